What follows belongs to an exercise in optimizing a design on an open flow for small area and a short achievable clock period; a production flow would make more cautious choices. Where RTL was checked, it was by simulation tests only, not by an equivalence proof against the original. Runs are listed by start time; runs that overlapped did not see each other's results, and the first one shown may already differ from the original design. Some runs may be left out. An edit can pass the tests and still lose a function that they never use. Function not checked in runs 2 to 5, 10, 16, 17 and 19: the RTL went through the layout flow alone. Power is estimated from default activity; no workload was simulated.

$ cat run.sh
#!/bin/bash
# synth_recipe.tcl (not shown) runs the flow's synth.tcl, then flattens the netlist and writes it again
# the make line also repeats each setting of config.mk as NAME=value (left out here)
make -C /OpenROAD-flow-scripts/flow DESIGN_CONFIG=/design/flow/config.mk WORK_HOME=/design/flow/orfs CLKGATE_MAP_FILE= SYNTH_SCRIPT=/design/flow/synth_recipe.tcl finish
$ cat config.mk
export PLATFORM = sky130hd
export DESIGN_NAME = dualPortRAM
export DESIGN_NICKNAME = dualPortRAM
export VERILOG_FILES = /design/flow/design.v
export SDC_FILE = /design/flow/constraint.sdc
export NUM_CORES = 4
export LEC_CHECK = 0
export CAP_MARGIN = 20
export CORE_MARGIN = 2
export CORE_UTILIZATION = 40
export SLEW_MARGIN = 20
$ cat constraint.sdc
create_clock -name core_clock -period 3.6 [get_ports {clk}]
set_input_delay 0.7200 -clock core_clock [delete_from_list [all_inputs] [get_ports {clk}]]
set_output_delay 0.7200 -clock core_clock [all_outputs]
set_load 0.01 [all_outputs]
$ cat design.v
`timescale 1ns / 1ps
module dualPortRAM(clk,rst,wr_en,rd_en,din,wr_add,rd_add,dout);
	input clk,rst;
	input wr_en, rd_en;
	input [5:0] wr_add,rd_add;
	input [7:0] din;
	output reg [7:0] dout;
	reg [7:0] ram [63:0];
	integer i;
	always@(posedge clk or posedge rst)begin
		if(rst)begin
			for(i=0;i<64;i=i+1)begin
				ram[i] <= 8'd0;
			end
			dout <=8'd0;
		end
		else begin
			if(wr_en)begin
				ram[wr_add] <= din;
			end
			if(rd_en)begin
				dout <= ram[rd_add];
			end
		end
	end
endmodule
==> results of run 1 <==
[cells in the mapped netlist (23+ instances only)]
library cell / n
clkbuf_1: 107
a32oi_1: 78
mux2_2: 521
nand3_1: 143
buf_2: 30
a22oi_1: 28
a31oi_1: 31
dfrtp_1: 520
nand4_1: 57
nor2_1: 23
nand2_1: 55
and3_1: 39
[power by group through the flow]
stage	clock (mW)	combinational, mW	sequential (mW)
floorplan	0	1.07	7.00
global placement	0	1.56	7.19
detailed placement	0	1.61	7.21
CTS	6.09	1.61	7.11
global route	6.33	1.73	7.20
finish	6.05	1.62	7.15
[stage by stage]
step | instance area [µm²] | total power [mW] | util, %
2_1_floorplan | 23800 | 8.07 | -
3_3_place_gp | 26400 | 8.75 | 44.7
3_5_place_dp | 26400 | 8.81 | 44.7
4_1_cts | 28200 | 14.8 | 48.0
5_1_grt | 28200 | 15.3 | 48.0
6_report | 28200 | 14.8 | 48.0
[state kept, by name (all words and copies together), names as in the netlist]
signal	flops
ram	512
dout	8
[cells in the final DEF, fill, tap and decap left out, drive strengths merged, types with 12 or more instances in the layout]
cell type      netlist  final
mux2               521    521
dfrtp              520    520
buf                 57    221
nand3              144    144
a32oi               78     78
clkbuf             107     76
nand4               57     57
nand2               55     55
and3                39     39
a31oi               31     31
nor2                31     31
a22oi               28     28
and2                25     25
clkdlybuf4s50        0     23
a22o                18     18
nor4                15     15
clkinv               0     12
[cell families (layout without fill, tap and decap cells)]
| group | after synthesis | count (layout) | synth area share [%] |
|---|---|---|---|
| mux | 530 | 530 | 25.0 |
| flops | 520 | 520 | 54.7 |
| simple gates | 432 | 432 | 10.4 |
| compound gates | 204 | 204 | 6.78 |
| buf+inv | 165 | 347 | 3.06 |
[worst paths after layout]
check | startpoint | endpoint | slack, ns | cells after the start
worst max-delay path | rd_add[5] | dout[6] | 0.13 | 10
worst min-delay path | rst | ram[40][3] | 0.49 | 2
worst max register to register | ram[46][0] | dout[0] | 1.28 | 6
worst min register to register | ram[54][5] | ram[54][5] | 0.50 | 1
max in group asynchronous | rst | ram[22][3] | 2.09 | 3
min in group core_clock | ram[54][5] | ram[54][5] | 0.50 | 1
[layer usage]
metal	share of wire (%)	wire length, µm
met5	0.041	41
met4	6.7	6660
met3	11	10600
met2	43	42700
met1	40	39900
[worst max-delay path: stages]
cell	delay, ns
clkdlybuf4s50_1	0.44
buf_4	0.19
and2_2	0.32
buf_12	0.22
and2_1	0.18
buf_4	0.17
a22oi_1	0.40
nand4_1	0.38
nor4b_1	0.73
a21oi_1	0.16
[area by class of cell]
type	count	area share (%)
flip-flops and latches	520	46.1
repair buffers	244	7.81
well taps	773	3.42
multi-input cells	1166	36.0
inverters	1	0.0266
clock buffers	76	5.55
clock inverters	26	1.16
==> results.cfg, run 1 <==
[cts]
cts_buffer_depth = 3
post_cts_buffers = 0
cts_resized = 0
clock-sinks = 520
cts_root_buffer = clkbuf_16
hold_buffers = 0
clkLatencyLatePin_ns = 0.63
clk_pin_slew_ns = 0.06
h-tree-depth = 2
cts_tree = built
cts_buffers = 56

[place]
gp_congestion = 1.08
preCtsSetupSlack_ns = -0.338
io_buffers = 31
place_hpwl_mm = 70.5
dp.cells = 2704

[yosys]
synth_top_area_share_pct = 54.7
ys_types = 60
synthArstFlopShare_pct = 100
synthFlopType = dfrtp_1
synth_seq_cells = 520
synth.area.top_cells = dfrtp_1, mux2_2, nand3_1
postSynthNetCount = 1875
synth-edff-count = 0
syn-cell-area_um2 = 23800
syn_avg_cell_area_um2 = 12.8
synth_area_leader_cell = dfrtp_1
yosysSeqAreaShare_pct = 54.7
netlist_instances = 1851
ys_warn_count = 2

[sta]
fin_crit_sh_pct = 96.3
hold_slack_ns = 0.488
skew_ns = 0.0231
worst_slack_ns = 0.135
slew_headroom_pct = 29.4
finalHoldViolations = 0
setup-tns-final_ns = 0
timing_worst_slew_pin_value_ns = 1.06
report.final.setup_viol = 0
rsz0062_at_grt = false
min_period_ns = 3.47
fmax_ghz = 0.289
slew_viol_final = 0

[die]
dieArea_um2 = 61400
io_pins = 32
die_w_um = 248
initial_core_util_pct = 40.4
core_area_um2 = 58900
num_rows = 89
die_y_um = 248

[route]
routed_wl_mm = 99.9
first_pass_iters = 6
drc_errors = 0
postRouteAntennaNets = 0
vias = 18292
via_per_inst = 6.52
wl_per_cell_um = 35.6
initialDrtViolationCount = 2399

[layout]
instances_no_fill = 2806
antenna_cells = 0
multi_input_area_um2 = 10200
drive_gt1_share_pct = 42.5
area_growth_pct = 18.8
regArea_um2 = 13000
nets = 2013
fillers = 5205

[worst_hold_path]
min_path_type = input port to async pin

[critical_path]
required_ns = 4.09
critPathCaptureType = register
cp_max_fo = 14
path_class = input port to register
start_kind = input port
cp.arrival_ns = 3.95

[power_and_ir_drop]
power_density_nw_per_um2 = 524
intPower_mw = 11.0
seqPwrFrac_pct = 48.2
p_leak_nw = 13.1
netSwitchingPower_mw = 3.84
p_clk_share_pct = 40.8
comb_power_share_pct = 11.0
peakVddDrop_mv = 0.434
p_sw_share_pct = 25.9

[outcome]
status = no timing/DRC/antenna violations

[global_route]
antenna_found_initial = 3
grt_overflow_total = 0
grtUsageMet3_pct = 8.78
grt_max_degree = 103
grt_usage_pct = 32.9
grt_pass1_vias = 18073
met1_usage_pct = 44.2
top_usage_layer = met2
grt_util_met2_pct = 48.4
grt_pass1_wl_mm = 141

[flow_run]
maxCapViolations = 0
==> inputs of run 2 (changes only) <==
==> design.v (replaced) <==
`timescale 1ns / 1ps
module dualPortRAM(clk,rst,wr_en,rd_en,din,wr_add,rd_add,dout);
	input clk,rst;
	input wr_en, rd_en;
	input [5:0] wr_add,rd_add;
	input [7:0] din;
	output reg [7:0] dout;
	reg [7:0] ram [63:0];
	reg [63:0] valid;
	wire [7:0] whi_n, wlo_n;
	wire [63:0] we;
	wire [7:0] rhi, rlo;
	wire [63:0] rsel;
	wire rd_en_n;
	genvar g, b, t;
	generate
		for (g = 0; g < 8; g = g + 1) begin : pre
			dp_dec4n #(.K(g)) u_whi (.en(wr_en), .a(wr_add[5:3]), .y(whi_n[g]));
			dp_dec3n #(.K(g)) u_wlo (.a(wr_add[2:0]), .y(wlo_n[g]));
			dp_dec4 #(.K(g)) u_rhi (.en(rd_en), .a(rd_add[5:3]), .y(rhi[g]));
			dp_dec3 #(.K(g)) u_rlo (.a(rd_add[2:0]), .y(rlo[g]));
		end
		for (g = 0; g < 64; g = g + 1) begin : row
			dp_nor2 u_we (.a(whi_n[g/8]), .b(wlo_n[g%8]), .y(we[g]));
			dp_and3 u_rs (.a(rhi[g/8]), .b(rlo[g%8]), .c(valid[g]), .y(rsel[g]));
			always @(posedge clk)
				if (we[g]) ram[g] <= din;
			always @(posedge clk or posedge rst)
				if (rst) valid[g] <= 1'b0;
				else valid[g] <= valid[g] | we[g];
		end
	endgenerate
	dp_inv u_rdn (.a(rd_en), .y(rd_en_n));
	wire [7:0] rdata;
	generate
		for (b = 0; b < 8; b = b + 1) begin : col
			wire [65:0] s, d;
			wire [21:0] n;
			wire [5:0] o;
			wire [1:0] m;
			for (t = 0; t < 64; t = t + 1) begin : term
				assign s[t] = rsel[t];
				assign d[t] = ram[t][b];
			end
			assign s[64] = rd_en_n;
			assign d[64] = dout[b];
			assign s[65] = 1'b0;
			assign d[65] = 1'b0;
			for (t = 0; t < 21; t = t + 1) begin : ao
				dp_a222oi u (.a1(s[3*t]), .a2(d[3*t]), .b1(s[3*t+1]), .b2(d[3*t+1]),
				             .c1(s[3*t+2]), .c2(d[3*t+2]), .y(n[t]));
			end
			dp_a22oi u_last (.a1(s[63]), .a2(d[63]), .b1(s[64]), .b2(d[64]), .y(n[21]));
			dp_nand4 u_o0 (.a(n[0]),  .b(n[1]),  .c(n[2]),  .d(n[3]),  .y(o[0]));
			dp_nand4 u_o1 (.a(n[4]),  .b(n[5]),  .c(n[6]),  .d(n[7]),  .y(o[1]));
			dp_nand4 u_o2 (.a(n[8]),  .b(n[9]),  .c(n[10]), .d(n[11]), .y(o[2]));
			dp_nand4 u_o3 (.a(n[12]), .b(n[13]), .c(n[14]), .d(n[15]), .y(o[3]));
			dp_nand3 u_o4 (.a(n[16]), .b(n[17]), .c(n[18]), .y(o[4]));
			dp_nand3 u_o5 (.a(n[19]), .b(n[20]), .c(n[21]), .y(o[5]));
			dp_nor3 u_m0 (.a(o[0]), .b(o[1]), .c(o[2]), .y(m[0]));
			dp_nor3 u_m1 (.a(o[3]), .b(o[4]), .c(o[5]), .y(m[1]));
			dp_nand2 u_f (.a(m[0]), .b(m[1]), .y(rdata[b]));
		end
	endgenerate
	always @(posedge clk or posedge rst)
		if (rst) dout <= 8'd0;
		else dout <= rdata;
endmodule
module dp_dec4n #(parameter K = 0) (input en, input [2:0] a, output y);
	assign y = ~(en & (a == K));
endmodule
module dp_dec3n #(parameter K = 0) (input [2:0] a, output y);
	assign y = ~(a == K);
endmodule
module dp_dec4 #(parameter K = 0) (input en, input [2:0] a, output y);
	assign y = en & (a == K);
endmodule
module dp_dec3 #(parameter K = 0) (input [2:0] a, output y);
	assign y = (a == K);
endmodule
module dp_inv(input a, output y);
	assign y = ~a;
endmodule
module dp_nor2(input a, b, output y);
	assign y = ~(a | b);
endmodule
module dp_nand2(input a, b, output y);
	assign y = ~(a & b);
endmodule
module dp_nand3(input a, b, c, output y);
	assign y = ~(a & b & c);
endmodule
module dp_nand4(input a, b, c, d, output y);
	assign y = ~(a & b & c & d);
endmodule
module dp_nor3(input a, b, c, output y);
	assign y = ~(a | b | c);
endmodule
module dp_and3(input a, b, c, output y);
	assign y = a & b & c;
endmodule
module dp_a22oi(input a1, a2, b1, b2, output y);
	assign y = ~((a1 & a2) | (b1 & b2));
endmodule
module dp_a222oi(input a1, a2, b1, b2, c1, c2, output y);
	assign y = ~((a1 & a2) | (b1 & b2) | (c1 & c2));
endmodule
--- a/config.mk
+++ b/config.mk
@@ -11 +11,2 @@
 export SLEW_MARGIN = 20
+export SYNTH_HIERARCHICAL = 1
==> run 2 against run 1 <==
Against the previous run: via count is 36% lower; maximum frequency is 7.9% higher; critical path depth is 2 lower; sequential share of layout area is 24 points higher; routed wire length is 47% lower; count of clock-buffer cells in the layout stayed put; total power is 6.7% lower; register-to-register slack hardly changed; sequential power is 7.1% higher; first-iteration DRC count is 24% lower.
==> results.cfg, run 2 <==
[critical_path]
path_class = input port to register
cp-endpoint = dout[2]
reg2reg_from = valid[6]
cp_max_fo = 8
reg2reg_slack_ns = 1.28
critPathCaptureType = register
required_ns = 4.08
start_kind = input port
r2r_cells = 5
reg2reg_to = dout[2]
cp.arrival_ns = 3.69
cp-startpoint = rd_add[0]

[layout]
reg_top3 = ram: 512 flops, valid: 64 flops, dout: 8 flops
drive_gt1_share_pct = 17.6
final_cell_mix = edfxtp_1, a222oi_1, buf_4
largest_reg_flops = 512
nets = 1277
fillers = 4329
multi_input_area_um2 = 3600
regArea_um2 = 17200
final_common_cell = edfxtp_1
area_growth_pct = 17.6
instances_no_fill = 1981
antenna_cells = 0
largest-register = ram

[die]
die_w_um = 232
dieArea_um2 = 54000
num_rows = 83
core_area_um2 = 51400
die_y_um = 232
io_pins = 32
initial_core_util_pct = 40.6

[yosys]
synth_most_common_cell = edfxtp_1
synth.area.top_cells = edfxtp_1, dfrtp_1, a222oi_1
synth_area_leader_cell = edfxtp_1
ys_warn_count = 8
yosysSeqAreaShare_pct = 82.4
synth-edff-count = 512
synth_top_area_share_pct = 73.8
postSynthNetCount = 1090
synthArstFlopShare_pct = 12.3
syn_avg_cell_area_um2 = 19.6
synth_seq_cells = 584
synthFlopType = edfxtp_1
synth_commonest_cells = edfxtp_1, a222oi_1, dfrtp_1
syn-cell-area_um2 = 20800
netlist_instances = 1066
ys_types = 25

[cts]
cts_buffers = 57
clkLatencyLatePin_ns = 0.61
clk_pin_slew_ns = 0.06
cts_buffer_depth = 3
hold_buffers = 0
clock-sinks = 584
cts_root_buffer = clkbuf_16
h-tree-depth = 2
cts_tree = built
cts_resized = 0
post_cts_buffers = 0

[route]
routed_wl_mm = 53.3
initialDrtViolationCount = 1825
wl_per_cell_um = 26.9
drc_errors = 0
first_pass_iters = 8
postRouteAntennaNets = 0
via_per_inst = 5.96
vias = 11798

[place]
dp.cells = 1873
io_buffers = 31
gp_congestion = 0.868
place_hpwl_mm = 34.4

[power_and_ir_drop]
p_leak_nw = 8.48
power_density_nw_per_um2 = 564
fin_total_pwr_mw = 13.8
peakVddDrop_mv = 0.377

[sta]
min_period_ns = 3.21
rsz0062_at_grt = false
slew_headroom_pct = 48.5
report.final.setup_viol = 0
fin_crit_sh_pct = 89.2
skew_ns = 0.0185
fmax_ghz = 0.311
slew_viol_final = 0
finalHoldViolations = 0
timing_worst_slew_pin_value_ns = 0.770

[global_route]
grt_max_degree = 65
grt_usage_pct = 20.0
grt_overflow_total = 0
grt_pass1_wl_mm = 78.9
grt_pass1_vias = 11772
antenna_found_initial = 1

[worst_hold_path]
min_path_type = register to register

[outcome]
status = no timing/DRC/antenna violations

[flow_run]
maxCapViolations = 0
run 2: per-stage QoR:
| stage | util (%) | cell area (µm²) | hold slack, ns | worst slack (ns) | setup TNS (ns) |
|---|---|---|---|---|---|
| after global placement | 44.2 | 22700 | 0.438 | -0.183 | -0.637 |
| after CTS | 47.6 | 24500 | 0.456 | 0.436 | 0 |
| after global routing | 47.7 | 24500 | 0.461 | 0.351 | 0 |
| final | 47.7 | 24500 | 0.456 | 0.388 | 0 |
| after floorplan | - | 20800 | 0.424 | 1.06 | 0 |
| after detailed placement | 44.2 | 22700 | 0.440 | -0.211 | -0.841 |
run 2: layer usage:
metal  routed length (µm)  track usage [%]  vias to the layer above
met5                    0                0                        -
met2                24100             30.3                      543
met3                 4140             2.95                       84
met1                23500             29.4                     6119
met4                 1630             7.03                        0
li1                     -                -                     5052
run 2: worst min path at each step:
stage                         start         to  slack [ns]  cells after the start
after global routing      valid[51]  valid[51]        0.46                      1
after CTS                 valid[27]  valid[27]        0.46                      1
after detailed placement  valid[62]  valid[62]        0.44                      1
after global placement    valid[61]  valid[61]        0.44                      1
final                      valid[5]   valid[5]        0.46                      1
after floorplan            valid[0]   valid[0]        0.42                      1
run 2: power by group:
group / switching, mW / internal (mW)
sequential: 0.0996 / 7.56
combinational: 0.309 / 0.171
clock: 2.46 / 3.22
total: 2.87 / 10.9
run 2: Yosys stat by module, one instance, submodules excluded, a selection:
module	flops+latches	cell area (µm²)
dp_inv	0	3.75
dp_a222oi	0	10.0
dp_nor2	0	3.75
dp_nand3	0	5.00
dp_and3	0	6.26
dp_nand2	0	3.75
dp_nand4	0	6.26
dualPortRAM	584	17600
dp_nor3	0	10.0
dp_a22oi	0	12.5
run 2: kinds of logic (layout without fill, tap and decap cells):
group | after synthesis | after routing | synth area share [%]
flops | 584 | 584 | 82.4
simple gates | 296 | 296 | 8.73
compound gates | 176 | 176 | 8.55
buf+inv | 10 | 245 | 0.324
run 2: area by class of cell:
cell class	instances	area share, %
clock buffers	76	6.27
clock inverters	31	1.02
inverters	2	0.0357
multi-input cells	472	14.7
flip-flops and latches	584	70.1
well taps	680	3.47
repair buffers	136	4.44
run 2: critical path, stage by stage:
cell	delay, ns
clkdlybuf4s50_1	0.65
and3b_1	0.36
buf_4	0.22
and3_1	0.26
a222oi_1	0.58
nand4_1	0.33
nor3_2	0.47
nand2_1	0.09
==> inputs of run 3 (changes only) <==
--- a/config.mk
+++ b/config.mk
@@ -10,2 +10,3 @@
 export CORE_UTILIZATION = 40
+export SETUP_SLACK_MARGIN = 1.5
 export SLEW_MARGIN = 20
==> run 3 against run 2 <==
Against the previous run: still clean on timing, DRC and antenna; cell count increased by 1.3%; worst hold slack got worse by 0.12 ns; via count up 0.75%; sequential power about the same; count of clock-buffer cells in the layout increased by 4; synthesized area unchanged; worst setup slack improved by 0.86 ns; largest cell class unchanged.
==> results.cfg, run 3 <==
[global_route]
grt_usage_pct = 20.4
grt_overflow_total = 0
antenna_found_initial = 2
grt_pass1_vias = 11966
grt_max_degree = 65
grt_pass1_wl_mm = 80.2

[yosys]
synth_top_family_by_area = simple AND/OR/NAND/NOR gates
ys_types = 25
synth_seq_cells = 584
syn-cell-area_um2 = 20800
synthFlopType = edfxtp_1
postSynthNetCount = 1090
synth_area_leader_cell = edfxtp_1
synthArstFlopShare_pct = 12.3
synth_most_common_cell = edfxtp_1
synth_adder_area_share_pct = 0
netlist_instances = 1066
synth_commonest_cells = edfxtp_1, a222oi_1, dfrtp_1
synth_xor_area_share_pct = 0
ys_warn_count = 8
yosys.area_share.simple_pct = 8.73
synth_top_area_share_pct = 73.8
synth_mux_area_share_pct = 0
yosysSeqAreaShare_pct = 82.4
syn_avg_cell_area_um2 = 19.6
synth-edff-count = 512
synth.area.top_cells = edfxtp_1, dfrtp_1, a222oi_1
synth_compound_area_share_pct = 8.55

[sta]
setup-tns-final_ns = 0
timing_worst_slew_pin_value_ns = 0.988
min_period_ns = 2.35
report.final.setup_viol = 0
skew_ns = 0.0114
fin_crit_sh_pct = 65.4
worst_slack_ns = 1.25
rsz0062_at_grt = true
slew_viol_final = 0
fmax_ghz = 0.425
finalHoldViolations = 0
slew_headroom_pct = 34.2

[critical_path]
required_ns = 4.07
cp_max_fo = 5
reg2reg_from = valid[26]
path_class = input port to register
start_kind = input port
cp.arrival_ns = 2.82
cp-startpoint = rd_en
critPathCaptureType = register
reg2reg_slack_ns = 1.42

[route]
via_per_inst = 5.92
initialDrtViolationCount = 1821
vias = 11886
first_pass_iters = 7
wl_per_cell_um = 27.1
drc_errors = 0
routed_wl_mm = 54.4
postRouteAntennaNets = 0

[die]
initial_core_util_pct = 40.6
io_pins = 32
num_rows = 83
die_w_um = 232
core_area_um2 = 51400
dieArea_um2 = 54000
die_y_um = 232

[layout]
postLayoutCellArea_um2 = 25000
reg_top3 = ram: 512 flops, valid: 64 flops, dout: 8 flops
area_growth_pct = 19.9
drive_gt1_share_pct = 23.0
nets = 1305
largest-register = ram
final_cell_mix = edfxtp_1, a222oi_1, buf_4
final_common_cell = edfxtp_1
largest_reg_flops = 512

[cts]
clk_pin_slew_ns = 0.06
cts_buffer_depth = 3
cts_buffers = 56
cts_root_buffer = clkbuf_16
clock-sinks = 584
h-tree-depth = 2
clkLatencyLatePin_ns = 0.60
cts_tree = built
hold_buffers = 0

[place]
place_area_um2 = 22800
place_hpwl_mm = 35.0
io_buffers = 31
gp_congestion = 0.815
preCtsSetupSlack_ns = -0.170

[worst_hold_path]
worstHoldStart = din[5]
min_path_type = input port to register

[flow_run]
maxCapViolations = 0

[power_and_ir_drop]
fin_total_pwr_mw = 13.7
power_density_nw_per_um2 = 547
peakVddDrop_mv = 0.362
p_leak_nw = 8.70

[outcome]
status = no timing/DRC/antenna violations
## run 3: modules after synthesis, one instance, submodules excluded, excerpt
| module | flip-flops and latches | cells inside | times used | cell area [µm²] |
|---|---|---|---|---|
| dp_a222oi | 0 | 1 | 168 | 10.0 |
| dp_nand4 | 0 | 1 | 32 | 6.26 |
| dp_a22oi | 0 | 1 | 8 | 12.5 |
| dp_nor2 | 0 | 1 | 64 | 3.75 |
| dp_and3 | 0 | 1 | 64 | 6.26 |
| dp_nor3 | 0 | 1 | 16 | 10.0 |
## run 3: area by class of cell
type	instances	area (µm²)
diodes	1	2.50
clock buffers	80	1570
clock inverters	23	134
fillers	4266	26400
inverters	2	11.3
multi-input cells	472	3810
flip-flops and latches	584	17200
well taps	680	851
repair buffers	165	1440
## run 3: per-layer routing
metal / vias up / part of all wire [%] / GRT usage, %
met3: 100 / 6.8 / 3.29
li1: 5110 / - / -
met2: 496 / 49 / 33.3
met5: - / 0 / 0
met4: 0 / 3.2 / 7.75
met1: 6180 / 41 / 27.6
## run 3: path summary, 6_finish.rpt
path	cells past startpoint	endpoint
max reg2reg	6	dout[4]
min	1	ram[51][5]
max in group asynchronous	3	dout[6]
max	8	dout[4]
min in group asynchronous	2	valid[23]
min reg2reg	1	valid[47]
## run 3: logic make-up (layout without fill, tap and decap cells)
logic type / after synthesis / after routing
other cells: 0 / 1
simple gates: 296 / 296
buf+inv: 10 / 270
compound gates: 176 / 176
flops: 584 / 584
## run 3: where the power goes
| group | internal (mW) | switching [mW] | total [mW] | leakage, nW |
|---|---|---|---|---|
| logic | 0.196 | 0.323 | 0.518 | 2.36 |
| clock network | 3.09 | 2.41 | 5.50 | 0.837 |
| registers | 7.56 | 0.101 | 7.66 | 5.51 |
| total | 10.9 | 2.83 | 13.7 | 8.70 |
## run 3: timing repair
item | CTS | global route
gates resized for setup | 143 | 8
endpoints found under the setup margin | 187 | 217
pin swaps | 79 | 29
setup buffers | 24 | 1
gates cloned | 1 | 0
## run 3: per-stage QoR
stage          util [%]  hold slack, ns  std cells
3_5_place_dp       44.3           0.440       1877
6_report           48.6           0.339       2007
5_1_grt            48.6           0.337       2006
3_3_place_gp       44.3           0.438       1877
4_1_cts            48.5           0.313       2005
2_1_floorplan         -           0.424       1066
## run 3: critical path: stages
cell	delay, ns
buf_8	0.10
and4b_2	0.31
and3_4	0.20
buf_4	0.13
a222oi_1	0.54
nand4_1	0.33
nor3_4	0.36
nand2_1	0.11
==> inputs of run 4 (changes only) <==
--- a/config.mk
+++ b/config.mk
@@ -10,2 +10,3 @@
 export CORE_UTILIZATION = 40
+export CTS_BUF_LIST = sky130_fd_sc_hd__clkbuf_4 sky130_fd_sc_hd__clkbuf_8
 export SETUP_SLACK_MARGIN = 1.5
==> run 4 against run 3 <==
Against the previous run: worst setup slack improved by 0.078 ns; global-route usage increased by 0.28 points; via count increased by 2.1%; design area increased by 0.15%; largest power group unchanged; synthesized cell count unchanged; cell count increased by 3.2%; first-iteration DRC count increased by 1.4%; sequential share of layout area decreased by 0.10 points; combinational power decreased by 1%; largest cell class unchanged; clock power increased by 3%.
==> results.cfg, run 4 <==
[die]
io_pins = 32
die_y_um = 232
initial_core_util_pct = 40.6
num_rows = 83
dieArea_um2 = 54000
core_area_um2 = 51400
die_w_um = 232

[worst_hold_path]
min_path_type = input port to register

[cts]
cts_buffers = 92
cts_root_buffer = clkbuf_8
clkLatencyLatePin_ns = 0.70
clock-sinks = 584
clk_pin_slew_ns = 0.06
cts_tree = built
cts_buffer_depth = 3
h-tree-depth = 3

[place]
place_area_um2 = 22800
io_buffers = 31
preCtsSetupSlack_ns = -0.170
place_hpwl_mm = 35.0
gp_congestion = 0.815

[critical_path]
path_cells = buf_6 > and4b_2 > and3_4 > buf_4 > a222oi_1 > nand4_1 > nor3_4 > nand2_1
start_kind = input port
cp_slowest_cell = a222oi_1
crit_path_max_incr_delay_ns = 0.52
critPathCaptureType = register
required_ns = 4.16
cp.arrival_ns = 2.84
cp_max_fo = 9
path_class = input port to register

[route]
via_per_inst = 5.86
initialDrtViolationCount = 1846
drc_errors = 0
postRouteAntennaNets = 0
first_pass_iters = 9
wl_per_cell_um = 26.6
vias = 12141
routed_wl_mm = 55.1

[global_route]
grt_pass1_vias = 12287
grt_usage_pct = 20.7
antenna_found_initial = 2
grt_pass1_wl_mm = 80.8
grt_max_degree = 65
grt_overflow_total = 0

[sta]
slew_viol_final = 0
worst_slack_ns = 1.32
fmax_ghz = 0.439
rsz0062_at_grt = true
report.final.setup_viol = 0
setup-tns-final_ns = 0
finalHoldViolations = 0
hold_slack_ns = 0.266
skew_ns = 0.0418
timing_worst_slew_pin_value_ns = 0.948
slew_headroom_pct = 36.8
min_period_ns = 2.28
fin_crit_sh_pct = 63.2

[yosys]
syn-cell-area_um2 = 20800
syn_avg_cell_area_um2 = 19.6
synth-edff-count = 512
netlist_instances = 1066
ys_warn_count = 8
synth.area.top_cells = edfxtp_1, dfrtp_1, a222oi_1
synth_seq_cells = 584
synthFlopType = edfxtp_1
synth_most_common_cell = edfxtp_1
synth_top_area_share_pct = 73.8
postSynthNetCount = 1090
yosysSeqAreaShare_pct = 82.4
synthArstFlopShare_pct = 12.3
synth_area_leader_cell = edfxtp_1
ys_types = 25
synth_commonest_cells = edfxtp_1, a222oi_1, dfrtp_1

[power_and_ir_drop]
p_clk_share_pct = 40.8
intPower_mw = 10.8
p_sw_share_pct = 21.7
comb_power_share_pct = 3.7
peakVddDrop_mv = 0.240
seqPwrFrac_pct = 55.5
netSwitchingPower_mw = 2.99
power_density_nw_per_um2 = 552
p_leak_nw = 8.77
fin_total_pwr_mw = 13.8

[outcome]
status = no timing/DRC/antenna violations

[layout]
nets = 1336
largest-register = ram
antenna_cells = 0
reg_top3 = ram: 512 flops, valid: 64 flops, dout: 8 flops
postLayoutCellArea_um2 = 25000
final_cell_mix = edfxtp_1, a222oi_1, buf_4
drive_gt1_share_pct = 28.6
area_growth_pct = 20.1
final_common_cell = edfxtp_1
largest_reg_flops = 512

[flow_run]
maxCapViolations = 0
==> run 4: cell counts after synthesis <==
No cell type changed its count.
==> run 4: layout make-up <==
| cell class | count | area, µm² |
|---|---|---|
| tap | 680 | 851 |
| inverter | 2 | 11.3 |
| sequential | 584 | 17200 |
| fill | 4263 | 26400 |
| timing repair buffer | 160 | 1290 |
| clock buffer | 144 | 1730 |
| clock inverter | 29 | 166 |
| multi-input combinational | 472 | 3810 |
==> run 4: timing repair <==
action | in CTS | in global routing
gates cloned | 0 | 0
resized for setup | 124 | 35
pin swaps | 25 | 41
setup buffers | 13 | 8
setup endpoints to repair | 34 | 170
hold buffers | 0 | 0
==> run 4: power groups by stage <==
stage | Clock [mW] | Combinational (mW) | Sequential [mW]
after global routing | 6.03 | 0.555 | 7.68
after CTS | 5.74 | 0.500 | 7.66
after global placement | 0 | 0.470 | 7.79
after floorplan | 0 | 0.211 | 7.75
final | 5.64 | 0.512 | 7.67
after detailed placement | 0 | 0.485 | 7.80
==> run 4: worst max-delay path, delay by kind of cell <==
family / cells / cell delay, ns
AND/OR/NAND/NOR: 5 / 1.34
AO/OA/AOI/OAI: 1 / 0.52
buffers and inverters: 2 / 0.24
==> run 4: Yosys stat by module, one instance, submodules excluded, excerpt <==
module / times used / area (µm²)
dp_a22oi: 8 / 12.5
dualPortRAM: 1 / 17600
dp_and3: 64 / 6.26
dp_nor3: 16 / 10.0
dp_nand4: 32 / 6.26
dp_nor2: 64 / 3.75
dp_inv: 1 / 3.75
dp_nand2: 8 / 3.75
dp_a222oi: 168 / 10.0
dp_nand3: 16 / 5.00
==> run 4: worst paths after layout <==
path                       startpoint         end  slack (ns)  cells past startpoint
max                             rd_en     dout[4]        1.32                      8
min                            din[5]  ram[51][5]        0.27                      1
max reg2reg                 valid[26]     dout[4]        1.41                      6
min reg2reg                 valid[62]   valid[62]        0.45                      1
max in group asynchronous         rst     dout[6]        2.43                      3
min in group asynchronous         rst   valid[23]        0.44                      2
==> run 4: stage by stage <==
step	utilization, %	std cells
2_1_floorplan	-	1066
5_1_grt	48.7	2071
3_5_place_dp	44.3	1877
4_1_cts	48.3	2063
6_report	48.7	2071
3_3_place_gp	44.3	1877
==> run 4: kinds of logic (layout without fill, tap and decap cells) <==
family / Yosys count / in the layout / share of synthesized area, %
compound gates: 176 / 176 / 8.55
buf+inv: 10 / 335 / 0.324
flops: 584 / 584 / 82.4
simple gates: 296 / 296 / 8.73
==> run 4: layer usage <==
| layer | global-route usage [%] | up-vias | routed length (µm) |
|---|---|---|---|
| li1 | - | 5188 | - |
| met1 | 27.2 | 6317 | 22700 |
| met2 | 34.0 | 535 | 26900 |
| met3 | 4.33 | 99 | 3950 |
| met4 | 7.53 | 2 | 1460 |
| met5 | 0 | - | 11 |
==> inputs of run 5 (changes only) <==
==> design.v (replaced) <==
`timescale 1ns / 1ps
module dualPortRAM(clk,rst,wr_en,rd_en,din,wr_add,rd_add,dout);
	input clk,rst;
	input wr_en, rd_en;
	input [5:0] wr_add,rd_add;
	input [7:0] din;
	output reg [7:0] dout;
	reg [7:0] ram [63:0];
	reg [63:0] valid;
	wire [5:0] wa_n, ra_n;
	wire [11:0] wa = {wa_n, wr_add};
	wire [11:0] ra = {ra_n, rd_add};
	wire rd_en_n;
	wire [7:0] whi_n, wlo_n;
	wire [63:0] we;
	wire [7:0] rhi, rlo;
	wire [63:0] rsel;
	genvar g, b, t;
	generate
		for (g = 0; g < 6; g = g + 1) begin : inv
			dp_inv u_wa (.a(wr_add[g]), .y(wa_n[g]));
			dp_inv u_ra (.a(rd_add[g]), .y(ra_n[g]));
		end
		for (g = 0; g < 8; g = g + 1) begin : pre
			dp_nand4 u_whi (.a(wr_en), .b(wa[5 + 6*(1-g/4)]), .c(wa[4 + 6*(1-(g/2)%2)]),
			                .d(wa[3 + 6*(1-g%2)]), .y(whi_n[g]));
			dp_nand3 u_wlo (.a(wa[2 + 6*(1-g/4)]), .b(wa[1 + 6*(1-(g/2)%2)]),
			                .c(wa[0 + 6*(1-g%2)]), .y(wlo_n[g]));
			dp_and4 u_rhi (.a(rd_en), .b(ra[5 + 6*(1-g/4)]), .c(ra[4 + 6*(1-(g/2)%2)]),
			               .d(ra[3 + 6*(1-g%2)]), .y(rhi[g]));
			dp_and3 u_rlo (.a(ra[2 + 6*(1-g/4)]), .b(ra[1 + 6*(1-(g/2)%2)]),
			               .c(ra[0 + 6*(1-g%2)]), .y(rlo[g]));
		end
		for (g = 0; g < 64; g = g + 1) begin : row
			dp_nor2 u_we (.a(whi_n[g/8]), .b(wlo_n[g%8]), .y(we[g]));
			dp_and3 u_rs (.a(rhi[g/8]), .b(rlo[g%8]), .c(valid[g]), .y(rsel[g]));
			always @(posedge clk)
				if (we[g]) ram[g] <= din;
			always @(posedge clk or posedge rst)
				if (rst) valid[g] <= 1'b0;
				else valid[g] <= valid[g] | we[g];
		end
	endgenerate
	dp_inv u_rdn (.a(rd_en), .y(rd_en_n));
	wire [7:0] rdata;
	generate
		for (b = 0; b < 8; b = b + 1) begin : col
			wire [31:0] n;
			wire [8:0] o;
			wire [2:0] m;
			for (t = 0; t < 32; t = t + 1) begin : ao
				dp_a22oi u (.a1(rsel[2*t]), .a2(ram[2*t][b]), .b1(rsel[2*t+1]), .b2(ram[2*t+1][b]),
				             .y(n[t]));
			end
			for (t = 0; t < 8; t = t + 1) begin : o4
				dp_nand4 u (.a(n[4*t]), .b(n[4*t+1]), .c(n[4*t+2]), .d(n[4*t+3]), .y(o[t]));
			end
			dp_and2 u_hold (.a(rd_en_n), .b(dout[b]), .y(o[8]));
			for (t = 0; t < 3; t = t + 1) begin : m3
				dp_nor3 u (.a(o[3*t]), .b(o[3*t+1]), .c(o[3*t+2]), .y(m[t]));
			end
			dp_nand3 u_f (.a(m[0]), .b(m[1]), .c(m[2]), .y(rdata[b]));
		end
	endgenerate
	always @(posedge clk or posedge rst)
		if (rst) dout <= 8'd0;
		else dout <= rdata;
endmodule
module dp_inv(input a, output y);
	assign y = ~a;
endmodule
module dp_nor2(input a, b, output y);
	assign y = ~(a | b);
endmodule
module dp_and2(input a, b, output y);
	assign y = a & b;
endmodule
module dp_nand3(input a, b, c, output y);
	assign y = ~(a & b & c);
endmodule
module dp_nand4(input a, b, c, d, output y);
	assign y = ~(a & b & c & d);
endmodule
module dp_nor3(input a, b, c, output y);
	assign y = ~(a | b | c);
endmodule
module dp_and3(input a, b, c, output y);
	assign y = a & b & c;
endmodule
module dp_and4(input a, b, c, d, output y);
	assign y = a & b & c & d;
endmodule
module dp_a22oi(input a1, a2, b1, b2, output y);
	assign y = ~((a1 & a2) | (b1 & b2));
endmodule
--- a/config.mk
+++ b/config.mk
@@ -10,3 +10,2 @@
 export CORE_UTILIZATION = 40
-export CTS_BUF_LIST = sky130_fd_sc_hd__clkbuf_4 sky130_fd_sc_hd__clkbuf_8
 export SETUP_SLACK_MARGIN = 1.5
==> run 5 against run 4 <==
Against the previous run: still clean; clock skew decreased by 0.023 ns; combinational power is 3% lower; synthesized area increased by 7.5%; critical endpoint is now ram[28][5]; largest cell class unchanged; largest power group unchanged.
==> results.cfg, run 5 <==
[route]
via_per_inst = 5.60
drc_errors = 0
wl_per_cell_um = 26.2
postRouteAntennaNets = 0
routed_wl_mm = 57.4
first_pass_iters = 5
initialDrtViolationCount = 1170
vias = 12255

[global_route]
grt_max_degree = 65
grt_usage_pct = 20.0
grt_overflow_total = 0
grt_pass1_vias = 12257
antenna_found_initial = 1
grt_pass1_wl_mm = 83.7

[die]
initial_core_util_pct = 40.6
core_area_um2 = 55200
dieArea_um2 = 57900
num_rows = 86
die_w_um = 241
io_pins = 32
die_y_um = 241

[layout]
reg_top3 = ram: 512 flops, valid: 64 flops, dout: 8 flops
nets = 1415
antenna_cells = 0
final_common_cell = edfxtp_1
largest_reg_flops = 512
multi_input_area_um2 = 5600
fillers = 4550
final_cell_mix = edfxtp_1, a22oi_2, buf_4
regArea_um2 = 17200
area_growth_pct = 19.2
utilization_pct = 48.4
largest-register = ram
drive_gt1_share_pct = 41.2
instances_no_fill = 2188

[worst_hold_path]
min_path_type = input port to register

[yosys]
ys_types = 12
postSynthNetCount = 1206
synth.area.top_cells = edfxtp_1, a22oi_2, dfrtp_1
synthArstFlopShare_pct = 12.3
netlist_instances = 1182
syn-cell-area_um2 = 22400
synth_commonest_cells = edfxtp_1, a22oi_2, and3_1, dfrtp_1, nand4_1
synth_area_leader_cell = edfxtp_1
ys_warn_count = 9
yosysSeqAreaShare_pct = 76.6
synth_most_common_cell = edfxtp_1
synth_seq_cells = 584
synth_top_area_share_pct = 68.6
syn_avg_cell_area_um2 = 19.0
synth-edff-count = 512
synthFlopType = edfxtp_1

[power_and_ir_drop]
peakVddDrop_mv = 0.383
p_leak_nw = 8.65
power_density_nw_per_um2 = 520

[cts]
cts_buffers = 57
clk_pin_slew_ns = 0.06
h-tree-depth = 2
hold_buffers = 0
cts_tree = built
cts_root_buffer = clkbuf_16
clock-sinks = 584
cts_buffer_depth = 3
clkLatencyLatePin_ns = 0.62

[critical_path]
required_ns = 3.93
critPathCaptureType = register
reg2reg_slack_ns = 1.72
path_class = input port to register
start_kind = input port
cp-endpoint = ram[28][5]
cp.arrival_ns = 2.59
cp_max_fo = 7
cp-startpoint = wr_add[0]
reg2reg_to = dout[5]
reg2reg_from = valid[28]
r2r_cells = 5

[sta]
timing_worst_slew_pin_value_ns = 0.813
fmax_ghz = 0.442
setup-tns-final_ns = 0
fin_crit_sh_pct = 62.8
slew_viol_final = 0
rsz0062_at_grt = true
worst_slack_ns = 1.34
min_period_ns = 2.26
finalHoldViolations = 0
report.final.setup_viol = 0
slew_headroom_pct = 45.8
skew_ns = 0.0191

[place]
preCtsSetupSlack_ns = 0.0661
dp.cells = 2049
io_buffers = 31
place_hpwl_mm = 37.8
gp_congestion = 0.849

[flow_run]
maxCapViolations = 0

[outcome]
status = no timing/DRC/antenna violations
-- run 5: changes by cell type in the layout (fill, tap and decap cells not counted), sizes merged, moves of 7 or more --
cell / previous run / this run
a222oi: 168 / 0
a22oi: 8 / 256
and2: 0 / 8
and3: 65 / 72
and4: 1 / 8
buf: 151 / 130
clkbuf: 144 / 83
inv: 5 / 16
nand2: 8 / 0
nand4: 33 / 72
nor3: 17 / 24
-- run 5: Yosys stat by module, one instance, submodules excluded --
| module | cell area, µm² | cells inside | times used |
|---|---|---|---|
| dualPortRAM | 17600 | 649 | 1 |
| dp_a22oi | 12.5 | 1 | 256 |
| dp_nor3 | 10.0 | 1 | 24 |
| dp_and4 | 8.76 | 1 | 8 |
| dp_and2 | 6.26 | 1 | 8 |
| dp_and3 | 6.26 | 1 | 72 |
| dp_nand4 | 6.26 | 1 | 72 |
| dp_nand3 | 5.00 | 1 | 16 |
| dp_inv | 3.75 | 1 | 13 |
| dp_nor2 | 3.75 | 1 | 64 |
-- run 5: stage by stage --
step | instance area [µm²] | hold slack, ns | total power, mW
final | 26700 | 0.360 | 13.9
after global placement | 24300 | 0.438 | 8.26
after global routing | 26700 | 0.348 | 14.3
after detailed placement | 24300 | 0.440 | 8.28
after CTS | 26500 | 0.333 | 14.0
after floorplan | 22400 | 0.424 | 7.95
-- run 5: worst min-delay path by stage --
stage | end | slack [ns] | cells after the start | startpoint
after floorplan | valid[0] | 0.42 | 1 | valid[0]
after global placement | valid[14] | 0.44 | 1 | valid[14]
after detailed placement | valid[26] | 0.44 | 1 | valid[26]
after CTS | ram[17][1] | 0.33 | 1 | din[1]
after global routing | ram[17][1] | 0.35 | 1 | din[1]
final | ram[17][1] | 0.36 | 1 | din[1]
-- run 5: report_power, final --
group	switching [mW]	internal (mW)
registers	0.116	7.56
logic	0.330	0.167
clock network	2.50	3.22
-- run 5: repair_timing --
item,CTS,global route
gates resized for setup,178,32
pin swaps,21,14
endpoints found under the setup margin,200,371
cloned,0,0
setup buffers,4,27
-- run 5: worst max-delay path: stages --
cell and delay [ns]:
clkdlybuf4s50_1 0.57, inv_1 0.23, nand3_1 0.34, buf_4 0.30, nor2_1 0.19, buf_4 0.22
-- run 5: kinds of logic after synthesis --
logic type	synth area share [%]
buffers and inverters	0.234
AOI/OAI and AO/OA	14.3
and+or+nand+nor	8.84
DFF	76.6
-- run 5: area by class of cell --
type	count	area share (%)
multi-input cells	584	21.0
inverters	14	0.211
clock inverters	31	0.927
well taps	748	3.50
repair buffers	150	4.29
flip-flops and latches	584	64.3
clock buffers	77	5.77
-- run 5: metal layers --
layer / wire length [µm] / GRT usage [%]
met4: 1080 / 4.72
met1: 25400 / 28.7
met5: 0 / 0
met3: 3840 / 3.85
met2: 27100 / 31.8
==> inputs of run 6 (changes only) <==
--- a/design.v
+++ b/design.v
@@ -47,17 +47,11 @@
 		for (b = 0; b < 8; b = b + 1) begin : col
-			wire [31:0] n;
-			wire [8:0] o;
-			wire [2:0] m;
-			for (t = 0; t < 32; t = t + 1) begin : ao
-				dp_a22oi u (.a1(rsel[2*t]), .a2(ram[2*t][b]), .b1(rsel[2*t+1]), .b2(ram[2*t+1][b]),
-				             .y(n[t]));
+			wire [63:0] d;
+			wire [7:0] o;
+			for (t = 0; t < 64; t = t + 1) begin : dd
+				assign d[t] = ram[t][b];
 			end
-			for (t = 0; t < 8; t = t + 1) begin : o4
-				dp_nand4 u (.a(n[4*t]), .b(n[4*t+1]), .c(n[4*t+2]), .d(n[4*t+3]), .y(o[t]));
+			for (t = 0; t < 8; t = t + 1) begin : grp
+				dp_or8 u (.s(rsel[8*t+7:8*t]), .d(d[8*t+7:8*t]), .y(o[t]));
 			end
-			dp_and2 u_hold (.a(rd_en_n), .b(dout[b]), .y(o[8]));
-			for (t = 0; t < 3; t = t + 1) begin : m3
-				dp_nor3 u (.a(o[3*t]), .b(o[3*t+1]), .c(o[3*t+2]), .y(m[t]));
-			end
-			dp_nand3 u_f (.a(m[0]), .b(m[1]), .c(m[2]), .y(rdata[b]));
+			dp_fin u_f (.o(o), .h(rd_en_n), .e(dout[b]), .y(rdata[b]));
 		end
@@ -74,5 +68,2 @@
 endmodule
-module dp_and2(input a, b, output y);
-	assign y = a & b;
-endmodule
 module dp_nand3(input a, b, c, output y);
@@ -82,5 +73,2 @@
 	assign y = ~(a & b & c & d);
-endmodule
-module dp_nor3(input a, b, c, output y);
-	assign y = ~(a | b | c);
 endmodule
@@ -92,4 +80,7 @@
 endmodule
-module dp_a22oi(input a1, a2, b1, b2, output y);
-	assign y = ~((a1 & a2) | (b1 & b2));
+module dp_or8(input [7:0] s, input [7:0] d, output y);
+	assign y = |(s & d);
 endmodule
+module dp_fin(input [7:0] o, input h, input e, output y);
+	assign y = (|o) | (h & e);
+endmodule
==> run 6 against run 5 <==
Against the previous run: clock power up 4.9%; first-iteration DRC count up 0.85%; synthesized area down 6.4%; non-clock buffer count down 11; cell count down 4.1%; worst hold slack better by 0.10 ns; global-route usage up 0.42 points; critical path type unchanged.
==> results.cfg, run 6 <==
[yosys]
synth_top_area_share_pct = 73.3
synth-edff-count = 512
synthFlopType = edfxtp_1
ys_types = 12
postSynthNetCount = 1198
synth_most_common_cell = edfxtp_1
synth_adder_area_share_pct = 0
synth_xor_area_share_pct = 0
synth.area.top_cells = edfxtp_1, a22oi_1, dfrtp_1
yosysSeqAreaShare_pct = 81.9
ys_warn_count = 8
synth_top_family_by_area = compound AO/OA/AOI/OAI gates
syn_avg_cell_area_um2 = 17.9
synth_seq_cells = 584
synth_mux_area_share_pct = 0
syn-cell-area_um2 = 21000
synthArstFlopShare_pct = 12.3
synth_compound_area_share_pct = 9.16
synth_area_leader_cell = edfxtp_1
synth_commonest_cells = edfxtp_1, a22oi_1, and3_1, dfrtp_1, nand4_1
netlist_instances = 1174
yosys.area_share.simple_pct = 8.69

[route]
wl_met3_mm = 3.75
routed_wl_mm = 54.5
vias = 12167
first_pass_iters = 5
via_per_inst = 5.80
wl_per_cell_um = 26.0
m1WireLength_mm = 23.6
drc_errors = 0
dr_wl_met2_mm = 25.7
initialDrtViolationCount = 1180
highest_layer = met4
postRouteAntennaNets = 0

[global_route]
grt_max_degree = 49
antenna_found_initial = 0
grt_pass1_wl_mm = 81.1
grt_pass1_vias = 12151
grt_usage_pct = 20.5
grt_overflow_total = 0

[die]
dieArea_um2 = 54300
io_pins = 32
num_rows = 83
die_y_um = 233
core_area_um2 = 51600
die_w_um = 233
initial_core_util_pct = 40.6

[sta]
fin_crit_sh_pct = 60.4
fmax_ghz = 0.460
finalHoldViolations = 0
worst_slack_ns = 1.43
skew_ns = 0.0155
timing_worst_slew_pin_value_ns = 1.12
setup-tns-final_ns = 0
slew_viol_final = 0
min_period_ns = 2.17
rsz0062_at_grt = true
slew_headroom_pct = 25.7
report.final.setup_viol = 0

[layout]
instances_no_fill = 2098
final_common_cell = edfxtp_1
utilization_pct = 49.4
nets = 1396
fillers = 4230
final_cell_mix = edfxtp_1, a22oi_1, buf_4
antenna_cells = 0
largest-register = ram
drive_gt1_share_pct = 25.0
largest_reg_flops = 512
area_growth_pct = 21.5
reg_top3 = ram: 512 flops, valid: 64 flops, dout: 8 flops

[place]
io_buffers = 31
dp.cells = 1976
preCtsSetupSlack_ns = -0.218
place_hpwl_mm = 36.1
gp_congestion = 0.846

[power_and_ir_drop]
p_leak_nw = 8.52
peakVddDrop_mv = 0.433
power_density_nw_per_um2 = 555
fin_total_pwr_mw = 14.2

[critical_path]
cp_top_family = buffers and inverters
cp_slowest_cell = clkdlybuf4s50_1
cp.arrival_ns = 2.48
r2r_cells = 5
start_kind = input port
path_class = input port to register
critPathCaptureType = register
path_cells = clkdlybuf4s50_1 > inv_1 > nand3_1 > nor2_1 > buf_4
required_ns = 3.91
critPathBufInv = 3
cp_max_fo = 8
crit_path_max_incr_delay_ns = 0.55
path_depth = 5

[cts]
cts_root_buffer = clkbuf_16
clkLatencyLatePin_ns = 0.61
clk_pin_slew_ns = 0.06
cts_tree = built
cts_buffer_depth = 3
clock-sinks = 584
hold_buffers = 0
cts_buffers = 57
h-tree-depth = 2

[flow_run]
maxCapViolations = 0

[outcome]
status = no timing/DRC/antenna violations

[worst_hold_path]
min_path_type = register to register
hold_depth = 1
[run 6: changes by cell type in the layout (fill, tap and decap cells not counted), moves of 6 or more]
cell / change
buf_4: -7
nor4_4: +7
and2_1: -8
nor3_4: -7
nand2_1: +8
a22oi_1: +217
clkbuf_2: -6
a22oi_2: -217
nor3_2: -17
[run 6: path summary, 6_finish.rpt]
| path | start | end | slack [ns] |
|---|---|---|---|
| max in group asynchronous | rst | valid[37] | 2.25 |
| worst max register to register | valid[8] | dout[2] | 1.64 |
| min in group asynchronous | rst | valid[9] | 0.55 |
| worst max-delay path | wr_add[0] | ram[62][5] | 1.43 |
| worst min register to register | valid[45] | valid[45] | 0.46 |
| worst min-delay path | valid[45] | valid[45] | 0.46 |
[run 6: metal layers]
| metal | GRT usage, % | vias up |
|---|---|---|
| met4 | 6.49 | 0 |
| li1 | - | 5289 |
| met5 | 0 | - |
| met3 | 3.00 | 96 |
| met1 | 29.3 | 6316 |
| met2 | 32.3 | 466 |
[run 6: cell type report]
type / instances / area, µm² / share of cell area (%)
Clock buffer: 77 / 1560 / 6.13
Tap cell: 680 / 851 / 3.34
Inverter: 14 / 58.8 / 0.231
Timing Repair Buffer: 139 / 1080 / 4.26
Sequential cell: 584 / 17200 / 67.4
Multi-Input combinational cell: 576 / 4430 / 17.4
Clock inverter: 28 / 317 / 1.24
[run 6: cell families after synthesis]
logic type,Yosys count
buffers and inverters,14
flip-flops,584
AND/OR/NAND/NOR,320
AO/OA/AOI/OAI,256
[run 6: Yosys stat by module, one instance, submodules excluded, a selection]
module       cells inside  copies in the design  area [µm²]
dp_and4                 1                     8        8.76
dualPortRAM           649                     1       17600
dp_and3                 1                    72        6.26
dp_nand4                1                     8        6.26
dp_or8                  5                    64        36.3
dp_fin                  4                     8        21.3
dp_nand3                1                     8        5.00
[run 6: metrics by stage]
| stage | hold slack (ns) | cell area, µm² |
|---|---|---|
| 6_report | 0.462 | 25500 |
| 5_1_grt | 0.475 | 25500 |
| 4_1_cts | 0.461 | 25300 |
| 3_5_place_dp | 0.440 | 22800 |
| 3_3_place_gp | 0.438 | 22800 |
| 2_1_floorplan | 0.424 | 21000 |
[run 6: timing repair]
action	in CTS	in global routing
hold endpoints to repair	0	0
setup buffers	8	9
pin swaps	58	23
resized for setup	246	22
endpoints found under the setup margin	38	218
cloned	0	0
[run 6: power breakdown]
part,internal [mW],total [mW],switching (mW)
registers,7.56,7.68,0.111
clock network,3.53,6.00,2.47
logic,0.164,0.482,0.317
==> inputs of run 7 (changes only) <==
==> flow/run.sh (new file) <==
#!/bin/bash
# Standard ORFS layout (standard.sh), with these changes after synthesis:
#  - ports are buffered with buf_4 instead of the default delay-type buffer
#  - delay cells (clkdlybuf4s*, dlygate4sd*, dlymetal6s*) are not used
#  - repair_timing may change a cell's footprint
set -euo pipefail
PLATFORM_DONT_USE="sky130_fd_sc_hd__probe_p_8 sky130_fd_sc_hd__probec_p_8 sky130_fd_sc_hd__lpflow_bleeder_1 sky130_fd_sc_hd__lpflow_clkbufkapwr_1 sky130_fd_sc_hd__lpflow_clkbufkapwr_16 sky130_fd_sc_hd__lpflow_clkbufkapwr_2 sky130_fd_sc_hd__lpflow_clkbufkapwr_4 sky130_fd_sc_hd__lpflow_clkbufkapwr_8 sky130_fd_sc_hd__lpflow_clkinvkapwr_1 sky130_fd_sc_hd__lpflow_clkinvkapwr_16 sky130_fd_sc_hd__lpflow_clkinvkapwr_2 sky130_fd_sc_hd__lpflow_clkinvkapwr_4 sky130_fd_sc_hd__lpflow_clkinvkapwr_8 sky130_fd_sc_hd__lpflow_decapkapwr_12 sky130_fd_sc_hd__lpflow_decapkapwr_3 sky130_fd_sc_hd__lpflow_decapkapwr_4 sky130_fd_sc_hd__lpflow_decapkapwr_6 sky130_fd_sc_hd__lpflow_decapkapwr_8 sky130_fd_sc_hd__lpflow_inputiso0n_1 sky130_fd_sc_hd__lpflow_inputiso0p_1 sky130_fd_sc_hd__lpflow_inputiso1n_1 sky130_fd_sc_hd__lpflow_inputiso1p_1 sky130_fd_sc_hd__lpflow_inputisolatch_1 sky130_fd_sc_hd__lpflow_isobufsrc_1 sky130_fd_sc_hd__lpflow_isobufsrc_16 sky130_fd_sc_hd__lpflow_isobufsrc_2 sky130_fd_sc_hd__lpflow_isobufsrc_4 sky130_fd_sc_hd__lpflow_isobufsrc_8 sky130_fd_sc_hd__lpflow_isobufsrckapwr_16 sky130_fd_sc_hd__lpflow_lsbuf_lh_hl_isowell_tap_1 sky130_fd_sc_hd__lpflow_lsbuf_lh_hl_isowell_tap_2 sky130_fd_sc_hd__lpflow_lsbuf_lh_hl_isowell_tap_4 sky130_fd_sc_hd__lpflow_lsbuf_lh_isowell_4 sky130_fd_sc_hd__lpflow_lsbuf_lh_isowell_tap_1 sky130_fd_sc_hd__lpflow_lsbuf_lh_isowell_tap_2 sky130_fd_sc_hd__lpflow_lsbuf_lh_isowell_tap_4 "
EXTRA_DONT_USE="sky130_fd_sc_hd__clkdlybuf4s15_1 sky130_fd_sc_hd__clkdlybuf4s15_2 sky130_fd_sc_hd__clkdlybuf4s18_1 sky130_fd_sc_hd__clkdlybuf4s18_2 sky130_fd_sc_hd__clkdlybuf4s25_1 sky130_fd_sc_hd__clkdlybuf4s25_2 sky130_fd_sc_hd__clkdlybuf4s50_1 sky130_fd_sc_hd__clkdlybuf4s50_2 sky130_fd_sc_hd__dlygate4sd1_1 sky130_fd_sc_hd__dlygate4sd2_1 sky130_fd_sc_hd__dlygate4sd3_1 sky130_fd_sc_hd__dlymetal6s2s_1 sky130_fd_sc_hd__dlymetal6s4s_1 sky130_fd_sc_hd__dlymetal6s6s_1"
bash standard.sh synth > synth.log 2>&1
bash standard.sh DONT_USE_CELLS="$PLATFORM_DONT_USE $EXTRA_DONT_USE" \
  BUFFER_PORTS_ARGS="-buffer_cell sky130_fd_sc_hd__buf_4" \
  MATCH_CELL_FOOTPRINT=0 finish > layout.log 2>&1
==> standard.sh (new file) <==
#!/bin/bash
# synth_recipe.tcl (not shown) runs the flow's synth.tcl, then flattens the netlist and writes it again
# the make line also repeats each setting of config.mk as NAME=value (left out here)
make -C /OpenROAD-flow-scripts/flow DESIGN_CONFIG=/design/flow/config.mk WORK_HOME=/design/flow/orfs CLKGATE_MAP_FILE= SYNTH_SCRIPT=/design/flow/synth_recipe.tcl "${@:-finish}"
--- a/config.mk
+++ b/config.mk
@@ -10,2 +10,5 @@
 export CORE_UTILIZATION = 40
+export CTS_CLUSTER_DIAMETER = 100
+export CTS_CLUSTER_SIZE = 30
+export GPL_TIMING_DRIVEN = 0
 export SETUP_SLACK_MARGIN = 1.5
removed: run.sh
==> run 7 against run 6 <==
Against the previous run: flip-flop and latch count unchanged; clock skew up 0.0065 ns; synthesized cell count unchanged; register-to-register slack better by 0.03 ns; worst setup slack worse by 0.19 ns; routed wire length down 1.5%; largest power group unchanged; global-route usage down 0.52 points; first-iteration DRC count up 18%; still clean on timing, DRC and antenna; sequential power about the same; sequential share of layout area up 4.8 points; count of clock-buffer cells in the layout down 38.
==> results.cfg, run 7 <==
[yosys]
ys_types = 12
synthArstFlopShare_pct = 12.3
synth-edff-count = 512
postSynthNetCount = 1198
synth_area_leader_cell = edfxtp_1
synth_seq_cells = 584
yosysSeqAreaShare_pct = 81.9
netlist_instances = 1174
syn-cell-area_um2 = 21000
ys_warn_count = 8
synth_commonest_cells = edfxtp_1, a22oi_1, and3_1, dfrtp_1, nand4_1
syn_avg_cell_area_um2 = 17.9
synth_most_common_cell = edfxtp_1
synthFlopType = edfxtp_1
synth_top_area_share_pct = 73.3
synth.area.top_cells = edfxtp_1, a22oi_1, dfrtp_1

[cts]
clk_pin_slew_ns = 0.11
hold_buffers = 0
cts_buffers = 23
h-tree-depth = 1
cts_root_buffer = clkbuf_16
cts_buffer_depth = 3
clkLatencyLatePin_ns = 0.59
clock-sinks = 584
cts_tree = built

[route]
highest_layer = met4
wl_per_cell_um = 27.6
initialDrtViolationCount = 1397
routed_wl_mm = 53.7
drc_errors = 0
wl_met3_mm = 3.63
first_pass_iters = 5
m1WireLength_mm = 23.8
vias = 11656
via_per_inst = 6.00
dr_wl_met2_mm = 25.1
postRouteAntennaNets = 0

[power_and_ir_drop]
power_density_nw_per_um2 = 475
fin_total_pwr_mw = 11.3
p_leak_nw = 7.41
peakVddDrop_mv = 0.310

[place]
place_hpwl_mm = 32.4
preCtsSetupSlack_ns = 0.156
io_buffers = 31
gp_congestion = 0.853

[layout]
largest-register = ram
nets = 1272
antenna_cells = 0
final_common_cell = edfxtp_1
final_cell_mix = edfxtp_1, a22oi_1, nand4_1, dfrtp_1, and3_4
largest_reg_flops = 512
drive_gt1_share_pct = 21.3
area_growth_pct = 13.4
reg_top3 = ram: 512 flops, valid: 64 flops, dout: 8 flops

[global_route]
grt_pass1_vias = 11393
grt_pass1_wl_mm = 78.2
antenna_found_initial = 0
grt_overflow_total = 0
grt_usage_pct = 19.9
grt_max_degree = 65

[sta]
fin_crit_sh_pct = 65.7
timing_worst_slew_pin_value_ns = 1.12
rsz0062_at_grt = true
fmax_ghz = 0.423
finalHoldViolations = 0
hold_slack_ns = 0.236
min_period_ns = 2.36
slew_headroom_pct = 25.2
slew_viol_final = 0
worst_slack_ns = 1.24
skew_ns = 0.0220
setup-tns-final_ns = 0
report.final.setup_viol = 0

[critical_path]
crit_path_max_incr_delay_ns = 0.81
reg2reg_slack_ns = 1.67
start_kind = input port
cp_slowest_cell = nand3_1
cp_max_fo = 9
critPathCaptureType = register
path_class = input port to register
r2r_cells = 5
reg2reg_from = valid[29]
required_ns = 3.83
path_cells = buf_4 > inv_1 > nand3_1 > nor2_2
reg2reg_to = dout[1]
cp.arrival_ns = 2.59

[flow_run]
maxCapViolations = 0

[die]
initial_core_util_pct = 40.6
io_pins = 32
die_w_um = 233
num_rows = 83
core_area_um2 = 51600
die_y_um = 233
dieArea_um2 = 54300

[outcome]
status = no timing/DRC/antenna violations

[worst_hold_path]
min_path_type = input port to async pin
## run 7: cell count changes in the layout (fill, tap and decap cells not counted), sizes merged
cell / delta
bufinv: -7
clkinvlp: -2
clkdlybuf4s15: -3
clkdlybuf4s50: -8
dlygate4sd2: -4
buf: -75
clkbuf: -38
clkinv: -18
## run 7: what timing repair did
action,4_1_cts,5_1_grt
cloned,0,0
setup buffers,0,16
pin swaps,23,46
gates resized for setup,181,115
endpoints found under the setup margin,496,520
## run 7: layer usage
layer / up-vias / GRT usage, %
met2: 451 / 31.1
met1: 6119 / 30.3
met3: 65 / 2.32
li1: 5021 / -
met5: - / 0
met4: 0 / 4.08
## run 7: cell type report
| type | count | area (µm²) |
|---|---|---|
| clock buffers | 39 | 636 |
| well taps | 680 | 851 |
| flip-flops and latches | 584 | 17200 |
| inverters | 14 | 56.3 |
| clock inverters | 1 | 16.3 |
| repair buffers | 49 | 365 |
| multi-input cells | 576 | 4690 |
| fillers | 4365 | 27800 |
## run 7: cell families (layout without fill, tap and decap cells)
kind of cell / Yosys count / after routing / synth area share, %
DFF: 584 / 584 / 81.9
buffers and inverters: 14 / 103 / 0.251
AOI/OAI and AO/OA: 256 / 256 / 9.16
and+or+nand+nor: 320 / 320 / 8.69
## run 7: worst max-delay path: cells and delay by family
kind / cells / cell delay (ns)
and+or+nand+nor: 2 / 1.59
buffers and inverters: 2 / 0.27
## run 7: worst max path at each step
stage          cells after the start  slack (ns)         end       from
4_1_cts                            4        1.30  ram[46][7]  wr_add[0]
3_5_place_dp                       8        0.16     dout[7]  rd_add[0]
5_1_grt                            4        1.29  ram[45][5]  wr_add[1]
2_1_floorplan                      7        1.60     dout[0]  rd_add[4]
6_report                           4        1.24  ram[29][5]  wr_add[1]
3_3_place_gp                       8        0.20     dout[7]  rd_add[0]
## run 7: Yosys stat by module (local to each module, per instance), a selection
module       copies in the design  cell area [µm²]  cells inside
dp_nand3                        8             5.00             1
dp_or8                         64             36.3             5
dp_fin                          8             21.3             4
dp_inv                         13             3.75             1
dualPortRAM                     1            17600           649
dp_and4                         8             8.76             1
dp_nor2                        64             3.75             1
dp_and3                        72             6.26             1
## run 7: per-stage QoR
step	util (%)	cell area (µm²)	instances
2_1_floorplan	-	21000	1174
4_1_cts	45.2	23300	1927
3_3_place_gp	42.7	22100	1885
6_report	46.1	23800	1943
3_5_place_dp	42.8	22100	1887
5_1_grt	46.1	23800	1943
## run 7: report_power, final
| part | switching (mW) | total (mW) | internal, mW | leakage [nW] |
|---|---|---|---|---|
| Clock | 1.94 | 3.18 | 1.24 | 0.310 |
| Sequential | 0.104 | 7.66 | 7.55 | 5.52 |
| Combinational | 0.330 | 0.474 | 0.144 | 1.59 |
| Total | 2.38 | 11.3 | 8.93 | 7.41 |
==> inputs of run 8 (changes only) <==
--- a/config.mk
+++ b/config.mk
@@ -10,5 +10,2 @@
 export CORE_UTILIZATION = 40
-export CTS_CLUSTER_DIAMETER = 100
-export CTS_CLUSTER_SIZE = 30
-export GPL_TIMING_DRIVEN = 0
 export SETUP_SLACK_MARGIN = 1.5
==> run 8 against run 7 <==
Against the previous run: critical path depth did not move; largest power group unchanged; combinational power fell by 5.7%; still clean; sequential power barely moved; clock power rose by 84%.
==> results.cfg, run 8 <==
[yosys]
synth_seq_cells = 584
synth_top_area_share_pct = 73.3
syn-cell-area_um2 = 21000
synth.area.top_cells = edfxtp_1, a22oi_1, dfrtp_1
netlist_instances = 1174
ys_warn_count = 8
synth_area_leader_cell = edfxtp_1
synth_most_common_cell = edfxtp_1
syn_avg_cell_area_um2 = 17.9
synth_commonest_cells = edfxtp_1, a22oi_1, and3_1, dfrtp_1, nand4_1
ys_types = 12
yosysSeqAreaShare_pct = 81.9
synthArstFlopShare_pct = 12.3
synthFlopType = edfxtp_1
synth-edff-count = 512
postSynthNetCount = 1198

[global_route]
grt_pass1_wl_mm = 79.7
grt_usage_pct = 20.2
grt_max_degree = 65
grt_overflow_total = 0
antenna_found_initial = 1
grt_pass1_vias = 11796

[layout]
final_cell_mix = edfxtp_1, a22oi_1, nand4_1, dfrtp_1, or2_1
regArea_um2 = 17200
multi_input_area_um2 = 4400
drive_gt1_share_pct = 17.9
fillers = 4266
area_growth_pct = 18.2
antenna_cells = 0
postLayoutCellArea_um2 = 24800
final_common_cell = edfxtp_1
largest-register = ram
largest_reg_flops = 512
nets = 1348
reg_top3 = ram: 512 flops, valid: 64 flops, dout: 8 flops

[critical_path]
r2r_cells = 5
required_ns = 3.83
cp_max_fo = 9
reg2reg_from = valid[16]
start_kind = input port
cp-startpoint = wr_add[2]
reg2reg_to = dout[6]
cp.arrival_ns = 2.38
path_class = input port to register
critPathCaptureType = register
reg2reg_slack_ns = 1.66

[cts]
clock-sinks = 584
hold_buffers = 0
cts_buffers = 57
clk_pin_slew_ns = 0.06
cts_root_buffer = clkbuf_16
clkLatencyLatePin_ns = 0.61
cts_buffer_depth = 3
h-tree-depth = 2
cts_tree = built

[place]
place_hpwl_mm = 34.1
place_area_um2 = 22300
io_buffers = 31
preCtsSetupSlack_ns = 0.204
gp_congestion = 0.861

[power_and_ir_drop]
p_leak_nw = 8.03
seqPwrFrac_pct = 54.9
netSwitchingPower_mw = 2.85
power_density_nw_per_um2 = 564
p_clk_share_pct = 41.9
peakVddDrop_mv = 0.410
p_sw_share_pct = 20.4
intPower_mw = 11.1
comb_power_share_pct = 3.2

[sta]
worst_slack_ns = 1.44
skew_ns = 0.0200
fin_crit_sh_pct = 59.9
slew_headroom_pct = 41.1
slew_viol_final = 0
min_period_ns = 2.16
setup-tns-final_ns = 0
finalHoldViolations = 0
fmax_ghz = 0.464
rsz0062_at_grt = true
timing_worst_slew_pin_value_ns = 0.884
report.final.setup_viol = 0

[route]
drc_errors = 0
via_per_inst = 5.88
initialDrtViolationCount = 1409
postRouteAntennaNets = 0
wl_per_cell_um = 26.4
vias = 12068
first_pass_iters = 6
routed_wl_mm = 54.2

[worst_hold_path]
min_path_type = input port to async pin

[die]
die_w_um = 233
core_area_um2 = 51600
num_rows = 83
dieArea_um2 = 54300
io_pins = 32
die_y_um = 233
initial_core_util_pct = 40.6

[flow_run]
maxCapViolations = 0

[outcome]
status = no timing/DRC/antenna violations
-- run 8: timing repair --
| item | 4_1_cts | 5_1_grt |
|---|---|---|
| setup endpoints to repair | 19 | 76 |
| gates resized for setup | 101 | 103 |
| pin swaps | 17 | 43 |
| cloned | 0 | 0 |
| endpoints found under the hold margin | 0 | 0 |
| setup buffers | 0 | 7 |
-- run 8: power by group through the flow --
stage / Clock [mW] / Combinational (mW) / Sequential (mW)
after floorplan: 0 / 0.161 / 7.76
after global placement: 0 / 0.408 / 7.79
after detailed placement: 0 / 0.427 / 7.78
after CTS: 5.94 / 0.442 / 7.65
after global routing: 6.22 / 0.488 / 7.68
final: 5.86 / 0.447 / 7.67
-- run 8: per-module statistics from Yosys (local to each module, per instance), excerpt --
| module | area [µm²] | times used | flip-flops and latches | cells inside |
|---|---|---|---|---|
| dp_inv | 3.75 | 13 | 0 | 1 |
| dp_nor2 | 3.75 | 64 | 0 | 1 |
| dp_fin | 21.3 | 8 | 0 | 4 |
| dualPortRAM | 17600 | 1 | 584 | 649 |
| dp_nand4 | 6.26 | 8 | 0 | 1 |
| dp_or8 | 36.3 | 64 | 0 | 5 |
| dp_nand3 | 5.00 | 8 | 0 | 1 |
| dp_and4 | 8.76 | 8 | 0 | 1 |
-- run 8: worst max-delay path by stage --
stage / endpoint / slack, ns / depth (start not counted)
2_1_floorplan: dout[0] / 1.60 / 7
3_3_place_gp: dout[1] / 0.27 / 8
3_5_place_dp: dout[5] / 0.20 / 8
4_1_cts: dout[5] / 1.45 / 8
5_1_grt: dout[7] / 1.42 / 8
6_report: ram[42][4] / 1.44 / 4
-- run 8: metrics by stage --
step | hold slack [ns] | instances | total power [mW] | util (%)
floorplan | 0.424 | 1174 | 7.92 | -
detailed placement | 0.441 | 1938 | 8.21 | 43.1
global placement | 0.438 | 1938 | 8.19 | 43.1
CTS | 0.282 | 2045 | 14.0 | 47.4
global route | 0.330 | 2052 | 14.4 | 48.0
finish | 0.273 | 2052 | 14.0 | 48.0
-- run 8: worst max-delay path: stages --
cell and delay [ns]:
buf_4 0.14, inv_1 0.12, nand3_1 0.56, nor2_1 0.84
-- run 8: cell type report --
| class | count | area share (%) |
|---|---|---|
| clock buffer | 78 | 6.36 |
| clock inverter | 29 | 1.08 |
| inverter | 14 | 0.227 |
| multi-input combinational | 576 | 17.7 |
| sequential | 584 | 69.3 |
| tap | 680 | 3.43 |
| timing repair buffer | 91 | 1.89 |
-- run 8: per-layer routing --
layer  GRT usage [%]  share of wire [%]  vias to the layer above
met3            3.76                7.2                       99
met1            29.0                 43                     6252
li1                -                  -                     5206
met2            31.3                 46                      511
met4            6.37                3.2                        0
met5               0                  0                        -
-- run 8: kinds of logic (layout without fill, tap and decap cells) --
| logic type | Yosys count | count (layout) | synth area share, % |
|---|---|---|---|
| AO/OA/AOI/OAI | 256 | 256 | 9.16 |
| buffers and inverters | 14 | 212 | 0.251 |
| flip-flops | 584 | 584 | 81.9 |
| AND/OR/NAND/NOR | 320 | 320 | 8.69 |
==> inputs of run 9 (changes only) <==
--- a/design.v
+++ b/design.v
@@ -12,3 +12,3 @@
 	wire [11:0] ra = {ra_n, rd_add};
-	wire rd_en_n;
+	reg [7:0] dout_n;
 	wire [7:0] whi_n, wlo_n;
@@ -43,4 +43,3 @@
 	endgenerate
-	dp_inv u_rdn (.a(rd_en), .y(rd_en_n));
-	wire [7:0] rdata;
+	wire [7:0] rdata, rdata_n;
 	generate
@@ -55,3 +54,3 @@
 			end
-			dp_fin u_f (.o(o), .h(rd_en_n), .e(dout[b]), .y(rdata[b]));
+			dp_fin u_f (.o(o), .rd_en(rd_en), .qn(dout_n[b]), .y(rdata[b]), .yn(rdata_n[b]));
 		end
@@ -59,4 +58,10 @@
 	always @(posedge clk or posedge rst)
-		if (rst) dout <= 8'd0;
-		else dout <= rdata;
+		if (rst) begin
+			dout <= 8'd0;
+			dout_n <= 8'hff;
+		end
+		else begin
+			dout <= rdata;
+			dout_n <= rdata_n;
+		end
 endmodule
@@ -83,4 +88,14 @@
 endmodule
-module dp_fin(input [7:0] o, input h, input e, output y);
-	assign y = (|o) | (h & e);
+module dp_fin(input [7:0] o, input rd_en, input qn, output y, output yn);
+	wire oh;
+	wire [2:0] m;
+	dp_nor2 u_h (.a(rd_en), .b(qn), .y(oh));
+	dp_nor3 u_m0 (.a(o[0]), .b(o[1]), .c(o[2]), .y(m[0]));
+	dp_nor3 u_m1 (.a(o[3]), .b(o[4]), .c(o[5]), .y(m[1]));
+	dp_nor3 u_m2 (.a(o[6]), .b(o[7]), .c(oh), .y(m[2]));
+	dp_nand3 u_y (.a(m[0]), .b(m[1]), .c(m[2]), .y(y));
+	dp_and3 u_yn (.a(m[0]), .b(m[1]), .c(m[2]), .y(yn));
 endmodule
+module dp_nor3(input a, b, c, output y);
+	assign y = ~(a | b | c);
+endmodule
--- a/flow/run.sh
+++ b/flow/run.sh
@@ -5,2 +5,3 @@
 #  - repair_timing may change a cell's footprint
+#  - after floorplan, flow/size.tcl sets the drive strength of the decoder gates
 set -euo pipefail
@@ -11,2 +12,2 @@
   BUFFER_PORTS_ARGS="-buffer_cell sky130_fd_sc_hd__buf_4" \
-  MATCH_CELL_FOOTPRINT=0 finish > layout.log 2>&1
+  MATCH_CELL_FOOTPRINT=0 POST_FLOORPLAN_TCL="$PWD/flow/size.tcl" finish > layout.log 2>&1
==> flow/size.tcl (new file) <==
# Size the decoder and select drivers by the nets they drive. The names come
# from the hierarchy of rtl/dualPortRAM.v (instance.port of each gate module).
proc my_size_drivers {pattern drive} {
  set block [ord::get_db_block]
  set db [ord::get_db]
  set n 0
  foreach net [$block getNets] {
    set nm [string map {"\\" ""} [$net getName]]
    if {![string match $pattern $nm]} { continue }
    foreach it [$net getITerms] {
      if {![$it isOutputSignal]} { continue }
      set inst [$it getInst]
      set master [[$inst getMaster] getName]
      if {![regsub {_[0-9]+$} $master "_$drive" new]} { continue }
      if {$new eq $master} { continue }
      set m [$db findMaster $new]
      if {$m eq "NULL" || $m eq ""} { puts "size: no $new"; continue }
      $inst swapMaster $m
      incr n
    }
  }
  puts "size: $pattern -> _$drive: $n cells"
}
my_size_drivers {inv\[*\].u_wa.y} 4
my_size_drivers {inv\[*\].u_ra.y} 2
my_size_drivers {pre\[*\].u_whi.y} 4
my_size_drivers {pre\[*\].u_wlo.y} 4
my_size_drivers {pre\[*\].u_rhi.y} 4
my_size_drivers {pre\[*\].u_rlo.y} 4
my_size_drivers {row\[*\].u_we.y} 2
my_size_drivers {row\[*\].u_rs.y} 4
--- a/config.mk
+++ b/config.mk
@@ -9,4 +9,6 @@
 export CORE_MARGIN = 2
-export CORE_UTILIZATION = 40
-export SETUP_SLACK_MARGIN = 1.5
+export CORE_UTILIZATION = 70
+export CTS_CLUSTER_DIAMETER = 80
+export CTS_CLUSTER_SIZE = 24
+export SETUP_SLACK_MARGIN = 1.8
 export SLEW_MARGIN = 20
==> run 9 against run 8 <==
Against the previous run: register-to-register slack improved by 0.20 ns; critical path depth decreased by 3; via count rose by 0.70%; critical endpoint is now dout[6]; die area down 41%; sequential share of layout area up 2.8 points; combinational power grew 17%; largest power group unchanged; synthesized cell count increased by 2.0%; critical path type is now register to primary output.
==> results.cfg, run 9 <==
[critical_path]
cp_slowest_cell = dfrtp_1
critPathBufInv = 1
path_cells = buf_6
path_class = register to primary output
required_ns = 2.88
reg2reg_slack_ns = 1.86
reg2reg_from = valid[35]
start_kind = register
cp.arrival_ns = 1.17
cp_max_fo = 1
crit_path_max_incr_delay_ns = 0.44
critPathCaptureType = primary output
cp-startpoint = dout[6]
cp_top_family = flip-flops

[sta]
setup-tns-final_ns = 0
fin_crit_sh_pct = 52.6
report.final.setup_viol = 0
slew_headroom_pct = 46.4
finalHoldViolations = 0
rsz0062_at_grt = true
slew_viol_final = 0
fmax_ghz = 0.528
skew_ns = 0.0164
min_period_ns = 1.89
hold_slack_ns = 0.253
timing_worst_slew_pin_value_ns = 0.804

[layout]
postLayoutCellArea_um2 = 24100
nets = 1291
largest_reg_flops = 512
antenna_cells = 0
final_cell_mix = edfxtp_1, a22oi_1, and3_4, dfrtp_1
fillers = 1482
final_common_cell = edfxtp_1
largest-register = ram
reg_top3 = ram: 512 flops, valid: 64 flops
drive_gt1_share_pct = 24.7
utilization_pct = 80.7
area_growth_pct = 12.8

[place]
place_hpwl_mm = 32.7
place_area_um2 = 22900
io_buffers = 31
gp_congestion = 0.948

[global_route]
grt_pass1_wl_mm = 76.6
grtUsageMet3_pct = 5.39
grt_usage_pct = 34.0
met1_usage_pct = 49.3
top_usage_layer = met2
grt_overflow_total = 0
grt_pass1_vias = 11711
grt_util_met2_pct = 54.3
antenna_found_initial = 0
grt_max_degree = 65

[cts]
cts_root_buffer = clkbuf_16
clock-sinks = 592
hold_buffers = 0
clkLatencyLatePin_ns = 0.60
clk_pin_slew_ns = 0.10
cts_buffers = 28
cts_tree = built
cts_buffer_depth = 3
h-tree-depth = 1

[die]
die_y_um = 179
num_rows = 63
core_area_um2 = 29900
die_w_um = 179
io_pins = 32
dieArea_um2 = 31900
initial_core_util_pct = 71.5

[flow_run]
maxCapViolations = 0

[route]
via_per_inst = 7.24
initialDrtViolationCount = 1720
drc_errors = 0
routed_wl_mm = 52.8
vias = 12152
postRouteAntennaNets = 0
wl_per_cell_um = 31.4
first_pass_iters = 7

[power_and_ir_drop]
peakVddDrop_mv = 0.561
power_density_nw_per_um2 = 490
p_leak_nw = 7.60

[yosys]
synth.area.top_cells = edfxtp_1, a22oi_1, dfrtp_1
ys_warn_count = 8
synth-edff-count = 512
synth_top_area_share_pct = 71.9
synth_area_leader_cell = edfxtp_1
ys_types = 12
syn-cell-area_um2 = 21400
synth_commonest_cells = edfxtp_1, a22oi_1, and3_1
postSynthNetCount = 1221
netlist_instances = 1197
synthFlopType = edfxtp_1
syn_avg_cell_area_um2 = 17.9
synthArstFlopShare_pct = 13.5
yosysSeqAreaShare_pct = 81.4
synth_most_common_cell = edfxtp_1
synth_seq_cells = 592

[worst_hold_path]
min_path_type = input port to async pin

[outcome]
status = no timing/DRC/antenna violations
## run 9: changes by cell type in the layout (fill, tap and decap cells not counted), sizes merged, moves of 16 or more
| cell | change |
|---|---|
| nor3 | +24 |
| buf | -52 |
| clkinv | -20 |
| nor4 | -16 |
| clkbuf | -26 |
## run 9: final timing paths
check / end / depth (start not counted)
setup / recovery: dout[6] / 1
hold / removal: valid[30] / 2
setup reg to reg: dout_n[4] / 6
hold reg to reg: valid[15] / 1
max in group asynchronous: dout_n[1] / 3
min in group core_clock: valid[15] / 1
## run 9: routing by layer
layer  wire length, µm  up-vias
met5                 0        -
met4              2000        0
met3              5080      124
met2             25700      746
met1             19900     6190
li1                  -     5092
## run 9: modules after synthesis (local to each module, per instance), a selection
module,times used,flops+latches,area (µm²)
dp_inv,12,0,3.75
dp_nand3,16,0,5.00
dp_nand4,8,0,6.26
dp_nor3,24,0,10.0
dualPortRAM,1,592,17800
dp_or8,64,0,36.3
dp_and4,8,0,8.76
dp_nor2,72,0,3.75
dp_and3,80,0,6.26
## run 9: power by group
group / internal [mW] / switching (mW) / total (mW)
combinational: 0.172 / 0.349 / 0.521
sequential: 7.67 / 0.119 / 7.79
clock: 1.53 / 1.98 / 3.51
total: 9.37 / 2.45 / 11.8
## run 9: final cells by class
| cell class | instances | area, µm² | area share (%) |
|---|---|---|---|
| inverter | 13 | 80.1 | 0.332 |
| clock buffer | 51 | 808 | 3.35 |
| sequential | 592 | 17400 | 72.1 |
| timing repair buffer | 40 | 363 | 1.50 |
| tap | 390 | 488 | 2.02 |
| multi-input combinational | 592 | 4980 | 20.6 |
| clock inverter | 1 | 8.76 | 0.0363 |
## run 9: worst register-to-register path, stage by stage (launching register included)
cell and delay (ns):
dfrtp_1 0.39, and3_4 0.22, buf_1 0.11, a22oi_2 0.19, nand4_1 0.24, nor3_4 0.32
and3_1 0.19
## run 9: what timing repair did
action	CTS	global route
resized for setup	33	46
setup buffers	1	6
endpoints found under the setup margin	21	24
pin swaps	35	46
## run 9: kinds of logic after synthesis
| logic type | count (synthesis) | share of synthesized area, % |
|---|---|---|
| compound gates | 256 | 8.99 |
| buf+inv | 13 | 0.228 |
| flops | 592 | 81.4 |
| simple gates | 336 | 9.42 |
## run 9: stage by stage
stage / power, mW / std cells / worst slack [ns]
detailed placement: 8.43 / 1620 / 1.08
CTS: 11.8 / 1673 / 1.69
floorplan: 8.09 / 1197 / 1.74
global route: 12.1 / 1679 / 1.69
global placement: 8.40 / 1620 / 1.13
finish: 11.8 / 1679 / 1.71
==> inputs of run 10 (changes only) <==
--- a/design.v
+++ b/design.v
@@ -12,3 +12,4 @@
 	wire [11:0] ra = {ra_n, rd_add};
-	reg [7:0] dout_n;
+	reg [7:0] dout_fb;
+	wire rd_en_n;
 	wire [7:0] whi_n, wlo_n;
@@ -43,3 +44,4 @@
 	endgenerate
-	wire [7:0] rdata, rdata_n;
+	wire [7:0] rdata, rdata_fb;
+	dp_inv u_rdn (.a(rd_en), .y(rd_en_n));
 	generate
@@ -54,3 +56,3 @@
 			end
-			dp_fin u_f (.o(o), .rd_en(rd_en), .qn(dout_n[b]), .y(rdata[b]), .yn(rdata_n[b]));
+			dp_fin u_f (.o(o), .h(rd_en_n), .e(dout_fb[b]), .y(rdata[b]), .y2(rdata_fb[b]));
 		end
@@ -60,3 +62,3 @@
 			dout <= 8'd0;
-			dout_n <= 8'hff;
+			dout_fb <= 8'd0;
 		end
@@ -64,3 +66,3 @@
 			dout <= rdata;
-			dout_n <= rdata_n;
+			dout_fb <= rdata_fb;
 		end
@@ -88,6 +90,6 @@
 endmodule
-module dp_fin(input [7:0] o, input rd_en, input qn, output y, output yn);
+module dp_fin(input [7:0] o, input h, input e, output y, output y2);
 	wire oh;
 	wire [2:0] m;
-	dp_nor2 u_h (.a(rd_en), .b(qn), .y(oh));
+	dp_and2 u_h (.a(h), .b(e), .y(oh));
 	dp_nor3 u_m0 (.a(o[0]), .b(o[1]), .c(o[2]), .y(m[0]));
@@ -96,3 +98,6 @@
 	dp_nand3 u_y (.a(m[0]), .b(m[1]), .c(m[2]), .y(y));
-	dp_and3 u_yn (.a(m[0]), .b(m[1]), .c(m[2]), .y(yn));
+	dp_nand3 u_y2 (.a(m[0]), .b(m[1]), .c(m[2]), .y(y2));
+endmodule
+module dp_and2(input a, b, output y);
+	assign y = a & b;
 endmodule
--- a/flow/size.tcl
+++ b/flow/size.tcl
@@ -30,2 +30,2 @@
 my_size_drivers {row\[*\].u_we.y} 2
-my_size_drivers {row\[*\].u_rs.y} 4
+my_size_drivers {row\[*\].u_rs.y} 2
==> run 10 against run 9 <==
Against the previous run: via count fell by 0.16%; largest cell class unchanged; utilization is 0.088 points higher; cell count up 0.30%; design area grew 0.11%; flip-flop and latch count unchanged; critical endpoint is now dout_fb[1]; worst setup slack worse by 0.0094 ns; synthesized area about the same; global-route usage decreased by 0.14 points; clock power about the same.
==> results.cfg, run 10 <==
[outcome]
status = no timing/DRC/antenna violations

[sta]
worst_slack_ns = 1.70
finalHoldViolations = 0
setup-tns-final_ns = 0
fmax_ghz = 0.526
timing_worst_slew_pin_value_ns = 0.800
hold_slack_ns = 0.268
rsz0062_at_grt = true
slew_headroom_pct = 46.7
fin_crit_sh_pct = 52.8
skew_ns = 0.0234
slew_viol_final = 0
min_period_ns = 1.90
report.final.setup_viol = 0

[die]
dieArea_um2 = 31900
die_w_um = 179
initial_core_util_pct = 71.5
num_rows = 63
io_pins = 32
core_area_um2 = 29900
die_y_um = 179

[layout]
largest_reg_flops = 512
area_growth_pct = 12.9
fillers = 1503
largest-register = ram
final_common_cell = edfxtp_1
instances_no_fill = 1684
nets = 1294
final_cell_mix = edfxtp_1, a22oi_1, dfrtp_1
reg_top3 = ram: 512 flops, valid: 64 flops
drive_gt1_share_pct = 25.5

[cts]
clk_pin_slew_ns = 0.09
cts_tree = built
clock-sinks = 592
cts_root_buffer = clkbuf_16
clkLatencyLatePin_ns = 0.59
cts_buffers = 28
h-tree-depth = 1
cts_buffer_depth = 3
hold_buffers = 0

[global_route]
grt_util_met2_pct = 53.2
grt_overflow_total = 0
met1_usage_pct = 49.7
top_usage_layer = met2
grtUsageMet3_pct = 5.43
grt_usage_pct = 33.9
grt_pass1_wl_mm = 76.0
grt_max_degree = 65
antenna_found_initial = 2
grt_pass1_vias = 11649

[yosys]
synth.area.top_cells = edfxtp_1, dfrtp_1, a22oi_1
netlist_instances = 1198
ys_types = 12
postSynthNetCount = 1222
ys_warn_count = 8
syn-cell-area_um2 = 21400
synth_top_area_share_pct = 71.9
synth_seq_cells = 592
synthFlopType = edfxtp_1
syn_avg_cell_area_um2 = 17.8
synth_most_common_cell = edfxtp_1
yosysSeqAreaShare_pct = 81.3
synth_area_leader_cell = edfxtp_1
synth_commonest_cells = edfxtp_1, a22oi_1, dfrtp_1
synth-edff-count = 512
synthArstFlopShare_pct = 13.5

[route]
routed_wl_mm = 52.7
initialDrtViolationCount = 1869
via_per_inst = 7.20
wl_per_cell_um = 31.3
drc_errors = 0
vias = 12133
postRouteAntennaNets = 0
first_pass_iters = 6

[place]
preCtsSetupSlack_ns = 0.838
dp.cells = 1621
place_hpwl_mm = 32.6
io_buffers = 31
gp_congestion = 0.919

[critical_path]
start_kind = input port
reg2reg_to = dout_fb[1]
r2r_cells = 5
required_ns = 4.06
reg2reg_from = valid[14]
critPathCaptureType = register
cp.arrival_ns = 2.37
cp_max_fo = 8
path_class = input port to register
reg2reg_slack_ns = 1.80

[worst_hold_path]
min_path_type = input port to async pin

[power_and_ir_drop]
p_leak_nw = 7.72
power_density_nw_per_um2 = 488
peakVddDrop_mv = 0.552

[flow_run]
maxCapViolations = 0
[run 10: cell type report]
cell class / count / area [µm²] / share of cell area [%]
flip-flops and latches: 592 / 17400 / 72.0
clock buffers: 50 / 805 / 3.33
inverters: 14 / 86.3 / 0.358
multi-input cells: 592 / 4990 / 20.7
well taps: 390 / 488 / 2.02
clock inverters: 1 / 8.76 / 0.0363
diodes: 3 / 7.51 / 0.0311
repair buffers: 42 / 372 / 1.54
[run 10: worst max-delay path, stage by stage]
cell     delay, ns
buf_12        0.09
inv_6         0.03
and4_4        0.24
and3_4        0.24
a22oi_1       0.26
nand4_1       0.30
nor3_4        0.36
nand3_1       0.11
[run 10: Yosys stat by module (local to each module, per instance), excerpt]
module       area, µm²  copies in the design
dp_nand4          6.26                     8
dp_inv            3.75                    13
dp_nor3           10.0                    24
dp_or8            36.3                    64
dp_and3           6.26                    72
dualPortRAM      17800                     1
dp_and2           6.26                     8
dp_nor2           3.75                    64
dp_and4           8.76                     8
dp_nand3          5.00                    24
[run 10: repair_timing]
item	CTS	global route
setup buffers	3	6
endpoints found under the setup margin	24	24
pin swaps	51	45
gates resized for setup	87	56
[run 10: metal layers]
metal / vias up / routed length (µm)
met5: - / 0
met4: 0 / 2190
met3: 138 / 4480
met2: 715 / 25500
met1: 6179 / 20600
li1: 5101 / -
[run 10: cells by family (layout without fill, tap and decap cells)]
group	Yosys count	count (layout)	share of synthesized area [%]
compound gates	256	256	8.99
simple gates	336	336	9.46
flops	592	592	81.3
other cells	0	3	0
buf+inv	14	107	0.246
[run 10: worst max-delay path by stage]
stage,cells past startpoint,slack [ns],startpoint,end
2_1_floorplan,7,1.70,rd_add[3],dout[0]
4_1_cts,1,1.68,dout[2],dout[2]
3_5_place_dp,8,0.84,rd_add[4],dout[3]
6_report,8,1.70,rd_add[4],dout_fb[1]
5_1_grt,8,1.66,rd_add[4],dout_fb[0]
3_3_place_gp,8,0.87,rd_add[4],dout[3]
[run 10: through the flow]
| step | area [µm²] | total power [mW] | util [%] |
|---|---|---|---|
| final | 24100 | 11.8 | 80.8 |
| after global routing | 24100 | 12.1 | 80.8 |
| after CTS | 23900 | 11.8 | 79.9 |
| after detailed placement | 22700 | 8.39 | 75.8 |
| after global placement | 22700 | 8.37 | 75.8 |
| after floorplan | 21600 | 8.06 | - |
[run 10: report_power, final]
part	leakage (nW)	internal, mW	switching, mW
Clock	0.387	1.53	1.97
Sequential	5.62	7.66	0.116
Combinational	1.71	0.174	0.347
Total	7.72	9.36	2.43
==> inputs of run 11 (changes only) <==
--- a/design.v
+++ b/design.v
@@ -12,4 +12,3 @@
 	wire [11:0] ra = {ra_n, rd_add};
-	reg [7:0] dout_fb;
-	wire rd_en_n;
+	reg [7:0] dout_n;
 	wire [7:0] whi_n, wlo_n;
@@ -44,4 +43,3 @@
 	endgenerate
-	wire [7:0] rdata, rdata_fb;
-	dp_inv u_rdn (.a(rd_en), .y(rd_en_n));
+	wire [7:0] rdata, rdata_n;
 	generate
@@ -56,3 +54,3 @@
 			end
-			dp_fin u_f (.o(o), .h(rd_en_n), .e(dout_fb[b]), .y(rdata[b]), .y2(rdata_fb[b]));
+			dp_fin u_f (.o(o), .rd_en(rd_en), .qn(dout_n[b]), .y(rdata[b]), .yn(rdata_n[b]));
 		end
@@ -62,3 +60,3 @@
 			dout <= 8'd0;
-			dout_fb <= 8'd0;
+			dout_n <= 8'hff;
 		end
@@ -66,3 +64,3 @@
 			dout <= rdata;
-			dout_fb <= rdata_fb;
+			dout_n <= rdata_n;
 		end
@@ -90,6 +88,6 @@
 endmodule
-module dp_fin(input [7:0] o, input h, input e, output y, output y2);
+module dp_fin(input [7:0] o, input rd_en, input qn, output y, output yn);
 	wire oh;
 	wire [2:0] m;
-	dp_and2 u_h (.a(h), .b(e), .y(oh));
+	dp_nor2 u_h (.a(rd_en), .b(qn), .y(oh));
 	dp_nor3 u_m0 (.a(o[0]), .b(o[1]), .c(o[2]), .y(m[0]));
@@ -98,6 +96,3 @@
 	dp_nand3 u_y (.a(m[0]), .b(m[1]), .c(m[2]), .y(y));
-	dp_nand3 u_y2 (.a(m[0]), .b(m[1]), .c(m[2]), .y(y2));
-endmodule
-module dp_and2(input a, b, output y);
-	assign y = a & b;
+	dp_and3 u_yn (.a(m[0]), .b(m[1]), .c(m[2]), .y(yn));
 endmodule
--- a/flow/size.tcl
+++ b/flow/size.tcl
@@ -25,6 +25,6 @@
 my_size_drivers {inv\[*\].u_ra.y} 2
-my_size_drivers {pre\[*\].u_whi.y} 4
-my_size_drivers {pre\[*\].u_wlo.y} 4
-my_size_drivers {pre\[*\].u_rhi.y} 4
-my_size_drivers {pre\[*\].u_rlo.y} 4
+my_size_drivers {pre\[*\].u_whi.y} 2
+my_size_drivers {pre\[*\].u_wlo.y} 2
+my_size_drivers {pre\[*\].u_rhi.y} 2
+my_size_drivers {pre\[*\].u_rlo.y} 2
 my_size_drivers {row\[*\].u_we.y} 2
==> run 11 against run 10 <==
Against the previous run: highest routed layer unchanged; total power hardly changed; clock skew is 0.0021 ns lower; combinational power is 2% lower; clock power hardly changed; maximum frequency is 1.3% lower; first-iteration DRC count is 3.4% lower; critical path type unchanged; routed wire length is 2.0% lower; still clean.
==> results.cfg, run 11 <==
[yosys]
synth_xor_area_share_pct = 0
synth_seq_cells = 592
synth_mux_area_share_pct = 0
synth.area.top_cells = edfxtp_1, a22oi_1, dfrtp_1
synthFlopType = edfxtp_1
synth_compound_area_share_pct = 8.99
synth_area_leader_cell = edfxtp_1
synth-edff-count = 512
synth_commonest_cells = edfxtp_1, a22oi_1, and3_1
syn_avg_cell_area_um2 = 17.9
ys_types = 12
ys_warn_count = 8
synthArstFlopShare_pct = 13.5
synth_adder_area_share_pct = 0
postSynthNetCount = 1221
syn-cell-area_um2 = 21400
netlist_instances = 1197
yosysSeqAreaShare_pct = 81.4
synth_top_area_share_pct = 71.9
yosys.area_share.simple_pct = 9.42
synth_most_common_cell = edfxtp_1
synth_top_family_by_area = simple AND/OR/NAND/NOR gates

[layout]
fillers = 1496
largest_reg_flops = 512
final_cell_mix = edfxtp_1, a22oi_1, a22oi_2
antenna_cells = 0
area_growth_pct = 13.3
drive_gt1_share_pct = 27.5
postLayoutCellArea_um2 = 24200
reg_top3 = ram: 512 flops, valid: 64 flops
instances_no_fill = 1684
final_common_cell = edfxtp_1
largest-register = ram
nets = 1296

[cts]
clk_pin_slew_ns = 0.10
cts_buffers = 28
clock-sinks = 592
cts_buffer_depth = 3
clkLatencyLatePin_ns = 0.59
cts_root_buffer = clkbuf_16
h-tree-depth = 1
cts_tree = built

[critical_path]
reg2reg_to = dout_n[5]
crit_path_max_incr_delay_ns = 0.36
cp.arrival_ns = 2.45
reg2reg_from = valid[53]
cp_max_fo = 8
cp-endpoint = dout_n[5]
path_depth = 9
start_kind = input port
path_class = input port to register
cp_slowest_cell = nor3_2
reg2reg_slack_ns = 1.82
required_ns = 4.12
critPathCaptureType = register
path_cells = buf_12 > inv_6 > and3_4 > and3_4 > buf_1 > a22oi_1 > nand4_1 > nor3_2 > and3_1
critPathBufInv = 3
r2r_cells = 6
cp-startpoint = rd_add[1]
cp_top_family = simple AND/OR/NAND/NOR gates
critPathMostFrequentCell = and3_4

[place]
io_buffers = 31
preCtsSetupSlack_ns = 0.829
dp.cells = 1619
place_area_um2 = 22500
gp_congestion = 0.938
place_hpwl_mm = 32.7

[sta]
finalHoldViolations = 0
timing_worst_slew_pin_value_ns = 0.767
slew_viol_final = 0
slew_headroom_pct = 48.8
skew_ns = 0.0213
worst_slack_ns = 1.67
setup-tns-final_ns = 0
min_period_ns = 1.93
fin_crit_sh_pct = 53.5
report.final.setup_viol = 0
fmax_ghz = 0.519
rsz0062_at_grt = true
hold_slack_ns = 0.187

[outcome]
status = no timing/DRC/antenna violations

[die]
io_pins = 32
dieArea_um2 = 31900
initial_core_util_pct = 71.5
die_w_um = 179
die_y_um = 179
core_area_um2 = 29900
num_rows = 63

[power_and_ir_drop]
p_clk_share_pct = 29.7
comb_power_share_pct = 4.4
intPower_mw = 9.37
netSwitchingPower_mw = 2.41
p_sw_share_pct = 20.4
seqPwrFrac_pct = 66.0
peakVddDrop_mv = 0.579
p_leak_nw = 7.67
power_density_nw_per_um2 = 487

[route]
vias = 12000
routed_wl_mm = 51.7
first_pass_iters = 5
drc_errors = 0
via_per_inst = 7.13
wl_per_cell_um = 30.7
postRouteAntennaNets = 0
initialDrtViolationCount = 1805

[global_route]
antenna_found_initial = 0
grt_overflow_total = 0
grt_pass1_vias = 11658
grt_max_degree = 65
grt_usage_pct = 33.3
grt_pass1_wl_mm = 75.6

[flow_run]
maxCapViolations = 0

[worst_hold_path]
min_path_type = input port to async pin
==> run 11: changes by cell type in the layout (fill, tap and decap cells not counted), moves of 8 or more <==
cell and delta:
a22oi_1 -22, a22oi_2 +22, and3_2 -15, and3_4 +15, and2_1 -8, and3_1 +8
dfstp_2 +8, nand3_4 -8, nand4_2 +8, nand4_4 -8, nor2_1 +8
==> run 11: what timing repair did <==
action,4_1_cts,5_1_grt
setup endpoints to repair,27,27
pin swaps,78,64
hold buffers,0,0
setup buffers,5,8
resized for setup,145,46
==> run 11: per-module statistics from Yosys, one instance, submodules excluded, a selection <==
module	flops+latches	cell area, µm²
dp_nand3	0	5.00
dp_inv	0	3.75
dp_nor3	0	10.0
dualPortRAM	592	17800
dp_or8	0	36.3
dp_nor2	0	3.75
dp_and4	0	8.76
dp_nand4	0	6.26
dp_and3	0	6.26
==> run 11: worst min-delay path by stage <==
| stage | cells past startpoint | to | from |
|---|---|---|---|
| 4_1_cts | 2 | valid[0] | rst |
| 5_1_grt | 2 | valid[22] | rst |
| 2_1_floorplan | 1 | valid[13] | valid[13] |
| 3_3_place_gp | 1 | valid[20] | valid[20] |
| 3_5_place_dp | 1 | valid[1] | valid[1] |
| 6_report | 2 | valid[0] | rst |
==> run 11: routing by layer <==
layer	routed length [µm]	up-vias	GRT usage [%]
li1	-	5094	-
met1	20100	6146	49.0
met2	25300	670	53.4
met3	4840	90	5.43
met4	1420	0	8.84
met5	0	-	0
==> run 11: power groups by stage <==
stage / registers (mW) / logic (mW) / clock network (mW)
after floorplan: 7.89 / 0.199 / 0
after global placement: 7.90 / 0.451 / 0
after detailed placement: 7.90 / 0.468 / 0
after CTS: 7.76 / 0.503 / 3.52
after global routing: 7.79 / 0.553 / 3.75
final: 7.77 / 0.514 / 3.49
==> run 11: area by class of cell <==
cell class / count / area [µm²] / area share, %
timing repair buffer: 45 / 390 / 1.61
inverter: 13 / 82.6 / 0.341
tap: 390 / 488 / 2.02
clock inverter: 1 / 8.76 / 0.0362
multi-input combinational: 592 / 5050 / 20.9
sequential: 592 / 17400 / 71.8
clock buffer: 51 / 808 / 3.34
==> run 11: metrics by stage <==
step | power [mW] | utilization [%]
after floorplan | 8.09 | -
after global placement | 8.35 | 75.4
after detailed placement | 8.37 | 75.4
after CTS | 11.8 | 80.3
after global routing | 12.1 | 81.1
final | 11.8 | 81.1
==> run 11: cells by family after synthesis <==
logic type | count (synthesis)
AOI/OAI and AO/OA | 256
and+or+nand+nor | 336
buffers and inverters | 13
DFF | 592
==> inputs of run 12 (changes only) <==
--- a/flow/size.tcl
+++ b/flow/size.tcl
@@ -25,7 +25,7 @@
 my_size_drivers {inv\[*\].u_ra.y} 2
-my_size_drivers {pre\[*\].u_whi.y} 2
-my_size_drivers {pre\[*\].u_wlo.y} 2
-my_size_drivers {pre\[*\].u_rhi.y} 2
-my_size_drivers {pre\[*\].u_rlo.y} 2
+my_size_drivers {pre\[*\].u_whi.y} 4
+my_size_drivers {pre\[*\].u_wlo.y} 4
+my_size_drivers {pre\[*\].u_rhi.y} 4
+my_size_drivers {pre\[*\].u_rlo.y} 4
 my_size_drivers {row\[*\].u_we.y} 2
-my_size_drivers {row\[*\].u_rs.y} 2
+my_size_drivers {row\[*\].u_rs.y} 4
--- a/config.mk
+++ b/config.mk
@@ -9,3 +9,3 @@
 export CORE_MARGIN = 2
-export CORE_UTILIZATION = 70
+export CORE_UTILIZATION = 76
 export CTS_CLUSTER_DIAMETER = 80
==> run 12 against run 11 <==
Against the previous run: still clean; synthesized area unchanged; utilization increased by 6.9 points; maximum frequency rose by 0.32%; clock skew is 0.0038 ns lower; worst setup slack gained 0.0061 ns; critical endpoint is now dout_n[4].
==> results.cfg, run 12 <==
[layout]
largest_reg_flops = 512
regArea_um2 = 17400
largest-register = ram
final_cell_mix = edfxtp_1, a22oi_1, a22oi_2
drive_gt1_share_pct = 26.9
reg_top3 = ram: 512 flops, valid: 64 flops
multi_input_area_um2 = 5110
fillers = 1069
final_common_cell = edfxtp_1
nets = 1309
area_growth_pct = 14.0

[yosys]
netlist_instances = 1197
ys_warn_count = 8
synth_commonest_cells = edfxtp_1, a22oi_1, and3_1
yosysSeqAreaShare_pct = 81.4
syn-cell-area_um2 = 21400
synthArstFlopShare_pct = 13.5
synthFlopType = edfxtp_1
ys_types = 12
synth_seq_cells = 592
synth_area_leader_cell = edfxtp_1
synth.area.top_cells = edfxtp_1, a22oi_1, dfrtp_1
syn_avg_cell_area_um2 = 17.9
synth_most_common_cell = edfxtp_1
postSynthNetCount = 1221
synth_top_area_share_pct = 71.9
synth-edff-count = 512

[sta]
min_period_ns = 1.92
hold_slack_ns = 0.294
skew_ns = 0.0175
fin_crit_sh_pct = 53.4
slew_headroom_pct = 43.8
slew_viol_final = 0
timing_worst_slew_pin_value_ns = 0.841
setup-tns-final_ns = 0
finalHoldViolations = 0
report.final.setup_viol = 0
fmax_ghz = 0.520
rsz0062_at_grt = true

[die]
num_rows = 61
die_y_um = 172
initial_core_util_pct = 77.1
io_pins = 32
dieArea_um2 = 29500
die_w_um = 172
core_area_um2 = 27700

[route]
first_pass_iters = 6
postRouteAntennaNets = 0
initialDrtViolationCount = 2210
via_per_inst = 7.47
vias = 12601
routed_wl_mm = 54.8
wl_per_cell_um = 32.5
drc_errors = 0

[cts]
cts_tree = built
h-tree-depth = 1
cts_buffer_depth = 3
cts_root_buffer = clkbuf_16
clock-sinks = 592
cts_buffers = 28
clk_pin_slew_ns = 0.10
clkLatencyLatePin_ns = 0.58

[global_route]
grt_max_degree = 65
grt_pass1_wl_mm = 78.0
grt_pass1_vias = 12131
grt_overflow_total = 0
grt_usage_pct = 37.5
antenna_found_initial = 0

[worst_hold_path]
min_path_type = input port to async pin

[power_and_ir_drop]
p_leak_nw = 7.67
peakVddDrop_mv = 0.746
power_density_nw_per_um2 = 485

[critical_path]
crit_path_max_incr_delay_ns = 0.35
required_ns = 4.12
path_cells = buf_8 > and3_4 > and3_4 > a22oi_2 > nand4_1 > nor3_4 > and3_1
critPathMostFrequentCell = and3_4
critPathCaptureType = register
cp_max_fo = 8
start_kind = input port
reg2reg_slack_ns = 1.78
cp_slowest_cell = nand4_1
cp_top_family = simple AND/OR/NAND/NOR gates
critPathBufInv = 1
path_class = input port to register
cp.arrival_ns = 2.44

[place]
gp_congestion = 0.953
io_buffers = 31
place_hpwl_mm = 32.2

[flow_run]
maxCapViolations = 0

[outcome]
status = no timing/DRC/antenna violations
-- run 12: final cells by class --
cell class,count,area share [%]
clock inverter,1,0.0359
sequential,592,71.4
tap,378,1.94
timing repair buffer,58,2.01
antenna,1,0.0103
clock buffer,51,3.32
inverter,13,0.339
multi-input combinational,592,21.0
-- run 12: layer usage --
metal	GRT usage (%)	part of all wire (%)	vias up
met3	5.98	11	160
met2	61.0	49	956
met1	52.5	35	6368
met4	14.3	4.9	0
li1	-	-	5117
met5	0	0	-
-- run 12: cells by family after synthesis --
group | synth area share [%]
flops | 81.4
compound gates | 8.99
buf+inv | 0.228
simple gates | 9.42
-- run 12: per-module statistics from Yosys (local to each module, per instance), a selection --
| module | flip-flops and latches | area [µm²] |
|---|---|---|
| dp_and3 | 0 | 6.26 |
| dp_inv | 0 | 3.75 |
| dp_nand3 | 0 | 5.00 |
| dp_nand4 | 0 | 6.26 |
| dp_nor2 | 0 | 3.75 |
| dp_nor3 | 0 | 10.0 |
| dp_or8 | 0 | 36.3 |
| dualPortRAM | 592 | 17800 |
-- run 12: repair_timing --
item | CTS | global route
endpoints found under the setup margin | 23 | 24
hold buffers | 0 | 0
buffers inserted | 10 | 16
resized for setup | 38 | 76
pin swaps | 37 | 75
-- run 12: where the power goes --
group	total [mW]	leakage, nW	internal (mW)	switching, mW
Sequential	7.80	5.60	7.67	0.130
Combinational	0.530	1.69	0.181	0.350
Clock	3.48	0.388	1.53	1.95
Total	11.8	7.67	9.38	2.43
-- run 12: stage by stage --
step | utilization (%) | instance area, µm² | total power, mW | instances | setup WS (ns)
final | 88.0 | 24400 | 11.8 | 1686 | 1.68
after global routing | 87.9 | 24400 | 12.1 | 1685 | 1.66
after CTS | 86.4 | 23900 | 11.8 | 1669 | 1.69
after detailed placement | 82.7 | 22900 | 8.42 | 1607 | 1.07
after global placement | 82.7 | 22900 | 8.39 | 1607 | 1.09
after floorplan | - | 21800 | 8.09 | 1197 | 1.74
-- run 12: final timing paths --
path | start | to | depth (start not counted)
worst max register to register | valid[29] | dout_n[4] | 5
worst max-delay path | rd_add[0] | dout_n[4] | 7
min in group core_clock | valid[12] | valid[12] | 1
max in group asynchronous | rst | dout_n[2] | 3
worst min-delay path | rst | valid[5] | 2
worst min register to register | valid[12] | valid[12] | 1
-- run 12: worst register-to-register path: cells and delay by family (launching register included) --
kind / cells / cell delay (ns)
compound gates: 1 / 0.23
flops: 1 / 0.39
simple gates: 4 / 1.13
==> inputs of run 13 (changes only) <==
--- a/config.mk
+++ b/config.mk
@@ -9,6 +9,6 @@
 export CORE_MARGIN = 2
-export CORE_UTILIZATION = 76
+export CORE_UTILIZATION = 70
 export CTS_CLUSTER_DIAMETER = 80
 export CTS_CLUSTER_SIZE = 24
-export SETUP_SLACK_MARGIN = 1.8
+export SETUP_SLACK_MARGIN = 1.65
 export SLEW_MARGIN = 20
==> run 13 against run 12 <==
Against the previous run: still clean; synthesized cell count stayed put; design area is 2.1% lower; worst setup slack worse by 0.062 ns; combinational power is 4% lower; critical path depth is 2 higher; clock power hardly changed; first-iteration DRC count is 18% lower; flip-flop and latch count stayed put; sequential power hardly changed; worst hold slack worse by 0.11 ns; largest cell class unchanged.
==> results.cfg, run 13 <==
[power_and_ir_drop]
netSwitchingPower_mw = 2.43
p_sw_share_pct = 20.6
power_density_nw_per_um2 = 494
peakVddDrop_mv = 0.608
p_leak_nw = 7.56
p_clk_share_pct = 29.6
seqPwrFrac_pct = 66.1
comb_power_share_pct = 4.3
intPower_mw = 9.36

[die]
initial_core_util_pct = 71.5
dieArea_um2 = 31900
io_pins = 32
die_w_um = 179
num_rows = 63
core_area_um2 = 29900
die_y_um = 179

[cts]
cts_buffers = 28
cts_buffer_depth = 3
clock-sinks = 592
cts_root_buffer = clkbuf_16
cts_tree = built
clk_pin_slew_ns = 0.10
clkLatencyLatePin_ns = 0.59
h-tree-depth = 1

[critical_path]
reg2reg_from = valid[16]
required_ns = 4.14
cp-startpoint = rd_add[1]
cp.arrival_ns = 2.52
cp_max_fo = 8
start_kind = input port
path_class = input port to register
critPathCaptureType = register

[sta]
slew_viol_final = 0
rsz0062_at_grt = true
finalHoldViolations = 0
slew_headroom_pct = 45.0
timing_worst_slew_pin_value_ns = 0.825
fin_crit_sh_pct = 55.1
fmax_ghz = 0.504
report.final.setup_viol = 0
setup-tns-final_ns = 0
min_period_ns = 1.98
skew_ns = 0.0242

[layout]
reg_top3 = ram: 512 flops, valid: 64 flops
largest_reg_flops = 512
final_common_cell = edfxtp_1
area_growth_pct = 11.6
multi_input_area_um2 = 4760
regArea_um2 = 17400
final_cell_mix = edfxtp_1, a22oi_1, and3_4
largest-register = ram
antenna_cells = 0
nets = 1292
fillers = 1573
utilization_pct = 79.8
drive_gt1_share_pct = 21.5

[yosys]
synth.area.top_cells = edfxtp_1, a22oi_1, dfrtp_1
synthFlopType = edfxtp_1
netlist_instances = 1197
postSynthNetCount = 1221
ys_warn_count = 8
synth_commonest_cells = edfxtp_1, a22oi_1, and3_1
ys_types = 12
synth_top_area_share_pct = 71.9
synth_seq_cells = 592
synthArstFlopShare_pct = 13.5
yosysSeqAreaShare_pct = 81.4
syn_avg_cell_area_um2 = 17.9
synth_most_common_cell = edfxtp_1
synth-edff-count = 512
synth_area_leader_cell = edfxtp_1
syn-cell-area_um2 = 21400

[global_route]
grt_pass1_wl_mm = 76.5
grt_max_degree = 65
grt_pass1_vias = 11733
grt_usage_pct = 34.0
grt_overflow_total = 0
antenna_found_initial = 0

[route]
postRouteAntennaNets = 0
vias = 12107
via_per_inst = 7.21
first_pass_iters = 6
initialDrtViolationCount = 1804
routed_wl_mm = 52.2
wl_per_cell_um = 31.1
drc_errors = 0

[worst_hold_path]
min_path_type = input port to async pin

[flow_run]
maxCapViolations = 0

[outcome]
status = no timing/DRC/antenna violations

[place]
gp_congestion = 0.905
io_buffers = 31
place_hpwl_mm = 33.1
[run 13: final cells by class]
type	instances	share of cell area (%)
multi-input cells	592	20.0
flip-flops and latches	592	72.9
clock buffers	51	3.39
well taps	390	2.05
repair buffers	41	1.37
inverters	13	0.304
clock inverters	1	0.0367
[run 13: routing by layer]
metal,GRT usage (%),vias to the layer above,routed length (µm)
li1,-,5078,-
met1,50.4,6161,19800
met2,53.3,780,25100
met3,6.49,88,5850
met4,9.15,0,1350
met5,0,-,0
[run 13: logic make-up (layout without fill, tap and decap cells)]
logic type / count (synthesis) / in the layout / share of synthesized area, %
AO/OA/AOI/OAI: 256 / 256 / 8.99
flip-flops: 592 / 592 / 81.4
buffers and inverters: 13 / 106 / 0.228
AND/OR/NAND/NOR: 336 / 336 / 9.42
[run 13: worst paths after layout]
path	end	slack [ns]	depth (start not counted)
min in group core_clock	valid[25]	0.47	1
max in group asynchronous	dout_n[4]	2.53	3
max reg2reg	dout_n[2]	1.77	5
max	dout_n[6]	1.62	9
min	valid[63]	0.18	2
min reg2reg	valid[25]	0.47	1
[run 13: worst max-delay path, stage by stage]
cell     delay, ns
buf_4         0.11
inv_2         0.05
and3_4        0.24
buf_6         0.14
and3_4        0.17
a22oi_1       0.22
nand4_1       0.18
nor3_2        0.45
and3_1        0.23
[run 13: per-module statistics from Yosys (local to each module, per instance), excerpt]
| module | cell area [µm²] | flip-flops and latches |
|---|---|---|
| dualPortRAM | 17800 | 592 |
| dp_and4 | 8.76 | 0 |
| dp_nand3 | 5.00 | 0 |
| dp_inv | 3.75 | 0 |
| dp_nor3 | 10.0 | 0 |
| dp_nor2 | 3.75 | 0 |
| dp_and3 | 6.26 | 0 |
| dp_nand4 | 6.26 | 0 |
| dp_or8 | 36.3 | 0 |
[run 13: what timing repair did]
item | 4_1_cts | 5_1_grt
pin swaps | 4 | 15
endpoints found under the setup margin | 9 | 10
cloned | 0 | 0
resized for setup | 6 | 18
buffers inserted | 0 | 9
hold buffers | 0 | 0
[run 13: metrics by stage]
stage / area (µm²) / hold slack, ns / worst slack, ns / total power [mW] / std cells
final: 23900 / 0.181 / 1.62 / 11.8 / 1680
after global routing: 23900 / 0.198 / 1.64 / 12.1 / 1680
after CTS: 23700 / 0.177 / 1.67 / 11.8 / 1671
after detailed placement: 22900 / 0.450 / 0.970 / 8.43 / 1619
after global placement: 22900 / 0.447 / 0.996 / 8.41 / 1619
after floorplan: 21400 / 0.424 / 1.66 / 8.06 / 1197
[run 13: power groups by stage]
| stage | clock network, mW | registers [mW] | logic [mW] |
|---|---|---|---|
| after floorplan | 0 | 7.88 | 0.186 |
| after global placement | 0 | 7.93 | 0.478 |
| after detailed placement | 0 | 7.93 | 0.500 |
| after CTS | 3.51 | 7.78 | 0.503 |
| after global routing | 3.73 | 7.81 | 0.547 |
| final | 3.49 | 7.79 | 0.510 |
==> inputs of run 14 (changes only) <==
--- a/flow/run.sh
+++ b/flow/run.sh
@@ -6,2 +6,3 @@
 #  - after floorplan, flow/size.tcl sets the drive strength of the decoder gates
+#  - clock tree: clusters of at most 18 sinks driven by clkbuf_8, no dummy loads
 set -euo pipefail
@@ -12,2 +13,4 @@
   BUFFER_PORTS_ARGS="-buffer_cell sky130_fd_sc_hd__buf_4" \
-  MATCH_CELL_FOOTPRINT=0 POST_FLOORPLAN_TCL="$PWD/flow/size.tcl" finish > layout.log 2>&1
+  MATCH_CELL_FOOTPRINT=0 \
+  CTS_ARGS="-sink_clustering_enable -repair_clock_nets -sink_clustering_size 18 -sink_clustering_max_diameter 60 -sink_clustering_buffer sky130_fd_sc_hd__clkbuf_8 -buf_list {sky130_fd_sc_hd__clkbuf_8 sky130_fd_sc_hd__clkbuf_16} -dont_use_dummy_load" \
+  POST_FLOORPLAN_TCL="$PWD/flow/size.tcl" finish > layout.log 2>&1
--- a/config.mk
+++ b/config.mk
@@ -10,5 +10,3 @@
 export CORE_UTILIZATION = 70
-export CTS_CLUSTER_DIAMETER = 80
-export CTS_CLUSTER_SIZE = 24
-export SETUP_SLACK_MARGIN = 1.65
+export SETUP_SLACK_MARGIN = 1.8
 export SLEW_MARGIN = 20
==> run 14 against run 13 <==
Against the previous run: still clean; first-iteration DRC count fell by 5.0%; clock power is 14% lower; non-clock buffer count shrank 7; design area grew 0.35%; utilization up 0.28 points; count of clock-buffer cells in the layout shrank 11; sequential power about the same; flip-flop and latch count unchanged; sequential share of layout area shrank 0.26 points; worst setup slack improved by 0.090 ns; register-to-register slack better by 0.12 ns; largest power group unchanged; highest routed layer unchanged.
==> results.cfg, run 14 <==
[critical_path]
critPathBufInv = 2
critPathCaptureType = register
start_kind = input port
cp_slowest_cell = a22oi_2
crit_path_max_incr_delay_ns = 0.29
critPathMostFrequentCell = and3_4
path_class = input port to register
cp_top_family = simple AND/OR/NAND/NOR gates
cp.arrival_ns = 2.37
required_ns = 4.07
path_cells = buf_12 > inv_6 > and3_4 > and3_4 > a22oi_2 > nand4_1 > nor3_2 > and3_1
cp_max_fo = 8

[cts]
clkLatencyLatePin_ns = 0.53
hold_buffers = 0
clock-sinks = 592
cts_tree = built
h-tree-depth = 2
cts_buffer_depth = 3
cts_buffers = 40
cts_root_buffer = clkbuf_16
clk_pin_slew_ns = 0.11

[place]
preCtsSetupSlack_ns = 1.08
dp.cells = 1620
place_hpwl_mm = 32.7
gp_congestion = 0.948
io_buffers = 31

[sta]
slew_headroom_pct = 46.5
finalHoldViolations = 0
min_period_ns = 1.89
rsz0062_at_grt = true
slew_viol_final = 0
worst_slack_ns = 1.71
fmax_ghz = 0.528
skew_ns = 0.0770
fin_crit_sh_pct = 52.6
timing_worst_slew_pin_value_ns = 0.801
report.final.setup_viol = 0
setup-tns-final_ns = 0

[route]
via_per_inst = 7.26
wl_per_cell_um = 31.1
routed_wl_mm = 51.7
first_pass_iters = 5
initialDrtViolationCount = 1714
drc_errors = 0
vias = 12061
postRouteAntennaNets = 0

[die]
die_y_um = 179
io_pins = 32
initial_core_util_pct = 71.5
dieArea_um2 = 31900
core_area_um2 = 29900
num_rows = 63
die_w_um = 179

[layout]
area_growth_pct = 12.0
drive_gt1_share_pct = 26.3
nets = 1297
instances_no_fill = 1661
final_common_cell = edfxtp_1
multi_input_area_um2 = 5010
fillers = 1508
largest-register = ram
largest_reg_flops = 512
final_cell_mix = edfxtp_1, a22oi_1, and3_4, dfrtp_1
regArea_um2 = 17400
reg_top3 = ram: 512 flops, valid: 64 flops
antenna_cells = 0

[global_route]
antenna_found_initial = 0
grt_pass1_wl_mm = 76.0
grt_pass1_vias = 11795
grt_usage_pct = 33.8
grt_max_degree = 65
grt_overflow_total = 0

[yosys]
ys_types = 12
netlist_instances = 1197
syn_avg_cell_area_um2 = 17.9
syn-cell-area_um2 = 21400
synth_top_area_share_pct = 71.9
ys_warn_count = 8
synth-edff-count = 512
synthFlopType = edfxtp_1
yosysSeqAreaShare_pct = 81.4
synth_seq_cells = 592
synth_commonest_cells = edfxtp_1, a22oi_1, and3_1
synth.area.top_cells = edfxtp_1, a22oi_1, dfrtp_1
synth_most_common_cell = edfxtp_1
synthArstFlopShare_pct = 13.5
synth_area_leader_cell = edfxtp_1
postSynthNetCount = 1221

[outcome]
status = no timing/DRC/antenna violations

[power_and_ir_drop]
peakVddDrop_mv = 0.567
p_leak_nw = 7.51
power_density_nw_per_um2 = 473

[flow_run]
maxCapViolations = 0

[worst_hold_path]
min_path_type = input port to async pin
[run 14: changes by cell type in the layout (fill, tap and decap cells not counted), moves of 6 or more]
cell       change
a22oi_2       +49
clkbuf_16     -24
clkbuf_1      -22
buf_1          -6
clkbuf_8      +35
a22oi_1       -49
buf_4          -9
[run 14: routing by layer]
metal	up-vias	track usage, %	wire length (µm)
li1	5068	-	-
met1	6143	49.5	20000
met2	724	53.5	24900
met3	126	5.24	4870
met4	0	11.5	1960
met5	-	0	0
[run 14: what timing repair did]
item	CTS	global route
resized for setup	45	42
setup buffers	1	0
endpoints found under the setup margin	24	25
pin swaps	45	54
[run 14: final timing paths]
| path | slack [ns] | end | startpoint | depth (start not counted) |
|---|---|---|---|---|
| max in group asynchronous | 2.38 | dout_n[1] | rst | 3 |
| hold / removal | 0.34 | valid[45] | rst | 2 |
| hold reg to reg | 0.48 | valid[31] | valid[31] | 1 |
| setup / recovery | 1.71 | dout_n[0] | rd_add[0] | 8 |
| setup reg to reg | 1.89 | dout_n[0] | valid[48] | 5 |
| min in group core_clock | 0.48 | valid[31] | valid[31] | 1 |
[run 14: area by class of cell]
class / instances / share of cell area, %
Clock buffer: 40 / 2.54
Inverter: 13 / 0.376
Multi-Input combinational cell: 592 / 20.9
Sequential cell: 592 / 72.6
Tap cell: 390 / 2.04
Timing Repair Buffer: 34 / 1.47
[run 14: cell families after synthesis]
| logic type | share of synthesized area (%) |
|---|---|
| AOI/OAI and AO/OA | 8.99 |
| buffers and inverters | 0.228 |
| DFF | 81.4 |
| and+or+nand+nor | 9.42 |
[run 14: modules after synthesis, one instance, submodules excluded, excerpt]
module,flip-flops and latches,cells,times used
dp_or8,0,5,64
dp_nor2,0,1,72
dp_nand3,0,1,16
dp_and4,0,1,8
dp_nor3,0,1,24
dp_nand4,0,1,8
[run 14: power by group]
group	switching [mW]	total (mW)	internal [mW]
registers	0.119	7.79	7.67
clock network	1.87	3.01	1.13
logic	0.348	0.522	0.175
[run 14: worst register-to-register path: stages (launching register included)]
cell     delay, ns
dfrtp_1       0.41
and3_4        0.23
a22oi_2       0.29
nand4_1       0.25
nor3_2        0.28
and3_1        0.20
[run 14: stage by stage]
| stage | util, % | area [µm²] | hold slack [ns] | power, mW |
|---|---|---|---|---|
| final | 80.1 | 23900 | 0.343 | 11.3 |
| after floorplan | - | 21800 | 0.432 | 8.09 |
| after global placement | 76.7 | 22900 | 0.447 | 8.40 |
| after global routing | 80.1 | 23900 | 0.366 | 11.6 |
| after detailed placement | 76.7 | 22900 | 0.449 | 8.43 |
| after CTS | 79.5 | 23700 | 0.347 | 11.3 |
==> inputs of run 15 (changes only) <==
--- a/flow/run.sh
+++ b/flow/run.sh
@@ -6,3 +6,2 @@
 #  - after floorplan, flow/size.tcl sets the drive strength of the decoder gates
-#  - clock tree: clusters of at most 18 sinks driven by clkbuf_8, no dummy loads
 set -euo pipefail
@@ -13,4 +12,2 @@
   BUFFER_PORTS_ARGS="-buffer_cell sky130_fd_sc_hd__buf_4" \
-  MATCH_CELL_FOOTPRINT=0 \
-  CTS_ARGS="-sink_clustering_enable -repair_clock_nets -sink_clustering_size 18 -sink_clustering_max_diameter 60 -sink_clustering_buffer sky130_fd_sc_hd__clkbuf_8 -buf_list {sky130_fd_sc_hd__clkbuf_8 sky130_fd_sc_hd__clkbuf_16} -dont_use_dummy_load" \
-  POST_FLOORPLAN_TCL="$PWD/flow/size.tcl" finish > layout.log 2>&1
+  MATCH_CELL_FOOTPRINT=0 POST_FLOORPLAN_TCL="$PWD/flow/size.tcl" finish > layout.log 2>&1
--- a/flow/size.tcl
+++ b/flow/size.tcl
@@ -31 +31,2 @@
 my_size_drivers {row\[*\].u_rs.y} 4
+my_size_drivers {dout\[*\]} 4
--- a/config.mk
+++ b/config.mk
@@ -10,2 +10,4 @@
 export CORE_UTILIZATION = 70
+export CTS_CLUSTER_DIAMETER = 80
+export CTS_CLUSTER_SIZE = 24
 export SETUP_SLACK_MARGIN = 1.8
==> run 15 against run 14 <==
Against the previous run: die area is the same; flip-flop and latch count stayed put; highest routed layer unchanged; maximum frequency down 2.9%; critical path depth rose by 2; sequential share of layout area fell by 1.9 points; first-iteration DRC count shrank 5.7%; largest power group unchanged; cell count grew 4.1%; critical endpoint is now dout_n[5].
==> results.cfg, run 15 <==
[yosys]
synth_adder_area_share_pct = 0
yosysSeqAreaShare_pct = 81.4
synth_seq_cells = 592
synth_mux_area_share_pct = 0
synth_top_area_share_pct = 71.9
yosys.area_share.simple_pct = 9.42
synth_most_common_cell = edfxtp_1
synth.area.top_cells = edfxtp_1, a22oi_1, dfrtp_1
synth-edff-count = 512
synth_xor_area_share_pct = 0
synth_commonest_cells = edfxtp_1, a22oi_1, and3_1
synth_area_leader_cell = edfxtp_1
synthFlopType = edfxtp_1
synthArstFlopShare_pct = 13.5
syn_avg_cell_area_um2 = 17.9
netlist_instances = 1197
ys_warn_count = 8
syn-cell-area_um2 = 21400
postSynthNetCount = 1221
synth_top_family_by_area = simple AND/OR/NAND/NOR gates
ys_types = 12
synth_compound_area_share_pct = 8.99

[power_and_ir_drop]
p_sw_share_pct = 20.5
peakVddDrop_mv = 0.484
intPower_mw = 9.40
netSwitchingPower_mw = 2.43
comb_power_share_pct = 4.6
p_leak_nw = 7.74
p_clk_share_pct = 29.6
seqPwrFrac_pct = 65.8
power_density_nw_per_um2 = 480

[layout]
multi_input_area_um2 = 5180
instances_no_fill = 1729
final_common_cell = edfxtp_1
largest-register = ram
reg_top3 = ram: 512 flops, valid: 64 flops
drive_gt1_share_pct = 28.1
area_growth_pct = 15.2
nets = 1340
regArea_um2 = 17400
fillers = 1407
postLayoutCellArea_um2 = 24600
final_cell_mix = edfxtp_1, a22oi_1, a22oi_2
utilization_pct = 82.4
largest_reg_flops = 512

[die]
die_w_um = 179
num_rows = 63
die_y_um = 179
dieArea_um2 = 31900
initial_core_util_pct = 71.5
io_pins = 32
core_area_um2 = 29900

[route]
via_per_inst = 7.14
highest_layer = met4
dr_wl_met2_mm = 25.7
wl_met3_mm = 5.19
m1WireLength_mm = 20.0
drc_errors = 0
postRouteAntennaNets = 0
first_pass_iters = 5
initialDrtViolationCount = 1617
vias = 12342
routed_wl_mm = 52.7
wl_per_cell_um = 30.5

[cts]
cts_buffers = 28
clk_pin_slew_ns = 0.10
h-tree-depth = 1
cts_tree = built
clkLatencyLatePin_ns = 0.58
cts_root_buffer = clkbuf_16
cts_buffer_depth = 3
clock-sinks = 592

[outcome]
status = no timing/DRC/antenna violations

[critical_path]
cp_slowest_cell = nor3_2
required_ns = 4.12
cp.arrival_ns = 2.47
cp_max_fo = 8
start_kind = input port
crit_path_max_incr_delay_ns = 0.29
critPathMostFrequentCell = buf_6
critPathBufInv = 4
reg2reg_slack_ns = 1.80
path_class = input port to register
path_cells = buf_8 > buf_6 > and3_4 > buf_6 > and3_4 > buf_6 > a22oi_1 > nand4_1 > nor3_2 > and3_1
critPathCaptureType = register
cp_top_family = simple AND/OR/NAND/NOR gates

[sta]
rsz0062_at_grt = true
min_period_ns = 1.95
fmax_ghz = 0.513
skew_ns = 0.0146
slew_viol_final = 0
fin_crit_sh_pct = 54.2
finalHoldViolations = 0
setup-tns-final_ns = 0
report.final.setup_viol = 0
timing_worst_slew_pin_value_ns = 0.791
hold_slack_ns = 0.0943
slew_headroom_pct = 47.2

[place]
io_buffers = 31
gp_congestion = 0.844
place_hpwl_mm = 32.3
place_area_um2 = 23000
dp.cells = 1621

[global_route]
grt_max_degree = 65
grt_pass1_vias = 11920
grt_usage_pct = 33.7
antenna_found_initial = 0
grt_overflow_total = 0
grt_pass1_wl_mm = 76.1

[flow_run]
maxCapViolations = 0

[worst_hold_path]
min_path_type = input port to async pin
run 15: stage by stage:
step           setup WS, ns  power [mW]
2_1_floorplan          1.74        8.09
3_3_place_gp           1.01        8.40
3_5_place_dp          0.982        8.43
4_1_cts                1.64        11.8
5_1_grt                1.62        12.1
6_report               1.65        11.8
run 15: kinds of logic after synthesis:
group / Yosys count
DFF: 592
and+or+nand+nor: 336
buffers and inverters: 13
AOI/OAI and AO/OA: 256
run 15: timing repair:
item | 4_1_cts | 5_1_grt
setup buffers | 13 | 41
cloned | 0 | 0
hold buffers | 0 | 0
pin swaps | 68 | 87
endpoints found under the setup margin | 24 | 24
resized for setup | 66 | 72
run 15: Yosys stat by module, one instance, submodules excluded, a selection:
module       cells inside  copies in the design  cell area (µm²)  flip-flops and latches
dp_nor2                 1                    72             3.75                       0
dp_inv                  1                    12             3.75                       0
dp_and3                 1                    80             6.26                       0
dp_nor3                 1                    24             10.0                       0
dp_or8                  5                    64             36.3                       0
dp_nand4                1                     8             6.26                       0
dualPortRAM           657                     1            17800                     592
dp_and4                 1                     8             8.76                       0
dp_nand3                1                    16             5.00                       0
run 15: final timing paths:
kind                            depth (start not counted)         to  startpoint
worst max-delay path                                   10  dout_n[5]   rd_add[1]
worst min-delay path                                    2  valid[22]         rst
min in group core_clock                                 1  valid[20]   valid[20]
worst min register to register                          1  valid[20]   valid[20]
worst max register to register                          6  dout_n[0]    valid[1]
max in group asynchronous                               3  valid[26]         rst
run 15: cell type report:
type	instances	share of cell area (%)
Antenna cell	1	0.0102
Clock buffer	51	3.28
Clock inverter	1	0.0356
Inverter	13	0.325
Multi-Input combinational cell	592	21.0
Sequential cell	592	70.7
Tap cell	390	1.98
Timing Repair Buffer	89	2.61
run 15: worst register-to-register path, delay by kind of cell (launching register included):
family / cells / cell delay [ns]
and+or+nand+nor: 4 / 1.04
DFF: 1 / 0.39
AOI/OAI and AO/OA: 1 / 0.21
buffers and inverters: 1 / 0.12
run 15: metal layers:
layer | track usage [%] | vias up
met1 | 49.0 | 6327
met5 | 0 | -
met4 | 10.1 | 0
li1 | - | 5180
met2 | 54.0 | 728
met3 | 5.51 | 107
run 15: power by group through the flow:
stage	sequential, mW	clock (mW)	combinational [mW]
final	7.79	3.50	0.540
after global routing	7.81	3.76	0.580
after CTS	7.78	3.50	0.520
after detailed placement	7.93	0	0.497
after global placement	7.92	0	0.477
after floorplan	7.89	0	0.199
==> inputs of run 16 (changes only) <==
--- a/design.v
+++ b/design.v
@@ -12,3 +12,4 @@
 	wire [11:0] ra = {ra_n, rd_add};
-	reg [7:0] dout_n;
+	reg [7:0] dout_fb;
+	wire rd_en_n;
 	wire [7:0] whi_n, wlo_n;
@@ -43,3 +44,4 @@
 	endgenerate
-	wire [7:0] rdata, rdata_n;
+	wire [7:0] rdata, rdata_fb;
+	dp_inv u_rdn (.a(rd_en), .y(rd_en_n));
 	generate
@@ -47,3 +49,3 @@
 			wire [63:0] d;
-			wire [7:0] o;
+			wire [5:0] o;
 			for (t = 0; t < 64; t = t + 1) begin : dd
@@ -51,6 +53,7 @@
 			end
-			for (t = 0; t < 8; t = t + 1) begin : grp
-				dp_or8 u (.s(rsel[8*t+7:8*t]), .d(d[8*t+7:8*t]), .y(o[t]));
+			for (t = 0; t < 5; t = t + 1) begin : grp
+				dp_or12 u (.s(rsel[12*t+11:12*t]), .d(d[12*t+11:12*t]), .y(o[t]));
 			end
-			dp_fin u_f (.o(o), .rd_en(rd_en), .qn(dout_n[b]), .y(rdata[b]), .yn(rdata_n[b]));
+			dp_or5 u_g5 (.s({rd_en_n, rsel[63:60]}), .d({dout_fb[b], d[63:60]}), .y(o[5]));
+			dp_fin u_f (.o(o), .y(rdata[b]), .y2(rdata_fb[b]));
 		end
@@ -60,3 +63,3 @@
 			dout <= 8'd0;
-			dout_n <= 8'hff;
+			dout_fb <= 8'd0;
 		end
@@ -64,3 +67,3 @@
 			dout <= rdata;
-			dout_n <= rdata_n;
+			dout_fb <= rdata_fb;
 		end
@@ -85,14 +88,28 @@
 endmodule
-module dp_or8(input [7:0] s, input [7:0] d, output y);
+module dp_or12(input [11:0] s, input [11:0] d, output y);
+	wire [3:0] n;
+	genvar i;
+	generate
+		for (i = 0; i < 4; i = i + 1) begin : ao
+			dp_a222oi u (.a1(s[3*i]), .a2(d[3*i]), .b1(s[3*i+1]), .b2(d[3*i+1]),
+			             .c1(s[3*i+2]), .c2(d[3*i+2]), .y(n[i]));
+		end
+	endgenerate
+	dp_nand4 u_y (.a(n[0]), .b(n[1]), .c(n[2]), .d(n[3]), .y(y));
+endmodule
+module dp_a222oi(input a1, a2, b1, b2, c1, c2, output y);
+	assign y = ~((a1 & a2) | (b1 & b2) | (c1 & c2));
+endmodule
+module dp_or5(input [4:0] s, input [4:0] d, output y);
 	assign y = |(s & d);
 endmodule
-module dp_fin(input [7:0] o, input rd_en, input qn, output y, output yn);
-	wire oh;
-	wire [2:0] m;
-	dp_nor2 u_h (.a(rd_en), .b(qn), .y(oh));
+module dp_fin(input [5:0] o, output y, output y2);
+	wire [1:0] m;
 	dp_nor3 u_m0 (.a(o[0]), .b(o[1]), .c(o[2]), .y(m[0]));
 	dp_nor3 u_m1 (.a(o[3]), .b(o[4]), .c(o[5]), .y(m[1]));
-	dp_nor3 u_m2 (.a(o[6]), .b(o[7]), .c(oh), .y(m[2]));
-	dp_nand3 u_y (.a(m[0]), .b(m[1]), .c(m[2]), .y(y));
-	dp_and3 u_yn (.a(m[0]), .b(m[1]), .c(m[2]), .y(yn));
+	dp_nand2 u_y (.a(m[0]), .b(m[1]), .y(y));
+	dp_nand2 u_y2 (.a(m[0]), .b(m[1]), .y(y2));
+endmodule
+module dp_nand2(input a, b, output y);
+	assign y = ~(a & b);
 endmodule
--- a/flow/size.tcl
+++ b/flow/size.tcl
@@ -31,2 +31 @@
 my_size_drivers {row\[*\].u_rs.y} 4
-my_size_drivers {dout\[*\]} 4
==> run 16 against run 15 <==
Against the previous run: cell count fell by 7.2%; non-clock buffer count fell by 11; via count fell by 3.1%; flip-flop and latch count did not move; clock skew rose by 0.0098 ns; synthesized area fell by 2.1%; count of clock-buffer cells in the layout fell by 1; first-iteration DRC count rose by 50%; combinational power fell by 3%; sequential share of layout area rose by 3.0 points; design area fell by 4.3%; largest power group unchanged; clock power rose by 2%; still clean on timing, DRC and antenna.
==> results.cfg, run 16 <==
[outcome]
status = no timing/DRC/antenna violations

[layout]
final_common_cell = edfxtp_1
utilization_pct = 79.7
postLayoutCellArea_um2 = 23600
area_growth_pct = 12.6
reg_top3 = ram: 512 flops, valid: 64 flops
largest_reg_flops = 512
final_cell_mix = edfxtp_1, a222oi_1, dfrtp_1
drive_gt1_share_pct = 21.0
instances_no_fill = 1605
largest-register = ram
antenna_cells = 0
nets = 1218

[critical_path]
critPathCaptureType = register
start_kind = input port
path_cells = buf_12 > inv_6 > and4_4 > buf_1 > and3_4 > a222oi_1 > nand4_1 > nor3_4 > nand2_1
path_class = input port to register
r2r_cells = 5
cp.arrival_ns = 2.73
reg2reg_from = valid[6]
reg2reg_slack_ns = 1.45
cp_max_fo = 8
crit_path_max_incr_delay_ns = 0.50
reg2reg_to = dout_fb[1]
required_ns = 4.06
cp_slowest_cell = nand4_1

[sta]
timing_worst_slew_pin_value_ns = 0.826
worst_slack_ns = 1.34
skew_ns = 0.0244
hold_slack_ns = 0.300
finalHoldViolations = 0
fin_crit_sh_pct = 62.8
fmax_ghz = 0.442
report.final.setup_viol = 0
slew_viol_final = 0
slew_headroom_pct = 44.8
setup-tns-final_ns = 0
rsz0062_at_grt = true
min_period_ns = 2.26

[worst_hold_path]
min_path_type = input port to async pin

[power_and_ir_drop]
comb_power_share_pct = 4.4
intPower_mw = 9.47
fin_total_pwr_mw = 11.9
netSwitchingPower_mw = 2.39
seqPwrFrac_pct = 65.5
power_density_nw_per_um2 = 503
p_sw_share_pct = 20.2
peakVddDrop_mv = 0.482
p_clk_share_pct = 30.1
p_leak_nw = 7.76

[yosys]
netlist_instances = 1086
synth_top_family_by_area = simple AND/OR/NAND/NOR gates
synthFlopType = edfxtp_1
synth_compound_area_share_pct = 8.32
synthArstFlopShare_pct = 13.5
synth_area_leader_cell = edfxtp_1
synth_xor_area_share_pct = 0
synth_most_common_cell = edfxtp_1
ys_warn_count = 8
synth_mux_area_share_pct = 0
postSynthNetCount = 1110
synth_seq_cells = 592
synth-edff-count = 512
yosysSeqAreaShare_pct = 83.1
syn-cell-area_um2 = 20900
synth_commonest_cells = edfxtp_1, a222oi_1, dfrtp_1
yosys.area_share.simple_pct = 8.37
synth_adder_area_share_pct = 0
synth.area.top_cells = edfxtp_1, dfrtp_1, a222oi_1
ys_types = 13
synth_top_area_share_pct = 73.5
syn_avg_cell_area_um2 = 19.3

[route]
postRouteAntennaNets = 0
drc_errors = 0
via_per_inst = 7.45
routed_wl_mm = 50.9
wl_per_cell_um = 31.7
initialDrtViolationCount = 2427
first_pass_iters = 11
vias = 11959

[cts]
h-tree-depth = 1
cts_tree = built
cts_buffers = 28
cts_buffer_depth = 3
clk_pin_slew_ns = 0.10
cts_root_buffer = clkbuf_16
clkLatencyLatePin_ns = 0.58
hold_buffers = 0
clock-sinks = 592

[place]
preCtsSetupSlack_ns = 0.772
gp_congestion = 0.860
place_hpwl_mm = 31.3
place_area_um2 = 22300
io_buffers = 31
dp.cells = 1508

[global_route]
grt_max_degree = 65
antenna_found_initial = 1
grt_usage_pct = 33.2
grt_pass1_wl_mm = 73.4
grt_pass1_vias = 11436
grt_overflow_total = 0

[flow_run]
maxCapViolations = 0

[die]
die_y_um = 177
dieArea_um2 = 31300
initial_core_util_pct = 70.8
die_w_um = 177
num_rows = 63
core_area_um2 = 29600
io_pins = 32
-- run 16: repair_timing --
item	4_1_cts	5_1_grt
cloned	0	0
setup buffers	30	16
endpoints found under the setup margin	24	24
pin swaps	57	29
resized for setup	38	15
-- run 16: worst max-delay path: cells and delay by family --
| family | cells | cell delay, ns |
|---|---|---|
| AO/OA/AOI/OAI | 1 | 0.43 |
| buffers and inverters | 3 | 0.23 |
| AND/OR/NAND/NOR | 5 | 1.32 |
-- run 16: per-module statistics from Yosys, one instance, submodules excluded, a selection --
| module | copies in the design | cell area, µm² | flops+latches | cells inside |
|---|---|---|---|---|
| dp_nand4 | 48 | 6.26 | 0 | 1 |
| dp_nand2 | 16 | 3.75 | 0 | 1 |
| dp_nor2 | 64 | 3.75 | 0 | 1 |
| dp_nand3 | 8 | 5.00 | 0 | 1 |
| dp_inv | 13 | 3.75 | 0 | 1 |
| dp_and3 | 72 | 6.26 | 0 | 1 |
| dp_nor3 | 16 | 10.0 | 0 | 1 |
| dp_a222oi | 160 | 10.0 | 0 | 1 |
| dp_and4 | 8 | 8.76 | 0 | 1 |
| dp_or5 | 8 | 21.3 | 0 | 3 |
-- run 16: cells by family (layout without fill, tap and decap cells) --
family | Yosys count | count (layout)
flops | 592 | 592
simple gates | 304 | 304
compound gates | 176 | 176
buf+inv | 14 | 143
-- run 16: worst max-delay path by stage --
stage | startpoint | to | slack [ns] | cells past startpoint
after global placement | rd_add[1] | dout_fb[1] | 0.73 | 7
after CTS | rd_add[0] | dout_fb[1] | 1.47 | 8
after floorplan | rd_add[4] | dout[1] | 1.65 | 6
final | rd_add[4] | dout_fb[1] | 1.34 | 9
after global routing | rd_add[5] | dout[4] | 1.39 | 8
after detailed placement | rd_add[0] | dout_fb[1] | 0.77 | 7
-- run 16: layout make-up --
type,count,area [µm²]
sequential,592,17400
fill,1530,5990
multi-input combinational,480,4180
clock buffer,50,826
timing repair buffer,78,579
tap,390,488
inverter,14,86.3
clock inverter,1,30.0
-- run 16: routing by layer --
layer  global-route usage, %  up-vias  part of all wire, %
met5                       0        -                0.016
met4                    10.7        2                  3.3
met3                    7.30       92                   12
met2                    51.9      784                   48
met1                    48.0     6152                   37
li1                        -     4929                    -
-- run 16: power groups by stage --
stage | clock network (mW) | logic (mW) | registers [mW]
after floorplan | 0 | 0.199 | 7.87
after global placement | 0 | 0.469 | 7.90
after detailed placement | 0 | 0.488 | 7.91
after CTS | 3.59 | 0.515 | 7.76
after global routing | 3.83 | 0.563 | 7.79
final | 3.57 | 0.524 | 7.77
==> inputs of run 17 (changes only) <==
--- a/flow/run.sh
+++ b/flow/run.sh
@@ -6,2 +6,3 @@
 #  - after floorplan, flow/size.tcl sets the drive strength of the decoder gates
+#  - clock tree: clusters of at most 18 sinks driven by clkbuf_8, no dummy loads
 set -euo pipefail
@@ -12,2 +13,4 @@
   BUFFER_PORTS_ARGS="-buffer_cell sky130_fd_sc_hd__buf_4" \
-  MATCH_CELL_FOOTPRINT=0 POST_FLOORPLAN_TCL="$PWD/flow/size.tcl" finish > layout.log 2>&1
+  MATCH_CELL_FOOTPRINT=0 \
+  CTS_ARGS="-sink_clustering_enable -repair_clock_nets -sink_clustering_size 18 -sink_clustering_max_diameter 60 -sink_clustering_buffer sky130_fd_sc_hd__clkbuf_8 -buf_list {sky130_fd_sc_hd__clkbuf_8 sky130_fd_sc_hd__clkbuf_16} -dont_use_dummy_load" \
+  POST_FLOORPLAN_TCL="$PWD/flow/size.tcl" finish > layout.log 2>&1
--- a/config.mk
+++ b/config.mk
@@ -10,4 +10,2 @@
 export CORE_UTILIZATION = 70
-export CTS_CLUSTER_DIAMETER = 80
-export CTS_CLUSTER_SIZE = 24
 export SETUP_SLACK_MARGIN = 1.8
==> run 17 against run 16 <==
Against the previous run: flip-flop and latch count is the same; total power fell by 5.2%; clock power down 17%; die area unchanged; clock skew increased by 0.013 ns.
==> results.cfg, run 17 <==
[yosys]
synth_mux_area_share_pct = 0
synthFlopType = edfxtp_1
synth_top_family_by_area = simple AND/OR/NAND/NOR gates
yosysSeqAreaShare_pct = 83.1
synth_adder_area_share_pct = 0
synth.area.top_cells = edfxtp_1, dfrtp_1, a222oi_1
synth_compound_area_share_pct = 8.32
ys_warn_count = 8
netlist_instances = 1086
synth_seq_cells = 592
synth_area_leader_cell = edfxtp_1
syn-cell-area_um2 = 20900
syn_avg_cell_area_um2 = 19.3
yosys.area_share.simple_pct = 8.37
synth_top_area_share_pct = 73.5
synth_commonest_cells = edfxtp_1, a222oi_1, dfrtp_1
synth_xor_area_share_pct = 0
synth_most_common_cell = edfxtp_1
synth-edff-count = 512
postSynthNetCount = 1110
ys_types = 13
synthArstFlopShare_pct = 13.5

[layout]
nets = 1215
utilization_pct = 78.6
final_cell_mix = edfxtp_1, a222oi_1, dfrtp_1
largest-register = ram
fillers = 1581
postLayoutCellArea_um2 = 23200
drive_gt1_share_pct = 22.3
largest_reg_flops = 512
antenna_cells = 0
area_growth_pct = 11.0
instances_no_fill = 1579
final_common_cell = edfxtp_1
reg_top3 = ram: 512 flops, valid: 64 flops

[die]
num_rows = 63
core_area_um2 = 29600
initial_core_util_pct = 70.8
io_pins = 32
dieArea_um2 = 31300
die_y_um = 177
die_w_um = 177

[route]
initialDrtViolationCount = 2224
first_pass_iters = 9
drc_errors = 0
vias = 11728
wl_per_cell_um = 31.8
postRouteAntennaNets = 0
via_per_inst = 7.43
routed_wl_mm = 50.2

[place]
preCtsSetupSlack_ns = 0.772
place_area_um2 = 22300
io_buffers = 31
place_hpwl_mm = 31.3
gp_congestion = 0.860
dp.cells = 1508

[critical_path]
required_ns = 4.00
cp.arrival_ns = 2.70
crit_path_max_incr_delay_ns = 0.54
cp_max_fo = 6
path_cells = buf_8 > inv_4 > and4_4 > and3_4 > a222oi_1 > nand4_1 > nor3_4 > nand2_1
start_kind = input port
cp_slowest_cell = a222oi_1
critPathCaptureType = register
path_class = input port to register

[sta]
setup-tns-final_ns = 0
fin_crit_sh_pct = 64.0
report.final.setup_viol = 0
rsz0062_at_grt = true
fmax_ghz = 0.434
min_period_ns = 2.30
hold_slack_ns = 0.331
worst_slack_ns = 1.30
slew_viol_final = 0
skew_ns = 0.0373
timing_worst_slew_pin_value_ns = 0.798
finalHoldViolations = 0
slew_headroom_pct = 46.7

[flow_run]
maxCapViolations = 0

[power_and_ir_drop]
fin_total_pwr_mw = 11.3
p_leak_nw = 7.62
peakVddDrop_mv = 0.390
power_density_nw_per_um2 = 484

[outcome]
status = no timing/DRC/antenna violations

[cts]
clk_pin_slew_ns = 0.10
clkLatencyLatePin_ns = 0.53
cts_buffers = 39
cts_tree = built
cts_root_buffer = clkbuf_16
cts_buffer_depth = 3
h-tree-depth = 2
clock-sinks = 592

[global_route]
antenna_found_initial = 0
grt_max_degree = 65
grt_pass1_vias = 11462
grt_pass1_wl_mm = 73.3
grt_overflow_total = 0
grt_usage_pct = 33.3

[worst_hold_path]
min_path_type = input port to async pin
run 17: cell families after synthesis:
family                 after synthesis
AND/OR/NAND/NOR                    304
flip-flops                         592
AO/OA/AOI/OAI                      176
buffers and inverters               14
run 17: path summary, 6_finish.rpt:
check	startpoint	end	slack [ns]	depth (start not counted)
worst max-delay path	rd_add[3]	dout_fb[1]	1.30	8
worst min-delay path	rst	valid[12]	0.33	2
worst max register to register	valid[6]	dout_fb[1]	1.48	5
worst min register to register	valid[46]	valid[46]	0.47	1
max in group asynchronous	rst	dout_fb[7]	2.51	3
min in group core_clock	valid[46]	valid[46]	0.47	1
run 17: what timing repair did:
action                                  CTS  global route
hold buffers                              0             0
endpoints found under the setup margin   23            23
gates resized for setup                  42             8
pin swaps                                54            47
setup buffers                            21            11
run 17: metal layers:
metal	wire (µm)	GRT usage, %
met1	18600	47.6
met2	23900	51.2
met3	5940	8.23
met4	1800	12.5
met5	0	0
run 17: cell type report:
cell class,count,area [µm²],share of cell area [%]
Timing Repair Buffer,64,504,2.17
Multi-Input combinational cell,480,4180,18.0
Clock buffer,39,593,2.55
Inverter,14,83.8,0.361
Tap cell,390,488,2.10
Sequential cell,592,17400,74.8
run 17: report_power, final:
group	total, mW	leakage (nW)	switching [mW]	internal, mW
logic	0.513	1.69	0.341	0.172
clock network	2.97	0.306	1.86	1.11
registers	7.77	5.62	0.111	7.66
run 17: per-module statistics from Yosys, one instance, submodules excluded, excerpt:
module / cells / flip-flops and latches / cell area [µm²]
dp_a222oi: 1 / 0 / 10.0
dp_and4: 1 / 0 / 8.76
dp_inv: 1 / 0 / 3.75
dp_nand2: 1 / 0 / 3.75
dp_nand3: 1 / 0 / 5.00
dp_nand4: 1 / 0 / 6.26
dp_nor2: 1 / 0 / 3.75
dp_nor3: 1 / 0 / 10.0
dualPortRAM: 657 / 592 / 17800
run 17: worst max-delay path, delay by kind of cell:
kind                   cells  cell delay (ns)
AO/OA/AOI/OAI              1             0.54
buffers and inverters      2             0.13
AND/OR/NAND/NOR            5             1.30
==> inputs of run 18 (changes only) <==
--- a/design.v
+++ b/design.v
@@ -12,4 +12,3 @@
 	wire [11:0] ra = {ra_n, rd_add};
-	reg [7:0] dout_fb;
-	wire rd_en_n;
+	reg [7:0] dout_n;
 	wire [7:0] whi_n, wlo_n;
@@ -44,4 +43,3 @@
 	endgenerate
-	wire [7:0] rdata, rdata_fb;
-	dp_inv u_rdn (.a(rd_en), .y(rd_en_n));
+	wire [7:0] rdata, rdata_n;
 	generate
@@ -49,3 +47,3 @@
 			wire [63:0] d;
-			wire [5:0] o;
+			wire [7:0] o;
 			for (t = 0; t < 64; t = t + 1) begin : dd
@@ -53,7 +51,6 @@
 			end
-			for (t = 0; t < 5; t = t + 1) begin : grp
-				dp_or12 u (.s(rsel[12*t+11:12*t]), .d(d[12*t+11:12*t]), .y(o[t]));
+			for (t = 0; t < 8; t = t + 1) begin : grp
+				dp_or8 u (.s(rsel[8*t+7:8*t]), .d(d[8*t+7:8*t]), .y(o[t]));
 			end
-			dp_or5 u_g5 (.s({rd_en_n, rsel[63:60]}), .d({dout_fb[b], d[63:60]}), .y(o[5]));
-			dp_fin u_f (.o(o), .y(rdata[b]), .y2(rdata_fb[b]));
+			dp_fin u_f (.o(o), .rd_en(rd_en), .qn(dout_n[b]), .y(rdata[b]), .yn(rdata_n[b]));
 		end
@@ -63,3 +60,3 @@
 			dout <= 8'd0;
-			dout_fb <= 8'd0;
+			dout_n <= 8'hff;
 		end
@@ -67,3 +64,3 @@
 			dout <= rdata;
-			dout_fb <= rdata_fb;
+			dout_n <= rdata_n;
 		end
@@ -88,28 +85,14 @@
 endmodule
-module dp_or12(input [11:0] s, input [11:0] d, output y);
-	wire [3:0] n;
-	genvar i;
-	generate
-		for (i = 0; i < 4; i = i + 1) begin : ao
-			dp_a222oi u (.a1(s[3*i]), .a2(d[3*i]), .b1(s[3*i+1]), .b2(d[3*i+1]),
-			             .c1(s[3*i+2]), .c2(d[3*i+2]), .y(n[i]));
-		end
-	endgenerate
-	dp_nand4 u_y (.a(n[0]), .b(n[1]), .c(n[2]), .d(n[3]), .y(y));
-endmodule
-module dp_a222oi(input a1, a2, b1, b2, c1, c2, output y);
-	assign y = ~((a1 & a2) | (b1 & b2) | (c1 & c2));
-endmodule
-module dp_or5(input [4:0] s, input [4:0] d, output y);
+module dp_or8(input [7:0] s, input [7:0] d, output y);
 	assign y = |(s & d);
 endmodule
-module dp_fin(input [5:0] o, output y, output y2);
-	wire [1:0] m;
+module dp_fin(input [7:0] o, input rd_en, input qn, output y, output yn);
+	wire oh;
+	wire [2:0] m;
+	dp_nor2 u_h (.a(rd_en), .b(qn), .y(oh));
 	dp_nor3 u_m0 (.a(o[0]), .b(o[1]), .c(o[2]), .y(m[0]));
 	dp_nor3 u_m1 (.a(o[3]), .b(o[4]), .c(o[5]), .y(m[1]));
-	dp_nand2 u_y (.a(m[0]), .b(m[1]), .y(y));
-	dp_nand2 u_y2 (.a(m[0]), .b(m[1]), .y(y2));
-endmodule
-module dp_nand2(input a, b, output y);
-	assign y = ~(a & b);
+	dp_nor3 u_m2 (.a(o[6]), .b(o[7]), .c(oh), .y(m[2]));
+	dp_nand3 u_y (.a(m[0]), .b(m[1]), .c(m[2]), .y(y));
+	dp_and3 u_yn (.a(m[0]), .b(m[1]), .c(m[2]), .y(yn));
 endmodule
--- a/flow/run.sh
+++ b/flow/run.sh
@@ -6,3 +6,2 @@
 #  - after floorplan, flow/size.tcl sets the drive strength of the decoder gates
-#  - clock tree: clusters of at most 18 sinks driven by clkbuf_8, no dummy loads
 set -euo pipefail
@@ -13,4 +12,2 @@
   BUFFER_PORTS_ARGS="-buffer_cell sky130_fd_sc_hd__buf_4" \
-  MATCH_CELL_FOOTPRINT=0 \
-  CTS_ARGS="-sink_clustering_enable -repair_clock_nets -sink_clustering_size 18 -sink_clustering_max_diameter 60 -sink_clustering_buffer sky130_fd_sc_hd__clkbuf_8 -buf_list {sky130_fd_sc_hd__clkbuf_8 sky130_fd_sc_hd__clkbuf_16} -dont_use_dummy_load" \
-  POST_FLOORPLAN_TCL="$PWD/flow/size.tcl" finish > layout.log 2>&1
+  MATCH_CELL_FOOTPRINT=0 POST_FLOORPLAN_TCL="$PWD/flow/size.tcl" finish > layout.log 2>&1
--- a/config.mk
+++ b/config.mk
@@ -10,3 +10,5 @@
 export CORE_UTILIZATION = 70
-export SETUP_SLACK_MARGIN = 1.8
+export CTS_CLUSTER_DIAMETER = 80
+export CTS_CLUSTER_SIZE = 24
+export SETUP_SLACK_MARGIN = 2.0
 export SLEW_MARGIN = 20
==> run 18 against run 17 <==
Against the previous run: global-route usage is 0.60 points higher; cell count is 6.5% higher; worst hold slack worse by 0.026 ns; routed wire length is 4.3% higher; register-to-register slack better by 0.34 ns; via count is 4.8% higher; design area is 4.8% higher; combinational power is 5.8% higher; synthesized area is 2.1% higher; critical endpoint is now dout_n[0].
==> results.cfg, run 18 <==
[global_route]
grt_overflow_total = 0
grt_pass1_wl_mm = 76.9
grt_pass1_vias = 11747
antenna_found_initial = 2
grt_usage_pct = 33.9
grt_max_degree = 65

[die]
dieArea_um2 = 31900
io_pins = 32
initial_core_util_pct = 71.5
num_rows = 63
core_area_um2 = 29900
die_y_um = 179
die_w_um = 179

[sta]
timing_worst_slew_pin_value_ns = 0.890
min_period_ns = 1.89
fmax_ghz = 0.528
slew_headroom_pct = 40.6
setup-tns-final_ns = 0
report.final.setup_viol = 0
worst_slack_ns = 1.71
rsz0062_at_grt = true
finalHoldViolations = 0
slew_viol_final = 0
fin_crit_sh_pct = 52.6
skew_ns = 0.0148

[route]
vias = 12290
via_per_inst = 7.31
initialDrtViolationCount = 2039
wl_per_cell_um = 31.1
first_pass_iters = 5
postRouteAntennaNets = 0
routed_wl_mm = 52.4
drc_errors = 0

[place]
preCtsSetupSlack_ns = 1.02
place_hpwl_mm = 32.5
gp_congestion = 0.891
io_buffers = 31

[yosys]
synth.area.top_cells = edfxtp_1, a22oi_1, dfrtp_1
synthFlopType = edfxtp_1
ys_warn_count = 8
yosysSeqAreaShare_pct = 81.4
postSynthNetCount = 1221
synth_seq_cells = 592
syn-cell-area_um2 = 21400
synth_area_leader_cell = edfxtp_1
synth_most_common_cell = edfxtp_1
netlist_instances = 1197
synth-edff-count = 512
synth_commonest_cells = edfxtp_1, a22oi_1, and3_1
synth_top_area_share_pct = 71.9
ys_types = 12
syn_avg_cell_area_um2 = 17.9
synthArstFlopShare_pct = 13.5

[critical_path]
crit_path_max_incr_delay_ns = 0.35
required_ns = 4.12
start_kind = input port
cp_max_fo = 8
r2r_cells = 5
reg2reg_slack_ns = 1.82
reg2reg_to = dout_n[0]
critPathCaptureType = register
path_class = input port to register
reg2reg_from = valid[24]
path_cells = buf_6 > and4_4 > and3_4 > a22oi_1 > nand4_1 > nor3_4 > and3_1
cp.arrival_ns = 2.42
cp_slowest_cell = nor3_4

[cts]
clkLatencyLatePin_ns = 0.59
h-tree-depth = 1
cts_buffers = 28
clk_pin_slew_ns = 0.09
cts_buffer_depth = 3
cts_tree = built
hold_buffers = 0
cts_root_buffer = clkbuf_16
clock-sinks = 592

[layout]
nets = 1292
largest_reg_flops = 512
drive_gt1_share_pct = 25.9
largest-register = ram
reg_top3 = ram: 512 flops, valid: 64 flops
final_cell_mix = edfxtp_1, a22oi_1, and3_4, dfrtp_1
final_common_cell = edfxtp_1
fillers = 1459
area_growth_pct = 13.9

[flow_run]
maxCapViolations = 0

[power_and_ir_drop]
power_density_nw_per_um2 = 489
peakVddDrop_mv = 0.518
p_leak_nw = 7.67

[worst_hold_path]
min_path_type = input port to async pin

[outcome]
status = no timing/DRC/antenna violations
==> run 18: kinds of logic (layout without fill, tap and decap cells) <==
kind of cell,after synthesis,in the layout,synth area share (%)
AOI/OAI and AO/OA,256,256,8.99
buffers and inverters,13,106,0.228
DFF,592,592,81.4
other,0,2,0
and+or+nand+nor,336,336,9.42
==> run 18: area by class of cell <==
| cell class | count | area (µm²) | share of cell area [%] |
|---|---|---|---|
| sequential | 592 | 17400 | 71.4 |
| multi-input combinational | 592 | 5120 | 21.0 |
| clock buffer | 52 | 855 | 3.51 |
| tap | 390 | 488 | 2.00 |
| timing repair buffer | 41 | 398 | 1.63 |
| inverter | 13 | 90.1 | 0.370 |
| antenna | 2 | 5.00 | 0.0206 |
==> run 18: metal layers <==
metal | vias up | GRT usage [%] | part of all wire (%)
met3 | 126 | 5.73 | 12
li1 | 5094 | - | -
met1 | 6184 | 52.9 | 39
met5 | - | 0 | 0
met4 | 0 | 11.3 | 4.2
met2 | 886 | 50.1 | 45
==> run 18: report_power, final <==
group	switching (mW)	leakage [nW]	internal (mW)	total, mW
clock network	1.97	0.407	1.61	3.58
registers	0.111	5.60	7.67	7.78
logic	0.361	1.66	0.182	0.543
total	2.44	7.67	9.46	11.9
==> run 18: critical path: cells and delay by family <==
kind	cells	cell delay (ns)
simple gates	5	1.30
compound gates	1	0.27
buf+inv	1	0.11
==> run 18: stage by stage <==
step	hold WS [ns]	std cells	utilization (%)	power, mW	area, µm²
2_1_floorplan	0.432	1197	-	8.09	21800
3_3_place_gp	0.447	1619	76.7	8.40	22900
3_5_place_dp	0.449	1619	76.7	8.43	22900
4_1_cts	0.317	1673	80.7	11.9	24100
5_1_grt	0.364	1680	81.5	12.2	24300
6_report	0.305	1682	81.5	11.9	24300
==> run 18: Yosys stat by module, one instance, submodules excluded, a selection <==
| module | area, µm² | copies in the design | flip-flops and latches | cells |
|---|---|---|---|---|
| dp_and3 | 6.26 | 80 | 0 | 1 |
| dp_and4 | 8.76 | 8 | 0 | 1 |
| dp_inv | 3.75 | 12 | 0 | 1 |
| dp_nand3 | 5.00 | 16 | 0 | 1 |
| dp_nand4 | 6.26 | 8 | 0 | 1 |
| dp_nor2 | 3.75 | 72 | 0 | 1 |
| dp_nor3 | 10.0 | 24 | 0 | 1 |
| dp_or8 | 36.3 | 64 | 0 | 5 |
| dualPortRAM | 17800 | 1 | 592 | 657 |
==> run 18: what timing repair did <==
item	4_1_cts	5_1_grt
pin swaps	60	46
setup endpoints to repair	24	59
resized for setup	69	43
endpoints found under the hold margin	0	0
buffers inserted	2	7
==> run 18: how the worst max path moves through the flow <==
| stage | slack (ns) | start | end |
|---|---|---|---|
| after global routing | 1.68 | rd_add[0] | dout_n[0] |
| after global placement | 1.07 | rd_add[1] | dout_n[5] |
| after floorplan | 1.74 | wr_add[4] | ram[0][0] |
| after detailed placement | 1.02 | rd_add[1] | dout_n[5] |
| final | 1.71 | rd_add[4] | dout_n[0] |
| after CTS | 1.73 | dout[3] | dout[3] |
==> inputs of run 19 (changes only) <==
--- a/design.v
+++ b/design.v
@@ -12,3 +12,4 @@
 	wire [11:0] ra = {ra_n, rd_add};
-	reg [7:0] dout_n;
+	reg [7:0] dout_fb;
+	wire rd_en_n;
 	wire [7:0] whi_n, wlo_n;
@@ -43,3 +44,4 @@
 	endgenerate
-	wire [7:0] rdata, rdata_n;
+	wire [7:0] rdata, rdata_fb;
+	dp_inv u_rdn (.a(rd_en), .y(rd_en_n));
 	generate
@@ -54,3 +56,3 @@
 			end
-			dp_fin u_f (.o(o), .rd_en(rd_en), .qn(dout_n[b]), .y(rdata[b]), .yn(rdata_n[b]));
+			dp_fin u_f (.o(o), .h(rd_en_n), .e(dout_fb[b]), .y(rdata[b]), .y2(rdata_fb[b]));
 		end
@@ -60,3 +62,3 @@
 			dout <= 8'd0;
-			dout_n <= 8'hff;
+			dout_fb <= 8'd0;
 		end
@@ -64,3 +66,3 @@
 			dout <= rdata;
-			dout_n <= rdata_n;
+			dout_fb <= rdata_fb;
 		end
@@ -88,6 +90,6 @@
 endmodule
-module dp_fin(input [7:0] o, input rd_en, input qn, output y, output yn);
+module dp_fin(input [7:0] o, input h, input e, output y, output y2);
 	wire oh;
 	wire [2:0] m;
-	dp_nor2 u_h (.a(rd_en), .b(qn), .y(oh));
+	dp_and2 u_h (.a(h), .b(e), .y(oh));
 	dp_nor3 u_m0 (.a(o[0]), .b(o[1]), .c(o[2]), .y(m[0]));
@@ -96,3 +98,6 @@
 	dp_nand3 u_y (.a(m[0]), .b(m[1]), .c(m[2]), .y(y));
-	dp_and3 u_yn (.a(m[0]), .b(m[1]), .c(m[2]), .y(yn));
+	dp_nand3 u_y2 (.a(m[0]), .b(m[1]), .c(m[2]), .y(y2));
+endmodule
+module dp_and2(input a, b, output y);
+	assign y = a & b;
 endmodule
--- a/flow/run.sh
+++ b/flow/run.sh
@@ -6,2 +6,3 @@
 #  - after floorplan, flow/size.tcl sets the drive strength of the decoder gates
+#  - clock tree: clusters of at most 18 sinks driven by clkbuf_8, no dummy loads
 set -euo pipefail
@@ -12,2 +13,4 @@
   BUFFER_PORTS_ARGS="-buffer_cell sky130_fd_sc_hd__buf_4" \
-  MATCH_CELL_FOOTPRINT=0 POST_FLOORPLAN_TCL="$PWD/flow/size.tcl" finish > layout.log 2>&1
+  MATCH_CELL_FOOTPRINT=0 \
+  CTS_ARGS="-sink_clustering_enable -repair_clock_nets -sink_clustering_size 18 -sink_clustering_max_diameter 60 -sink_clustering_buffer sky130_fd_sc_hd__clkbuf_8 -buf_list {sky130_fd_sc_hd__clkbuf_8 sky130_fd_sc_hd__clkbuf_16} -dont_use_dummy_load" \
+  POST_FLOORPLAN_TCL="$PWD/flow/size.tcl" finish > layout.log 2>&1
--- a/config.mk
+++ b/config.mk
@@ -10,5 +10,3 @@
 export CORE_UTILIZATION = 70
-export CTS_CLUSTER_DIAMETER = 80
-export CTS_CLUSTER_SIZE = 24
-export SETUP_SLACK_MARGIN = 2.0
+export SETUP_SLACK_MARGIN = 1.8
 export SLEW_MARGIN = 20
==> run 19 against run 18 <==
Against the previous run: critical path type unchanged; design area fell by 1.5%; sequential share of layout area rose by 1.0 points; largest cell class unchanged; routed wire length fell by 2.8%; flip-flop and latch count did not move; sequential power barely moved; synthesized cell count barely moved.
==> results.cfg, run 19 <==
[critical_path]
required_ns = 4.00
start_kind = input port
cp_top_family = simple AND/OR/NAND/NOR gates
crit_path_max_incr_delay_ns = 0.31
critPathBufInv = 3
path_cells = buf_12 > inv_8 > and4_4 > and3_4 > buf_1 > a22oi_2 > nand4_1 > nor3_4 > nand3_1
cp_slowest_cell = nor3_4
critPathCaptureType = register
cp_max_fo = 8
cp.arrival_ns = 2.36
path_class = input port to register

[die]
core_area_um2 = 29900
initial_core_util_pct = 71.5
io_pins = 32
die_y_um = 179
die_w_um = 179
num_rows = 63
dieArea_um2 = 31900

[yosys]
synth-edff-count = 512
ys_types = 12
synth_area_leader_cell = edfxtp_1
yosysSeqAreaShare_pct = 81.3
synthFlopType = edfxtp_1
ys_warn_count = 8
synth.area.top_cells = edfxtp_1, dfrtp_1, a22oi_1
synth_commonest_cells = edfxtp_1, a22oi_1, dfrtp_1
synthArstFlopShare_pct = 13.5
synth_top_area_share_pct = 71.9
syn_avg_cell_area_um2 = 17.8
netlist_instances = 1198
syn-cell-area_um2 = 21400
synth_seq_cells = 592
postSynthNetCount = 1222
synth_most_common_cell = edfxtp_1

[sta]
rsz0062_at_grt = true
report.final.setup_viol = 0
setup-tns-final_ns = 0
skew_ns = 0.0321
slew_viol_final = 0
slew_headroom_pct = 45.0
fin_crit_sh_pct = 54.4
min_period_ns = 1.96
fmax_ghz = 0.511
timing_worst_slew_pin_value_ns = 0.825
finalHoldViolations = 0

[cts]
h-tree-depth = 2
clkLatencyLatePin_ns = 0.52
clock-sinks = 592
cts_buffers = 39
clk_pin_slew_ns = 0.11
cts_root_buffer = clkbuf_16
cts_tree = built
cts_buffer_depth = 3
hold_buffers = 0

[layout]
final_cell_mix = edfxtp_1, a22oi_1, dfrtp_1
nets = 1307
reg_top3 = ram: 512 flops, valid: 64 flops
drive_gt1_share_pct = 25.7
area_growth_pct = 12.2
regArea_um2 = 17400
fillers = 1514
multi_input_area_um2 = 5060
final_common_cell = edfxtp_1
largest_reg_flops = 512
antenna_cells = 0
largest-register = ram

[global_route]
grt_max_degree = 81
antenna_found_initial = 0
grt_pass1_wl_mm = 74.6
grt_pass1_vias = 11583
grt_usage_pct = 32.8
grt_overflow_total = 0

[route]
drc_errors = 0
initialDrtViolationCount = 1642
wl_per_cell_um = 30.5
vias = 12081
routed_wl_mm = 50.9
via_per_inst = 7.23
postRouteAntennaNets = 0
first_pass_iters = 6

[worst_hold_path]
min_path_type = input port to async pin

[power_and_ir_drop]
fin_total_pwr_mw = 11.3
peakVddDrop_mv = 0.484
power_density_nw_per_um2 = 470
p_leak_nw = 7.61

[place]
place_hpwl_mm = 32.4
gp_congestion = 0.831
io_buffers = 31

[flow_run]
maxCapViolations = 0

[outcome]
status = no timing/DRC/antenna violations
## run 19: modules after synthesis (local to each module, per instance), excerpt
module / cells / cell area (µm²) / flip-flops and latches / times used
dp_and3: 1 / 6.26 / 0 / 72
dualPortRAM: 657 / 17800 / 592 / 1
dp_and2: 1 / 6.26 / 0 / 8
dp_nand4: 1 / 6.26 / 0 / 8
dp_nor3: 1 / 10.0 / 0 / 24
dp_or8: 5 / 36.3 / 0 / 64
dp_nand3: 1 / 5.00 / 0 / 24
## run 19: cell type report
| cell class | instances | area share, % |
|---|---|---|
| Clock buffer | 39 | 2.47 |
| Sequential cell | 592 | 72.5 |
| Inverter | 14 | 0.339 |
| Timing Repair Buffer | 44 | 1.59 |
| Tap cell | 390 | 2.04 |
| Multi-Input combinational cell | 592 | 21.1 |
## run 19: through the flow
step                      util, %  instances  cell area (µm²)  setup slack, ns  hold slack, ns
after floorplan                 -       1198            21600             1.70           0.424
after global placement       76.6       1620            22900            0.967           0.447
after detailed placement     76.6       1620            22900            0.958           0.449
after CTS                    79.7       1666            23800             1.71           0.474
after global routing         80.3       1671            24000             1.64           0.486
final                        80.3       1671            24000             1.64           0.458
## run 19: worst paths after layout
kind                            startpoint         end  slack [ns]  cells past startpoint
worst max-delay path             rd_add[5]  dout_fb[4]        1.64                      9
worst min-delay path                   rst   valid[45]        0.46                      3
worst max register to register    valid[8]  dout_fb[4]        1.83                      6
worst min register to register   valid[21]   valid[21]        0.47                      1
max in group asynchronous              rst   valid[20]        2.59                      3
min in group core_clock          valid[21]   valid[21]        0.47                      1
## run 19: kinds of logic (layout without fill, tap and decap cells)
group,Yosys count,in the layout,synth area share [%]
AO/OA/AOI/OAI,256,256,8.99
buffers and inverters,14,97,0.246
flip-flops,592,592,81.3
AND/OR/NAND/NOR,336,336,9.46
## run 19: layer usage
| layer | share of wire [%] | global-route usage, % |
|---|---|---|
| met5 | 0 | 0 |
| met4 | 4.1 | 12.5 |
| met3 | 8.9 | 4.73 |
| met2 | 48 | 51.6 |
| met1 | 39 | 48.0 |
## run 19: what timing repair did
item,CTS,global route
setup buffers,7,5
gates resized for setup,58,34
gates cloned,0,0
pin swaps,64,36
setup endpoints to repair,20,22
## run 19: where the power goes
group / total (mW) / switching (mW) / internal [mW]
combinational: 0.515 / 0.343 / 0.172
clock: 2.99 / 1.88 / 1.11
sequential: 7.77 / 0.110 / 7.66
## run 19: worst register-to-register path, cell delays in order (launching register included)
cell and delay (ns):
dfrtp_1 0.41, and3_4 0.23, buf_1 0.12, a22oi_2 0.19, nand4_1 0.28, nor3_4 0.31
nand3_1 0.11

-- port drivers added, routing unchanged --
The results above use ideal ports. As a check the final layouts listed here were re-extracted and re-timed, cells and wires unchanged.
Step 1, drivers: a clkbuf_16 drives clk and a buf_2 each remaining input, both assumed.
Step 2 moves the port delays by t, midway between the first and last clock arrival at a register: inputs arrive t later, outputs are due t later. That takes back most of the time a late clock gives input paths.
Three values: no drivers, after step 1, after step 2; two values: the first two.
| run | t, ns | slack for setup (ns) | hold WS [ns] | worst setup path at the end | worst slew at a driven data input, ns |
|---|---|---|---|---|---|
| run 1 | 0.681 | 0.135 / 0.172 / -0.509 | 0.488 / 0.451 / 0.500 | input to register | 0.04 |
| run 2 | 0.659 | 0.388 / 0.414 / -0.245 | 0.456 / 0.456 / 0.456 | input to register | 0.09 |
| run 3 | 0.648 | 1.246 / 1.181 / 0.533 | 0.339 / 0.323 / 0.456 | input to register | 0.14 |
| run 4 | 0.732 | 1.323 / 1.259 / 0.527 | 0.266 / 0.251 / 0.452 | input to register | 0.14 |
| run 5 | 0.669 | 1.340 / 1.371 / 0.701 | 0.360 / 0.328 / 0.456 | input to register | 0.09 |
| run 6 | 0.657 | 1.426 / 1.457 / 0.800 | 0.462 / 0.460 / 0.462 | input to register | 0.05 |
| run 7 | 0.629 | 1.236 / 1.264 / 0.635 | 0.236 / 0.210 / 0.467 | input to register | 0.04 |
| run 8 | 0.659 | 1.445 / 1.463 / 0.805 | 0.273 / 0.240 / 0.451 | input to register | 0.09 |
| run 9 | 0.641 | 1.707 / 1.653 / 1.046 | 0.253 / 0.221 / 0.474 | input to register | 0.09 |
| run 10 | 0.627 | 1.698 / 1.653 / 1.043 | 0.268 / 0.241 / 0.464 | input to register | 0.10 |
| run 11 | 0.633 | 1.672 / 1.664 / 1.031 | 0.187 / 0.156 / 0.470 | input to register | 0.09 |
| run 12 | 0.625 | 1.679 / 1.632 / 1.025 | 0.294 / 0.273 / 0.475 | input to register | 0.12 |
| run 13 | 0.633 | 1.616 / 1.573 / 0.940 | 0.181 / 0.151 / 0.472 | input to register | 0.09 |
| run 14 | 0.539 | 1.706 / 1.689 / 1.149 | 0.343 / 0.312 / 0.477 | input to register | 0.11 |
| run 15 | 0.625 | 1.650 / 1.605 / 1.017 | 0.094 / 0.065 / 0.470 | input to register | 0.11 |
| run 16 | 0.617 | 1.338 / 1.327 / 0.710 | 0.300 / 0.269 / 0.468 | input to register | 0.07 |
| run 17 | 0.569 | 1.296 / 1.300 / 0.731 | 0.331 / 0.299 / 0.469 | input to register | 0.07 |
| run 18 | 0.639 | 1.706 / 1.682 / 1.044 | 0.305 / 0.270 / 0.474 | input to register | 0.14 |
| run 19 | 0.557 | 1.642 / 1.619 / 1.062 | 0.458 / 0.430 / 0.471 | input to register | 0.09 |
Met with ideal ports but missed after step 2: setup timing in run 1 and run 2. The setup slack of run 4, which loses most, moves by -0.064 ns with the drivers and by -0.796 ns with both steps.
